Context: an optimization exercise on an open-source flow, tuned for small area. The choices shown serve that exercise and are no tape-out recipe.
In this exercise RTL edits were held to simulation tests only and were not proved equivalent to the original.
Runs are listed by start time; runs that overlapped did not see each other's results, and the first one shown may already differ from the original design.
Not every run is shown, and edits may drop behaviour that the tests do not exercise.

File: flow/constraint.sdc
create_clock -name core_clock -period 12.0 [get_ports {CLOCK_50}]
set_input_delay 2.4000 -clock core_clock [delete_from_list [all_inputs] [get_ports {CLOCK_50}]]
set_output_delay 2.4000 -clock core_clock [all_outputs]
set_load 0.01 [all_outputs]
File: flow/config.mk
export PLATFORM = sky130hd
export DESIGN_NAME = ULA8bit_PRINCIPAL
export DESIGN_NICKNAME = ULA8bit_PRINCIPAL
export VERILOG_FILES = /design/flow/design.v
export SDC_FILE = /design/flow/constraint.sdc
export NUM_CORES = 4
export LEC_CHECK = 0
export CAP_MARGIN = 20
export CORE_MARGIN = 2
export CORE_UTILIZATION = 40
export SLEW_MARGIN = 20
File: flow/design.v
module ULA8bit_PRINCIPAL(
    input  CLOCK_50,       
    input  [7:0]  SW,     
    input  [1:0]  KEY,    
	 input  [1:0]  Exib,  
    output [8:0] LEDR,   
	 output [6:0]  HEX0,    
    output [6:0]  HEX1,    
    output [6:0]  HEX2,     
	 output [6:0] seg_display_operador  
);
    wire [1:0] state;            
    wire [7:0] A_registered;     
    wire [7:0] B_registered;     
    wire [2:0] OP_registered;    
    wire [1:0] sel_exibicao_registered;  
    wire [7:0] resultado_anterior;  
    wire [8:0] resultado_completo;  
    wire [7:0] primeiro_operando;   
    wire [7:0] segundo_operando;   
    wire [7:0] result;            
    wire       overflow_calc;     
    wire       zero_calc;         
    wire       negative_calc;     
    wire       error_calc;        
    wire       overflow_reg;      
    wire       zero_reg;          
    wire       negative_reg;      
    wire       error_reg;         
    wire [2:0] OP = SW[7:5];
    wire [1:0] exibicao = Exib;
    wire key_advance_debounced, reset_debounced;
    debounce debounce_advance (
        .clk(CLOCK_50),
        .btn_in(KEY[0]),
        .btn_out(key_advance_debounced)
    );
    debounce debounce_reset (
        .clk(CLOCK_50),
        .btn_in(KEY[1]),
        .btn_out(reset_debounced)
    );
    contador_estados contador(
        .clk_btn(CLOCK_50),        
        .rst_n_btn(reset_debounced),  
        .key_advance(key_advance_debounced),  
        .q(state)
    );
    reg [1:0] state_prev;
    always @(posedge CLOCK_50 or negedge reset_debounced) begin
        if (!reset_debounced)
            state_prev <= 2'b11;   
        else
            state_prev <= state;
    end
    wire enable_A = (state == 2'b00) & (resultado_anterior == 8'b00000000);
    wire enable_B = (state == 2'b01);
    wire enable_OP = (state == 2'b10);
    wire enable_resultado = (state == 2'b11) & (state_prev != 2'b11);
    DFF8bit_simples registro_A(
        .D(SW),
        .clk(CLOCK_50),
        .rst(reset_debounced),
        .en(enable_A),
        .Q(A_registered)
    );
    DFF8bit_simples registro_B(
        .D(SW),
        .clk(CLOCK_50),
        .rst(reset_debounced),
        .en(enable_B),
        .Q(B_registered)
    );
    DFF3bit_simples registro_OP(
        .D(OP),
        .clk(CLOCK_50),
        .rst(reset_debounced),
        .en(enable_OP),
        .Q(OP_registered)
    );
    DFF2bit_simples registro_sel_exibicao(
        .D(exibicao),
        .clk(CLOCK_50),
        .rst(reset_debounced),
        .en(enable_OP),
        .Q(sel_exibicao_registered)
    );
    registrador_resultado reg_resultado(
        .resultado(result),
        .overflow(overflow_calc),
        .clk(CLOCK_50),
        .rst(reset_debounced),
        .en(enable_resultado),
        .Q(resultado_completo)
    );
    assign resultado_anterior = resultado_completo[7:0];
    wire sel_primeiro = (resultado_anterior != 8'b00000000);
    mux_operando mux_op(
        .A(A_registered),
        .resultado_anterior(resultado_anterior),
        .sel(sel_primeiro),
        .out(primeiro_operando)
    );
    assign segundo_operando = B_registered;
    wire [7:0] sum;
    wire sum_cout;
    Addition8bit somador(
        .A(primeiro_operando),
        .B(segundo_operando),
        .Cin(1'b0),   
        .Sum(sum),
        .Cout(sum_cout)
    );
    wire [7:0] sub;
    wire sub_cout;
    SUB8bit subtrator(
        .A(primeiro_operando),
        .B(segundo_operando),
        .Result(sub),
        .Borrow(sub_cout)
    );
    wire [7:0] or_result;
    OR8bit or_module(
        .A(primeiro_operando),
        .B(segundo_operando),
        .Result(or_result)
    );
    wire [7:0] and_result;
    AND8bit and_module(
        .A(primeiro_operando),
        .B(segundo_operando),
        .Result(and_result)
    );
    wire [7:0] xor_result;
    XOR8bit xor_module(
        .A(primeiro_operando),
        .B(segundo_operando),
        .Result(xor_result)
    );
    wire [7:0] mult_result;
    wire mult_overflow;
    MULT8bit mult_module(
        .A(primeiro_operando),
        .B(segundo_operando),
        .Result(mult_result),
        .Overflow(mult_overflow)
    );
    wire [7:0] div_quotient, div_remainder;
    wire div_error, div_fractional;
    DIV8bit div_module(
        .A(primeiro_operando),
        .B(segundo_operando),
        .Quotient(div_quotient),
        .Remainder(div_remainder),
        .Error(div_error),
        .Fractional(div_fractional)
    );
    wire [7:0] not_result;
    NOT8bit not_module(
        .A(primeiro_operando),
        .Result(not_result)
    );
    MUX8x8 result_mux(
        .in0(sum),            
        .in1(sub),            
        .in2(or_result),      
        .in3(and_result),     
        .in4(xor_result),     
        .in5(mult_result),    
        .in6(div_quotient),   
        .in7(not_result),     
        .sel(OP_registered),  
        .out(result)          
    );
    FLAGS8bit flags_detector(
        .Result(result),               
        .Cout(sum_cout),               
        .Borrow(sub_cout),             
        .MultOvf(mult_overflow),       
        .DivError(div_error),          
        .Op(OP_registered),            
        .Overflow(overflow_calc),      
        .Zero(zero_calc),              
        .Negative(negative_calc),      
        .Error(error_calc)             
    );
    wire overflow_existente;
    or or_overflow_latch(overflow_existente, overflow_calc, overflow_reg);
    DFF_simples reg_overflow(
        .d(overflow_existente),   
        .clk(CLOCK_50),
        .rst(reset_debounced),
        .en(enable_resultado),
        .q(overflow_reg)
    );
    DFF_simples reg_zero(
        .d(zero_calc),
        .clk(CLOCK_50),
        .rst(reset_debounced),
        .en(enable_resultado),
        .q(zero_reg)
    );
    DFF_simples reg_negative(
        .d(negative_calc),
        .clk(CLOCK_50),
        .rst(reset_debounced),
        .en(enable_resultado),
        .q(negative_reg)
    );
    DFF_simples reg_error(
        .d(error_calc),
        .clk(CLOCK_50),
        .rst(reset_debounced),
        .en(enable_resultado),
        .q(error_reg)
    );
    assign LEDR[1]   = overflow_reg;              
    assign LEDR[0]   = zero_reg;                  
    assign LEDR[2]  = negative_reg;              
    assign LEDR[3]  = error_reg;                 
	 assign LEDR[8:7] = state;
	 assign LEDR[6:4] = 3'b000;  
    main conversor_display (
        .bin(resultado_completo[7:0]),   
        .sel(sel_exibicao_registered),         
        .segmentsUn(HEX0),               
        .segmentsDez(HEX1),              
        .segmentsCen(HEX2)               
    );
    display7seg_OPERADOR disp_operador(
        .bin(OP_registered),
        .seg(seg_display_operador)
    );
endmodule
module AND4bit(
    input  [3:0] A, B,      
    output [3:0] Result     
);
    and and0(Result[0], A[0], B[0]);
    and and1(Result[1], A[1], B[1]);
    and and2(Result[2], A[2], B[2]);
    and and3(Result[3], A[3], B[3]);
endmodule
module AND8bit(
    input  [7:0] A, B,
    output [7:0] Result
);
    AND4bit and_low(
        .A(A[3:0]),
        .B(B[3:0]),
        .Result(Result[3:0])
    );
    AND4bit and_high(
        .A(A[7:4]),
        .B(B[7:4]),
        .Result(Result[7:4])
    );
endmodule
module Addition4bit(
    input  [3:0] A, B,
    input        Cin,
    output [3:0] Sum,
    output       Cout
);
    wire C1, C2, C3;  
    Rot2Ckt1 bit0(.S(Sum[0]), .Cout(C1), .A(A[0]), .B(B[0]), .Cin(Cin));
    Rot2Ckt1 bit1(.S(Sum[1]), .Cout(C2), .A(A[1]), .B(B[1]), .Cin(C1));
    Rot2Ckt1 bit2(.S(Sum[2]), .Cout(C3), .A(A[2]), .B(B[2]), .Cin(C2));
    Rot2Ckt1 bit3(.S(Sum[3]), .Cout(Cout), .A(A[3]), .B(B[3]), .Cin(C3));
endmodule
module Addition8bit(
    input  [7:0] A, B,
    input        Cin,
    output [7:0] Sum,
    output       Cout
);
    wire C4;  
    Addition4bit low_bits(
        .A(A[3:0]),
        .B(B[3:0]),
        .Cin(Cin),
        .Sum(Sum[3:0]),
        .Cout(C4)
    );
    Addition4bit high_bits(
        .A(A[7:4]),
        .B(B[7:4]),
        .Cin(C4),
        .Sum(Sum[7:4]),
        .Cout(Cout)
    );
endmodule
module DFF2bit_simples(
    input  [1:0] D,       
    input        clk,     
    input        rst,     
    input        en,      
    output [1:0] Q        
);
    DFF_simples dff0(.d(D[0]), .clk(clk), .rst(rst), .en(en), .q(Q[0]));
    DFF_simples dff1(.d(D[1]), .clk(clk), .rst(rst), .en(en), .q(Q[1]));
endmodule
module DFF3bit_simples(
    input  [2:0] D,       
    input        clk,     
    input        rst,     
    input        en,      
    output [2:0] Q        
);
    DFF_simples dff0(.d(D[0]), .clk(clk), .rst(rst), .en(en), .q(Q[0]));
    DFF_simples dff1(.d(D[1]), .clk(clk), .rst(rst), .en(en), .q(Q[1]));
    DFF_simples dff2(.d(D[2]), .clk(clk), .rst(rst), .en(en), .q(Q[2]));
endmodule
module DFF8bit_simples(
    input  [7:0] D,       
    input        clk,     
    input        rst,     
    input        en,      
    output [7:0] Q        
);
    DFF_simples dff0(.d(D[0]), .clk(clk), .rst(rst), .en(en), .q(Q[0]));
    DFF_simples dff1(.d(D[1]), .clk(clk), .rst(rst), .en(en), .q(Q[1]));
    DFF_simples dff2(.d(D[2]), .clk(clk), .rst(rst), .en(en), .q(Q[2]));
    DFF_simples dff3(.d(D[3]), .clk(clk), .rst(rst), .en(en), .q(Q[3]));
    DFF_simples dff4(.d(D[4]), .clk(clk), .rst(rst), .en(en), .q(Q[4]));
    DFF_simples dff5(.d(D[5]), .clk(clk), .rst(rst), .en(en), .q(Q[5]));
    DFF_simples dff6(.d(D[6]), .clk(clk), .rst(rst), .en(en), .q(Q[6]));
    DFF_simples dff7(.d(D[7]), .clk(clk), .rst(rst), .en(en), .q(Q[7]));
endmodule
module DFF_simples(
    input  d,       
    input  clk,     
    input  rst,     
    input  en,      
    output q        
);
    reg q_reg;
    always @(posedge clk or negedge rst) begin
        if (!rst)
            q_reg <= 1'b0;     
        else if (en)
            q_reg <= d;        
    end
    assign q = q_reg;
endmodule
module DIV4bit_practical(
    input  [3:0] A, B,
    output [3:0] Quotient,
    output [3:0] Remainder,
    output       Error,
    output       Fractional   
);
    wire nB0, nB1, nB2, nB3;
    not inv_b0(nB0, B[0]);
    not inv_b1(nB1, B[1]);
    not inv_b2(nB2, B[2]);
    not inv_b3(nB3, B[3]);
    wire B_zero;
    and and_bzero(B_zero, nB0, nB1, nB2, nB3);
    buf buf_err(Error, B_zero);
    wire not_B_zero;
    not inv_bzero(not_B_zero, B_zero);
    wire B_one, B_two, B_four, B_eight;
    and and_b1(B_one, B[0], nB1, nB2, nB3);      
    and and_b2(B_two, nB0, B[1], nB2, nB3);      
    and and_b4(B_four, nB0, nB1, B[2], nB3);     
    and and_b8(B_eight, nB0, nB1, nB2, B[3]);    
    wire B_three, B_five, B_six, B_seven, B_nine, B_ten, B_twelve, B_fifteen;
    and and_b3(B_three, B[0], B[1], nB2, nB3);       
    and and_b5(B_five, B[0], nB1, B[2], nB3);        
    and and_b6(B_six, nB0, B[1], B[2], nB3);         
    and and_b7(B_seven, B[0], B[1], B[2], nB3);      
    and and_b9(B_nine, B[0], nB1, nB2, B[3]);       
    and and_b10(B_ten, nB0, B[1], nB2, B[3]);       
    and and_b12(B_twelve, nB0, nB1, B[2], B[3]);     
    and and_b15(B_fifteen, B[0], B[1], B[2], B[3]);  
    wire B_supported;
    wire supp1, supp2, supp3, supp4;
    or or_supp1(supp1, B_one, B_two, B_four, B_eight);
    or or_supp2(supp2, B_three, B_five, B_six, B_seven);
    or or_supp3(supp3, B_nine, B_ten, B_twelve, B_fifteen);
    or or_supp4(supp4, supp1, supp2, supp3);
    and and_supported(B_supported, supp4, not_B_zero);
    wire B_unsupported;
    not inv_supported(B_unsupported, B_supported);
    wire q0_d1, q0_d2, q0_d4, q0_d8;
    and q0_div1(q0_d1, A[0], B_one, not_B_zero);
    and q0_div2(q0_d2, A[1], B_two, not_B_zero);
    and q0_div4(q0_d4, A[2], B_four, not_B_zero);
    and q0_div8(q0_d8, A[3], B_eight, not_B_zero);
    wire q0_special;
    or or_q0_special(q0_special, q0_d1, q0_d2, q0_d4, q0_d8);
    wire q1_d1, q1_d2, q1_d4, q1_d8;
    and q1_div1(q1_d1, A[1], B_one, not_B_zero);
    and q1_div2(q1_d2, A[2], B_two, not_B_zero);
    and q1_div4(q1_d4, A[3], B_four, not_B_zero);
    and q1_div8(q1_d8, 1'b0, B_eight, not_B_zero);
    wire q1_special;
    or or_q1_special(q1_special, q1_d1, q1_d2, q1_d4, q1_d8);
    wire q2_d1, q2_d2, q2_d4, q2_d8;
    and q2_div1(q2_d1, A[2], B_one, not_B_zero);
    and q2_div2(q2_d2, A[3], B_two, not_B_zero);
    and q2_div4(q2_d4, 1'b0, B_four, not_B_zero);
    and q2_div8(q2_d8, 1'b0, B_eight, not_B_zero);
    wire q2_special;
    or or_q2_special(q2_special, q2_d1, q2_d2, q2_d4, q2_d8);
    wire q3_d1, q3_d2, q3_d4, q3_d8;
    and q3_div1(q3_d1, A[3], B_one, not_B_zero);
    and q3_div2(q3_d2, 1'b0, B_two, not_B_zero);
    and q3_div4(q3_d4, 1'b0, B_four, not_B_zero);
    and q3_div8(q3_d8, 1'b0, B_eight, not_B_zero);
    wire q3_special;
    or or_q3_special(q3_special, q3_d1, q3_d2, q3_d4, q3_d8);
    wire r0_d1, r0_d2, r0_d4, r0_d8;
    and r0_div1(r0_d1, 1'b0, B_one, not_B_zero);
    and r0_div2(r0_d2, A[0], B_two, not_B_zero);
    and r0_div4(r0_d4, A[0], B_four, not_B_zero);
    and r0_div8(r0_d8, A[0], B_eight, not_B_zero);
    wire r0_special;
    or or_r0_special(r0_special, r0_d1, r0_d2, r0_d4, r0_d8);
    wire r1_d1, r1_d2, r1_d4, r1_d8;
    and r1_div1(r1_d1, 1'b0, B_one, not_B_zero);
    and r1_div2(r1_d2, 1'b0, B_two, not_B_zero);
    and r1_div4(r1_d4, A[1], B_four, not_B_zero);
    and r1_div8(r1_d8, A[1], B_eight, not_B_zero);
    wire r1_special;
    or or_r1_special(r1_special, r1_d1, r1_d2, r1_d4, r1_d8);
    wire r2_d1, r2_d2, r2_d4, r2_d8;
    and r2_div1(r2_d1, 1'b0, B_one, not_B_zero);
    and r2_div2(r2_d2, 1'b0, B_two, not_B_zero);
    and r2_div4(r2_d4, 1'b0, B_four, not_B_zero);
    and r2_div8(r2_d8, A[2], B_eight, not_B_zero);
    wire r2_special;
    or or_r2_special(r2_special, r2_d1, r2_d2, r2_d4, r2_d8);
    wire r3_d1, r3_d2, r3_d4, r3_d8;
    and r3_div1(r3_d1, 1'b0, B_one, not_B_zero);
    and r3_div2(r3_d2, 1'b0, B_two, not_B_zero);
    and r3_div4(r3_d4, 1'b0, B_four, not_B_zero);
    and r3_div8(r3_d8, 1'b0, B_eight, not_B_zero);
    wire r3_special;
    or or_r3_special(r3_special, r3_d1, r3_d2, r3_d4, r3_d8);
    wire q0_unsupported, q1_unsupported, q2_unsupported, q3_unsupported;
    and and_q0_unsup(q0_unsupported, 1'b0, B_unsupported);
    and and_q1_unsup(q1_unsupported, 1'b0, B_unsupported);
    and and_q2_unsup(q2_unsupported, 1'b0, B_unsupported);
    and and_q3_unsup(q3_unsupported, 1'b0, B_unsupported);
    or or_q0_final(Quotient[0], q0_special, q0_unsupported);
    or or_q1_final(Quotient[1], q1_special, q1_unsupported);
    or or_q2_final(Quotient[2], q2_special, q2_unsupported);
    or or_q3_final(Quotient[3], q3_special, q3_unsupported);
    wire r0_unsupported, r1_unsupported, r2_unsupported, r3_unsupported;
    and and_r0_unsup(r0_unsupported, 1'b0, B_unsupported);
    and and_r1_unsup(r1_unsupported, 1'b0, B_unsupported);
    and and_r2_unsup(r2_unsupported, 1'b0, B_unsupported);
    and and_r3_unsup(r3_unsupported, 1'b0, B_unsupported);
    or or_r0_final(Remainder[0], r0_special, r0_unsupported);
    or or_r1_final(Remainder[1], r1_special, r1_unsupported);
    or or_r2_final(Remainder[2], r2_special, r2_unsupported);
    or or_r3_final(Remainder[3], r3_special, r3_unsupported);
    wire remainder_not_zero;
    wire r0_or_r1, r2_or_r3, remainder_any;
    or or_r01(r0_or_r1, Remainder[0], Remainder[1]);
    or or_r23(r2_or_r3, Remainder[2], Remainder[3]);
    or or_remainder(remainder_any, r0_or_r1, r2_or_r3);
    wire fractional_condition;
    and fractional_cond(fractional_condition, remainder_any, not_B_zero, B_supported);
    and fractional_and(Fractional, fractional_condition, 1'b1);
endmodule
module DIV8bit(
    input  [7:0] A, B,
    output [7:0] Quotient,
    output [7:0] Remainder,
    output       Error,
    output       Fractional
);
    wire [3:0] div_low_low_q, div_low_low_r;
    wire [3:0] div_low_high_q, div_low_high_r;
    wire [3:0] div_high_low_q, div_high_low_r;
    wire [3:0] div_high_high_q, div_high_high_r;
    wire [3:0] error_low_low, error_low_high, error_high_low, error_high_high;
    wire [3:0] fractional_low_low, fractional_low_high, fractional_high_low, fractional_high_high;
    wire B_low_zero, B_high_zero, B_low_supported, B_high_supported;
    wire use_low_div, use_high_div;
    wire nB0, nB1, nB2, nB3, nB4, nB5, nB6, nB7;
    not inv_b0(nB0, B[0]);
    not inv_b1(nB1, B[1]);
    not inv_b2(nB2, B[2]);
    not inv_b3(nB3, B[3]);
    not inv_b4(nB4, B[4]);
    not inv_b5(nB5, B[5]);
    not inv_b6(nB6, B[6]);
    not inv_b7(nB7, B[7]);
    and and_b_low_zero(B_low_zero, nB0, nB1, nB2, nB3);
    and and_b_high_zero(B_high_zero, nB4, nB5, nB6, nB7);
    wire B_zero;
    and and_b_zero(B_zero, B_low_zero, B_high_zero);
    assign Error = B_zero;
    DIV4bit_practical div_ll(
        .A(A[3:0]),
        .B(B[3:0]),
        .Quotient(div_low_low_q),
        .Remainder(div_low_low_r),
        .Error(error_low_low[0]),
        .Fractional(fractional_low_low[0])
    );
    DIV4bit_practical div_lh(
        .A(A[3:0]),
        .B(B[7:4]),
        .Quotient(div_low_high_q),
        .Remainder(div_low_high_r),
        .Error(error_low_high[0]),
        .Fractional(fractional_low_high[0])
    );
    DIV4bit_practical div_hl(
        .A(A[7:4]),
        .B(B[3:0]),
        .Quotient(div_high_low_q),
        .Remainder(div_high_low_r),
        .Error(error_high_low[0]),
        .Fractional(fractional_high_low[0])
    );
    DIV4bit_practical div_hh(
        .A(A[7:4]),
        .B(B[7:4]),
        .Quotient(div_high_high_q),
        .Remainder(div_high_high_r),
        .Error(error_high_high[0]),
        .Fractional(fractional_high_high[0])
    );
    wire not_B_low_zero;
    not inv_b_low_zero(not_B_low_zero, B_low_zero);
    assign use_low_div = not_B_low_zero;
    wire not_B_high_zero;
    not inv_b_high_zero(not_B_high_zero, B_high_zero);
    wire use_high_div_temp;
    and and_use_high(use_high_div_temp, B_low_zero, not_B_high_zero);
    assign use_high_div = use_high_div_temp;
    wire [3:0] q_low_sel;
    wire [3:0] q_low_low, q_low_high;
    assign q_low_low = div_low_low_q;
    assign q_low_high = div_low_high_q;
    wire q_low_sel_bit;
    or or_q_low_sel(q_low_sel_bit, use_low_div, use_high_div);
    wire [3:0] q_high_sel;
    wire [3:0] q_high_low, q_high_high;
    assign q_high_low = div_high_low_q;
    assign q_high_high = div_high_high_q;
    wire [3:0] r_low_sel;
    wire [3:0] r_low_low, r_low_high;
    assign r_low_low = div_low_low_r;
    assign r_low_high = div_low_high_r;
    wire [3:0] r_high_sel;
    wire [3:0] r_high_low, r_high_high;
    assign r_high_low = div_high_low_r;
    assign r_high_high = div_high_high_r;
    assign Quotient[3:0] = use_low_div ? q_low_low : (use_high_div ? q_low_high : 4'b0000);
    assign Quotient[7:4] = use_low_div ? q_high_low : (use_high_div ? q_high_high : 4'b0000);
    assign Remainder[3:0] = use_low_div ? r_low_low : (use_high_div ? r_low_high : 4'b0000);
    assign Remainder[7:4] = use_low_div ? r_high_low : (use_high_div ? r_high_high : 4'b0000);
    wire fractional_any;
    or or_fractional(fractional_any, fractional_low_low[0], fractional_low_high[0], 
                    fractional_high_low[0], fractional_high_high[0]);
    assign Fractional = fractional_any & ~B_zero;
endmodule
module FLAGS8bit(
    input  [7:0] Result,      
    input        Cout,        
    input        Borrow,      
    input        MultOvf,     
    input        DivError,    
    input  [2:0] Op,          
    output       Overflow,    
    output       Zero,        
    output       Negative,    
    output       Error        
);
    wire n0, n1, n2, n3, n4, n5, n6, n7;
    not not0(n0, Result[0]);
    not not1(n1, Result[1]);
    not not2(n2, Result[2]);
    not not3(n3, Result[3]);
    not not4(n4, Result[4]);
    not not5(n5, Result[5]);
    not not6(n6, Result[6]);
    not not7(n7, Result[7]);
    wire and_low, and_high;
    and and_low_4(and_low, n0, n1, n2, n3);
    and and_high_4(and_high, n4, n5, n6, n7);
    and zero_flag(Zero, and_low, and_high);
    buf negative_buf(Negative, Result[7]);
    buf error_buf(Error, DivError);
    wire n_op0, n_op1, n_op2;
    not not_op0(n_op0, Op[0]);
    not not_op1(n_op1, Op[1]);
    not not_op2(n_op2, Op[2]);
    wire is_soma;
    and is_soma_and(is_soma, n_op2, n_op1, n_op0);
    wire is_sub;
    and is_sub_and(is_sub, n_op2, n_op1, Op[0]);
    wire is_mult;
    and is_mult_and(is_mult, Op[2], n_op1, Op[0]);
    wire ovf_soma;
    and ovf_soma_and(ovf_soma, is_soma, Cout);
    wire ovf_sub;
    and ovf_sub_and(ovf_sub, is_sub, Borrow);
    wire ovf_mult;
    and ovf_mult_and(ovf_mult, is_mult, MultOvf);
    wire ovf_temp;
    or ovf_or1(ovf_temp, ovf_soma, ovf_sub);
    or ovf_or2(Overflow, ovf_temp, ovf_mult);
endmodule
module MULT4bit(
    input  [3:0] A, B,      
    output [3:0] Result,    
    output       Overflow   
);
    wire p00, p01, p02, p03;   
    wire p10, p11, p12, p13;   
    wire p20, p21, p22, p23;   
    wire p30, p31, p32, p33;   
    and and00(p00, A[0], B[0]);
    and and01(p01, A[0], B[1]);
    and and02(p02, A[0], B[2]);
    and and03(p03, A[0], B[3]);
    and and10(p10, A[1], B[0]);
    and and11(p11, A[1], B[1]);
    and and12(p12, A[1], B[2]);
    and and13(p13, A[1], B[3]);
    and and20(p20, A[2], B[0]);
    and and21(p21, A[2], B[1]);
    and and22(p22, A[2], B[2]);
    and and23(p23, A[2], B[3]);
    and and30(p30, A[3], B[0]);
    and and31(p31, A[3], B[1]);
    and and32(p32, A[3], B[2]);
    and and33(p33, A[3], B[3]);
    buf res0(Result[0], p00);
    wire sum1_carry;
    wire sum1_result;
    xor sum1_xor(sum1_result, p01, p10);
    and sum1_and(sum1_carry, p01, p10);
    buf res1(Result[1], sum1_result);
    wire sum2_temp1, sum2_temp2, sum2_carry1, sum2_carry2;
    xor sum2_xor1(sum2_temp1, p02, p11);
    and sum2_and1(sum2_carry1, p02, p11);
    xor sum2_xor2(sum2_temp2, sum2_temp1, p20);
    and sum2_and2(sum2_carry2, sum2_temp1, p20);
    wire sum2_final, sum2_carry3;
    xor sum2_xor3(sum2_final, sum2_temp2, sum1_carry);
    and sum2_and3(sum2_carry3, sum2_temp2, sum1_carry);
    buf res2(Result[2], sum2_final);
    wire sum3_temp1, sum3_temp2, sum3_temp3, sum3_temp4, sum3_temp5, sum3_temp6;
    wire sum3_carry1, sum3_carry2, sum3_carry3, sum3_carry4, sum3_carry5, sum3_carry6;
    xor sum3_xor1(sum3_temp1, p03, p12);
    and sum3_and1(sum3_carry1, p03, p12);
    xor sum3_xor2(sum3_temp2, sum3_temp1, p21);
    and sum3_and2(sum3_carry2, sum3_temp1, p21);
    xor sum3_xor3(sum3_temp3, sum3_temp2, p30);
    and sum3_and3(sum3_carry3, sum3_temp2, p30);
    xor sum3_xor4(sum3_temp4, sum3_temp3, sum2_carry1);
    and sum3_and4(sum3_carry4, sum3_temp3, sum2_carry1);
    xor sum3_xor5(sum3_temp5, sum3_temp4, sum2_carry2);
    and sum3_and5(sum3_carry5, sum3_temp4, sum2_carry2);
    xor sum3_xor6(sum3_temp6, sum3_temp5, sum2_carry3);
    and sum3_and6(sum3_carry6, sum3_temp5, sum2_carry3);
    buf res3(Result[3], sum3_temp6);
    wire sum4_temp1, sum4_temp2, sum4_temp3, sum4_temp4, sum4_temp5, sum4_temp6;
    wire sum4_carry1, sum4_carry2, sum4_carry3, sum4_carry4, sum4_carry5, sum4_carry6;
    xor sum4_xor1(sum4_temp1, p13, p22);
    and sum4_and1(sum4_carry1, p13, p22);
    xor sum4_xor2(sum4_temp2, sum4_temp1, p31);
    and sum4_and2(sum4_carry2, sum4_temp1, p31);
    xor sum4_xor3(sum4_temp3, sum4_temp2, sum3_carry1);
    and sum4_and3(sum4_carry3, sum4_temp2, sum3_carry1);
    xor sum4_xor4(sum4_temp4, sum4_temp3, sum3_carry2);
    and sum4_and4(sum4_carry4, sum4_temp3, sum3_carry2);
    xor sum4_xor5(sum4_temp5, sum4_temp4, sum3_carry3);
    and sum4_and5(sum4_carry5, sum4_temp4, sum3_carry3);
    xor sum4_xor6(sum4_temp6, sum4_temp5, sum3_carry4);
    and sum4_and6(sum4_carry6, sum4_temp5, sum3_carry4);
    wire ov_temp1, ov_temp2, ov_temp3, ov_temp4, ov_temp5;
    or ov_or1(ov_temp1, sum4_temp6, sum3_carry5);
    or ov_or2(ov_temp2, sum3_carry6, sum4_carry1);
    or ov_or3(ov_temp3, sum4_carry2, sum4_carry3);
    or ov_or4(ov_temp4, sum4_carry4, sum4_carry5);
    or ov_or5(ov_temp5, sum4_carry6, ov_temp1);
    wire ov_temp6, ov_temp7;
    or ov_or6(ov_temp6, ov_temp2, ov_temp3);
    or ov_or7(ov_temp7, ov_temp4, ov_temp5);
    or ov_or8(Overflow, ov_temp6, ov_temp7);
endmodule
module MULT8bit(
    input  [7:0] A, B,
    output [7:0] Result,
    output       Overflow
);
    wire [3:0] mult_low_low, mult_low_high, mult_high_low, mult_high_high;
    wire [3:0] overflow_low_low, overflow_low_high, overflow_high_low, overflow_high_high;
    wire [7:0] partial_sum1, partial_sum2, final_sum;
    wire [7:0] carry1, carry2, final_carry;
    MULT4bit mult_ll(
        .A(A[3:0]),
        .B(B[3:0]),
        .Result(mult_low_low),
        .Overflow(overflow_low_low[0])
    );
    MULT4bit mult_lh(
        .A(A[3:0]),
        .B(B[7:4]),
        .Result(mult_low_high),
        .Overflow(overflow_low_high[0])
    );
    MULT4bit mult_hl(
        .A(A[7:4]),
        .B(B[3:0]),
        .Result(mult_high_low),
        .Overflow(overflow_high_low[0])
    );
    MULT4bit mult_hh(
        .A(A[7:4]),
        .B(B[7:4]),
        .Result(mult_high_high),
        .Overflow(overflow_high_high[0])
    );
    wire [7:0] shifted_low_high;
    assign shifted_low_high = {mult_low_high, 4'b0000};
    Addition8bit adder1(
        .A({4'b0000, mult_low_low}),
        .B(shifted_low_high),
        .Cin(1'b0),
        .Sum(partial_sum1),
        .Cout(carry1[0])
    );
    wire [7:0] shifted_high_low, shifted_high_high;
    assign shifted_high_low = {4'b0000, mult_high_low};
    assign shifted_high_high = {mult_high_high, 4'b0000};
    Addition8bit adder2(
        .A(shifted_high_low),
        .B(shifted_high_high),
        .Cin(1'b0),
        .Sum(partial_sum2),
        .Cout(carry2[0])
    );
    Addition8bit adder3(
        .A(partial_sum1),
        .B(partial_sum2),
        .Cin(1'b0),
        .Sum(final_sum),
        .Cout(final_carry[0])
    );
    assign Result = final_sum;
    wire overflow_condition;
    wire overflow_any;
    or or_overflow_any(overflow_any, overflow_low_low[0], overflow_low_high[0], 
                       overflow_high_low[0], overflow_high_high[0]);
    or or_overflow_final(overflow_condition, final_carry[0], overflow_any);
    assign Overflow = overflow_condition;
endmodule
module MUX8x4(
    input  [3:0] in0,   
    input  [3:0] in1,   
    input  [3:0] in2,   
    input  [3:0] in3,   
    input  [3:0] in4,   
    input  [3:0] in5,   
    input  [3:0] in6,   
    input  [3:0] in7,   
    input  [2:0] sel,   
    output [3:0] out    
);
    wire n0, n1, n2;
    not inv0(n0, sel[0]);   
    not inv1(n1, sel[1]);   
    not inv2(n2, sel[2]);   
    wire sel0, sel1, sel2, sel3, sel4, sel5, sel6, sel7;
    and dec0(sel0, n2, n1, n0);
    and dec1(sel1, n2, n1, sel[0]);
    and dec2(sel2, n2, sel[1], n0);
    and dec3(sel3, n2, sel[1], sel[0]);
    and dec4(sel4, sel[2], n1, n0);
    and dec5(sel5, sel[2], n1, sel[0]);
    and dec6(sel6, sel[2], sel[1], n0);
    and dec7(sel7, sel[2], sel[1], sel[0]);
    wire out0_temp0, out0_temp1, out0_temp2, out0_temp3;
    and a0_0(out0_temp0, in0[0], sel0);   
    and a0_1(out0_temp1, in1[0], sel1);   
    and a0_2(out0_temp2, in2[0], sel2);   
    and a0_3(out0_temp3, in3[0], sel3);   
    wire out0_temp4, out0_temp5, out0_temp6, out0_temp7;
    and a0_4(out0_temp4, in4[0], sel4);   
    and a0_5(out0_temp5, in5[0], sel5);   
    and a0_6(out0_temp6, in6[0], sel6);   
    and a0_7(out0_temp7, in7[0], sel7);   
    wire out0_temp8, out0_temp9;
    or o0_0(out0_temp8, out0_temp0, out0_temp1, out0_temp2, out0_temp3);
    or o0_1(out0_temp9, out0_temp4, out0_temp5, out0_temp6, out0_temp7);
    or o0_final(out[0], out0_temp8, out0_temp9);
    wire out1_temp0, out1_temp1, out1_temp2, out1_temp3;
    and a1_0(out1_temp0, in0[1], sel0);   
    and a1_1(out1_temp1, in1[1], sel1);   
    and a1_2(out1_temp2, in2[1], sel2);   
    and a1_3(out1_temp3, in3[1], sel3);   
    wire out1_temp4, out1_temp5, out1_temp6, out1_temp7;
    and a1_4(out1_temp4, in4[1], sel4);   
    and a1_5(out1_temp5, in5[1], sel5);   
    and a1_6(out1_temp6, in6[1], sel6);   
    and a1_7(out1_temp7, in7[1], sel7);   
    wire out1_temp8, out1_temp9;
    or o1_0(out1_temp8, out1_temp0, out1_temp1, out1_temp2, out1_temp3);
    or o1_1(out1_temp9, out1_temp4, out1_temp5, out1_temp6, out1_temp7);
    or o1_final(out[1], out1_temp8, out1_temp9);
    wire out2_temp0, out2_temp1, out2_temp2, out2_temp3;
    and a2_0(out2_temp0, in0[2], sel0);   
    and a2_1(out2_temp1, in1[2], sel1);   
    and a2_2(out2_temp2, in2[2], sel2);   
    and a2_3(out2_temp3, in3[2], sel3);   
    wire out2_temp4, out2_temp5, out2_temp6, out2_temp7;
    and a2_4(out2_temp4, in4[2], sel4);   
    and a2_5(out2_temp5, in5[2], sel5);   
    and a2_6(out2_temp6, in6[2], sel6);   
    and a2_7(out2_temp7, in7[2], sel7);   
    wire out2_temp8, out2_temp9;
    or o2_0(out2_temp8, out2_temp0, out2_temp1, out2_temp2, out2_temp3);
    or o2_1(out2_temp9, out2_temp4, out2_temp5, out2_temp6, out2_temp7);
    or o2_final(out[2], out2_temp8, out2_temp9);
    wire out3_temp0, out3_temp1, out3_temp2, out3_temp3;
    and a3_0(out3_temp0, in0[3], sel0);   
    and a3_1(out3_temp1, in1[3], sel1);   
    and a3_2(out3_temp2, in2[3], sel2);   
    and a3_3(out3_temp3, in3[3], sel3);   
    wire out3_temp4, out3_temp5, out3_temp6, out3_temp7;
    and a3_4(out3_temp4, in4[3], sel4);   
    and a3_5(out3_temp5, in5[3], sel5);   
    and a3_6(out3_temp6, in6[3], sel6);   
    and a3_7(out3_temp7, in7[3], sel7);   
    wire out3_temp8, out3_temp9;
    or o3_0(out3_temp8, out3_temp0, out3_temp1, out3_temp2, out3_temp3);
    or o3_1(out3_temp9, out3_temp4, out3_temp5, out3_temp6, out3_temp7);
    or o3_final(out[3], out3_temp8, out3_temp9);
endmodule
module MUX8x8(
    input  [7:0] in0,   
    input  [7:0] in1,   
    input  [7:0] in2,   
    input  [7:0] in3,   
    input  [7:0] in4,   
    input  [7:0] in5,   
    input  [7:0] in6,   
    input  [7:0] in7,   
    input  [2:0] sel,   
    output [7:0] out    
);
    MUX8x4 mux_low(
        .in0(in0[3:0]),    
        .in1(in1[3:0]),    
        .in2(in2[3:0]),    
        .in3(in3[3:0]),    
        .in4(in4[3:0]),    
        .in5(in5[3:0]),    
        .in6(in6[3:0]),    
        .in7(in7[3:0]),    
        .sel(sel),
        .out(out[3:0])
    );
    MUX8x4 mux_high(
        .in0(in0[7:4]),    
        .in1(in1[7:4]),    
        .in2(in2[7:4]),    
        .in3(in3[7:4]),    
        .in4(in4[7:4]),    
        .in5(in5[7:4]),    
        .in6(in6[7:4]),    
        .in7(in7[7:4]),    
        .sel(sel),
        .out(out[7:4])
    );
endmodule
module NOT8bit(
    input  [7:0] A,
    output [7:0] Result
);
    not not0(Result[0], A[0]);
    not not1(Result[1], A[1]);
    not not2(Result[2], A[2]);
    not not3(Result[3], A[3]);
    not not4(Result[4], A[4]);
    not not5(Result[5], A[5]);
    not not6(Result[6], A[6]);
    not not7(Result[7], A[7]);
endmodule
module OR4bit(
    input  [3:0] A, B,      
    output [3:0] Result     
);
    or or0(Result[0], A[0], B[0]);
    or or1(Result[1], A[1], B[1]);
    or or2(Result[2], A[2], B[2]);
    or or3(Result[3], A[3], B[3]);
endmodule
module OR8bit(
    input  [7:0] A, B,
    output [7:0] Result
);
    OR4bit or_low(
        .A(A[3:0]),
        .B(B[3:0]),
        .Result(Result[3:0])
    );
    OR4bit or_high(
        .A(A[7:4]),
        .B(B[7:4]),
        .Result(Result[7:4])
    );
endmodule
module Rot2Ckt1( S, Cout, A, B, Cin); input A, B, Cin; output S, Cout; wire T1, T2, T3; xor Xor0(T1, A, B); and And0(T2, A, B); and And1(T3, T1, Cin); or Or0(Cout, T2, T3); xor Xor1 (S, T1, Cin); endmodule
module SUB8bit(
    input  [7:0] A, B,
    output [7:0] Result,
    output       Borrow
);
    wire [7:0] notB;
    wire [7:0] sub_result;
    not not0(notB[0], B[0]);
    not not1(notB[1], B[1]);
    not not2(notB[2], B[2]);
    not not3(notB[3], B[3]);
    not not4(notB[4], B[4]);
    not not5(notB[5], B[5]);
    not not6(notB[6], B[6]);
    not not7(notB[7], B[7]);
    Addition8bit sub_adder(
        .A(A),
        .B(notB),
        .Cin(1'b1),         
        .Sum(sub_result),
        .Cout(Borrow)
    );
    assign Result = sub_result;
endmodule
module XOR4bit(
    input  [3:0] A, B,      
    output [3:0] Result     
);
    xor xor0(Result[0], A[0], B[0]);
    xor xor1(Result[1], A[1], B[1]);
    xor xor2(Result[2], A[2], B[2]);
    xor xor3(Result[3], A[3], B[3]);
endmodule
module XOR8bit(
    input  [7:0] A, B,
    output [7:0] Result
);
    XOR4bit xor_low(
        .A(A[3:0]),
        .B(B[3:0]),
        .Result(Result[3:0])
    );
    XOR4bit xor_high(
        .A(A[7:4]),
        .B(B[7:4]),
        .Result(Result[7:4])
    );
endmodule
module binToBcd (
    input  wire [7:0] S,            
    output wire [6:0] segmentsUn,
    output wire [6:0] segmentsDez,
    output wire [6:0] segmentsCen   
);
    wire [3:0] unidade_out;
    wire [3:0] dezena_out;
    wire [3:0] centena_out;
    wire nB0, nB1, nB2, nB3, nB4, nB5, nB6, nB7;
    wire gnd_wire;
    wire U1_term1, U1_term2, U1_term3, U1_term4, U1_term5, U1_term6, U1_term7, U1_term8, U1_term9, U1_term10, U1_term11, U1_term12, U1_term13, U1_term14, U1_term15, U1_term16, U1_term17, U1_term18, U1_term19, U1_term20, U1_term21, U1_term22, U1_term23, U1_term24, U1_term25, U1_term26, U1_term27, U1_term28, U1_term29, U1_term30, U1_term31, U1_term32, U1_term33, U1_term34, U1_term35;
    wire U2_term1, U2_term2, U2_term3, U2_term4, U2_term5, U2_term6, U2_term7, U2_term8, U2_term9, U2_term10, U2_term11, U2_term12, U2_term13, U2_term14, U2_term15, U2_term16, U2_term17, U2_term18, U2_term19, U2_term20, U2_term21, U2_term22, U2_term23, U2_term24, U2_term25, U2_term26, U2_term27, U2_term28, U2_term29, U2_term30, U2_term31, U2_term32, U2_term33, U2_term34, U2_term35;
    wire U3_term1, U3_term2, U3_term3, U3_term4, U3_term5, U3_term6, U3_term7, U3_term8, U3_term9, U3_term10, U3_term11, U3_term12, U3_term13, U3_term14, U3_term15, U3_term16, U3_term17, U3_term18, U3_term19, U3_term20, U3_term21, U3_term22, U3_term23, U3_term24, U3_term25;
    wire D0_term1, D0_term2, D0_term3, D0_term4, D0_term5, D0_term6, D0_term7, D0_term8, D0_term9, D0_term10, D0_term11, D0_term12, D0_term13, D0_term14, D0_term15, D0_term16, D0_term17, D0_term18, D0_term19, D0_term20, D0_term21, D0_term22, D0_term23, D0_term24, D0_term25, D0_term26, D0_term27, D0_term28, D0_term29, D0_term30, D0_term31;
    wire D1_term1, D1_term2, D1_term3, D1_term4, D1_term5, D1_term6, D1_term7, D1_term8, D1_term9, D1_term10, D1_term11;
    wire D2_term1, D2_term2, D2_term3, D2_term4, D2_term5, D2_term6, D2_term7, D2_term8;
    wire D3_term1, D3_term2, D3_term3, D3_term4, D3_term5;
    wire C0_term1, C0_term2, C0_term3, C0_term4, C0_term5;
    wire C1_term1, C1_term2, C1_term3;
    not inv_B0 (nB0, S[7]);  
    not inv_B1 (nB1, S[6]);  
    not inv_B2 (nB2, S[5]);  
    not inv_B3 (nB3, S[4]);  
    not inv_B4 (nB4, S[3]);  
    not inv_B5 (nB5, S[2]);  
    not inv_B6 (nB6, S[1]);  
    not inv_B7 (nB7, S[0]);  
    and gnd_inst (gnd_wire, S[0], nB7);
    buf buf_U0 (unidade_out[0], S[0]);
    and and_U1_1 (U1_term1, S[7], S[6], S[5], S[3], S[2], nB6);
    and and_U1_2 (U1_term2, S[7], S[6], S[3], S[2], S[1], nB2);
    and and_U1_3 (U1_term3, S[7], S[5], S[4], S[2], S[1], nB4);
    and and_U1_4 (U1_term4, S[5], S[4], S[3], S[2], S[1], nB0);
    and and_U1_5 (U1_term5, S[7], S[6], S[5], S[3], nB3, nB6);
    and and_U1_6 (U1_term6, S[7], S[6], S[5], S[1], nB4, nB5);
    and and_U1_7 (U1_term7, S[7], S[6], S[3], S[1], nB2, nB3);
    and and_U1_8 (U1_term8, S[7], S[5], S[3], S[2], nB3, nB6);
    and and_U1_9 (U1_term9, S[7], S[3], S[2], S[1], nB2, nB3);
    and and_U1_10(U1_term10, S[6], S[5], S[3], S[1], nB0, nB5);
    and and_U1_11(U1_term11, S[7], S[6], S[2], nB2, nB4, nB6);
    and and_U1_12(U1_term12, S[7], S[5], S[1], nB1, nB3, nB4);
    and and_U1_13(U1_term13, S[7], S[4], S[3], nB1, nB2, nB6);
    and and_U1_14(U1_term14, S[7], S[4], S[3], nB2, nB5, nB6);
    and and_U1_15(U1_term15, S[6], S[3], S[2], nB0, nB2, nB6);
    and and_U1_16(U1_term16, S[5], S[4], S[2], nB0, nB4, nB6);
    and and_U1_17(U1_term17, S[5], S[3], S[1], nB0, nB1, nB3);
    and and_U1_18(U1_term18, S[4], S[2], S[1], nB0, nB2, nB4);
    and and_U1_19(U1_term19, S[7], S[5], S[4], S[3], S[1], nB1, nB5);
    and and_U1_20(U1_term20, S[7], S[6], nB2, nB3, nB4, nB6);
    and and_U1_21(U1_term21, S[7], S[3], nB1, nB2, nB5, nB6);
    and and_U1_22(U1_term22, S[7], S[2], nB2, nB3, nB4, nB6);
    and and_U1_23(U1_term23, S[6], S[5], nB0, nB4, nB5, nB6);
    and and_U1_24(U1_term24, S[6], S[3], nB0, nB2, nB3, nB6);
    and and_U1_25(U1_term25, S[6], S[1], nB0, nB2, nB4, nB5);
    and and_U1_26(U1_term26, S[3], S[2], nB0, nB2, nB3, nB6);
    and and_U1_27(U1_term27, S[6], S[5], S[2], S[1], nB0, nB3, nB4);
    and and_U1_28(U1_term28, S[5], nB0, nB1, nB3, nB4, nB6);
    and and_U1_29(U1_term29, S[1], nB0, nB1, nB2, nB3, nB4);
    and and_U1_30(U1_term30, S[7], S[5], S[4], nB1, nB4, nB5, nB6);
    and and_U1_31(U1_term31, S[7], S[4], S[1], nB1, nB2, nB4, nB5);
    and and_U1_32(U1_term32, S[5], S[4], S[3], nB0, nB1, nB5, nB6);
    and and_U1_33(U1_term33, S[4], S[3], S[1], nB0, nB1, nB2, nB5);
    and and_U1_34(U1_term34, S[4], nB0, nB1, nB2, nB4, nB5, nB6);
    and and_U1_35(U1_term35, S[4], nB0, nB1, nB2, nB4, nB5, nB6);  
    or or_U1 (unidade_out[1], U1_term1, U1_term2, U1_term3, U1_term4, U1_term5, U1_term6, U1_term7, U1_term8, U1_term9, U1_term10, U1_term11, U1_term12, U1_term13, U1_term14, U1_term15, U1_term16, U1_term17, U1_term18, U1_term19, U1_term20, U1_term21, U1_term22, U1_term23, U1_term24, U1_term25, U1_term26, U1_term27, U1_term28, U1_term29, U1_term30, U1_term31, U1_term32, U1_term33, U1_term34, U1_term35);
    and and_U2_1 (U2_term1, S[6], S[5], S[4], S[3], S[2], S[1]);
    and and_U2_2 (U2_term2, S[7], S[6], S[4], S[2], S[1], nB4);
    and and_U2_3 (U2_term3, S[6], S[4], S[3], S[2], S[1], nB0);
    and and_U2_4 (U2_term4, S[7], S[6], S[3], S[2], nB2, nB3);
    and and_U2_5 (U2_term5, S[7], S[6], S[3], S[2], nB3, nB6);
    and and_U2_6 (U2_term6, S[7], S[4], S[3], S[1], nB1, nB5);
    and and_U2_7 (U2_term7, S[6], S[5], S[4], S[2], nB0, nB6);
    and and_U2_8 (U2_term8, S[6], S[5], S[4], S[2], nB4, nB6);
    and and_U2_9 (U2_term9, S[6], S[5], S[3], S[1], nB3, nB5);
    and and_U2_10(U2_term10, S[5], S[3], S[2], S[1], nB1, nB3);
    and and_U2_11(U2_term11, S[7], S[6], S[2], nB2, nB3, nB6);
    and and_U2_12(U2_term12, S[7], S[6], S[1], nB3, nB4, nB5);
    and and_U2_13(U2_term13, S[7], S[2], S[1], nB1, nB3, nB4);
    and and_U2_14(U2_term14, S[6], S[4], S[2], nB0, nB2, nB4);
    and and_U2_15(U2_term15, S[6], S[3], S[2], nB2, nB3, nB6);
    and and_U2_16(U2_term16, S[6], S[3], S[1], nB0, nB3, nB5);
    and and_U2_17(U2_term17, S[5], S[4], S[3], nB1, nB5, nB6);
    and and_U2_18(U2_term18, S[4], S[3], S[1], nB1, nB2, nB5);
    and and_U2_19(U2_term19, S[3], S[2], S[1], nB0, nB1, nB3);
    and and_U2_20(U2_term20, S[7], S[4], nB1, nB2, nB4, nB5);
    and and_U2_21(U2_term21, S[7], S[4], nB1, nB4, nB5, nB6);
    and and_U2_22(U2_term22, S[6], S[5], nB0, nB3, nB5, nB6);
    and and_U2_23(U2_term23, S[6], S[5], nB3, nB4, nB5, nB6);
    and and_U2_24(U2_term24, S[5], S[2], nB0, nB1, nB3, nB6);
    and and_U2_25(U2_term25, S[5], S[2], nB1, nB3, nB4, nB6);
    and and_U2_26(U2_term26, S[7], S[6], S[4], S[3], nB2, nB5, nB6);
    and and_U2_27(U2_term27, S[7], S[4], S[3], S[2], nB1, nB2, nB6);
    and and_U2_28(U2_term28, S[6], S[5], S[4], S[1], nB0, nB4, nB5);
    and and_U2_29(U2_term29, S[5], S[4], S[2], S[1], nB0, nB1, nB4);
    and and_U2_30(U2_term30, S[6], nB0, nB2, nB3, nB4, nB5);
    and and_U2_31(U2_term31, S[4], nB0, nB1, nB2, nB5, nB6);
    and and_U2_32(U2_term32, S[2], nB0, nB1, nB2, nB3, nB4);
    and and_U2_33(U2_term33, S[7], S[3], nB1, nB2, nB3, nB5, nB6);
    and and_U2_34(U2_term34, S[5], S[1], nB0, nB1, nB3, nB4, nB5);
    and and_U2_35(U2_term35, S[5], S[1], nB0, nB1, nB3, nB4, nB5);  
    or or_U2 (unidade_out[2], U2_term1, U2_term2, U2_term3, U2_term4, U2_term5, U2_term6, U2_term7, U2_term8, U2_term9, U2_term10, U2_term11, U2_term12, U2_term13, U2_term14, U2_term15, U2_term16, U2_term17, U2_term18, U2_term19, U2_term20, U2_term21, U2_term22, U2_term23, U2_term24, U2_term25, U2_term26, U2_term27, U2_term28, U2_term29, U2_term30, U2_term31, U2_term32, U2_term33, U2_term34, U2_term35);
    and and_U3_1 (U3_term1, S[7], S[6], S[5], S[3], S[2], S[1], nB3);
    and and_U3_2 (U3_term2, S[7], S[6], S[5], S[4], S[3], nB5, nB6);
    and and_U3_3 (U3_term3, S[7], S[6], S[4], S[3], S[1], nB2, nB5);
    and and_U3_4 (U3_term4, S[7], S[5], S[4], S[3], S[2], nB1, nB6);
    and and_U3_5 (U3_term5, S[7], S[4], S[3], S[2], S[1], nB1, nB2);
    and and_U3_6 (U3_term6, S[6], S[5], S[4], S[2], S[1], nB0, nB4);
    and and_U3_7 (U3_term7, S[7], S[6], S[5], S[2], nB3, nB4, nB6);
    and and_U3_8 (U3_term8, S[7], S[6], S[2], S[1], nB2, nB3, nB4);
    and and_U3_9 (U3_term9, S[7], S[5], S[4], S[1], nB1, nB4, nB5);
    and and_U3_10(U3_term10, S[6], S[5], S[3], S[2], nB0, nB3, nB6);
    and and_U3_11(U3_term11, S[6], S[3], S[2], S[1], nB0, nB2, nB3);
    and and_U3_12(U3_term12, S[5], S[4], S[3], S[1], nB0, nB1, nB5);
    and and_U3_13(U3_term13, S[7], S[6], S[4], nB2, nB4, nB5, nB6);
    and and_U3_14(U3_term14, S[7], S[5], S[3], nB1, nB3, nB5, nB6);
    and and_U3_15(U3_term15, S[7], S[4], S[2], nB1, nB2, nB4, nB6);
    and and_U3_16(U3_term16, S[7], S[3], S[1], nB1, nB2, nB3, nB5);
    and and_U3_17(U3_term17, S[6], S[5], S[1], nB0, nB3, nB4, nB5);
    and and_U3_18(U3_term18, S[6], S[4], S[3], nB0, nB2, nB5, nB6);
    and and_U3_19(U3_term19, S[5], S[2], S[1], nB0, nB1, nB3, nB4);
    and and_U3_20(U3_term20, S[4], S[3], S[2], nB0, nB1, nB2, nB6);
    and and_U3_21(U3_term21, S[6], S[2], nB0, nB2, nB3, nB4, nB6);
    and and_U3_22(U3_term22, S[5], S[4], nB0, nB1, nB4, nB5, nB6);
    and and_U3_23(U3_term23, S[4], S[1], nB0, nB1, nB2, nB4, nB5);
    and and_U3_24(U3_term24, S[7], nB1, nB2, nB3, nB4, nB5, nB6);
    and and_U3_25(U3_term25, S[3], nB0, nB1, nB2, nB3, nB5, nB6);
    or or_U3 (unidade_out[3], U3_term1, U3_term2, U3_term3, U3_term4, U3_term5, U3_term6, U3_term7, U3_term8, U3_term9, U3_term10, U3_term11, U3_term12, U3_term13, U3_term14, U3_term15, U3_term16, U3_term17, U3_term18, U3_term19, U3_term20, U3_term21, U3_term22, U3_term23, U3_term24, U3_term25);
    and and_D0_1 (D0_term1, S[7], S[6], S[5], S[3], S[2]);
    and and_D0_2 (D0_term2, S[7], S[6], S[5], S[3], S[1]);
    and and_D0_3 (D0_term3, S[7], S[5], S[3], S[2], S[1]);
    and and_D0_4 (D0_term4, S[7], S[6], S[5], S[3], nB3);
    and and_D0_5 (D0_term5, S[7], S[5], S[3], S[2], nB3);
    and and_D0_6 (D0_term6, S[7], S[5], S[3], S[1], nB3);
    and and_D0_7 (D0_term7, S[7], S[6], S[2], nB2, nB4);
    and and_D0_8 (D0_term8, S[7], S[6], S[1], nB2, nB4);
    and and_D0_9 (D0_term9, S[7], S[4], S[3], nB1, nB2);
    and and_D0_10(D0_term10, S[7], S[4], S[3], nB2, nB5);
    and and_D0_11(D0_term11, S[7], S[2], S[1], nB2, nB4);
    and and_D0_12(D0_term12, S[6], S[3], S[2], nB0, nB2);
    and and_D0_13(D0_term13, S[6], S[3], S[1], nB0, nB2);
    and and_D0_14(D0_term14, S[5], S[4], S[2], nB0, nB4);
    and and_D0_15(D0_term15, S[3], S[2], S[1], nB0, nB2);
    and and_D0_16(D0_term16, S[7], S[6], nB2, nB3, nB4);
    and and_D0_17(D0_term17, S[7], S[3], nB1, nB2, nB5);
    and and_D0_18(D0_term18, S[7], S[2], nB2, nB3, nB4);
    and and_D0_19(D0_term19, S[7], S[1], nB2, nB3, nB4);
    and and_D0_20(D0_term20, S[6], S[5], nB0, nB4, nB5);
    and and_D0_21(D0_term21, S[6], S[3], nB0, nB2, nB3);
    and and_D0_22(D0_term22, S[5], S[1], nB0, nB1, nB4);
    and and_D0_23(D0_term23, S[3], S[2], nB0, nB2, nB3);
    and and_D0_24(D0_term24, S[3], S[1], nB0, nB2, nB3);
    and and_D0_25(D0_term25, S[7], S[6], S[2], S[1], nB3, nB4);
    and and_D0_26(D0_term26, S[6], S[3], S[2], S[1], nB0, nB3);
    and and_D0_27(D0_term27, S[5], nB0, nB1, nB3, nB4);
    and and_D0_28(D0_term28, S[7], S[5], S[4], nB1, nB4, nB5);
    and and_D0_29(D0_term29, S[6], S[2], S[1], nB0, nB2, nB3);
    and and_D0_30(D0_term30, S[5], S[4], S[3], nB0, nB1, nB5);
    and and_D0_31(D0_term31, S[4], nB0, nB1, nB2, nB4, nB5);
    or or_D0 (dezena_out[0], D0_term1, D0_term2, D0_term3, D0_term4, D0_term5, D0_term6, D0_term7, D0_term8, D0_term9, D0_term10, D0_term11, D0_term12, D0_term13, D0_term14, D0_term15, D0_term16, D0_term17, D0_term18, D0_term19, D0_term20, D0_term21, D0_term22, D0_term23, D0_term24, D0_term25, D0_term26, D0_term27, D0_term28, D0_term29, D0_term30, D0_term31);
    and and_D1_1 (D1_term1, S[7], S[5], nB3);
    and and_D1_2 (D1_term2, S[6], S[5], S[4], S[3], nB0);
    and and_D1_3 (D1_term3, S[7], nB1, nB3, nB4);
    and and_D1_4 (D1_term4, S[7], nB1, nB3, nB5);
    and and_D1_5 (D1_term5, S[6], nB0, nB2, nB3);
    and and_D1_6 (D1_term6, S[5], nB1, nB3, nB4);
    and and_D1_7 (D1_term7, S[4], S[3], S[2], nB0, nB1);
    and and_D1_8 (D1_term8, S[7], S[6], S[4], S[3], S[2], nB2);
    and and_D1_9 (D1_term9, S[7], S[5], nB1, nB4, nB5);
    and and_D1_10(D1_term10, S[4], S[3], nB0, nB1, nB2);
    and and_D1_11(D1_term11, S[4], S[2], nB0, nB1, nB2);
    or or_D1 (dezena_out[1], D1_term1, D1_term2, D1_term3, D1_term4, D1_term5, D1_term6, D1_term7, D1_term8, D1_term9, D1_term10, D1_term11);
    and and_D2_1 (D2_term1, S[7], S[6], S[5], S[4]);
    and and_D2_2 (D2_term2, S[7], S[5], nB1, nB3);
    and and_D2_3 (D2_term3, S[7], S[4], nB1, nB2);
    and and_D2_4 (D2_term4, S[5], S[4], nB0, nB1);
    and and_D2_5 (D2_term5, S[5], S[3], nB0, nB1);
    and and_D2_6 (D2_term6, S[6], nB0, nB2, nB3);
    and and_D2_7 (D2_term7, S[7], S[3], S[2], nB1, nB2);
    and and_D2_8 (D2_term8, S[5], S[4], nB1, nB4, nB5);
    or or_D2 (dezena_out[2], D2_term1, D2_term2, D2_term3, D2_term4, D2_term5, D2_term6, D2_term7, D2_term8);
    and and_D3_1 (D3_term1, S[6], S[4], nB0, nB2);
    and and_D3_2 (D3_term2, S[7], S[5], S[4], S[3], nB1);
    and and_D3_3 (D3_term3, S[7], S[5], S[4], S[2], nB1);
    and and_D3_4 (D3_term4, S[7], S[6], nB2, nB3, nB4);
    and and_D3_5 (D3_term5, S[6], S[5], nB0, nB3, nB4, nB5);
    or or_D3 (dezena_out[3], D3_term1, D3_term2, D3_term3, D3_term4, D3_term5);
    and and_C0_1 (C0_term1, S[7], nB1);
    and and_C0_2 (C0_term2, S[6], S[5], S[4], nB0);
    and and_C0_3 (C0_term3, S[6], S[5], S[3], nB0);
    and and_C0_4 (C0_term4, S[6], S[5], S[2], nB0);
    and and_C0_5 (C0_term5, S[7], nB2, nB3, nB4);
    or or_C0 (centena_out[0], C0_term1, C0_term2, C0_term3, C0_term4, C0_term5);
    and and_C1_1 (C1_term1, S[7], S[6], S[5]);
    and and_C1_2 (C1_term2, S[7], S[6], S[4]);
    and and_C1_3 (C1_term3, S[7], S[6], S[3]);
    or or_C1 (centena_out[1], C1_term1, C1_term2, C1_term3);
    buf buf_C2 (centena_out[2], gnd_wire);
    buf buf_C3 (centena_out[3], gnd_wire);
    decoderSaida dec0 (.S(unidade_out), .segments(segmentsUn));  
    decoderSaida dec1 (.S(dezena_out),  .segments(segmentsDez));  
    decoderSaida dec2 (.S(centena_out), .segments(segmentsCen));  
endmodule
module binToHex(
    input [7:0] result,
    output [6:0] segmentsUn,
    output [6:0] segmentsDez,
	 output [6:0] segmentsCen
);
    wire [3:0] s0;    
    wire [3:0] s1;    
	 wire [3:0] s2;    
    buf u3(s0[3], result[3]);
    buf u2(s0[2], result[2]);
    buf u1(s0[1], result[1]);
    buf u0(s0[0], result[0]);
    buf d3(s1[3], result[7]);
    buf d2(s1[2], result[6]);
    buf d1(s1[1], result[5]);
    buf d0(s1[0], result[4]);
	 buf c3(s2[3], 1'b0);
    buf c2(s2[2], 1'b0);
    buf c1(s2[1], 1'b0);
    buf c0(s2[0], 1'b0);
    decoderSaida dec0 (.S(s0), .segments(segmentsUn));  
    decoderSaida dec1 (.S(s1), .segments(segmentsDez));  
	 decoderSaida dec2 (.S(s2), .segments(segmentsCen));  
endmodule
module binToOct(
    input [7:0] result,
    output [6:0] segmentsUn,
    output [6:0] segmentsDez,
	output [6:0] segmentsCen
);
    wire [3:0] s0;    
    wire [3:0] s1;    
	wire [3:0] s2;  
    buf u3(s0[3], 1'b0);
    buf u2(s0[2], result[2]);
    buf u1(s0[1], result[1]);
    buf u0(s0[0], result[0]);
    buf d3(s1[3], 1'b0);
    buf d2(s1[2], result[5]);
    buf d1(s1[1], result[4]);
    buf d0(s1[0], result[3]);
	 buf c3(s2[3], 1'b0);
    buf c2(s2[2], 1'b0);
    buf c1(s2[1], result[7]);
    buf c0(s2[0], result[6]);
    decoderSaida dec0 (.S(s0), .segments(segmentsUn));  
    decoderSaida dec1 (.S(s1), .segments(segmentsDez));  
	decoderSaida dec2 (.S(s2), .segments(segmentsCen));  
endmodule
module contador_estados (
    input  wire clk_btn,    
    input  wire rst_n_btn,  
    input  wire key_advance,  
    output reg  [1:0] q     
);
    wire q0, q1;
    assign q1 = q[1];
    assign q0 = q[0];
    wire t0 = ~(q1 & q0);
    wire t1 = q0;
    reg key_advance_prev;
    wire key_advance_edge = key_advance_prev & ~key_advance;  
    always @(posedge clk_btn or negedge rst_n_btn) begin
        if (~rst_n_btn) begin
            q <= 2'b00;  
            key_advance_prev <= 1'b1;
        end else begin
            key_advance_prev <= key_advance;
            if (key_advance_edge) begin
                q[0] <= q0 ^ t0;
                q[1] <= q1 ^ t1;
            end
        end
    end
endmodule
module debounce(
    input clk,
    input btn_in,
    output btn_out
);
    reg ff1, ff2, ff3;
    always @(posedge clk) begin
        ff1 <= btn_in;
        ff2 <= ff1;
        ff3 <= ff2;
    end
    assign btn_out = ff3;
endmodule
module decoderSaida(
    input [3:0] S,
    output [6:0] segments
);
    wire S3_n, S2_n, S1_n, S0_n;
    not nS3(S3_n, S[3]);
    not nS2(S2_n, S[2]);
    not nS1(S1_n, S[1]);
    not nS0(S0_n, S[0]);
    wire a0, a1, a2, a3;
    and and_a0(a0, S3_n, S2_n, S1_n, S[0]);
    and and_a1(a1, S3_n, S[2], S1_n, S0_n);
    and and_a2(a2, S[3], S2_n, S[1], S[0]);
    and and_a3(a3, S[3], S[2], S1_n, S[0]);
    or or_a(segments[6], a0, a1, a2, a3);
    wire b0, b1, b2, b3;
	 and and_b0(b0, S3_n, S1_n, S[0]);
	 and and_b1(b1, S[2], S[1], S0_n);
	 and and_b2(b2, S[3], S[1], S[0]);
	 and and_b3(b3, S[3], S[2], S0_n);
	 or or_b(segments[5], b0, b1, b2, b3);
    wire c0, c1, c2, c3;
    and and_c0(c0, S3_n, S2_n, S1_n, S[0]);
    and and_c1(c1, S3_n, S2_n, S[1], S0_n);
    and and_c2(c2, S[3], S[2], S0_n);
	 and and_c3(c3, S[3], S[2], S[1]);
    or or_c(segments[4], c0, c1, c2, c3);
    wire d0, d1, d2, d3, d4;
    and and_d0(d0, S2_n, S1_n, S[0]);
    and and_d1(d1, S3_n, S[2], S1_n, S0_n);
    and and_d2(d2, S[2], S[1], S[0]);
	 and and_d3(d3, S[3], S2_n, S1_n, S[0]);
	 and and_d4(d4, S[3], S2_n, S[1], S0_n);
    or or_d(segments[3], d0, d1, d2, d3, d4);
    wire e0, e1, e2;
    and and_e0(e0, S3_n, S[1], S[0]);
    and and_e1(e1, S3_n, S[2], S1_n);
	 and and_e2(e2, S[3], S2_n, S1_n, S[0]);
    or or_e(segments[2], e0, e1, e2);
    wire f0, f1, f2;
    and and_f0(f0, S3_n, S2_n, S[1]);
    and and_f1(f1, S3_n, S[1], S[0]);
	 and and_f2(f2, S[3], S[2], S1_n, S[0]);
    or or_f(segments[1], f0, f1, f2);
    wire g0, g1, g2;
    and and_g0(g0, S3_n, S2_n, S1_n);
    and and_g1(g1, S3_n, S[2], S[1], S[0]);
    and and_g2(g2, S[3], S[2], S1_n, S0_n);
    or or_g(segments[0], g0, g1, g2);
endmodule
module display7seg_OPERADOR(
  input [2:0] bin,     
  output [6:0] seg      
);
  wire n2, n1, n0;
  not inv2(n2, bin[2]);
  not inv1(n1, bin[1]);
  not inv0(n0, bin[0]);
  wire dig_soma, dig_sub, dig_or, dig_and, dig_xor, dig_mult, dig_div, dig_nusado, dig8, dig9;
  wire digA, digB, digC, digD, digE, digF;
  and and_dig(dig_soma, n2, n1, n0);
  and and_dig_sub(dig_sub, n2, n1, bin[0]);
  and and_dig_or(dig_or, n2, bin[1], n0);
  and and_dig_and(dig_and, n2, bin[1], bin[0]);
  and and_dig_xor(dig_xor, bin[2], n1, n0);
  and and_dig_mult(dig_mult, bin[2], n1, bin[0]);
  and and_dig_div(dig_div, bin[2], bin[1], n0);
  and and_dig_nusado(dig_nusado, bin[2], bin[1], bin[0]);
	 or seg_a(seg[0], dig_sub,dig_or,dig_mult,dig_nusado);
	 or seg_b(seg[1], dig_soma,dig_sub,dig_or,dig_xor,dig_mult);
	 or seg_c(seg[2], dig_sub,dig_mult);
	 or seg_d(seg[3], dig_sub,dig_and ,dig_nusado,dig_mult);
	 or seg_e(seg[4], dig_soma,dig_sub,dig_nusado);
	 or seg_f(seg[5], dig_sub,dig_or,dig_xor,dig_nusado );
	 or seg_g(seg[6],dig_nusado );
endmodule
module main(
    input [7:0] bin,
    input [1:0] sel,      
    output [6:0] segmentsUn,
    output [6:0] segmentsDez,
	 output [6:0] segmentsCen
);
    wire [6:0] C_oct, D_oct, U_oct, C_hex, D_hex, U_hex, C_dec, D_dec, U_dec;
    binToOct convOct(.result(bin), .segmentsUn(U_oct), .segmentsDez(D_oct), .segmentsCen(C_oct));
    binToHex convHex(.result(bin), .segmentsUn(U_hex), .segmentsDez(D_hex), .segmentsCen(C_hex));
    binToBcd convBcd(.S(bin), .segmentsUn(U_dec), .segmentsDez(D_dec), .segmentsCen(C_dec));
	 wire [3:0] C_mux;	
    mux4to1 muxC0(C_oct[0], C_hex[0], C_dec[0], 1'b1, sel, segmentsCen[0]);
    mux4to1 muxC1(C_oct[1], C_hex[1], C_dec[1], 1'b1, sel, segmentsCen[1]);
    mux4to1 muxC2(C_oct[2], C_hex[2], C_dec[2], 1'b1, sel, segmentsCen[2]);
    mux4to1 muxC3(C_oct[3], C_hex[3], C_dec[3], 1'b1, sel, segmentsCen[3]);
	 mux4to1 muxC4(C_oct[4], C_hex[4], C_dec[4], 1'b1, sel, segmentsCen[4]);
	 mux4to1 muxC5(C_oct[5], C_hex[5], C_dec[5], 1'b1, sel, segmentsCen[5]);
	 mux4to1 muxC6(C_oct[6], C_hex[6], C_dec[6], 1'b1, sel, segmentsCen[6]);
    wire [3:0] D_mux;
    mux4to1 muxD0(D_oct[0], D_hex[0], D_dec[0], 1'b1, sel, segmentsDez[0]);
    mux4to1 muxD1(D_oct[1], D_hex[1], D_dec[1], 1'b1, sel, segmentsDez[1]);
    mux4to1 muxD2(D_oct[2], D_hex[2], D_dec[2], 1'b1, sel, segmentsDez[2]);
    mux4to1 muxD3(D_oct[3], D_hex[3], D_dec[3], 1'b1, sel, segmentsDez[3]);
	 mux4to1 muxD4(D_oct[4], D_hex[4], D_dec[4], 1'b1, sel, segmentsDez[4]);
	 mux4to1 muxD5(D_oct[5], D_hex[5], D_dec[5], 1'b1, sel, segmentsDez[5]);
	 mux4to1 muxD6(D_oct[6], D_hex[6], D_dec[6], 1'b1, sel, segmentsDez[6]);
    wire [3:0] U_mux;
    mux4to1 muxU0(U_oct[0], U_hex[0], U_dec[0], 1'b1, sel, segmentsUn[0]);
    mux4to1 muxU1(U_oct[1], U_hex[1], U_dec[1], 1'b1, sel, segmentsUn[1]);
    mux4to1 muxU2(U_oct[2], U_hex[2], U_dec[2], 1'b1, sel, segmentsUn[2]);
    mux4to1 muxU3(U_oct[3], U_hex[3], U_dec[3], 1'b1, sel, segmentsUn[3]);
	 mux4to1 muxU4(U_oct[4], U_hex[4], U_dec[4], 1'b1, sel, segmentsUn[4]);
	 mux4to1 muxU5(U_oct[5], U_hex[5], U_dec[5], 1'b1, sel, segmentsUn[5]);
	 mux4to1 muxU6(U_oct[6], U_hex[6], U_dec[6], 1'b1, sel, segmentsUn[6]);
endmodule
module mux2to1(A, B, Selector, Y);
input Selector, A, B;     
output Y;                  
wire a1, a2;               
wire w_notS;              
not notS(w_notS, Selector);
and And1(a1, A, w_notS);
and And2(a2, Selector, B);
or Or0(Y, a1, a2);
endmodule
module mux4to1(A, B, C, D, Selector, Y);
input A, B, C, D;           
input [1:0] Selector;       
output Y;                  
wire y1, y2;               
mux2to1 mux1(
	.A(A),
	.B(B),
	.Selector(Selector[0]),
	.Y(y1)        
);
mux2to1 mux2(
	.A(C),
	.B(D),
	.Selector(Selector[0]),
	.Y(y2)         
);
mux2to1 mux3(
	.A(y1),
	.B(y2),
	.Selector(Selector[1]),
	.Y(Y)           
);
endmodule
module mux_operando(
    input  [7:0] A,                     
    input  [7:0] resultado_anterior,   
    input        sel,                  
    output [7:0] out                   
);
    assign out = sel ? resultado_anterior : A;
endmodule
module registrador_resultado(
    input  [7:0] resultado,     
    input        overflow,      
    input        clk,           
    input        rst,           
    input        en,            
    output [8:0] Q              
);
    reg [8:0] Q_reg;
    always @(posedge clk or negedge rst) begin
        if (!rst) begin
            Q_reg <= 9'b000000000;  
        end else if (en) begin
            Q_reg <= {overflow, resultado[7:0]};
        end
    end
    assign Q = Q_reg;
endmodule
File: flow/run.sh
#!/bin/bash
# synth_recipe.tcl (not shown) runs the flow's synth.tcl, then flattens the netlist and writes it again
# the make line also repeats each setting of config.mk as NAME=value (left out here)
make -C /OpenROAD-flow-scripts/flow DESIGN_CONFIG=/design/flow/config.mk WORK_HOME=/design/flow/orfs CLKGATE_MAP_FILE= SYNTH_SCRIPT=/design/flow/synth_recipe.tcl finish
==> metrics.cfg, run 1 <==
[outcome]
run_status=no timing/DRC/antenna violations

[yosys]
synth_seq_cells=43
syn_inst=929
sequential_cell_area_fraction_in_the_yosys_report_pct=14.6
dominantRegCellSynth=dfrtp_1
async_flop_share_pct=86.0
synthSimpleGateAreaFrac_pct=23.8
synthesis.yosys.warnings=5
synth.cell_area_um2=7210
synth_cell_types=88
synth_compound_area_share_pct=22.4
post_synth_fa_ha_maj_area_fraction_pct=22.7
synth-edff-count=0
synthesis.area_per_instance_um2=7.76
synth-xor-area-share_pct=0.972
largest_family_of_logic_cells_by_synthesized_area=simple AND/OR/NAND/NOR gates
muxShareOfSynthArea_pct=3.61

[route]
top_signal_layer_used=met4
first_iter_violations=760
drt_pass1_iterations=6
routedLengthMet1_um=10100
dr_wl_met3_um=1260
remaining_drc_errors=0
vias_per_cell=6.05
vias=6814
dr_wl_met2_um=9390
antenna_violating_nets_post_route=0
wire_per_inst_um=18.7
route.final.wire_length_um=21000

[finish]
fill_cells=1851
final_area_um2=7560
antenna_cells_inserted=0
areaGrowthSynthToFinish_pct=4.84
utilization_pct=42.4
final_nets=1023
layoutNonFillerInstCount=1127
register_area_um2=1050
share_of_post_route_cells_with_drive_strength_above_1_pct=6.79
multi_input_area_um2=5310
layout_common_cells=nor2_1 (112), nand2_1 (86), ha_1 (83)
largest_register_ffs=8
mostFrequentLayoutCell=nor2_1

[timing]
fmax_ghz=0.128
timing.final.crit_period_ps=7820
grt_setup_unrepaired=false
timing_max_transition_violations_final=0
max-slew-margin-rel_pct=41.1
worst_slew_pin_slew_ps=861
finalCritPeriodShare_pct=65.1
worst_clock_skew_ps=3.53
aggregate_negative_setup_slack_ps=0
final-setup-viol-count=0
report.final.hold_viol_count=0

[global_routing]
largest_net_degree_at_the_start_of_global_routing=60
antenna_violations_before_repair=0
grt_usage_pct=21.4
vias_in_the_first_global_route=6097
globalRouteOverflowTotal=0
grt_pass1_wl_um=34100

[setup_path]
crit_path_end_kind=flop
worst-path-max-fanout=43
worstPathRequired_ps=12220
startpoint_type=flop
r2r.worst_path.cells=25
reg2reg_slack_ps=4180
reg2reg_launch_point=reg_resultado.Q_reg[7]$_DFFE_PN0P_
critical_path_arrival_ps=8040
regToRegEndpoint=reg_zero.q_reg$_DFFE_PN0P_
critical_path_class=flop to flop

[clock_tree]
cts.root.buffer_cell=clkbuf_16
setup_repair_bufs_after_cts=0
cts.hold.buffers_added=0
cts_sink_cnt=43
tritoncts=built
total_cts_buffers=5
clkLatencyLatePin_ps=280
cts-resized-gates=0
htree_levels=2
clock_buffer_depth=2
path_clk_slew_ps=60

[min_path]
worstHoldPathCells=0
min_to=contador.key_advance_prev$_DFF_PN1_
min_path_type=flop to flop
worstHoldStart=debounce_advance.ff3$_DFF_P_

[place]
placedInstanceArea_um2=7410
finalWeightedCongestion=0.974
post_dp_hpwl_um=15400
port_buffers=46
place_inst=1119

[floorplanning]
vertical_extent_of_the_die_um=138
fp.dieArea_um2=19100
floorplan.initialDensity_pct=40.4
rows=49
ioPinCount=50
core_um2=17800
floorplan.die.width_um=138

[run]
max_cap_violations=0

-- stage by stage --
step	setup slack, ps	hold WS (ps)
finish	4180	310
global route	3780	326
CTS	4250	311
detailed placement	4260	302
global placement	4440	301
floorplan	4980	292
-- layout make-up --
type / count / share of cell area (%)
clock inverter: 2 / 0.199
sequential: 43 / 13.9
timing repair buffer: 61 / 7.58
tap: 229 / 3.79
multi-input combinational: 737 / 70.3
clock buffer: 6 / 1.84
inverter: 49 / 2.43
-- synthesized netlist by cell type, types with 14 or more instances --
cell / count / area [um2]
nand3_1: 25 / 125
fa_1: 30 / 601
nor2_1: 112 / 420
dfrtp_1: 34 / 851
nor2b_1: 22 / 138
mux2_2: 14 / 158
buf_4: 42 / 315
inv_1: 38 / 143
nor3_1: 22 / 110
clkbuf_1: 28 / 105
a31oi_1: 20 / 125
nand2_1: 86 / 323
ha_1: 83 / 1040
a21oi_1: 50 / 250
o21ai_0: 60 / 300
-- critical path: stages, from the launching register on --
cell and delay [ps]:
dfrtp_1 320, buf_4 380, inv_1 280, ha_1 380, nor4b_2 220, a31oi_2 630
nor2_1 90, ha_1 320, ha_1 290, ha_1 290, ha_1 290, ha_1 300
ha_1 280, inv_1 50, fa_1 400, fa_1 380, fa_1 380, fa_1 390
fa_1 490, mux2i_1 80, nand3_1 100, o311ai_0 120, a2111oi_0 730, nand2_1 100
nor4_1 230, a32o_1 210
-- cell families after synthesis --
family | count (synthesis)
simple gates | 347
xor+xnor | 8
compound gates | 243
flops | 43
fa+ha+maj | 113
other cells | 1
mux | 23
buf+inv | 151
-- worst max path at each step --
stage,start,to,slack (ps),depth (start not counted)
after floorplan,reg_resultado.Q_reg[6]$_DFFE_PN0P_,reg_zero.q_reg$_DFFE_PN0P_,4980,26
after global placement,reg_resultado.Q_reg[7]$_DFFE_PN0P_,reg_zero.q_reg$_DFFE_PN0P_,4440,25
after detailed placement,reg_resultado.Q_reg[7]$_DFFE_PN0P_,reg_zero.q_reg$_DFFE_PN0P_,4260,25
after CTS,reg_resultado.Q_reg[7]$_DFFE_PN0P_,reg_zero.q_reg$_DFFE_PN0P_,4250,25
after global routing,reg_resultado.Q_reg[7]$_DFFE_PN0P_,reg_zero.q_reg$_DFFE_PN0P_,3780,25
final,reg_resultado.Q_reg[7]$_DFFE_PN0P_,reg_zero.q_reg$_DFFE_PN0P_,4180,25
-- layer usage --
metal | vias to the layer above | global-route usage [%]
met1 | 3274 | 32.9
met3 | 34 | 2.08
li1 | 3229 | -
met2 | 277 | 32.9
met5 | - | 0
met4 | 0 | 3.97
Power of run 1 is not shown: the default activity estimate is doubtful for this run.
==> inputs of run 2 (changes only) <==
==> flow/design.v (replaced) <==
module ULA8bit_PRINCIPAL(
    input        CLOCK_50,
    input  [7:0] SW,
    input  [1:0] KEY,
    input  [1:0] Exib,
    output [8:0] LEDR,
    output [6:0] HEX0,
    output [6:0] HEX1,
    output [6:0] HEX2,
    output [6:0] seg_display_operador
);
    reg k0_1, k0_2, k0_3, k1_1, k1_2, k1_3;
    always @(posedge CLOCK_50) begin
        k0_1 <= KEY[0]; k0_2 <= k0_1; k0_3 <= k0_2;
        k1_1 <= KEY[1]; k1_2 <= k1_1; k1_3 <= k1_2;
    end
    wire rst_n = k1_3;
    reg       key_prev;
    reg [1:0] state;
    wire      adv = key_prev & ~k0_3;
    always @(posedge CLOCK_50 or negedge rst_n) begin
        if (!rst_n) begin
            key_prev <= 1'b1;
            state    <= 2'b00;
        end else begin
            key_prev <= k0_3;
            if (adv) begin
                state[0] <= state[0] ^ ~(state[1] & state[0]);
                state[1] <= state[1] ^ state[0];
            end
        end
    end
    reg was11;
    always @(posedge CLOCK_50) was11 <= state[1] & state[0];
    wire load = state[1] & state[0] & ~was11;
    reg [7:0] A, B;
    always @(posedge CLOCK_50) begin
        if (state == 2'b00) A <= SW;
        if (state == 2'b01) B <= SW;
    end
    reg [2:0] op;
    reg [1:0] mode;
    reg [7:0] res;
    reg       loaded, ovf, err;
    always @(posedge CLOCK_50 or negedge rst_n) begin
        if (!rst_n) begin
            op <= 3'b000;
            mode <= 2'b00;
        end else if (state == 2'b10) begin
            op <= SW[7:5];
            mode <= Exib;
        end
    end
    wire       res_nz = |res;
    wire [7:0] a = res_nz ? res : A;
    wire [7:0] b = B;
    wire [8:0] sum  = {1'b0, a} + {1'b0, b};
    wire [8:0] diff = {1'b0, a} + {1'b0, ~b} + 9'd1;
    wire [3:0] al = a[3:0], ah = a[7:4], bl = b[3:0], bh = b[7:4];
    wire [3:0] m_ll = al * bl, m_hl = ah * bl, m_lh = al * bh, m_hh = ah * bh;
    wire [8:0] msum = {1'b0, m_lh, m_ll} + {1'b0, m_hh, m_hl};
    function ov4(input [3:0] x, input [3:0] y);
        reg [6:0] s;
        begin
            s = ({3'b0, x} & {7{y[0]}})
              + ({2'b0, x, 1'b0} & {7{y[1]}})
              + ({2'b0, x[2:0], 2'b0} & {7{y[2]}})
              + ({2'b0, x[1:0], 3'b0} & {7{y[3]}});
            ov4 = |s[6:4];
        end
    endfunction
    wire mult_ovf = msum[8] | ov4(al, bl) | ov4(al, bh) | ov4(ah, bl) | ov4(ah, bh);
    wire [3:0] d = (bl != 4'd0) ? bl : bh;
    reg  [7:0] quo;
    always @* begin
        case (d)
            4'd1: quo = a;
            4'd2: quo = {1'b0, a[7:5], 1'b0, a[3:1]};
            4'd4: quo = {2'b0, a[7:6], 2'b0, a[3:2]};
            4'd8: quo = {3'b0, a[7], 3'b0, a[3]};
            default: quo = 8'd0;
        endcase
    end
    reg [7:0] r;
    always @* begin
        case (op)
            3'd0: r = sum[7:0];
            3'd1: r = diff[7:0];
            3'd2: r = a | b;
            3'd3: r = a & b;
            3'd4: r = a ^ b;
            3'd5: r = msum[7:0];
            3'd6: r = quo;
            default: r = ~a;
        endcase
    end
    wire ovf_new = (op == 3'd0 & sum[8]) | (op == 3'd1 & diff[8]) | (op == 3'd5 & mult_ovf);
    always @(posedge CLOCK_50 or negedge rst_n) begin
        if (!rst_n) begin
            res <= 8'd0;
            loaded <= 1'b0;
            ovf <= 1'b0;
            err <= 1'b0;
        end else if (load) begin
            res <= r;
            loaded <= 1'b1;
            ovf <= ovf | ovf_new;
            err <= (b == 8'd0);
        end
    end
    assign LEDR[0] = loaded & ~res_nz;
    assign LEDR[1] = ovf;
    assign LEDR[2] = res[7];
    assign LEDR[3] = err;
    assign LEDR[6:4] = 3'b000;
    assign LEDR[8:7] = state;
    wire [3:0] u10 = res % 8'd10;
    wire [7:0] q10 = res / 8'd10;
    wire [3:0] t10 = q10 % 8'd10;
    wire [1:0] h10 = res / 8'd100;
    reg [3:0] dig0, dig1;
    reg [1:0] dig2;
    always @* begin
        case (mode)
            2'b00: begin dig0 = {1'b0, res[2:0]}; dig1 = {1'b0, res[5:3]}; dig2 = res[7:6]; end
            2'b01: begin dig0 = res[3:0]; dig1 = res[7:4]; dig2 = 2'd0; end
            default: begin dig0 = u10; dig1 = t10; dig2 = h10; end
        endcase
    end
    function [6:0] seg7(input [3:0] v);
        case (v)
            4'd0: seg7 = 7'b0000001;
            4'd1: seg7 = 7'b1111001;
            4'd2: seg7 = 7'b0010010;
            4'd3: seg7 = 7'b0000110;
            4'd4: seg7 = 7'b1001100;
            4'd5: seg7 = 7'b0100100;
            4'd6: seg7 = 7'b0100000;
            4'd7: seg7 = 7'b0001111;
            4'd8: seg7 = 7'b0000000;
            4'd9: seg7 = 7'b0001100;
            4'd10: seg7 = 7'b0001000;
            4'd11: seg7 = 7'b1100000;
            4'd12: seg7 = 7'b0110001;
            4'd13: seg7 = 7'b1000010;
            4'd14: seg7 = 7'b0110000;
            default: seg7 = 7'b0111000;
        endcase
    endfunction
    wire blank = mode[1] & mode[0];
    assign HEX0 = blank ? 7'h7f : seg7(dig0);
    assign HEX1 = blank ? 7'h7f : seg7(dig1);
    assign HEX2 = blank ? 7'h7f : seg7({2'b00, dig2});
    reg [6:0] opseg;
    always @* begin
        case (op)
            3'd0: opseg = 7'b0010010;
            3'd1: opseg = 7'b0111111;
            3'd2: opseg = 7'b0100011;
            3'd3: opseg = 7'b0001000;
            3'd4: opseg = 7'b0100010;
            3'd5: opseg = 7'b0001111;
            3'd6: opseg = 7'b0000000;
            default: opseg = 7'b1111001;
        endcase
    end
    assign seg_display_operador = opseg;
endmodule
--- a/flow/config.mk
+++ b/flow/config.mk
@@ -5,6 +5,7 @@
 export SDC_FILE = /design/flow/constraint.sdc
 export NUM_CORES = 4
 export LEC_CHECK = 0
+export ABC_AREA = 1
 export CAP_MARGIN = 20
 export CORE_MARGIN = 2
 export CORE_UTILIZATION = 40
==> run 2 against run 1 <==
Synthesized cell count is 13% lower. Utilization rose by 3.2 points. Die area shrank 19%. Non-clock buffer count shrank 10. Final cell count fell by 8.5%. Worst hold slack improved by 4.5 ps. Worst setup slack better by 1100 ps. Critical path type is now flop to output pin. Via count down 21%. Global-route usage fell by 1.2 points. Clock-buffer cell count down 1.
==> metrics.cfg, run 2 <==
[timing]
timing.final.crit_period_ps=6670
report.final.hold_viol_count=0
aggregate_negative_setup_slack_ps=0
grt_setup_unrepaired=false
worst_slew_pin_slew_ps=1010
timing_max_transition_violations_final=0
worst_clock_skew_ps=7.71
final-setup-viol-count=0
fmax_ghz=0.150
finalCritPeriodShare_pct=55.6
max-slew-margin-rel_pct=32.4

[floorplanning]
ioPinCount=50
rows=44
core_um2=14400
vertical_extent_of_the_die_um=124
fp.dieArea_um2=15500
floorplan.die.width_um=124
floorplan.initialDensity_pct=40.4

[clock_tree]
cts.hold.buffers_added=0
clkLatencyLatePin_ps=280
cts-resized-gates=0
cts_sink_cnt=42
tritoncts=built
htree_levels=2
total_cts_buffers=5
path_clk_slew_ps=60
setup_repair_bufs_after_cts=0
cts.root.buffer_cell=clkbuf_16
clock_buffer_depth=2

[route]
remaining_drc_errors=0
route.final.wire_length_um=15400
wire_per_inst_um=14.9
drt_pass1_iterations=4
first_iter_violations=304
vias_per_cell=5.22
antenna_violating_nets_post_route=0
vias=5383

[setup_path]
startpoint_type=flop
crit_slowest_cell=dfrtp_1
cp_common_cell=nand2_2
reg2reg_launch_point=res[4]$_DFFE_PN0P_
r2r.worst_path.cells=25
critical_path_arrival_ps=4270
critical_path_class=flop to output pin
critPathMaxStageDelay_ps=570
regToRegEndpoint=ovf$_DFFE_PN0P_
crit_path_end_kind=output pin
reg2reg_slack_ps=6000
worst-path-max-fanout=10
worstPathRequired_ps=9600

[yosys]
yosys.area.top_type=ha_1
post_synth_most_frequent_cells=nand2_1 (123), inv_1 (119), nor2_1 (102)
async_flop_share_pct=45.2
synth_top_cell_area_share_pct=16.6
sequential_cell_area_fraction_in_the_yosys_report_pct=18.9
synth-edff-count=16
dominantRegCellSynth=dfrtp_1
syn_inst=807
synth_cell_types=50
synth.cell_area_um2=5800
synthesis.yosys.warnings=1
synth.most_common_cell=nand2_1
synth_top_cells_by_area=ha_1 (17%), edfxtp_1 (8.3%), nand2_1 (8.0%)
synthesis.area_per_instance_um2=7.19
synth_seq_cells=42

[finish]
areaGrowthSynthToFinish_pct=12.8
utilization_pct=45.6
antenna_cells_inserted=0
multi_input_area_um2=4040
register_area_um2=1100
mostFrequentLayoutCell=nand2_1
layout_common_cells=nand2_1 (123), inv_1 (119), nor2_1 (102)
final_nets=959
fill_cells=1481
share_of_post_route_cells_with_drive_strength_above_1_pct=8.03

[global_routing]
grt_usage_pct=20.2
vias_in_the_first_global_route=5115
grt_pass1_wl_um=26000
largest_net_degree_at_the_start_of_global_routing=20
globalRouteOverflowTotal=0
antenna_violations_before_repair=0

[min_path]
min_to=key_prev$_DFF_PN1_
worstHoldPathCells=0
min_path_type=flop to flop
worstHoldStart=k0_3$_DFF_P_

[outcome]
run_status=no timing/DRC/antenna violations

[place]
finalWeightedCongestion=0.946
post_dp_hpwl_um=12500
port_buffers=46

[run]
max_cap_violations=0

run 2: worst max-delay path: cells and delay by family (launching register included):
family / cells / cell delay [ps]
adder cells (fa/ha/maj): 1 / 320
buffers and inverters: 4 / 810
AND/OR/NAND/NOR: 25 / 2080
flip-flops: 1 / 570
AO/OA/AOI/OAI: 1 / 190
run 2: worst max path at each step:
stage | from | end | cells past startpoint
floorplan | res[7]$_DFFE_PN0P_ | HEX1[4] | 30
global placement | res[7]$_DFFE_PN0P_ | HEX1[3] | 29
detailed placement | res[7]$_DFFE_PN0P_ | HEX1[3] | 31
CTS | res[7]$_DFFE_PN0P_ | HEX1[3] | 31
global route | res[7]$_DFFE_PN0P_ | HEX0[5] | 28
finish | res[7]$_DFFE_PN0P_ | HEX1[3] | 31
run 2: per-layer routing:
layer / track usage, % / up-vias / wire (um)
li1: - / 2732 / -
met1: 29.9 / 2476 / 7570
met2: 32.0 / 160 / 6710
met3: 2.06 / 15 / 865
met4: 4.23 / 0 / 200
met5: 0 / - / 0
run 2: per-stage QoR:
step | hold slack (ps) | instances | setup WS [ps] | cell area [um2]
3_3_place_gp | 305 | 1023 | 5780 | 6400
3_5_place_dp | 314 | 1023 | 5690 | 6400
2_1_floorplan | 237 | 809 | 6560 | 5810
4_1_cts | 322 | 1031 | 5350 | 6550
6_report | 315 | 1031 | 5330 | 6550
5_1_grt | 325 | 1031 | 4830 | 6550
run 2: layout make-up:
type | count | share of cell area (%)
inverters | 142 | 8.14
multi-input cells | 604 | 61.7
clock buffers | 5 | 1.91
clock inverters | 3 | 0.325
well taps | 184 | 3.52
flip-flops and latches | 42 | 16.8
repair buffers | 51 | 7.61
run 2: cells by family (layout without fill, tap and decap cells):
kind of cell	count (synthesis)	count (layout)	share of synthesized area (%)
and+or+nand+nor	338	338	26.4
buffers and inverters	163	201	11.6
AOI/OAI and AO/OA	138	138	14.8
adders and majority gates	100	100	24.5
DFF	42	42	18.9
xor gates and xnor gates	25	25	3.77
other	1	3	0.0646
Power of run 2 is not shown: default switching activity piles up to over one toggle a cycle in this logic, so the estimate is an artifact.
==> inputs of run 3 (changes only) <==
--- a/flow/design.v
+++ b/flow/design.v
@@ -54,22 +54,29 @@
     wire       res_nz = |res;
     wire [7:0] a = res_nz ? res : A;
     wire [7:0] b = B;
-    wire [8:0] sum  = {1'b0, a} + {1'b0, b};
-    wire [8:0] diff = {1'b0, a} + {1'b0, ~b} + 9'd1;
+    reg  [7:0] r;
+    wire       ovf_new;
+    wire       inv  = (op == 3'd1);
+    wire       ones = (op == 3'd7);
+    wire [7:0] bb   = ones ? 8'hff : (b ^ {8{inv}});
+    wire [8:0] s    = {1'b0, a} + {1'b0, bb} + {8'd0, inv};
+    wire [7:0] p    = a ^ bb;
+    wire [7:0] g    = a & b;
     wire [3:0] al = a[3:0], ah = a[7:4], bl = b[3:0], bh = b[7:4];
-    wire [3:0] m_ll = al * bl, m_hl = ah * bl, m_lh = al * bh, m_hh = ah * bh;
-    wire [8:0] msum = {1'b0, m_lh, m_ll} + {1'b0, m_hh, m_hl};
-    function ov4(input [3:0] x, input [3:0] y);
-        reg [6:0] s;
+    function [4:0] pm(input [3:0] x, input [3:0] y);   
+        reg [6:0] t;
         begin
-            s = ({3'b0, x} & {7{y[0]}})
+            t = ({3'b0, x} & {7{y[0]}})
               + ({2'b0, x, 1'b0} & {7{y[1]}})
               + ({2'b0, x[2:0], 2'b0} & {7{y[2]}})
               + ({2'b0, x[1:0], 3'b0} & {7{y[3]}});
-            ov4 = |s[6:4];
+            pm = {|t[6:4], t[3:0]};
         end
     endfunction
-    wire mult_ovf = msum[8] | ov4(al, bl) | ov4(al, bh) | ov4(ah, bl) | ov4(ah, bh);
+    wire [4:0] ll = pm(al, bl), hl = pm(ah, bl), lh = pm(al, bh), hh = pm(ah, bh);
+    wire [4:0] lo = ll[3:0] + hl[3:0];
+    wire [4:0] hi = lh[3:0] + hh[3:0] + lo[4];
+    wire mult_ovf = hi[4] | ll[4] | hl[4] | lh[4] | hh[4];
     wire [3:0] d = (bl != 4'd0) ? bl : bh;
     reg  [7:0] quo;
     always @* begin
@@ -81,20 +88,17 @@
             default: quo = 8'd0;
         endcase
     end
-    reg [7:0] r;
     always @* begin
         case (op)
-            3'd0: r = sum[7:0];
-            3'd1: r = diff[7:0];
-            3'd2: r = a | b;
-            3'd3: r = a & b;
-            3'd4: r = a ^ b;
-            3'd5: r = msum[7:0];
+            3'd0, 3'd1: r = s[7:0];
+            3'd2: r = p | g;
+            3'd3: r = g;
+            3'd5: r = {hi[3:0], lo[3:0]};
             3'd6: r = quo;
-            default: r = ~a;
+            default: r = p;
         endcase
     end
-    wire ovf_new = (op == 3'd0 & sum[8]) | (op == 3'd1 & diff[8]) | (op == 3'd5 & mult_ovf);
+    assign ovf_new = ((op[2:1] == 2'b00) & s[8]) | ((op == 3'd5) & mult_ovf);
     always @(posedge CLOCK_50 or negedge rst_n) begin
         if (!rst_n) begin
             res <= 8'd0;
@@ -114,10 +118,25 @@
     assign LEDR[3] = err;
     assign LEDR[6:4] = 3'b000;
     assign LEDR[8:7] = state;
-    wire [3:0] u10 = res % 8'd10;
-    wire [7:0] q10 = res / 8'd10;
-    wire [3:0] t10 = q10 % 8'd10;
-    wire [1:0] h10 = res / 8'd100;
+    function [3:0] st5(input [2:0] r, input bit_in);   
+        reg [3:0] v;
+        begin
+            v = {r, bit_in};
+            st5 = (v >= 4'd5) ? {1'b1, v[2:0] - 3'd5} : {1'b0, v[2:0]};
+        end
+    endfunction
+    wire [2:0] q5 = res[7:5];
+    wire       t4 = (q5 >= 3'd5);
+    wire [2:0] r4 = t4 ? q5 - 3'd5 : q5;
+    wire [3:0] s3 = st5(r4, res[4]);
+    wire [3:0] s2 = st5(s3[2:0], res[3]);
+    wire [3:0] s1 = st5(s2[2:0], res[2]);
+    wire [3:0] s0 = st5(s1[2:0], res[1]);
+    wire [4:0] t = {t4, s3[3], s2[3], s1[3], s0[3]};
+    wire [3:0] u10 = {s0[2:0], res[0]};
+    wire [1:0] h10 = (t >= 5'd20) ? 2'd2 : (t >= 5'd10) ? 2'd1 : 2'd0;
+    wire [4:0] tt = t - {h10, 3'b0} - {h10, 1'b0};
+    wire [3:0] t10 = tt[3:0];
     reg [3:0] dig0, dig1;
     reg [1:0] dig2;
     always @* begin
==> flow/flow/run.sh (new file) <==
#!/bin/bash
# Layout flow: the standard synthesis, then the combinational logic between the
# registers is re-mapped with a stronger ABC script (registers, their names and cell types
# are kept as the standard synthesis made them), then the standard ORFS flow from floorplan
# to finish, with plain buffers on the ports.
set -euo pipefail
W=$PWD
F=$W/flow
R=$W/orfs/results/$FLOW_PLATFORM/ULA8bit_PRINCIPAL/base
LIB=$FLOW_HOME/platforms/$FLOW_PLATFORM/lib/sky130_fd_sc_hd__tt_025C_1v80.lib

# 1. standard synthesis (netlist only)
bash standard.sh $R/1_2_yosys.v > $W/log_synth.txt 2>&1
cp $R/1_2_yosys.v $W/std_synth.v

# 2. re-map the combinational logic
python3 $F/gen_models.py $LIB > $W/models.v 2> $W/log_models.txt
DU="-dont_use *probe* -dont_use *lpflow* -dont_use *clkdly* -dont_use *dlygate* -dont_use *dlymetal* -dont_use *ebuf* -dont_use *einv* -dont_use *clkinvlp*"
yosys -l $W/log_reopt.txt -p "
read_liberty -lib $LIB
read_verilog -overwrite $W/models.v
read_verilog $W/std_synth.v
hierarchy -top $FLOW_TOP
flatten
techmap
opt -purge
abc -liberty $LIB -script $F/remap.abc $DU
opt_clean -purge
hilomap -singleton -hicell sky130_fd_sc_hd__conb_1 HI -locell sky130_fd_sc_hd__conb_1 LO
insbuf -buf sky130_fd_sc_hd__buf_4 A X
splitnets
opt_clean -purge
write_verilog -noattr -nohex -nodec $W/remapped.v
tee -o $W/remapped_stat.txt stat -liberty $LIB
" > /dev/null 2>&1
cp $W/remapped.v $R/1_2_yosys.v
touch $R/1_2_yosys.v

# 3. the rest of the standard flow
bash standard.sh "BUFFER_PORTS_ARGS=-buffer_cell sky130_fd_sc_hd__buf_1" finish > $W/log_finish.txt 2>&1
==> flow/flow/gen_models.py (new file) <==
#!/usr/bin/env python3
# Writes Verilog models of the platform's combinational cells (from the liberty functions),
# so Yosys can read a mapped netlist's logic back into gates. Sequential cells are left out.
import re, sys
lib = open(sys.argv[1]).read()
out = []
pos = 0
cells = [(m.start(), m.group(1)) for m in re.finditer(r'\n\s*cell\s*\(\s*"?([\w]+)"?\s*\)\s*\{', lib)]
cells.append((len(lib), None))
for (s, name), (e, _) in zip(cells, cells[1:]):
    body = lib[s:e]
    if re.search(r'\b(ff|latch|statetable|ff_bank|latch_bank)\s*\(', body):
        continue
    pins = []
    for m in re.finditer(r'\n\s*pin\s*\(\s*"?(\w+)"?\s*\)\s*\{', body):
        # pin body up to next "pin (" or end
        pb = body[m.end():]
        nxt = re.search(r'\n\s*pin\s*\(', pb)
        pb = pb[:nxt.start()] if nxt else pb
        d = re.search(r'direction\s*:\s*"?(\w+)"?', pb)
        f = re.search(r'\bfunction\s*:\s*"([^"]*)"', pb)
        pins.append((m.group(1), d.group(1) if d else None, f.group(1) if f else None))
    outs = [p for p in pins if p[1] == 'output']
    ins = [p for p in pins if p[1] == 'input']
    if not outs or any(p[2] is None for p in outs):
        continue
    if any(p[1] not in ('input', 'output') for p in pins):
        continue
    def conv(f):
        f = f.replace('!', '~').replace('*', '&').replace('+', '|')
        f = re.sub(r'(\w+)\'', r'(~\1)', f)
        # implicit AND (space between operands)
        f = re.sub(r'(\w|\))\s+(?=[\w(~])', r'\1 & ', f)
        if f.strip() == '1': return "1'b1"
        if f.strip() == '0': return "1'b0"
        return f
    ports = [p[0] for p in ins] + [p[0] for p in outs]
    out.append("module %s(%s);" % (name, ", ".join(ports)))
    for p in ins: out.append("  input %s;" % p[0])
    for p in outs: out.append("  output %s;" % p[0])
    for p in outs: out.append("  assign %s = %s;" % (p[0], conv(p[2])))
    out.append("endmodule")
print("\n".join(out))
==> flow/flow/remap.abc (new file) <==
strash; &get -n; &deepsyn -T 60; &put; dch -f; &get -n; &nf -R 1000; &put; topo
==> flow/standard.sh (new file) <==
#!/bin/bash
# synth_recipe.tcl (not shown) runs the flow's synth.tcl, then flattens the netlist and writes it again
# the make line also repeats each setting of config.mk as NAME=value (left out here)
make -C /OpenROAD-flow-scripts/flow DESIGN_CONFIG=/design/flow/config.mk WORK_HOME=/design/flow/orfs CLKGATE_MAP_FILE= SYNTH_SCRIPT=/design/flow/synth_recipe.tcl "${@:-finish}"
--- a/flow/config.mk
+++ b/flow/config.mk
@@ -9,4 +9,5 @@
 export CAP_MARGIN = 20
 export CORE_MARGIN = 2
 export CORE_UTILIZATION = 40
+export CTS_BUF_LIST = sky130_fd_sc_hd__clkbuf_8
 export SLEW_MARGIN = 20
removed: flow/run.sh
==> run 3 against run 2 <==
Highest routed layer unchanged. Clock-buffer cell count unchanged. Clock skew increased by 1.4 ps. Synthesized cell count decreased by 38%. Final cell count decreased by 37%. Sequential share of layout area increased by 10 points. Maximum frequency decreased by 25%. Worst hold slack about the same. Utilization decreased by 0.90 points. Critical path depth decreased by 8.
==> metrics.cfg, run 3 <==
[place]
port_buffers=46
finalWeightedCongestion=0.924
post_dp_hpwl_um=8000

[route]
routedLengthMet1_um=4840
top_signal_layer_used=met4
vias=3896
antenna_violating_nets_post_route=0
route.final.wire_length_um=10700
remaining_drc_errors=0
drt_pass1_iterations=6
wire_per_inst_um=16.4
first_iter_violations=355
dr_wl_met2_um=4550
vias_per_cell=5.96
dr_wl_met3_um=921

[outcome]
run_status=no timing/DRC/antenna violations

[timing]
worst_clock_skew_ps=9.08
grt_setup_unrepaired=false
worst_slew_pin_slew_ps=1010
aggregate_negative_setup_slack_ps=0
fmax_ghz=0.113
finalCritPeriodShare_pct=73.9
timing_max_transition_violations_final=0
max-slew-margin-rel_pct=32.5
final-setup-viol-count=0
timing.final.crit_period_ps=8870
report.final.hold_viol_count=0

[clock_tree]
path_clk_slew_ps=100
tritoncts=built
cts_sink_cnt=42
total_cts_buffers=5
setup_repair_bufs_after_cts=0
clock_buffer_depth=2
clkLatencyLatePin_ps=310
cts.hold.buffers_added=0
htree_levels=2
cts-resized-gates=0
cts.root.buffer_cell=clkbuf_8

[global_routing]
grt_pass1_wl_um=17400
vias_in_the_first_global_route=3535
largest_net_degree_at_the_start_of_global_routing=21
globalRouteOverflowTotal=0
antenna_violations_before_repair=0
grt_usage_pct=21.3

[floorplanning]
rows=35
floorplan.initialDensity_pct=41.0
vertical_extent_of_the_die_um=101
core_um2=9200
ioPinCount=50
fp.dieArea_um2=10200
floorplan.die.width_um=101

[setup_path]
startpoint_type=flop
critical_path_arrival_ps=6470
reg2reg_slack_ps=6760
reg2reg_launch_point=res[2]$_DFFE_PN0P_
crit_path_end_kind=output pin
cp-startpoint=res[7]$_DFFE_PN0P_
worst-path-max-fanout=12
critical_path_class=flop to output pin
worstPathRequired_ps=9600

[yosys]
synthesis.area_per_instance_um2=7.58
synthesis.yosys.warnings=1
syn_inst=497
synth.cell_area_um2=3770

[finish]
antenna_cells_inserted=0
areaGrowthSynthToFinish_pct=9.00
share_of_post_route_cells_with_drive_strength_above_1_pct=1.84
layout_common_cells=nand2_1 (75), nor2_1 (54), o21ai_0 (48)
final_nets=555
mostFrequentLayoutCell=nand2_1

[run]
max_cap_violations=0

[min_path]
min_path_type=flop to flop
worstHoldStart=k0_3$_DFF_P_

run 3: changes by cell type in the layout (fill, tap and decap cells not counted), sizes merged, moves of 23 or more:
cell	before	now
ha	77	0
clkdlybuf4s50	46	0
nand2	151	75
buf	5	47
fa	23	0
inv	130	3
nor2	102	54
nand3	61	10
run 3: through the flow:
| step | setup slack (ps) | utilization [%] | hold WS, ps | cell area, um2 | std cells |
|---|---|---|---|---|---|
| after floorplan | 4600 | - | 237 | 3770 | 499 |
| after global placement | 4170 | 43.6 | 303 | 4010 | 646 |
| after detailed placement | 3640 | 43.6 | 308 | 4010 | 646 |
| after CTS | 3280 | 44.7 | 316 | 4110 | 654 |
| after global routing | 2490 | 44.7 | 337 | 4110 | 654 |
| final | 3130 | 44.7 | 315 | 4110 | 654 |
run 3: routing by layer:
layer  up-vias  GRT usage, %
li1       1899             -
met2       207          34.2
met4         0          7.69
met1      1750          29.2
met5         -             0
met3        40          2.98
run 3: final timing paths:
path | endpoint | cells after the start
setup / recovery | HEX0[5] | 23
hold / removal | key_prev$_DFF_PN1_ | 0
setup reg to reg | res[7]$_DFFE_PN0P_ | 19
hold reg to reg | key_prev$_DFF_PN1_ | 0
max in group asynchronous | loaded$_DFFE_PN0P_ | 0
min in group asynchronous | res[3]$_DFFE_PN0P_ | 0
run 3: final cells by class:
cell class,count,area (um2)
fillers,942,5090
well taps,111,139
clock inverters,3,26.3
inverters,10,37.5
multi-input cells,436,2560
flip-flops and latches,42,1100
clock buffers,5,68.8
repair buffers,47,180
run 3: worst max-delay path: stages, from the launching register on:
cell	delay [ps]
dfrtp_1	570
nor2b_1	260
nor2b_1	70
o21ai_0	120
a21boi_0	450
xnor2_1	230
nor2_1	110
o21ai_0	530
clkinv_1	190
o21ai_0	180
o31ai_1	120
a21boi_0	690
xnor2_1	230
o21ai_0	290
clkinv_1	90
o21ai_0	360
xor2_1	420
o21ai_0	240
o21ai_0	370
a21oi_1	90
nand2_1	100
o21ai_0	100
o21ai_0	190
buf_1	170
Power of run 3 is left out for the same reason.
==> inputs of run 4 (changes only) <==
==> flow/flow/run.sh (replaced) <==
#!/bin/bash
# Layout flow: the standard synthesis, then the combinational logic between the
# registers is re-mapped with ABC (&deepsyn, several seeds, the smallest result kept);
# registers, their names and cell types stay as the standard synthesis made them. Then the
# standard ORFS flow from floorplan to finish, with plain buf_1 buffers on the ports.
set -euo pipefail
W=$PWD
F=$W/flow
R=$W/orfs/results/$FLOW_PLATFORM/ULA8bit_PRINCIPAL/base
LIB=$FLOW_HOME/platforms/$FLOW_PLATFORM/lib/sky130_fd_sc_hd__tt_025C_1v80.lib
NJ=${NUM_CORES:-4}

# 1. standard synthesis (netlist only)
bash standard.sh $R/1_2_yosys.v > $W/log_synth.txt 2>&1
cp $R/1_2_yosys.v $W/std_synth.v

# 2. re-map the combinational logic, one ABC run per seed
python3 $F/gen_models.py $LIB > $W/models.v 2> $W/log_models.txt
DU="-dont_use *probe* -dont_use *lpflow* -dont_use *clkdly* -dont_use *dlygate* -dont_use *dlymetal* -dont_use *ebuf* -dont_use *einv* -dont_use *clkinvlp*"
remap() {
  local s=$1 d=$W/remap_$1
  mkdir -p $d
  sed "s/@SEED@/$s/" $F/remap.abc > $d/remap.abc
  yosys -l $d/log_yosys.txt -p "
read_liberty -lib $LIB
read_verilog -overwrite $W/models.v
read_verilog $W/std_synth.v
hierarchy -top $FLOW_TOP
flatten
techmap
opt -purge
abc -liberty $LIB -script $d/remap.abc $DU
opt_clean -purge
hilomap -singleton -hicell sky130_fd_sc_hd__conb_1 HI -locell sky130_fd_sc_hd__conb_1 LO
insbuf -buf sky130_fd_sc_hd__buf_4 A X
splitnets
opt_clean -purge
write_verilog -noattr -nohex -nodec $d/remapped.v
tee -o $d/stat.txt stat -liberty $LIB
" > /dev/null 2>&1 || true
}
SEEDS="0 1 2 3 4 5 6 7"
i=0
for s in $SEEDS; do
  remap $s &
  i=$((i+1))
  if (( i % NJ == 0 )); then wait; fi
done
wait
best=""; besta=""
for s in $SEEDS; do
  a=$(grep -o "Chip area for module.*: [0-9.]*" $W/remap_$s/stat.txt 2>/dev/null | awk '{print $NF}') || true
  echo "seed $s area ${a:-failed}" >> $W/log_remap_summary.txt
  if [[ -n "$a" ]] && { [[ -z "$besta" ]] || awk "BEGIN{exit !($a < $besta)}"; }; then best=$s; besta=$a; fi
done
echo "best seed $best area $besta" >> $W/log_remap_summary.txt
cp $W/remap_$best/remapped.v $W/remapped.v
cp $W/remapped.v $R/1_2_yosys.v
touch $R/1_2_yosys.v

# 3. the rest of the standard flow
bash standard.sh "BUFFER_PORTS_ARGS=-buffer_cell sky130_fd_sc_hd__buf_1" finish > $W/log_finish.txt 2>&1
==> flow/flow/remap.abc (replaced) <==
strash; &get -n; &deepsyn -T 10 -S @SEED@; &put; dch -f; &get -n; &nf -R 1000; &put; topo
==> run 4 against run 3 <==
Cell area stayed put. Wire length stayed put. Non-clock buffer count stayed put.
==> metrics.cfg, run 4 <==
[yosys]
synthesis.yosys.warnings=1
synth.cell_area_um2=3770
synthesis.area_per_instance_um2=7.58
syn_inst=497

[setup_path]
critical_path_arrival_ps=6470
reg2reg_slack_ps=6760
cp-startpoint=res[7]$_DFFE_PN0P_
startpoint_type=flop
crit_path_end_kind=output pin
r2r.worst_path.cells=19
worstPathRequired_ps=9600
regToRegEndpoint=res[7]$_DFFE_PN0P_
reg2reg_launch_point=res[2]$_DFFE_PN0P_
critical_path_class=flop to output pin
worst-path-max-fanout=12

[finish]
fill_cells=942
final_area_um2=4110
layout_common_cells=nand2_1 (75), nor2_1 (54), o21ai_0 (48)
antenna_cells_inserted=0
areaGrowthSynthToFinish_pct=9.00
share_of_post_route_cells_with_drive_strength_above_1_pct=1.84
mostFrequentLayoutCell=nand2_1
utilization_pct=44.7
final_nets=555

[global_routing]
grt_pass1_wl_um=17400
grt_busiest_layer=met2
antenna_violations_before_repair=0
vias_in_the_first_global_route=3535
met2_track_utilization_from_global_routing_pct=34.2
globalRouteOverflowTotal=0
grt_usage_pct=21.3
largest_net_degree_at_the_start_of_global_routing=21
globalRouteMet3Util_pct=2.98
grt_util_met1_pct=29.2

[route]
first_iter_violations=355
vias=3896
drt_pass1_iterations=6
wire_per_inst_um=16.4
remaining_drc_errors=0
route.final.wire_length_um=10700
antenna_violating_nets_post_route=0
vias_per_cell=5.96

[timing]
max-slew-margin-rel_pct=32.5
worst_slew_pin_slew_ps=1010
worst_clock_skew_ps=9.08
finalWorstSetupSlack_ps=3130
final-setup-viol-count=0
timing_max_transition_violations_final=0
fmax_ghz=0.113
finalCritPeriodShare_pct=73.9
aggregate_negative_setup_slack_ps=0
report.final.hold_viol_count=0
grt_setup_unrepaired=false
timing.final.crit_period_ps=8870

[clock_tree]
cts-resized-gates=0
cts.hold.buffers_added=0
cts_sink_cnt=42
htree_levels=2
path_clk_slew_ps=100
clock_buffer_depth=2
tritoncts=built
cts.root.buffer_cell=clkbuf_8
clkLatencyLatePin_ps=310
setup_repair_bufs_after_cts=0
total_cts_buffers=5

[place]
post_dp_hpwl_um=8000
placedInstanceArea_um2=4010
detailedPlace.worstSlack_ps=3640
port_buffers=46
finalWeightedCongestion=0.924

[floorplanning]
floorplan.initialDensity_pct=41.0
ioPinCount=50
fp.dieArea_um2=10200
rows=35
core_um2=9200
floorplan.die.width_um=101
vertical_extent_of_the_die_um=101

[min_path]
worstHoldPathCells=0
min_path_type=flop to flop
worstHoldStart=k0_3$_DFF_P_
min_to=key_prev$_DFF_PN1_

[outcome]
run_status=no timing/DRC/antenna violations

[run]
max_cap_violations=0

==> run 4: final cells by class <==
class                      count  area, um2  share of cell area [%]
timing repair buffer          47        180                    4.39
multi-input combinational    436       2560                    62.3
tap                          111        139                    3.38
clock inverter                 3       26.3                   0.640
inverter                      10       37.5                   0.914
sequential                    42       1100                    26.7
clock buffer                   5       68.8                    1.68
==> run 4: worst max-delay path by stage <==
stage | to | slack (ps) | cells past startpoint
after global placement | HEX0[3] | 4170 | 22
after floorplan | HEX0[5] | 4600 | 22
after detailed placement | HEX0[5] | 3640 | 23
after global routing | HEX0[5] | 2490 | 23
final | HEX0[5] | 3130 | 23
after CTS | HEX0[5] | 3280 | 23
==> run 4: through the flow <==
| step | std cells | hold WS, ps |
|---|---|---|
| after global routing | 654 | 337 |
| after detailed placement | 646 | 308 |
| after global placement | 646 | 303 |
| after floorplan | 499 | 237 |
| after CTS | 654 | 316 |
| final | 654 | 315 |
==> run 4: metal layers <==
metal / part of all wire, % / up-vias
met5: 0 / -
met4: 3.6 / 0
met3: 8.6 / 40
met2: 43 / 207
met1: 45 / 1750
li1: - / 1899
==> run 4: worst max-delay path, stage by stage, from the launching register on <==
cell and delay (ps):
dfrtp_1 570, nor2b_1 260, nor2b_1 70, o21ai_0 120, a21boi_0 450, xnor2_1 230
nor2_1 110, o21ai_0 530, clkinv_1 190, o21ai_0 180, o31ai_1 120, a21boi_0 690
xnor2_1 230, o21ai_0 290, clkinv_1 90, o21ai_0 360, xor2_1 420, o21ai_0 240
o21ai_0 370, a21oi_1 90, nand2_1 100, o21ai_0 100, o21ai_0 190, buf_1 170
Power of run 4 is left out for the same reason.
==> inputs of run 5 (changes only) <==
--- a/flow/design.v
+++ b/flow/design.v
@@ -56,27 +56,28 @@
     wire [7:0] b = B;
     reg  [7:0] r;
     wire       ovf_new;
-    wire       inv  = (op == 3'd1);
-    wire       ones = (op == 3'd7);
-    wire [7:0] bb   = ones ? 8'hff : (b ^ {8{inv}});
-    wire [8:0] s    = {1'b0, a} + {1'b0, bb} + {8'd0, inv};
-    wire [7:0] p    = a ^ bb;
-    wire [7:0] g    = a & b;
     wire [3:0] al = a[3:0], ah = a[7:4], bl = b[3:0], bh = b[7:4];
     function [4:0] pm(input [3:0] x, input [3:0] y);   
-        reg [6:0] t;
+        reg [5:0] t;
         begin
-            t = ({3'b0, x} & {7{y[0]}})
-              + ({2'b0, x, 1'b0} & {7{y[1]}})
-              + ({2'b0, x[2:0], 2'b0} & {7{y[2]}})
-              + ({2'b0, x[1:0], 3'b0} & {7{y[3]}});
-            pm = {|t[6:4], t[3:0]};
+            t = ({2'b0, x} & {6{y[0]}})
+              + ({2'b0, x[2:0], 1'b0} & {6{y[1]}})
+              + ({2'b0, x[1:0], 2'b0} & {6{y[2]}})
+              + ({2'b0, x[0], 3'b0} & {6{y[3]}});
+            pm = {(|t[5:4]) | (x[3] & y[1]) | (x[2] & y[2]) | (x[1] & y[3]), t[3:0]};
         end
     endfunction
     wire [4:0] ll = pm(al, bl), hl = pm(ah, bl), lh = pm(al, bh), hh = pm(ah, bh);
-    wire [4:0] lo = ll[3:0] + hl[3:0];
-    wire [4:0] hi = lh[3:0] + hh[3:0] + lo[4];
-    wire mult_ovf = hi[4] | ll[4] | hl[4] | lh[4] | hh[4];
+    wire mult_ovf = s[8] | ll[4] | hl[4] | lh[4] | hh[4];
+    wire       inv  = (op == 3'd1);
+    wire       ones = (op == 3'd7);
+    wire       mop  = (op == 3'd5);
+    wire [7:0] bb   = ones ? 8'hff : (b ^ {8{inv}});
+    wire [7:0] xa   = mop ? {lh[3:0], ll[3:0]} : a;
+    wire [7:0] xb   = mop ? {hh[3:0], hl[3:0]} : bb;
+    wire [8:0] s    = {1'b0, xa} + {1'b0, xb} + {8'd0, inv};
+    wire [7:0] p    = a ^ bb;
+    wire [7:0] g    = a & b;
     wire [3:0] d = (bl != 4'd0) ? bl : bh;
     reg  [7:0] quo;
     always @* begin
@@ -90,10 +91,9 @@
     end
     always @* begin
         case (op)
-            3'd0, 3'd1: r = s[7:0];
+            3'd0, 3'd1, 3'd5: r = s[7:0];
             3'd2: r = p | g;
             3'd3: r = g;
-            3'd5: r = {hi[3:0], lo[3:0]};
             3'd6: r = quo;
             default: r = p;
         endcase
==> flow/flow/run.sh (replaced) <==
#!/bin/bash
# Layout flow: the standard synthesis, then the combinational logic between the
# registers is re-mapped with ABC (&deepsyn with several seeds, with and without Yosys's
# full-adder extraction; the smallest result is kept). Registers, their names and cell types
# stay as the standard synthesis made them. Then the standard ORFS flow from floorplan to
# finish, with plain buf_1 buffers on the ports.
set -euo pipefail
W=$PWD
F=$W/flow
R=$W/orfs/results/$FLOW_PLATFORM/ULA8bit_PRINCIPAL/base
LIB=$FLOW_HOME/platforms/$FLOW_PLATFORM/lib/sky130_fd_sc_hd__tt_025C_1v80.lib
ADDERS=$FLOW_HOME/platforms/$FLOW_PLATFORM/cells_adders_hd.v
NJ=${NUM_CORES:-4}

# 1. standard synthesis (netlist only)
bash standard.sh $R/1_2_yosys.v > $W/log_synth.txt 2>&1
cp $R/1_2_yosys.v $W/std_synth.v

# 2. re-map the combinational logic
python3 $F/gen_models.py $LIB > $W/models.v 2> $W/log_models.txt
DU="-dont_use *probe* -dont_use *lpflow* -dont_use *clkdly* -dont_use *dlygate* -dont_use *dlymetal* -dont_use *ebuf* -dont_use *einv* -dont_use *clkinvlp*"
MAPSCRIPT="strash; dch -f; &get -n; &nf -R 1000 -p -C 32 -F 8; &put; topo"
remap() {
  local kind=$1 s=$2 d=$W/remap_$1_$2
  mkdir -p $d
  if [[ $kind == fa ]]; then
    echo "strash; &get -n; &deepsyn -T 10 -S $s; &put; map" > $d/p1.abc
    echo "$MAPSCRIPT" > $d/p2.abc
    MID="abc -script $d/p1.abc
opt -purge
extract_fa -fa
techmap -map $ADDERS
techmap
opt -purge"
  else
    echo "strash; &get -n; &deepsyn -T 10 -S $s; &put; $MAPSCRIPT" > $d/p2.abc
    MID=""
  fi
  yosys -l $d/log_yosys.txt -p "
read_liberty -lib $LIB
read_verilog -overwrite $W/models.v
read_verilog $W/std_synth.v
hierarchy -top $FLOW_TOP
flatten
techmap
opt -purge
$MID
abc -liberty $LIB -script $d/p2.abc $DU
opt_clean -purge
hilomap -singleton -hicell sky130_fd_sc_hd__conb_1 HI -locell sky130_fd_sc_hd__conb_1 LO
insbuf -buf sky130_fd_sc_hd__buf_4 A X
splitnets
opt_clean -purge
write_verilog -noattr -nohex -nodec $d/remapped.v
tee -o $d/stat.txt stat -liberty $LIB
" > /dev/null 2>&1 || true
}
RUNS="fa_0 fa_1 fa_2 fa_3 fa_4 fa_5 fa_6 fa_7 nf_0 nf_1 nf_2 nf_3 nf_4 nf_5 nf_6 nf_7"
i=0
for r in $RUNS; do
  remap ${r%_*} ${r#*_} &
  i=$((i+1))
  if (( i % NJ == 0 )); then wait; fi
done
wait
best=""; besta=""
for r in $RUNS; do
  a=$(grep -o "Chip area for module.*: [0-9.]*" $W/remap_$r/stat.txt 2>/dev/null | awk '{print $NF}') || true
  echo "$r area ${a:-failed}" >> $W/log_remap_summary.txt
  if [[ -n "$a" ]] && { [[ -z "$besta" ]] || awk "BEGIN{exit !($a < $besta)}"; }; then best=$r; besta=$a; fi
done
echo "best $best area $besta" >> $W/log_remap_summary.txt
cp $W/remap_$best/remapped.v $W/remapped.v
cp $W/remapped.v $R/1_2_yosys.v
touch $R/1_2_yosys.v

# 3. the rest of the standard flow
bash standard.sh "BUFFER_PORTS_ARGS=-buffer_cell sky130_fd_sc_hd__buf_1" finish > $W/log_finish.txt 2>&1
removed: flow/flow/remap.abc
==> run 5 against run 4 <==
Register-to-register slack got worse by 620 ps. Final cell count is 4.0% lower. Die area down 2.2%. Still clean. Highest routed layer unchanged. Non-clock buffer count up 2. Clock skew increased by 3.1 ps. Global-route usage is 0.57 points lower. Critical endpoint is now HEX1[0].
==> metrics.cfg, run 5 <==
[route]
antenna_violating_nets_post_route=0
wire_per_inst_um=16.4
drt_pass1_iterations=6
route.final.wire_length_um=10300
remaining_drc_errors=0
first_iter_violations=271
vias_per_cell=5.98
vias=3758

[timing]
worst_clock_skew_ps=12.2
worst_slew_pin_slew_ps=998
aggregate_negative_setup_slack_ps=0
final-setup-viol-count=0
finalCritPeriodShare_pct=63.6
finalWorstSetupSlack_ps=4360
timing_max_transition_violations_final=0
max-slew-margin-rel_pct=33.0
report.final.hold_viol_count=0
timing.final.crit_period_ps=7640
grt_setup_unrepaired=false
fmax_ghz=0.131

[clock_tree]
cts-resized-gates=0
path_clk_slew_ps=80
cts.hold.buffers_added=0
setup_repair_bufs_after_cts=0
tritoncts=built
clkLatencyLatePin_ps=300
total_cts_buffers=5
cts_sink_cnt=42
cts.root.buffer_cell=clkbuf_8
clock_buffer_depth=2
htree_levels=2

[global_routing]
grt_pass1_wl_um=16800
vias_in_the_first_global_route=3421
globalRouteOverflowTotal=0
antenna_violations_before_repair=0
largest_net_degree_at_the_start_of_global_routing=39
grt_usage_pct=20.7

[finish]
final_nets=536
share_of_post_route_cells_with_drive_strength_above_1_pct=2.13
antenna_cells_inserted=0
layout_common_cells=nand2_1 (75), buf_1 (46), nor2_1 (44)
areaGrowthSynthToFinish_pct=9.28
fill_cells=897
mostFrequentLayoutCell=nand2_1

[setup_path]
crit_path_end_kind=output pin
worstPathRequired_ps=9600
reg2reg_slack_ps=6140
startpoint_type=flop
worst-path-max-fanout=11
critical_path_class=flop to output pin
critical_path_arrival_ps=5240

[floorplanning]
ioPinCount=50
rows=35
core_um2=9060
floorplan.initialDensity_pct=40.6
vertical_extent_of_the_die_um=99.9
floorplan.die.width_um=99.9
fp.dieArea_um2=9990

[yosys]
synth.cell_area_um2=3680
synthesis.area_per_instance_um2=7.85
syn_inst=469
synthesis.yosys.warnings=1

[min_path]
min_path_type=flop to flop

[place]
finalWeightedCongestion=0.936
detailedPlace.worstSlack_ps=4770
post_dp_hpwl_um=7690
port_buffers=46

[run]
max_cap_violations=0

[outcome]
run_status=no timing/DRC/antenna violations

[run 5: through the flow]
stage / hold WS, ps / util [%] / instances / cell area, um2
2_1_floorplan: 237 / - / 471 / 3690
3_3_place_gp: 304 / 43.5 / 620 / 3940
3_5_place_dp: 307 / 43.5 / 620 / 3940
4_1_cts: 325 / 44.4 / 628 / 4020
5_1_grt: 330 / 44.4 / 628 / 4020
6_report: 320 / 44.4 / 628 / 4020
[run 5: path summary, 6_finish.rpt]
kind | startpoint | to | cells after the start
worst max-delay path | res[7]$_DFFE_PN0P_ | HEX1[0] | 22
worst min-delay path | k0_3$_DFF_P_ | key_prev$_DFF_PN1_ | 0
worst max register to register | res[7]$_DFFE_PN0P_ | res[6]$_DFFE_PN0P_ | 18
worst min register to register | k0_3$_DFF_P_ | key_prev$_DFF_PN1_ | 0
max in group asynchronous | k1_3$_DFF_P_ | op[2]$_DFFE_PN0N_ | 0
min in group asynchronous | k1_3$_DFF_P_ | ovf$_DFFE_PN0P_ | 0
[run 5: critical path, stage by stage, from the launching register on]
cell      delay, ps
dfrtp_1         510
clkinv_1        140
nor2_1           60
o21a_1          200
o21bai_1        200
a21oi_1         300
nor2_1           90
o21bai_1        370
xor2_1          170
nor2_1          170
nor2_1           80
nor2_1          310
clkinv_1        170
o21ai_0         250
a21oi_1         170
nand2_1         130
nand2_1          50
o21ai_0         600
xor2_1          230
nor2b_1         280
a211oi_1        130
o22ai_1         180
buf_1           170
[run 5: cell type report]
class / count / area (um2) / share of cell area [%]
flip-flops and latches: 42 / 1100 / 27.3
multi-input cells: 404 / 2460 / 61.1
inverters: 14 / 52.6 / 1.31
clock buffers: 5 / 68.8 / 1.71
clock inverters: 3 / 13.8 / 0.342
well taps: 111 / 139 / 3.45
repair buffers: 49 / 195 / 4.85
[run 5: routing by layer]
layer / wire length (um) / global-route usage (%) / part of all wire, % / vias up
li1: - / - / - / 1825
met1: 4560 / 29.2 / 44 / 1753
met2: 4880 / 33.8 / 47 / 174
met3: 788 / 3.90 / 7.7 / 6
met4: 66 / 3.90 / 0.64 / 0
met5: 0 / 0 / 0 / -
Power of run 5 is left out for the same reason.
==> inputs of run 6 (changes only) <==
--- a/flow/config.mk
+++ b/flow/config.mk
@@ -9,5 +9,7 @@
 export CAP_MARGIN = 20
 export CORE_MARGIN = 2
 export CORE_UTILIZATION = 40
-export CTS_BUF_LIST = sky130_fd_sc_hd__clkbuf_8
+export CTS_BUF_LIST = sky130_fd_sc_hd__clkbuf_16
+export CTS_CLUSTER_DIAMETER = 500
+export CTS_CLUSTER_SIZE = 50
 export SLEW_MARGIN = 20
==> run 6 against run 5 <==
Still clean on timing, DRC and antenna. Clock skew down 6.3 ps. Worst hold slack worse by 2.5 ps. Worst setup slack better by 15 ps. Sequential share of layout area down 0.38 points. First-iteration DRC count grew 7.7%. Sequential cell count did not move. Critical path type unchanged.
==> metrics.cfg, run 6 <==
[yosys]
synth.cell_area_um2=3680
syn_inst=469
synthesis.yosys.warnings=1
synthesis.area_per_instance_um2=7.85

[finish]
antenna_cells_inserted=0
layout_common_cells=nand2_1 (75), buf_1 (46), nor2_1 (44)
fill_cells=885
final_nets=536
areaGrowthSynthToFinish_pct=10.8
register_area_um2=1100
mostFrequentLayoutCell=nand2_1
share_of_post_route_cells_with_drive_strength_above_1_pct=2.13
utilization_pct=45.0
multi_input_area_um2=2460

[floorplanning]
fp.dieArea_um2=9990
floorplan.initialDensity_pct=40.6
rows=35
ioPinCount=50
core_um2=9060
vertical_extent_of_the_die_um=99.9
floorplan.die.width_um=99.9

[setup_path]
worst-path-max-fanout=11
crit_path_end_kind=output pin
critPathMaxStageDelay_ps=600
crit_slowest_cell=o21ai_0
critical_path_arrival_ps=5220
critPathBufInv=3
critical_path_class=flop to output pin
critical_path_cell_by_cell=clkinv_1 > nor2_1 > o21a_1 > o21bai_1 > a21oi_1 > nor2_1 > o21bai_1 > xor2_1 > nor2_1 > nor2_1 > nor2_1 > clkinv_1 > o21ai_0 > a21oi_1 > nand2_1 > nand2_1 > o21ai_0 > xor2_1 > nor2b_1 > a211oi_1 > o22ai_1 > buf_1
worstPathRequired_ps=9600
cp_common_cell=nor2_1
startpoint_type=flop
critical_path.top_delay_family=compound AO/OA/AOI/OAI gates

[global_routing]
largest_net_degree_at_the_start_of_global_routing=39
grt_usage_pct=20.8
globalRouteOverflowTotal=0
grt_pass1_wl_um=16800
antenna_violations_before_repair=0
vias_in_the_first_global_route=3427

[route]
remaining_drc_errors=0
vias=3775
antenna_violating_nets_post_route=0
drt_pass1_iterations=5
first_iter_violations=292
route.final.wire_length_um=10300
wire_per_inst_um=16.4
vias_per_cell=6.01

[clock_tree]
cts.hold.buffers_added=0
setup_repair_bufs_after_cts=0
cts_sink_cnt=42
htree_levels=2
cts-resized-gates=0
clkLatencyLatePin_ps=280
tritoncts=built
clock_buffer_depth=2
cts.root.buffer_cell=clkbuf_16
path_clk_slew_ps=60
total_cts_buffers=5

[timing]
finalCritPeriodShare_pct=63.5
worst_slew_pin_slew_ps=980
final-setup-viol-count=0
grt_setup_unrepaired=false
aggregate_negative_setup_slack_ps=0
report.final.hold_viol_count=0
timing.final.crit_period_ps=7620
timing_max_transition_violations_final=0
fmax_ghz=0.131
worst_clock_skew_ps=5.87
max-slew-margin-rel_pct=34.0

[place]
port_buffers=46
post_dp_hpwl_um=7690
finalWeightedCongestion=0.936

[outcome]
run_status=no timing/DRC/antenna violations

[run]
max_cap_violations=0

[min_path]
min_path_type=flop to flop

run 6: layout make-up:
type / count / area share, %
clock inverters: 3 / 0.337
multi-input cells: 404 / 60.2
inverters: 14 / 1.29
repair buffers: 49 / 4.79
well taps: 111 / 3.40
clock buffers: 5 / 3.07
flip-flops and latches: 42 / 26.9
run 6: layer usage:
layer  track usage [%]  vias up  part of all wire [%]
li1                  -     1817                     -
met1              29.3     1755                    45
met2              33.5      185                    46
met3              3.76       18                   7.6
met4              4.53        0                   1.4
met5                 0        -                     0
run 6: final timing paths:
path,from,end,slack (ps),depth (start not counted)
min in group asynchronous,k1_3$_DFF_P_,ovf$_DFFE_PN0P_,350,0
max in group asynchronous,k1_3$_DFF_P_,err$_DFFE_PN0P_,11090,0
worst min register to register,k0_3$_DFF_P_,key_prev$_DFF_PN1_,320,0
worst max-delay path,res[7]$_DFFE_PN0P_,HEX1[0],4380,22
worst max register to register,res[7]$_DFFE_PN0P_,res[6]$_DFFE_PN0P_,6130,18
worst min-delay path,k0_3$_DFF_P_,key_prev$_DFF_PN1_,320,0
run 6: through the flow:
stage,hold WS [ps],area (um2),cells,setup slack (ps)
floorplan,237,3690,471,5520
global placement,304,3940,620,5030
detailed placement,307,3940,620,4770
CTS,322,4080,628,4430
global route,327,4080,628,3790
finish,318,4080,628,4380
Power of run 6 is left out for the same reason.
==> inputs of run 7 (changes only) <==
--- a/flow/flow/run.sh
+++ b/flow/flow/run.sh
@@ -1,7 +1,7 @@
 #!/bin/bash
 # Layout flow: the standard synthesis, then the combinational logic between the
 # registers is re-mapped with ABC (&deepsyn with several seeds, with and without Yosys's
-# full-adder extraction; the smallest result is kept). Registers, their names and cell types
+# full-adder extraction, in rounds that restart from the smallest result so far). Registers, their names and cell types
 # stay as the standard synthesis made them. Then the standard ORFS flow from floorplan to
 # finish, with plain buf_1 buffers on the ports.
 set -euo pipefail
@@ -20,8 +20,8 @@
 python3 $F/gen_models.py $LIB > $W/models.v 2> $W/log_models.txt
 DU="-dont_use *probe* -dont_use *lpflow* -dont_use *clkdly* -dont_use *dlygate* -dont_use *dlymetal* -dont_use *ebuf* -dont_use *einv* -dont_use *clkinvlp*"
 MAPSCRIPT="strash; dch -f; &get -n; &nf -R 1000 -p -C 32 -F 8; &put; topo"
-remap() {
-  local kind=$1 s=$2 d=$W/remap_$1_$2
+remap() {  # remap KIND SEED INPUT OUTDIR
+  local kind=$1 s=$2 in=$3 d=$4
   mkdir -p $d
   if [[ $kind == fa ]]; then
     echo "strash; &get -n; &deepsyn -T 10 -S $s; &put; map" > $d/p1.abc
@@ -39,7 +39,7 @@
   yosys -l $d/log_yosys.txt -p "
 read_liberty -lib $LIB
 read_verilog -overwrite $W/models.v
-read_verilog $W/std_synth.v
+read_verilog $in
 hierarchy -top $FLOW_TOP
 flatten
 techmap
@@ -55,22 +55,31 @@
 tee -o $d/stat.txt stat -liberty $LIB
 " > /dev/null 2>&1 || true
 }
-RUNS="fa_0 fa_1 fa_2 fa_3 fa_4 fa_5 fa_6 fa_7 nf_0 nf_1 nf_2 nf_3 nf_4 nf_5 nf_6 nf_7"
-i=0
-for r in $RUNS; do
-  remap ${r%_*} ${r#*_} &
-  i=$((i+1))
-  if (( i % NJ == 0 )); then wait; fi
+# round 0 starts from the standard netlist with 16 runs; each later round starts from the
+# best netlist so far with 8 runs (new seeds); a round's best replaces it only if smaller.
+cur=$W/std_synth.v; besta=""; seed=0
+for round in 0 1 2 3 4 5 6 7; do
+  if (( round == 0 )); then n=8; else n=4; fi
+  runs=""
+  for k in $(seq 1 $n); do runs="$runs fa_$seed nf_$seed"; seed=$((seed+1)); done
+  i=0
+  for r in $runs; do
+    remap ${r%_*} ${r#*_} $cur $W/remap_r${round}_$r &
+    i=$((i+1))
+    if (( i % NJ == 0 )); then wait; fi
+  done
+  wait
+  for r in $runs; do
+    d=$W/remap_r${round}_$r
+    a=$(grep -o "Chip area for module.*: [0-9.]*" $d/stat.txt 2>/dev/null | awk '{print $NF}') || true
+    echo "round $round $r area ${a:-failed}" >> $W/log_remap_summary.txt
+    if [[ -n "$a" ]] && { [[ -z "$besta" ]] || awk "BEGIN{exit !($a < $besta)}"; }; then
+      besta=$a; cp $d/remapped.v $W/remapped.v
+    fi
+  done
+  echo "after round $round best area $besta" >> $W/log_remap_summary.txt
+  cur=$W/remapped.v
 done
-wait
-best=""; besta=""
-for r in $RUNS; do
-  a=$(grep -o "Chip area for module.*: [0-9.]*" $W/remap_$r/stat.txt 2>/dev/null | awk '{print $NF}') || true
-  echo "$r area ${a:-failed}" >> $W/log_remap_summary.txt
-  if [[ -n "$a" ]] && { [[ -z "$besta" ]] || awk "BEGIN{exit !($a < $besta)}"; }; then best=$r; besta=$a; fi
-done
-echo "best $best area $besta" >> $W/log_remap_summary.txt
-cp $W/remap_$best/remapped.v $W/remapped.v
 cp $W/remapped.v $R/1_2_yosys.v
 touch $R/1_2_yosys.v
 
--- a/flow/config.mk
+++ b/flow/config.mk
@@ -9,7 +9,5 @@
 export CAP_MARGIN = 20
 export CORE_MARGIN = 2
 export CORE_UTILIZATION = 40
-export CTS_BUF_LIST = sky130_fd_sc_hd__clkbuf_16
-export CTS_CLUSTER_DIAMETER = 500
-export CTS_CLUSTER_SIZE = 50
+export CTS_BUF_LIST = sky130_fd_sc_hd__clkbuf_8
 export SLEW_MARGIN = 20
==> run 7 against run 6 <==
Synthesized cell count down 2.3%. Sequential cell count unchanged. Via count down 2.4%. Synthesized area down 2.9%. Wire length down 2.7%. Maximum frequency down 0.78%. Global-route usage up 0.24 points. Worst hold slack worse by 0.94 ps.
==> metrics.cfg, run 7 <==
[floorplanning]
rows=34
vertical_extent_of_the_die_um=98.5
ioPinCount=50
floorplan.die.width_um=98.5
floorplan.initialDensity_pct=41.2
core_um2=8680
fp.dieArea_um2=9710

[timing]
grt_setup_unrepaired=false
timing_max_transition_violations_final=0
worst_slew_pin_slew_ps=981
finalCritPeriodShare_pct=64.0
timing.final.crit_period_ps=7680
finalWorstSetupSlack_ps=4320
aggregate_negative_setup_slack_ps=0
fmax_ghz=0.130
worst_clock_skew_ps=4.86
max-slew-margin-rel_pct=34.4
report.final.hold_viol_count=0
final-setup-viol-count=0

[route]
remaining_drc_errors=0
vias_per_cell=6.00
dr_wl_met2_um=4520
dr_wl_met3_um=725
vias=3685
first_iter_violations=307
routedLengthMet1_um=4660
top_signal_layer_used=met4
drt_pass1_iterations=5
antenna_violating_nets_post_route=0
route.final.wire_length_um=10100
wire_per_inst_um=16.4

[place]
post_dp_hpwl_um=7450
finalWeightedCongestion=0.943
detailedPlace.worstSlack_ps=4710
port_buffers=46

[clock_tree]
total_cts_buffers=5
cts.hold.buffers_added=0
cts.root.buffer_cell=clkbuf_8
cts_sink_cnt=42
clock_buffer_depth=2
clkLatencyLatePin_ps=310
htree_levels=2
path_clk_slew_ps=90
cts-resized-gates=0
setup_repair_bufs_after_cts=0
tritoncts=built

[setup_path]
reg2reg_launch_point=res[3]$_DFFE_PN0P_
crit_path_end_kind=output pin
startpoint_type=flop
crit_slowest_cell=dfrtp_1
reg2reg_slack_ps=6550
critPathBufInv=2
cp_common_cell=nor2_1
cp-startpoint=res[7]$_DFFE_PN0P_
critPathMaxStageDelay_ps=610
worst-path-max-fanout=13
critical_path.top_delay_family=simple AND/OR/NAND/NOR gates
worstPathRequired_ps=9600
critical_path_class=flop to output pin
critical_path_arrival_ps=5280

[min_path]
worstHoldStart=k0_3$_DFF_P_
min_path_type=flop to flop

[finish]
fill_cells=911
areaGrowthSynthToFinish_pct=10.6
mostFrequentLayoutCell=nand2_1
layout_common_cells=nand2_1 (63), buf_1 (46), nor2_1 (44), a21oi_1 (44), o21ai_0 (39)
share_of_post_route_cells_with_drive_strength_above_1_pct=2.57
antenna_cells_inserted=0
final_nets=522

[yosys]
synth.cell_area_um2=3570
synthesis.area_per_instance_um2=7.80
syn_inst=458
synthesis.yosys.warnings=1

[global_routing]
globalRouteOverflowTotal=0
vias_in_the_first_global_route=3360
antenna_violations_before_repair=0
grt_usage_pct=21.0
largest_net_degree_at_the_start_of_global_routing=26
grt_pass1_wl_um=16800

[outcome]
run_status=no timing/DRC/antenna violations

[run]
max_cap_violations=0

-- run 7: final cells by class --
| type | instances | area [um2] | share of cell area (%) |
|---|---|---|---|
| flip-flops and latches | 42 | 1100 | 27.8 |
| repair buffers | 49 | 195 | 4.94 |
| clock inverters | 3 | 48.8 | 1.23 |
| clock buffers | 5 | 68.8 | 1.74 |
| multi-input cells | 399 | 2380 | 60.1 |
| inverters | 8 | 30.0 | 0.760 |
| well taps | 108 | 135 | 3.42 |
-- run 7: worst register-to-register path, stage by stage, from the launching register on --
cell,delay (ps)
dfrtp_1,530
or3_1,400
nor4_2,210
buf_4,250
a21o_1,410
clkinv_1,190
a21oi_1,300
nor2_1,70
nor2_1,110
a21oi_1,70
maj3_1,400
fa_1,460
fa_1,410
nor2_1,150
a21oi_1,80
nor2b_1,160
a31oi_1,70
fa_1,420
fa_1,530
o22ai_1,90
-- run 7: stage by stage --
stage / cell area (um2) / cells / util [%] / hold slack (ps)
after global placement: 3830 / 606 / 44.2 / 304
after CTS: 3950 / 614 / 45.5 / 318
final: 3950 / 614 / 45.5 / 317
after floorplan: 3580 / 460 / - / 237
after detailed placement: 3830 / 606 / 44.2 / 307
after global routing: 3950 / 614 / 45.5 / 332
-- run 7: path summary, 6_finish.rpt --
path / to / depth (start not counted)
setup / recovery: HEX1[6] / 26
hold / removal: key_prev$_DFF_PN1_ / 0
setup reg to reg: res[7]$_DFFE_PN0P_ / 19
hold reg to reg: key_prev$_DFF_PN1_ / 0
max in group asynchronous: state[0]$_DFFE_PN0P_ / 0
min in group asynchronous: mode[0]$_DFFE_PN0N_ / 0
-- run 7: per-layer routing --
metal  vias to the layer above  GRT usage, %
met1                      1748          30.4
met2                       152          33.4
met5                         -             0
met4                         0          4.53
met3                        18          3.26
li1                       1767             -
Power of run 7 is left out for the same reason.
==> inputs of run 8 (changes only) <==
--- a/flow/flow/run.sh
+++ b/flow/flow/run.sh
@@ -58,7 +58,7 @@
 # round 0 starts from the standard netlist with 16 runs; each later round starts from the
 # best netlist so far with 8 runs (new seeds); a round's best replaces it only if smaller.
 cur=$W/std_synth.v; besta=""; seed=0
-for round in 0 1 2 3 4 5 6 7; do
+for round in $(seq 0 7); do
   if (( round == 0 )); then n=8; else n=4; fi
   runs=""
   for k in $(seq 1 $n); do runs="$runs fa_$seed nf_$seed"; seed=$((seed+1)); done
@@ -84,4 +84,7 @@
 touch $R/1_2_yosys.v
 
 # 3. the rest of the standard flow
-bash standard.sh "BUFFER_PORTS_ARGS=-buffer_cell sky130_fd_sc_hd__buf_1" finish > $W/log_finish.txt 2>&1
+CTS_BUF=sky130_fd_sc_hd__clkbuf_8
+bash standard.sh "BUFFER_PORTS_ARGS=-buffer_cell sky130_fd_sc_hd__buf_1" \
+  "CTS_ARGS=-sink_clustering_enable -repair_clock_nets -buf_list $CTS_BUF -dont_use_dummy_load" \
+  finish > $W/log_finish.txt 2>&1
--- a/flow/config.mk
+++ b/flow/config.mk
@@ -10,4 +10,5 @@
 export CORE_MARGIN = 2
 export CORE_UTILIZATION = 40
 export CTS_BUF_LIST = sky130_fd_sc_hd__clkbuf_8
+export GPL_TIMING_DRIVEN = 0
 export SLEW_MARGIN = 20
==> run 8 against run 7 <==
Clock skew increased by 16 ps. Cell area increased by 0.41%. Synthesized area unchanged. Clock-buffer cell count unchanged. Worst hold slack improved by 6.2 ps. Register-to-register slack got worse by 530 ps. Final cell count increased by 0.98%. Critical path depth unchanged. Sequential cell count unchanged. First-iteration DRC count increased by 11%. Global-route usage decreased by 0.41 points. Via count decreased by 0.65%. Largest cell class unchanged. Highest routed layer unchanged.
==> metrics.cfg, run 8 <==
[timing]
worst_clock_skew_ps=20.9
fmax_ghz=0.130
final-setup-viol-count=0
aggregate_negative_setup_slack_ps=0
timing_max_transition_violations_final=0
report.final.hold_viol_count=0
worst_slew_pin_slew_ps=1100
grt_setup_unrepaired=false
timing.final.crit_period_ps=7690
finalCritPeriodShare_pct=64.1
max-slew-margin-rel_pct=26.0

[setup_path]
worst-path-max-fanout=13
worstPathRequired_ps=9600
critical_path_arrival_ps=5290
crit_path_end_kind=output pin
crit_slowest_cell=dfrtp_1
critical_path.top_delay_family=simple AND/OR/NAND/NOR gates
critPathBufInv=2
startpoint_type=flop
cp_common_cell=nor2_1
critPathMaxStageDelay_ps=630
critical_path_class=flop to output pin

[finish]
areaGrowthSynthToFinish_pct=11.1
fill_cells=909
mostFrequentLayoutCell=nand2_1
share_of_post_route_cells_with_drive_strength_above_1_pct=3.71
antenna_cells_inserted=0
final_nets=531
layout_common_cells=nand2_1 (63), buf_1 (46), nor2_1 (44), a21oi_1 (44), o21ai_0 (39)

[yosys]
syn_inst=458
synthesis.area_per_instance_um2=7.80
synth.cell_area_um2=3570
synthesis.yosys.warnings=1

[place]
port_buffers=46
finalWeightedCongestion=0.942
post_dp_hpwl_um=7310

[global_routing]
grt_usage_pct=20.6
globalRouteOverflowTotal=0
grt_pass1_wl_um=16500
vias_in_the_first_global_route=3276
antenna_violations_before_repair=0
largest_net_degree_at_the_start_of_global_routing=27

[floorplanning]
ioPinCount=50
floorplan.die.width_um=98.5
floorplan.initialDensity_pct=41.2
core_um2=8680
rows=34
fp.dieArea_um2=9710
vertical_extent_of_the_die_um=98.5

[min_path]
min_path_type=flop to flop

[route]
first_iter_violations=342
drt_pass1_iterations=5
antenna_violating_nets_post_route=0
vias_per_cell=5.90
vias=3661
route.final.wire_length_um=10000
wire_per_inst_um=16.2
remaining_drc_errors=0

[clock_tree]
cts_sink_cnt=42
cts.root.buffer_cell=clkbuf_8
setup_repair_bufs_after_cts=0
path_clk_slew_ps=90
cts-resized-gates=0
clkLatencyLatePin_ps=300
total_cts_buffers=5
cts.hold.buffers_added=0
clock_buffer_depth=2
tritoncts=built
htree_levels=2

[run]
max_cap_violations=0

[outcome]
run_status=no timing/DRC/antenna violations

==> run 8: cell types whose count changed in the layout (fill, tap and decap cells not counted), sizes merged <==
cell      change
buf           +9
bufinv        -1
clkinvlp      -1
inv           -1
==> run 8: worst paths after layout <==
check / to / cells past startpoint / slack (ps) / startpoint
setup / recovery: HEX1[6] / 26 / 4310 / res[7]$_DFFE_PN0P_
hold reg to reg: key_prev$_DFF_PN1_ / 0 / 320 / k0_3$_DFF_P_
min in group asynchronous: state[1]$_DFFE_PN0P_ / 0 / 330 / k1_3$_DFF_P_
setup reg to reg: res[7]$_DFFE_PN0P_ / 19 / 6020 / res[4]$_DFFE_PN0P_
hold / removal: key_prev$_DFF_PN1_ / 0 / 320 / k0_3$_DFF_P_
max in group asynchronous: res[7]$_DFFE_PN0P_ / 0 / 11110 / k1_3$_DFF_P_
==> run 8: area by class of cell <==
class	count	area, um2	share of cell area (%)
Buffer	11	82.6	2.08
Tap cell	108	135	3.40
Timing Repair Buffer	47	178	4.48
Inverter	8	30.0	0.757
Sequential cell	42	1100	27.6
Multi-Input combinational cell	399	2380	59.9
Clock buffer	5	68.8	1.73
==> run 8: through the flow <==
| step | util [%] | instance area [um2] | hold slack (ps) | worst slack, ps | std cells |
|---|---|---|---|---|---|
| 3_5_place_dp | 44.9 | 3900 | 308 | 4630 | 615 |
| 3_3_place_gp | 44.8 | 3890 | 307 | 4730 | 614 |
| 2_1_floorplan | - | 3580 | 237 | 5270 | 460 |
| 6_report | 45.7 | 3970 | 323 | 4310 | 620 |
| 4_1_cts | 45.7 | 3970 | 321 | 4290 | 620 |
| 5_1_grt | 45.7 | 3970 | 329 | 3590 | 620 |
==> run 8: metal layers <==
metal	GRT usage (%)	up-vias	share of wire [%]
met5	0	-	0
met2	31.7	155	44
met4	4.11	0	1.4
met1	31.3	1695	48
li1	-	1796	-
met3	2.62	15	7.1
Power of run 8 is left out for the same reason.
==> inputs of run 9 (changes only) <==
--- a/flow/flow/run.sh
+++ b/flow/flow/run.sh
@@ -84,7 +84,7 @@
 touch $R/1_2_yosys.v
 
 # 3. the rest of the standard flow
-CTS_BUF=sky130_fd_sc_hd__clkbuf_8
+CTS_BUF="sky130_fd_sc_hd__clkbuf_16 -sink_clustering_size 50 -sink_clustering_max_diameter 1000"
 bash standard.sh "BUFFER_PORTS_ARGS=-buffer_cell sky130_fd_sc_hd__buf_1" \
   "CTS_ARGS=-sink_clustering_enable -repair_clock_nets -buf_list $CTS_BUF -dont_use_dummy_load" \
   finish > $W/log_finish.txt 2>&1
==> run 9 against run 8 <==
Cell area up 1.4%. Worst setup slack improved by 7.3 ps. Global-route usage grew 0.15 points. First-iteration DRC count increased by 10%. Register-to-register slack better by 20 ps. Sequential cell count did not move. Non-clock buffer count did not move.
==> metrics.cfg, run 9 <==
[outcome]
run_status=no timing/DRC/antenna violations

[setup_path]
critical_path.top_delay_family=simple AND/OR/NAND/NOR gates
cp_common_cell=nor2_1
critPathBufInv=2
worst-path-max-fanout=13
critPathMaxStageDelay_ps=620
critical_path_class=flop to output pin
critical_path_arrival_ps=5280
crit_path_end_kind=output pin
startpoint_type=flop
crit_slowest_cell=dfrtp_1
worstPathRequired_ps=9600

[route]
vias=3693
antenna_violating_nets_post_route=0
route.final.wire_length_um=10000
remaining_drc_errors=0
vias_per_cell=5.96
wire_per_inst_um=16.2
first_iter_violations=377
drt_pass1_iterations=5

[global_routing]
globalRouteOverflowTotal=0
globalRouteMet3Util_pct=2.98
grt_util_met1_pct=31.3
grt_usage_pct=20.7
grt_busiest_layer=met2
grt_pass1_wl_um=16600
met2_track_utilization_from_global_routing_pct=32.0
antenna_violations_before_repair=0
vias_in_the_first_global_route=3296
largest_net_degree_at_the_start_of_global_routing=27

[clock_tree]
cts.root.buffer_cell=clkbuf_16
cts-resized-gates=0
htree_levels=2
tritoncts=built
total_cts_buffers=5
path_clk_slew_ps=60
cts.hold.buffers_added=0
setup_repair_bufs_after_cts=0
clock_buffer_depth=2
clkLatencyLatePin_ps=280
cts_sink_cnt=42

[floorplanning]
floorplan.die.width_um=98.5
floorplan.initialDensity_pct=41.2
core_um2=8680
fp.dieArea_um2=9710
rows=34
ioPinCount=50
vertical_extent_of_the_die_um=98.5

[place]
post_dp_hpwl_um=7310
finalWeightedCongestion=0.942
port_buffers=46
detailedPlace.worstSlack_ps=4630
place_inst=615

[timing]
finalWorstSetupSlack_ps=4320
worst_slew_pin_slew_ps=1090
max-slew-margin-rel_pct=26.9
report.final.hold_viol_count=0
grt_setup_unrepaired=false
timing_max_transition_violations_final=0
timing.final.crit_period_ps=7680
finalCritPeriodShare_pct=64.0
aggregate_negative_setup_slack_ps=0
fmax_ghz=0.130
final-setup-viol-count=0
worst_clock_skew_ps=13.2

[min_path]
min_path_type=flop to flop

[yosys]
syn_inst=458
synthesis.yosys.warnings=1
synthesis.area_per_instance_um2=7.80
synth.cell_area_um2=3570

[finish]
layoutNonFillerInstCount=620
utilization_pct=46.4
mostFrequentLayoutCell=nand2_1
areaGrowthSynthToFinish_pct=12.6
antenna_cells_inserted=0
layout_common_cells=nand2_1 (63), buf_1 (46), nor2_1 (44), a21oi_1 (44), o21ai_0 (39)
final_nets=531
share_of_post_route_cells_with_drive_strength_above_1_pct=3.71

[run]
max_cap_violations=0

[run 9: through the flow]
step	hold slack (ps)	cell area [um2]
after floorplan	237	3580
after global placement	307	3890
after detailed placement	308	3900
after CTS	317	4030
after global routing	325	4030
final	319	4030
[run 9: cell type report]
| cell class | instances | area [um2] |
|---|---|---|
| clock buffers | 5 | 125 |
| fillers | 896 | 4650 |
| inverters | 8 | 30.0 |
| plain buffers | 11 | 82.6 |
| repair buffers | 47 | 178 |
| multi-input cells | 399 | 2380 |
| flip-flops and latches | 42 | 1100 |
| well taps | 108 | 135 |
[run 9: worst paths after layout]
path,startpoint,endpoint,slack [ps],cells past startpoint
min in group asynchronous,k1_3$_DFF_P_,state[1]$_DFFE_PN0P_,340,0
worst max-delay path,res[7]$_DFFE_PN0P_,HEX1[6],4320,26
worst max register to register,res[4]$_DFFE_PN0P_,res[7]$_DFFE_PN0P_,6040,19
worst min-delay path,k0_3$_DFF_P_,key_prev$_DFF_PN1_,320,0
max in group asynchronous,k1_3$_DFF_P_,res[7]$_DFFE_PN0P_,11100,0
worst min register to register,k0_3$_DFF_P_,key_prev$_DFF_PN1_,320,0
[run 9: layer usage]
| layer | vias to the layer above | routed length [um] |
|---|---|---|
| li1 | 1800 | - |
| met1 | 1706 | 4680 |
| met2 | 174 | 4420 |
| met3 | 13 | 822 |
| met4 | 0 | 109 |
| met5 | - | 0 |
[run 9: worst reg2reg max path, stage by stage (launching register included)]
cell and delay [ps]:
dfrtp_1 500, or3_1 440, nor4_2 540, buf_2 320, a21o_1 440, clkinv_1 200, a21oi_1 350, nor2_1 70
nor2_1 120, a21oi_1 80, maj3_1 400, fa_1 460, fa_1 450, nor2_1 160, a21oi_1 70, nor2b_1 150
a31oi_1 70, fa_1 400, fa_1 500, o22ai_1 90
Power of run 9 is left out for the same reason.
==> inputs of run 10 (changes only) <==
--- a/flow/flow/run.sh
+++ b/flow/flow/run.sh
@@ -84,7 +84,7 @@
 touch $R/1_2_yosys.v
 
 # 3. the rest of the standard flow
-CTS_BUF="sky130_fd_sc_hd__clkbuf_16 -sink_clustering_size 50 -sink_clustering_max_diameter 1000"
-bash standard.sh "BUFFER_PORTS_ARGS=-buffer_cell sky130_fd_sc_hd__buf_1" \
+CTS_BUF=sky130_fd_sc_hd__clkbuf_8
+bash standard.sh "BUFFER_PORTS_ARGS=-buffer_cell sky130_fd_sc_hd__buf_1" REMOVE_ABC_BUFFERS=1 \
   "CTS_ARGS=-sink_clustering_enable -repair_clock_nets -buf_list $CTS_BUF -dont_use_dummy_load" \
   finish > $W/log_finish.txt 2>&1
==> run 10 against run 9 <==
Still clean. Worst hold slack lost 5.2 ps. Global-route usage up 0.97 points. Final cell count fell by 1.8%. Synthesized cell count did not move. Worst setup slack worse by 150 ps. Utilization fell by 1.6 points. Sequential cell count stayed put. Critical endpoint unchanged. Largest cell class unchanged.
==> metrics.cfg, run 10 <==
[clock_tree]
total_cts_buffers=5
cts-resized-gates=0
clock_buffer_depth=2
cts.root.buffer_cell=clkbuf_8
clkLatencyLatePin_ps=290
cts_sink_cnt=42
path_clk_slew_ps=70
tritoncts=built
cts.hold.buffers_added=0
htree_levels=2
setup_repair_bufs_after_cts=0

[timing]
timing.final.crit_period_ps=7830
fmax_ghz=0.128
max-slew-margin-rel_pct=35.7
aggregate_negative_setup_slack_ps=0
final-setup-viol-count=0
worst_slew_pin_slew_ps=961
finalWorstSetupSlack_ps=4170
report.final.hold_viol_count=0
worst_clock_skew_ps=16.0
grt_setup_unrepaired=false
finalCritPeriodShare_pct=65.3
timing_max_transition_violations_final=0

[finish]
utilization_pct=44.8
layout_common_cells=nand2_1 (63), buf_1 (46), nor2_1 (44), a21oi_1 (44), o21ai_0 (39)
register_area_um2=1100
mostFrequentLayoutCell=nand2_1
final_area_um2=3890
multi_input_area_um2=2380
fill_cells=912
areaGrowthSynthToFinish_pct=8.75
antenna_cells_inserted=0
final_nets=520
share_of_post_route_cells_with_drive_strength_above_1_pct=1.60

[place]
placedInstanceArea_um2=3820
port_buffers=46
finalWeightedCongestion=0.964
detailedPlace.worstSlack_ps=4560
post_dp_hpwl_um=7540

[setup_path]
crit_slowest_cell=dfrtp_1
reg2reg_slack_ps=6280
critPathBufInv=2
crit_path_cell_count=26
critical_path_arrival_ps=5430
regToRegEndpoint=ovf$_DFFE_PN0P_
critPathMaxStageDelay_ps=640
startpoint_type=flop
worst-path-max-fanout=13
critical_path.top_delay_family=simple AND/OR/NAND/NOR gates
critical_path_capture_point=HEX1[6]
reg2reg_launch_point=res[4]$_DFFE_PN0P_
r2r.worst_path.cells=20
critical_path_class=flop to output pin
cp_common_cell=nor2_1
cp-startpoint=res[7]$_DFFE_PN0P_
crit_path_end_kind=output pin
worstPathRequired_ps=9600

[route]
wire_per_inst_um=17.0
first_iter_violations=308
vias=3633
drt_pass1_iterations=5
antenna_violating_nets_post_route=0
remaining_drc_errors=0
vias_per_cell=5.97
route.final.wire_length_um=10300

[floorplanning]
ioPinCount=50
rows=34
floorplan.die.width_um=98.5
vertical_extent_of_the_die_um=98.5
fp.dieArea_um2=9710
floorplan.initialDensity_pct=41.2
core_um2=8680

[global_routing]
grt_pass1_wl_um=17100
vias_in_the_first_global_route=3313
globalRouteOverflowTotal=0
antenna_violations_before_repair=0
largest_net_degree_at_the_start_of_global_routing=27
grt_usage_pct=21.7

[yosys]
syn_inst=458
synth.cell_area_um2=3570
synthesis.yosys.warnings=1
synthesis.area_per_instance_um2=7.80

[run]
max_cap_violations=0

[outcome]
run_status=no timing/DRC/antenna violations

[min_path]
min_path_type=flop to flop

## run 10: how the worst min path moves through the flow
| stage | from | to | slack, ps | depth (start not counted) |
|---|---|---|---|---|
| floorplan | k1_3$_DFF_P_ | err$_DFFE_PN0P_ | 240 | 0 |
| global route | k0_1$_DFF_P_ | k0_2$_DFF_P_ | 340 | 0 |
| CTS | k0_3$_DFF_P_ | key_prev$_DFF_PN1_ | 320 | 0 |
| global placement | k0_3$_DFF_P_ | key_prev$_DFF_PN1_ | 300 | 0 |
| finish | k0_3$_DFF_P_ | key_prev$_DFF_PN1_ | 310 | 0 |
| detailed placement | k0_3$_DFF_P_ | key_prev$_DFF_PN1_ | 310 | 0 |
## run 10: through the flow
step / hold slack, ps / cells
finish: 314 / 609
detailed placement: 311 / 604
CTS: 317 / 609
global placement: 303 / 603
global route: 338 / 609
floorplan: 237 / 449
## run 10: layout make-up
class	count	share of cell area [%]
clock buffers	5	1.77
inverters	8	0.773
multi-input cells	399	61.2
flip-flops and latches	42	28.2
well taps	108	3.48
repair buffers	47	4.57
## run 10: metal layers
layer	up-vias	GRT usage [%]	share of wire, %
met2	153	33.4	45
met1	1699	31.4	46
li1	1767	-	-
met4	0	5.16	1.4
met5	-	0	0
met3	14	4.54	7.8
Power of run 10 is left out for the same reason.
==> inputs of run 11 (changes only) <==
--- a/flow/flow/run.sh
+++ b/flow/flow/run.sh
@@ -84,7 +84,7 @@
 touch $R/1_2_yosys.v
 
 # 3. the rest of the standard flow
-CTS_BUF=sky130_fd_sc_hd__clkbuf_8
+CTS_BUF="sky130_fd_sc_hd__clkbuf_4 sky130_fd_sc_hd__clkbuf_8"
 bash standard.sh "BUFFER_PORTS_ARGS=-buffer_cell sky130_fd_sc_hd__buf_1" REMOVE_ABC_BUFFERS=1 \
-  "CTS_ARGS=-sink_clustering_enable -repair_clock_nets -buf_list $CTS_BUF -dont_use_dummy_load" \
+  "CTS_ARGS=-sink_clustering_enable -repair_clock_nets -buf_list {$CTS_BUF} -dont_use_dummy_load" \
   finish > $W/log_finish.txt 2>&1
==> run 11 against run 10 <==
Maximum frequency is the same. Wire length did not move. Clock skew stayed put. Synthesized cell count unchanged. Worst hold slack is the same. Utilization unchanged. First-iteration DRC count unchanged. Die area did not move. Register-to-register slack about the same. Critical path depth is the same. Worst setup slack unchanged. Critical endpoint unchanged. Highest routed layer unchanged.
==> metrics.cfg, run 11 <==
[outcome]
run_status=no timing/DRC/antenna violations

[place]
port_buffers=46
place_inst=604
detailedPlace.worstSlack_ps=4560
finalWeightedCongestion=0.964
post_dp_hpwl_um=7540

[yosys]
synthesis.area_per_instance_um2=7.80
synth.cell_area_um2=3570
synthesis.yosys.warnings=1
syn_inst=458

[timing]
max-slew-margin-rel_pct=35.7
finalWorstSetupSlack_ps=4170
finalCritPeriodShare_pct=65.3
report.final.hold_viol_count=0
worst_clock_skew_ps=16.0
grt_setup_unrepaired=false
timing_max_transition_violations_final=0
timing.final.crit_period_ps=7830
worst_slew_pin_slew_ps=961
aggregate_negative_setup_slack_ps=0
fmax_ghz=0.128
final-setup-viol-count=0
hold-worst-slack_ps=314

[floorplanning]
floorplan.initialDensity_pct=41.2
ioPinCount=50
floorplan.die.width_um=98.5
vertical_extent_of_the_die_um=98.5
fp.dieArea_um2=9710
core_um2=8680
rows=34

[clock_tree]
cts.root.buffer_cell=clkbuf_8
tritoncts=built
total_cts_buffers=5
clkLatencyLatePin_ps=290
cts.hold.buffers_added=0
path_clk_slew_ps=70
cts-resized-gates=0
setup_repair_bufs_after_cts=0
clock_buffer_depth=2
cts_sink_cnt=42
htree_levels=2

[global_routing]
grt_pass1_wl_um=17100
globalRouteOverflowTotal=0
antenna_violations_before_repair=0
vias_in_the_first_global_route=3313
grt_usage_pct=21.7
largest_net_degree_at_the_start_of_global_routing=27

[setup_path]
reg2reg_slack_ps=6280
critical_path_class=flop to output pin
worst-path-max-fanout=13
crit_path_end_kind=output pin
worstPathRequired_ps=9600
startpoint_type=flop
critical_path_arrival_ps=5430

[finish]
antenna_cells_inserted=0
layoutNonFillerInstCount=609
areaGrowthSynthToFinish_pct=8.75
share_of_post_route_cells_with_drive_strength_above_1_pct=1.60
layout_common_cells=nand2_1 (63), buf_1 (46), nor2_1 (44), a21oi_1 (44), o21ai_0 (39)
mostFrequentLayoutCell=nand2_1
final_nets=520
fill_cells=912

[route]
route.final.wire_length_um=10300
first_iter_violations=308
antenna_violating_nets_post_route=0
remaining_drc_errors=0
vias=3633
drt_pass1_iterations=5
vias_per_cell=5.97
wire_per_inst_um=17.0

[run]
max_cap_violations=0

[min_path]
min_path_type=flop to flop

-- run 11: metal layers --
| layer | global-route usage (%) | share of wire (%) |
|---|---|---|
| met1 | 31.4 | 46 |
| met2 | 33.4 | 45 |
| met3 | 4.54 | 7.8 |
| met4 | 5.16 | 1.4 |
| met5 | 0 | 0 |
-- run 11: metrics by stage --
step                util (%)  instance area [um2]
floorplan                  -                 3500
global placement        43.9                 3810
detailed placement      44.0                 3820
CTS                     44.8                 3890
global route            44.8                 3890
finish                  44.8                 3890
-- run 11: worst paths after layout --
path	from	end	cells past startpoint
max	res[7]$_DFFE_PN0P_	HEX1[6]	26
min	k0_3$_DFF_P_	key_prev$_DFF_PN1_	0
max reg2reg	res[4]$_DFFE_PN0P_	ovf$_DFFE_PN0P_	20
min reg2reg	k0_3$_DFF_P_	key_prev$_DFF_PN1_	0
max in group asynchronous	k1_3$_DFF_P_	err$_DFFE_PN0P_	0
min in group asynchronous	k1_3$_DFF_P_	ovf$_DFFE_PN0P_	0
-- run 11: area by class of cell --
type	instances	area, um2	share of cell area [%]
Clock buffer	5	68.8	1.77
Tap cell	108	135	3.48
Sequential cell	42	1100	28.2
Timing Repair Buffer	47	178	4.57
Inverter	8	30.0	0.773
Multi-Input combinational cell	399	2380	61.2
-- run 11: worst max-delay path, cell delays in order (launching register included) --
cell and delay, ps:
dfrtp_1 640, nand2b_1 160, xnor2_1 190, nor2b_1 310, nor2_1 70, a21oi_1 160, nor2_1 80, o21a_1 260
xnor2_1 230, nor2_1 70, or2_0 210, and2_0 250, o21ai_0 200, o31ai_1 90, nand2_1 100, nor2_1 40
nor2_1 210, clkinv_1 100, a221oi_1 600, nand2b_1 220, nand2b_1 90, nand2_1 110, mux2i_1 110, a21oi_1 200
o21ai_0 130, o21bai_1 130, buf_1 160
Power of run 11 is left out for the same reason.
==> inputs of run 12 (changes only) <==
--- a/flow/flow/run.sh
+++ b/flow/flow/run.sh
@@ -84,7 +84,7 @@
 touch $R/1_2_yosys.v
 
 # 3. the rest of the standard flow
-CTS_BUF="sky130_fd_sc_hd__clkbuf_4 sky130_fd_sc_hd__clkbuf_8"
+CTS_BUF=sky130_fd_sc_hd__clkbuf_8
 bash standard.sh "BUFFER_PORTS_ARGS=-buffer_cell sky130_fd_sc_hd__buf_1" REMOVE_ABC_BUFFERS=1 \
-  "CTS_ARGS=-sink_clustering_enable -repair_clock_nets -buf_list {$CTS_BUF} -dont_use_dummy_load" \
+  "CTS_ARGS=-sink_clustering_enable -repair_clock_nets -buf_list $CTS_BUF -root_buf sky130_fd_sc_hd__clkbuf_4 -sink_clustering_size 21 -sink_clustering_max_diameter 300 -dont_use_dummy_load" \
   finish > $W/log_finish.txt 2>&1
==> run 12 against run 11 <==
Still clean on timing, DRC and antenna. Sequential cell count did not move. Synthesized area did not move. Synthesized cell count did not move. Critical path depth did not move. First-iteration DRC count rose by 12%. Sequential share of layout area rose by 0.23 points. Worst hold slack got worse by 14 ps.
==> metrics.cfg, run 12 <==
[outcome]
run_status=no timing/DRC/antenna violations

[run]
max_cap_violations=0

[global_routing]
grt_usage_pct=21.7
antenna_violations_before_repair=0
grt_pass1_wl_um=17100
largest_net_degree_at_the_start_of_global_routing=27
vias_in_the_first_global_route=3326
globalRouteOverflowTotal=0

[finish]
mostFrequentLayoutCell=nand2_1
antenna_cells_inserted=0
layoutNonFillerInstCount=609
layout_common_cells=nand2_1 (63), buf_1 (46), nor2_1 (44), a21oi_1 (44), o21ai_0 (39)
share_of_post_route_cells_with_drive_strength_above_1_pct=1.60
areaGrowthSynthToFinish_pct=7.88
final_nets=520

[timing]
timing_max_transition_violations_final=0
worst_slew_pin_slew_ps=948
timing.final.crit_period_ps=7900
max-slew-margin-rel_pct=36.6
final-setup-viol-count=0
fmax_ghz=0.127
aggregate_negative_setup_slack_ps=0
grt_setup_unrepaired=false
worst_clock_skew_ps=24.8
report.final.hold_viol_count=0
finalCritPeriodShare_pct=65.8

[clock_tree]
cts_sink_cnt=42
clkLatencyLatePin_ps=360
htree_levels=2
tritoncts=built
total_cts_buffers=5
clock_buffer_depth=2
path_clk_slew_ps=120
cts.root.buffer_cell=clkbuf_4
cts-resized-gates=0
setup_repair_bufs_after_cts=0
cts.hold.buffers_added=0

[setup_path]
critical_path_class=flop to output pin
regToRegEndpoint=ovf$_DFFE_PN0P_
r2r.worst_path.cells=20
reg2reg_slack_ps=6300
crit_path_end_kind=output pin
startpoint_type=flop
worstPathRequired_ps=9600
worst-path-max-fanout=13
reg2reg_launch_point=res[4]$_DFFE_PN0P_
critical_path_arrival_ps=5500

[route]
drt_pass1_iterations=5
top_signal_layer_used=met4
first_iter_violations=344
dr_wl_met3_um=863
wire_per_inst_um=17.0
routedLengthMet1_um=4710
vias=3650
route.final.wire_length_um=10400
remaining_drc_errors=0
antenna_violating_nets_post_route=0
vias_per_cell=5.99
dr_wl_met2_um=4660

[place]
post_dp_hpwl_um=7540
port_buffers=46
finalWeightedCongestion=0.964
place_inst=604

[yosys]
synthesis.yosys.warnings=1
synth.cell_area_um2=3570
synthesis.area_per_instance_um2=7.80
syn_inst=458

[floorplanning]
floorplan.die.width_um=98.5
rows=34
fp.dieArea_um2=9710
vertical_extent_of_the_die_um=98.5
floorplan.initialDensity_pct=41.2
ioPinCount=50
core_um2=8680

[min_path]
min_path_type=flop to asynchronous set/reset pin

run 12: final cells by class:
type | count | area [um2]
tap | 108 | 135
fill | 916 | 4820
clock buffer | 5 | 37.5
sequential | 42 | 1100
multi-input combinational | 399 | 2380
inverter | 8 | 30.0
timing repair buffer | 47 | 178
run 12: worst max-delay path, cell delays in order (launching register included):
cell      delay [ps]
dfrtp_1          660
nand2b_1         170
xnor2_1          190
nor2b_1          320
nor2_1            70
a21oi_1          160
nor2_1            80
o21a_1           260
xnor2_1          240
nor2_1            70
or2_0            210
and2_0           260
o21ai_0          200
o31ai_1           90
nand2_1          100
nor2_1            40
nor2_1           200
clkinv_1         100
a221oi_1         590
nand2b_1         220
nand2b_1          90
nand2_1          110
mux2i_1          110
a21oi_1          200
o21ai_0          130
o21bai_1         130
buf_1            160
run 12: how the worst max path moves through the flow:
stage	start	end	slack, ps	cells past startpoint
6_report	res[7]$_DFFE_PN0P_	HEX1[6]	4100	26
5_1_grt	res[7]$_DFFE_PN0P_	HEX1[6]	3410	26
4_1_cts	res[7]$_DFFE_PN0P_	HEX1[6]	4160	26
3_5_place_dp	res[7]$_DFFE_PN0P_	HEX1[6]	4560	26
3_3_place_gp	res[7]$_DFFE_PN0P_	HEX1[6]	4690	26
2_1_floorplan	res[7]$_DFFE_PN0P_	HEX1[6]	5220	25
run 12: stage by stage:
| step | util (%) | hold slack, ps | worst slack, ps | instance area [um2] |
|---|---|---|---|---|
| global route | 44.4 | 347 | 3410 | 3850 |
| global placement | 43.9 | 303 | 4690 | 3810 |
| CTS | 44.4 | 323 | 4160 | 3850 |
| detailed placement | 44.0 | 311 | 4560 | 3820 |
| floorplan | - | 237 | 5220 | 3500 |
| finish | 44.4 | 300 | 4100 | 3850 |
run 12: layer usage:
layer	up-vias	global-route usage [%]
met2	164	33.2
met3	18	4.75
met5	-	1.54
met1	1703	31.4
li1	1765	-
met4	0	4.64
Power of run 12 is left out for the same reason.

## re-timing with driven ports
Ports are ideal in the flow. The routed layouts listed here were re-timed in OpenROAD. Step 1: set_driving_cell puts a clkbuf_16 on CLOCK_50 and a buf_2 on each other input, an assumption about the parent block. Step 2 also shifts input and output timing later by t, the mid clock arrival at the registers, as if the neighbouring blocks saw the same clock. Three values: ideal, step 1, step 2; two values: the first two.
run | t (ns) | slack for setup (ns) | worst setup path at the end | worst data-port slew with drivers (ns)
run 1 | 0.304 | 4.183 / 4.183 / 4.183 | register to register | 0.04
run 2 | 0.312 | 5.332 / 5.297 / 5.609 | register to output | 0.05
run 3 | 0.333 | 3.126 / 3.097 / 3.429 | register to output | 0.04
run 4 | 0.333 | 3.126 / 3.097 / 3.429 | register to output | 0.04
run 5 | 0.313 | 4.362 / 4.339 / 4.652 | register to output | 0.03
run 6 | 0.306 | 4.378 / 4.350 / 4.656 | register to output | 0.03
run 7 | 0.337 | 4.318 / 4.288 / 4.624 | register to output | 0.03
run 8 | 0.311 | 4.311 / 4.285 / 4.596 | register to output | 0.03
run 9 | 0.304 | 4.318 / 4.288 / 4.593 | register to output | 0.03
run 10 | 0.315 | 4.166 / 4.133 / 4.448 | register to output | 0.03
run 11 | 0.315 | 4.166 / 4.133 / 4.448 | register to output | 0.03
run 12 | 0.368 | 4.105 / 4.080 / 4.449 | register to output | 0.03
After both steps every run listed still meets setup and hold.
